From an optimization exercise on the open Yosys and OpenROAD flow, aimed at small area; shortcuts taken in it are not production practice.
Function was checked by simulation only, so behaviour that the tests miss may differ from the original.
Order is by start time. A run may have started before the one above it ended, and the first run may already hold edits.
The series may have gaps, and a smaller design here may also do less where the tests do not look.
In runs 7 to 18 the design's own scripts or RTL, not TritonCTS, make the clock network.
The clock input has no modelled driver; a real chip could not lean on it and would need a root buffer or a full tree.

[design/flow/design.v]
module fifo #(
	parameter DATA_WIDTH = 8,
	parameter DEPTH = 16
)(
	input wire clk,
	input wire rst,
	input wire wr_en,
	input wire rd_en,
	input wire [DATA_WIDTH-1:0] din,
	output wire [DATA_WIDTH-1:0] dout,
	output reg full,
	output reg empty
);
	localparam PTR_WIDTH = $clog2(DEPTH);
	reg [DATA_WIDTH-1:0] mem [0:DEPTH-1];
	reg [PTR_WIDTH-1:0] wr_ptr, rd_ptr;
	reg [PTR_WIDTH:0] count;
	wire do_wr = wr_en && !full;
	wire do_rd = rd_en && !empty;
	assign dout = mem[rd_ptr];
	always @(posedge clk or posedge rst) begin
	     if (rst) begin
		wr_ptr <= 0;
		rd_ptr <= 0;
		count <= 0;
		full <= 0;
		empty <= 1;
	     end else begin
	         if (wr_en && !full) begin
	            mem[wr_ptr]  <= din;
	            wr_ptr <= wr_ptr + 1;
		 end
		 if (rd_en && !empty) begin
		    rd_ptr <= rd_ptr + 1;
		 end
		 if (do_wr != do_rd)
		    count <= do_wr ? count + 1 : count - 1;
		 full <= (count == DEPTH);
		 empty <= (count == 0);
	     end
	end
endmodule	
module uart_rx (
    input wire clk,
    input wire rst,
    input wire rx,
    output reg [7:0] data_out,
    output reg done
);
    parameter IDLE = 3'd0;
    parameter START = 3'd1;
    parameter DATA = 3'd2;
    parameter STOP = 3'd3;
    parameter DONE_STATE = 3'd4;
    reg [2:0] state;
    reg [3:0] sample_cnt;
    reg [2:0] bit_cnt;
    reg [7:0] shift_reg;
    reg done_d;
    reg done_flag;
    always @(posedge clk or posedge rst) begin
        if (rst) begin
            state <= IDLE;
            sample_cnt <= 0;
            bit_cnt <= 0;
            shift_reg <= 0;
            data_out <= 0;
            done <= 0;
	    done_flag <= 0;
        end else begin
	    done <= done_flag;
	    done_flag <= 0;
            case (state)
                IDLE: begin
                    if (~rx) begin
                        state <= START;
                        sample_cnt <= 0;
                    end
                end
                START: begin
                    sample_cnt <= sample_cnt + 1;
                    if (sample_cnt == 7) begin
                        if (~rx) begin
                            state <= DATA;
                            sample_cnt <= 0;
                            bit_cnt <= 0;
                        end else
                            state <= IDLE;
                    end
                end
                DATA: begin
                    sample_cnt <= sample_cnt + 1;
                    if (sample_cnt == 15) begin
                        shift_reg <= {rx, shift_reg[7:1]};
                        sample_cnt <= 0;
                        if (bit_cnt == 7)
                            state <= STOP;
			else
			    bit_cnt <= bit_cnt + 1;
                    end
                end
                STOP: begin
                    sample_cnt <= sample_cnt + 1;
                    if (sample_cnt == 15) begin
                        if (rx) begin
                            data_out <= shift_reg;
                            done_flag <= 1;
                        end
                        state <= DONE_STATE;
                        sample_cnt <= 0;
                    end
                end
                DONE_STATE: state <= IDLE;
      		default: state <= IDLE;
             endcase
	end
    end
endmodule
module uart_tx(
	input wire clk,  
	input wire rst,  
	input wire tx_start,  
	input wire [7:0] data_in,  
	output reg tx,  
	output reg busy  
); 
	parameter IDLE = 3'b000;
	parameter START = 3'b001;
	parameter DATA = 3'b010;
	parameter STOP = 3'b011;
	parameter DONE = 3'b100;
	reg [2:0] state;
	reg [3:0] bit_cnt;  
	reg [7:0] shift_reg;  
	reg [3:0] baud_cnt;  
	always @(posedge clk or posedge rst) begin
	    if (rst) begin
		state <= IDLE;
		tx <= 1'b1;  
		busy <= 0;
		bit_cnt <= 0;
		shift_reg <= 0;
		baud_cnt <= 0;
	    end else begin
		case (state)
		   IDLE: begin
		      tx <= 1'b1;
		      busy <= 0;
		      if (tx_start) begin
			 shift_reg <= data_in;
			 state <= START;
			 busy <= 1;
			 baud_cnt <= 0;
		      end
		    end
		    START: begin
			tx <= 1'b0;
			if (baud_cnt == 15) begin
			   baud_cnt <= 0;
			   bit_cnt <= 0;
			   state <= DATA;
			end else
			   baud_cnt <= baud_cnt + 1;
		    end
		    DATA: begin
		       tx <= shift_reg[bit_cnt];
		       if (baud_cnt ==15) begin
			  baud_cnt <= 0;
			  if (bit_cnt == 7)
			     state <= STOP;
			  else
			     bit_cnt <= bit_cnt + 1;
		        end else
			     baud_cnt <= baud_cnt + 1;
		    end
		    STOP: begin
		       tx <= 1'b1;
		       if (baud_cnt == 15) begin
			   baud_cnt <= 0;
			   state <= DONE;
		       end else
			   baud_cnt <= baud_cnt + 1;
		    end
		    DONE: begin
		       state <= IDLE;
		    end
		    default: state <= IDLE;
	         endcase
	     end
	end
endmodule	
module uart_fifo_ctrl(
	input wire clk,
	input wire rst,
	input wire rx,
	output wire tx
);
	wire [7:0] rx_data;
	wire rx_done;
	wire tx_busy;
	wire [7:0] tx_data;
	wire fifo_empty, fifo_full;
	reg prev_tx_ready;
	wire tx_ready = !fifo_empty && !tx_busy;
	reg tx_start;
	always @(posedge clk or posedge rst) begin
	     if (rst)
	 	prev_tx_ready <= 0;
	     else
		prev_tx_ready <= tx_ready;
        end
	always @(*) begin
	    tx_start = tx_ready && !prev_tx_ready;
        end
	uart_rx u_rx(
		.clk(clk),
		.rst(rst),
		.rx(rx),
		.data_out(rx_data),
		.done(rx_done)
	);
	fifo u_fifo (
		.clk(clk),
		.rst(rst),
		.wr_en(rx_done),
		.rd_en(tx_start),
		.din(rx_data),
		.dout(tx_data),
		.full(fifo_full),
		.empty(fifo_empty)
	);
	uart_tx u_tx(
		.clk(clk),
		.rst(rst),
		.tx_start(tx_start),
		.data_in(tx_data),
		.tx(tx),
		.busy(tx_busy)	
	);
endmodule
[design/flow/run.sh]
#!/bin/bash
# synth_recipe.tcl (not shown) runs the flow's synth.tcl, then flattens the netlist and writes it again
# the make line also repeats each setting of config.mk as NAME=value (left out here)
make -C /OpenROAD-flow-scripts/flow DESIGN_CONFIG=/design/flow/config.mk WORK_HOME=/design/flow/orfs CLKGATE_MAP_FILE= SYNTH_SCRIPT=/design/flow/synth_recipe.tcl finish
[design/flow/config.mk]
export PLATFORM = sky130hd
export DESIGN_NAME = uart_fifo_ctrl
export DESIGN_NICKNAME = uart_fifo_ctrl
export VERILOG_FILES = /design/flow/design.v
export SDC_FILE = /design/flow/constraint.sdc
export NUM_CORES = 4
export LEC_CHECK = 0
export CAP_MARGIN = 20
export CORE_MARGIN = 2
export CORE_UTILIZATION = 40
export SLEW_MARGIN = 20
[design/flow/constraint.sdc]
create_clock -name core_clock -period 10.0 [get_ports {clk}]
set_input_delay 2.0000 -clock core_clock [delete_from_list [all_inputs] [get_ports {clk}]]
set_output_delay 2.0000 -clock core_clock [all_outputs]
set_load 0.01 [all_outputs]
==> results of run 1 <==
[layout by cell type, fill, tap and decap left out, types with 9 or more instances in the layout]
cell type,Yosys,routed
sky130_fd_sc_hd__edfxtp_1,128,128
sky130_fd_sc_hd__dfrtp_1,63,63
sky130_fd_sc_hd__nand2_1,52,52
sky130_fd_sc_hd__nor2_1,35,35
sky130_fd_sc_hd__a21oi_1,21,21
sky130_fd_sc_hd__mux2_2,19,19
sky130_fd_sc_hd__clkbuf_16,0,19
sky130_fd_sc_hd__a22oi_1,18,18
sky130_fd_sc_hd__o21ai_0,16,16
sky130_fd_sc_hd__o22ai_1,15,15
sky130_fd_sc_hd__ha_1,16,15
sky130_fd_sc_hd__inv_1,14,13
sky130_fd_sc_hd__mux2i_1,11,11
sky130_fd_sc_hd__a221oi_1,11,11
sky130_fd_sc_hd__nand3_1,11,11
sky130_fd_sc_hd__xnor2_1,9,9
[per-stage QoR]
stage,instance area [um^2],hold slack (ns),util (%)
2_1_floorplan,8020,0.331,-
3_3_place_gp,8270,0.334,42.2
3_5_place_dp,8270,0.350,42.2
4_1_cts,8850,0.365,45.2
5_1_grt,8870,0.377,45.3
6_report,8870,0.366,45.3
[routing by layer]
layer	global-route usage, %	wire [um]	up-vias
met3	4.61	1380	26
met4	5.44	341	0
li1	-	-	2182
met2	26.2	7890	194
met5	0	0	-
met1	22.6	7500	2383
[how the worst min path moves through the flow]
stage | start | to | slack, ns | depth (start not counted)
2_1_floorplan | u_rx.done_flag$_DFF_PP0_ | u_rx.done$_DFF_PP0_ | 0.33 | 0
3_3_place_gp | u_rx.done_flag$_DFF_PP0_ | u_rx.done$_DFF_PP0_ | 0.33 | 0
3_5_place_dp | u_rx.done_flag$_DFF_PP0_ | u_rx.done$_DFF_PP0_ | 0.35 | 0
4_1_cts | u_rx.done_flag$_DFF_PP0_ | u_rx.done$_DFF_PP0_ | 0.37 | 0
5_1_grt | u_rx.done_flag$_DFF_PP0_ | u_rx.done$_DFF_PP0_ | 0.38 | 0
6_report | u_rx.done_flag$_DFF_PP0_ | u_rx.done$_DFF_PP0_ | 0.37 | 0
[final cells by class]
class / instances / share of cell area (%)
tap: 265 / 3.74
multi-input combinational: 338 / 26.8
clock inverter: 10 / 0.790
clock buffer: 22 / 5.71
timing repair buffer: 7 / 0.677
sequential: 193 / 61.7
inverter: 14 / 0.592
[critical path: stages]
cell	delay [ns]
sky130_fd_sc_hd__clkdlybuf4s50_1	0.44
sky130_fd_sc_hd__nor2_1	0.32
sky130_fd_sc_hd__nand2_1	0.27
sky130_fd_sc_hd__nor2_1	0.59
[kinds of logic after synthesis]
| family | count (synthesis) | synth area share [%] |
|---|---|---|
| muxes | 34 | 4.93 |
| AOI/OAI and AO/OA | 126 | 11.1 |
| DFF | 193 | 68.2 |
| xor gates and xnor gates | 11 | 1.20 |
| buffers and inverters | 44 | 2.40 |
| adders and majority gates | 17 | 2.75 |
| and+or+nand+nor | 150 | 9.35 |
[synthesized netlist by cell type, types with 11 or more instances]
cell	count	area share, %
sky130_fd_sc_hd__nand3_1	11	0.69
sky130_fd_sc_hd__ha_1	16	2.5
sky130_fd_sc_hd__a22oi_1	18	1.7
sky130_fd_sc_hd__dfrtp_1	63	20
sky130_fd_sc_hd__mux2i_1	11	1.4
sky130_fd_sc_hd__nand2_1	52	2.4
sky130_fd_sc_hd__nor2_1	35	1.6
sky130_fd_sc_hd__o22ai_1	15	1.2
sky130_fd_sc_hd__o21ai_0	16	1.0
sky130_fd_sc_hd__a221oi_1	11	1.2
sky130_fd_sc_hd__a21oi_1	21	1.3
sky130_fd_sc_hd__buf_2	15	0.94
sky130_fd_sc_hd__nor3_1	11	0.69
sky130_fd_sc_hd__edfxtp_1	128	48
sky130_fd_sc_hd__inv_1	14	0.66
sky130_fd_sc_hd__mux2_2	19	2.7
==> results.txt, run 1 <==
- The run finished with no timing, DRC or antenna violations.
- The depth of the most critical reg-to-reg path is 5.
- Of the synthesized area, sequential elements account for between 60 and 70%.
- The final layout contains just under 600 nets.
- The area occupied by multi-input gates is between 2000 and 2500 um^2.
- The count of buffers added on input and output ports is 3.
- Once layout is complete, the cells apart from fillers number around 850.
- Routability-driven placement finished with a final weighted congestion of roughly 0.86.
- The tightest min-delay check is of the register to register type.
- The number of global-route vias before repair is 4,852.
- The CTS tree is yes.
- By startpoint and endpoint, the worst setup path is classified as primary input to register.
- The final-report setup violation count is 0.
- Timing analysis after detailed placement gives a worst setup slack of roughly 5.7 ns.
- The average instance in the mapped netlist occupies 13.9 um^2.
- The Yosys step of the flow raised 5 warnings.
- The number of buffers inserted to repair setup after CTS is 0.
- After layout, the worst path uses 35.7% of the clock period.
- The endpoint class of the critical path is a register.
- The worst setup path is launched from a primary input.
- The horizontal extent of the die is ~150 um.
- The clock transition at the register clock pins on the worst setup and hold paths after CTS is roughly 0.07 ns.
- The count of cells resized by post-cts repair is 0.
- The tool flagged a number of max-cap violations equal to 0.
- The final-layout setup total negative slack is 0 ns.
- The DRC violation count after routing is 0.
- From synthesis to final layout, the design area changed by 10.6%.
- The wire length per cell after detailed routing is roughly 20 um.
- Before antenna repair, the detailed router went through 5 iterations.
- In the synthesized netlist, the number of instances is approximately 580.
- The number of placed instances, taps included, is 817.
- The number of nets with antenna violations after detailed routing is 0.
- The effective utilization at floorplan is 40.9%.
- The count of flip-flops with a built-in enable after synthesis is roughly 130.
- The first-pass GRT wire length is around 27 mm.
- In this run, CTS created clock tree buffers numbering 17.
- The total routed wirelength is around 17 mm.
- In this run the clock root is driven by a sky130_fd_sc_hd__clkbuf_16.
- The startpoint of the worst register-to-register path is u_fifo.full$_DFF_PP0_.
- The critical path starts at rst.
- The hold violation total from the final report is 0.
- The die covers 21,200 um^2.
- Counting flops and latches in the post-synthesis netlist gives around 190.
- The most critical setup path has its endpoint at u_fifo.mem[8][6]$_DFFE_PP_.
- The achievable clock frequency is roughly 280 MHz.
- The setup slack of the most critical reg-to-reg path is 7.37 ns.
- Of all nets on the critical path, the largest fanout is 8.
- The register with the most flip-flops in the layout has about 130 of them.
- For the final database, setup skew stands at 0.00851 ns.
- The core region is 19,600 um^2.
- The post-route minimum period is 3.57 ns.
- No sink is reached through more buffers than the 2 on the longest clock path.
- The cell area that synthesis handed to floorplanning was ~8000 um^2.
- The floorplan row count is 51.
- The initial antenna violation count came to 0.
- In this run the number of H-tree levels came out at 4.
- Among all flip-flop cells after synthesis, the most frequent one is sky130_fd_sc_hd__edfxtp_1.
- The arrival time at the worst endpoint is between 3 and 4 ns.
- In the final layout, flip-flops and latches occupy between 5000 and 6000 um^2.
- The total track usage is 16.7%.
- Counting the fill cells in the layout gives 1,735.
- The largest register by flop count is u_fifo.mem.
- The clock reaches the later pin of the worst-skew pair after around 0.43 ns.
- Setup repair after global routing left no endpoint under its margin.
- The largest net degree at the start of global routing is 38.
- The number of vias per cell is 5.64.
- The final worst setup slack is about 6.4 ns.
- The clock net sink count is 193.
- The worst register-to-register path ends at u_fifo.mem[8][6]$_DFFE_PP_.
- The initial DRC count is 540.
- For the pin with the worst max-slew slack, the measured transition is 1.02 ns.
- The global-route congestion overflow total is 0.
- The number of antenna diodes in the final layout is 0.
- The detailed router placed between 4,000 and 5,000 vias in this run.
- The final-report max-slew violation count is 0.
- For the worst setup path, the data required time is a little over 10 ns.
- The I/O pin total is 4.
- The floorplan step set the die height to approximately 150 um.
- The number of buffers inserted by hold repair at cts is 0.
- The async set or reset register ratio after synthesis is between 30% and 40%.
- Yosys mapped the design onto 60 distinct sky130hd cell types.
- The synthesized netlist net count is 595.
- The fraction of layout cells with a size suffix above 1 is 13.4%.
- The worst slew margin relative to its limit is between 30% and 40%.
- The detailed placer's ending HPWL is about 11 mm.
Power of run 1 is not shown: the default activity estimate is doubtful for this run.
==> run 2: changes to the inputs <==
==> design/flow/design.v (replaced) <==
module uart_fifo_ctrl(
	input wire clk,
	input wire rst,
	input wire rx,
	output wire tx
);
	reg [3:0] lab;
	wire [3:0] lab_n = lab + 4'd1;
	always @(posedge clk)
		lab <= lab_n;
	reg [127:0] ring;
	wire [7:0] ring_out = ring[127:120];
	wire wr_now;
	reg [7:0] rx_sh;
	wire [7:0] ring_in = wr_now ? rx_sh : ring_out;
	always @(posedge clk)
		ring <= {ring[119:0], ring_in};
	reg [3:0] rx_ph;
	reg [3:0] rx_cnt;
	wire rx_idle = (rx_ph == 4'd3) || (rx_ph == 4'd2);
	wire rx_tick = (rx_cnt == 4'd15);
	always @(posedge clk)
		rx_cnt <= (rx_idle && !rx) ? 4'd8 : rx_cnt + 4'd1;
	always @(posedge clk)
		if (rx_ph[3] && rx_tick)
			rx_sh <= {rx, rx_sh[7:1]};
	always @(posedge clk or posedge rst) begin
		if (rst)
			rx_ph <= 4'd3;
		else if (rx_idle)
			rx_ph <= rx ? 4'd3 : 4'd7;
		else if (rx_ph == 4'd1)
			rx_ph <= 4'd2;
		else if (rx_ph == 4'd4)
			rx_ph <= 4'd3;
		else if (rx_tick) begin
			if (rx_ph == 4'd7)
				rx_ph <= rx ? 4'd3 : 4'd8;
			else if (rx_ph == 4'd0)
				rx_ph <= rx ? 4'd1 : 4'd4;
			else
				rx_ph <= rx_ph + 4'd1;
		end
	end
	reg [3:0] wp, rp;
	reg last_wr;	 
	reg full, empty;
	reg pend;	 
	wire do_wr = (rx_ph == 4'd2) && !full;
	wire do_rd;
	wire ptr_eq = (wp == rp);
	wire cnt0 = ptr_eq && !last_wr;
	assign wr_now = pend && (lab_n == wp);
	always @(posedge clk or posedge rst) begin
		if (rst) begin
			wp <= 4'd0;
			rp <= 4'd0;
			last_wr <= 1'b0;
			full <= 1'b0;
			empty <= 1'b1;
			pend <= 1'b0;
		end else begin
			if (do_wr)
				wp <= wp + 4'd1;
			if (do_rd)
				rp <= rp + 4'd1;
			if (do_wr != do_rd)
				last_wr <= do_wr;
			full <= ptr_eq && last_wr;
			empty <= cnt0;
			if (do_wr)
				pend <= 1'b1;
			else if (wr_now)
				pend <= 1'b0;
		end
	end
	reg [3:0] tx_ph;
	reg [3:0] tx_cnt;
	reg [7:0] tx_buf;
	wire tx_idle = (tx_ph == 4'd2);
	assign do_rd = tx_idle && !empty;
	wire tx_free = (tx_ph == 4'd0) || (tx_ph == 4'd1) || tx_idle;
	wire tx_pre = (tx_ph == 4'd6) || (tx_ph == 4'd7);
	always @(posedge clk)
		tx_cnt <= do_rd ? 4'd15 : tx_cnt + 4'd1;
	always @(posedge clk or posedge rst) begin
		if (rst)
			tx_ph <= 4'd2;
		else if (tx_idle) begin
			if (do_rd)
				tx_ph <= 4'd6;
		end else if (tx_cnt == 4'd15 || tx_ph == 4'd1)
			tx_ph <= tx_ph + 4'd1;
	end
	always @(posedge clk)
		if ((tx_free && lab == rp) || (tx_pre && wr_now && cnt0))
			tx_buf <= ring_in;
	assign tx = (tx_ph == 4'd7) ? 1'b0 : (tx_ph[3] ? tx_buf[tx_ph[2:0]] : 1'b1);
endmodule
==> results.txt, run 2 <==
- The initial antenna violation count was 0.
- Summed over all failing endpoints, the final setup total negative slack is 0 ns.
- The part of the cycle the worst path needs is roughly two fifths.
- The height of the chip is 115 um.
- The tool flagged a number of max-cap violations equal to 0.
- The terminus of the critical flop-to-flop path is tx_buf[1]$_DFFE_PP_.
- The worst hold path terminates at ring[40]$_DFF_P_.
- Counting flops per register, the top entry is ring.
- sky130_fd_sc_hd__dfxtp_1 is the most common cell in the netlist.
- The I/O pin total is 4.
- Averaged over all synthesized cells, the footprint is around 15 um^2.
- In this run, post-CTS repair resized a total of 0 instances.
- The worst hold path startpoint is ring[32]$_DFF_P_.
- For the pin with the worst max-slew slack, the measured transition is 0.794 ns.
- TritonCTS created 17 clock buffers.
- Counting instances, the worst hold path has a depth of 0.
- In this run the horizontal extent of the chip is 115 um.
- In this run the remaining antenna-violating nets after routing total 0.
- The number of antenna diodes in the final layout is 0.
- For this run, the slowest stage of the critical path takes 0.55 ns.
- STA puts the critical path data required time at 8.00 ns.
- The core region is 12,000 um^2.
- The initial DRC count is between 100 and 150.
- The floorplan has 40 rows.
- The number of instances in the synthesized netlist is 320.
- The clock root buffer master is sky130_fd_sc_hd__clkbuf_16.
- The most frequent standard cell in the layout excluding fill and tap cells is sky130_fd_sc_hd__dfxtp_1.
- The achievable clock frequency is 241 MHz.
- The clock transition at the register clock pins on the worst setup and hold paths after CTS is around 0.070 ns.
- The hold violation total from the final report was 0.
- The fraction of layout cells with a size suffix above 1 is 15.7%.
- The top-area cell type share of the netlist area is around 57%.
- The detailed placer's ending HPWL is just under 4 mm.
- The number of vias per cell is 4.49.
- The die covers 13,300 um^2.
- Once the floorplan was initialized, standard cells occupied 41.1% of the core.
- The number of buffers inserted to repair setup after CTS is 0.
- The overall via count from detail_route is around 2,200.
- Setup repair after global routing left no endpoint under its margin.
- The number of flip-flops in the largest register is about 130.
- The number of buffers inserted by hold repair at cts is 0.
- The filler cells instantiated in the layout total 1,064.
- The number of nets at the end of the flow is about 350.
- The number of global-route vias before repair was approximately 2,200.
- The count of flip-flops with a built-in enable after synthesis is 16.
- The kind of cell adding the most delay to the critical path is multiplexers.
- The area occupied by multi-input gates is between 1000 and 1500 um^2.
- At the end of routability-driven placement, the weighted congestion stood at a little over 0.7.
- The worst hold slack is between 0.3 and 0.4 ns.
- After detailed routing, the number of remaining DRC violations is 0.
- Counting every net in the synthesized netlist gives roughly 340.
- In the synthesized netlist the async set-or-reset flop fraction comes to a little under an eighth.
- The CTS tree is yes.
- The number of buffers and inverters on the critical path is 1.
- Across the routed clock network, the largest skew measured is between 0.009 and 0.01 ns.
- The pre-CTS setup slack is about 6.3 ns.
- The worst-skew pair later-pin latency is 0.41 ns.
- The number of port buffers is 3.
- STA classifies the critical path endpoint as an output port.
- Ranked by total cell area, the synthesized netlist is headed by sky130_fd_sc_hd__dfxtp_1 (57%), sky130_fd_sc_hd__edfxtp_1 (9.7%), sky130_fd_sc_hd__dfrtp_1 (8.1%), sky130_fd_sc_hd__ha_1 (3.3%), sky130_fd_sc_hd__mux2_4 (2.4%).
- The startpoint identified for the worst register-to-register timing path is lab[0]$_DFF_P_.
- The number of warnings printed during yosys synthesis is 1.
- The final-report setup violation count is 0.
- Dividing the detail-routed wire length by the instance count gives 12.5 um.
- The deepest clock path buffer count is 2.
- In the synthesized netlist the dominant register cell turns out to be sky130_fd_sc_hd__dfxtp_1.
- The type of the worst setup path is register to output port.
- The count of distinct cell types in the synthesized netlist is 47.
- The arrival time at the worst endpoint is roughly 2.2 ns.
- After synthesis the cells add up to a little under 5000 um^2.
- The final worst setup slack is just under 6 ns.
- The register area is ~3800 um^2.
- The critical path goes through mux4_2 -> a21oi_1 -> nor2_1 -> clkdlybuf4s50_1.
- The flow ran to the end and the layout has no timing, DRC or antenna violations.
- The largest net degree at the start of global routing is 21.
- The largest registers in the layout are ring x128, rx_sh x8, tx_buf x8.
- The synthesis-to-finish area growth is 15.5%.
- The synthesized design contains approximately 180 register bits.
- The clock tree synthesis step divided the H-tree into 4 levels.
- The number of cells on the worst reg-to-reg path is 5.
- The worst setup path is launched from a register.
- After synthesis, the most frequently instantiated cells are sky130_fd_sc_hd__dfxtp_1 (140), sky130_fd_sc_hd__dfrtp_1 (16), sky130_fd_sc_hd__edfxtp_1 (16).
- Sequential cells were found to cover 76.7% of the synthesized design area.
- The tree built by TritonCTS fans out to ~180 sinks.
- The first-pass GRT wire length is approximately 11 mm.
- The setup check on the worst reg-to-reg path leaves a slack of 7.58 ns.
- Global routing consumed, over all layers together, about a tenth of the routing resources.
- The worst-path cell with the longest stage delay is sky130_fd_sc_hd__mux4_2.
- The path category of the worst min-delay check is register to register.
- The worst slew margin relative to its limit is between 40% and 50%.
- The global-route congestion overflow total is 0.
- The routed design could run at a clock period as short as ~4.1 ns.
- The top cell types in the final layout, fill and taps aside, are sky130_fd_sc_hd__dfxtp_1 (140), sky130_fd_sc_hd__clkbuf_16 (17), sky130_fd_sc_hd__dfrtp_1 (16), sky130_fd_sc_hd__edfxtp_1 (16).
- The largest fanout of any net on the critical path is 7.
- The first detailed-routing pass ran for 4 iterations.
- The final-report max-slew violation count came to 0.
- Summed over all layers, the routed wires come to a little over 6 mm.
- The cell taking the most area after synthesis is sky130_fd_sc_hd__dfxtp_1.
[run 2: changes by cell type after synthesis, sizes merged, moves of 13 or more]
cell | previous run | this run
nor2 | 37 | 9
a21oi | 21 | 6
dfxtp | 0 | 140
edfxtp | 128 | 16
buf | 19 | 2
o21ai | 16 | 3
o22ai | 15 | 2
nand2 | 53 | 9
a22oi | 18 | 1
dfrtp | 63 | 16
[run 2: metal layers]
metal  vias up  track usage (%)  share of wire, %
met3         7             4.43               2.7
met4         0             5.14               1.4
li1       1124                -                 -
met2        18             15.0                42
met1      1087             14.0                54
met5         -                0                 0
[run 2: cell families after synthesis]
kind of cell             count (synthesis)  share of synthesized area [%]
AND/OR/NAND/NOR                         52                           5.93
AO/OA/AOI/OAI                           25                           3.57
buffers and inverters                   13                           1.29
flip-flops                             176                           76.7
adder cells (fa/ha/maj)                 14                           3.50
XOR/XNOR                                26                           4.76
multiplexers                            14                           4.23
[run 2: per-stage QoR]
stage | cell area [um^2] | instances | utilization [%]
3_5_place_dp | 5120 | 466 | 42.6
4_1_cts | 5710 | 498 | 47.5
3_3_place_gp | 5120 | 466 | 42.6
5_1_grt | 5710 | 498 | 47.5
6_report | 5710 | 498 | 47.5
2_1_floorplan | 4940 | 320 | -
[run 2: worst max-delay path by stage]
stage | cells past startpoint | endpoint | start | slack, ns
floorplan | 3 | tx | tx_ph[0]$_DFFE_PP0P_ | 6.81
global placement | 4 | tx | tx_ph[0]$_DFFE_PP0P_ | 6.28
detailed placement | 4 | tx | tx_ph[0]$_DFFE_PP0P_ | 6.29
CTS | 4 | tx | tx_ph[0]$_DFFE_PP0P_ | 5.83
global route | 4 | tx | tx_ph[0]$_DFFE_PP0P_ | 5.75
finish | 4 | tx | tx_ph[0]$_DFFE_PP0P_ | 5.85
[run 2: cell type report]
cell class,instances,share of cell area (%)
clock inverter,14,2.52
tap,147,3.22
inverter,9,0.592
multi-input combinational,131,19.0
sequential,176,66.4
timing repair buffer,3,0.526
clock buffer,18,7.70
[run 2: worst register-to-register path, cell delays in order, from the launching register on]
cell                      delay (ns)
sky130_fd_sc_hd__dfxtp_1        0.45
sky130_fd_sc_hd__ha_1           0.25
sky130_fd_sc_hd__xor2_2         0.18
sky130_fd_sc_hd__xnor2_1        0.15
sky130_fd_sc_hd__and4_1         0.59
sky130_fd_sc_hd__a32o_1         0.45
Power of run 2 is not shown: the default activity estimate is doubtful for this run.
==> run 3: changes to the inputs <==
--- a/design/flow/config.mk
+++ b/design/flow/config.mk
@@ -7,5 +7,7 @@
 export LEC_CHECK = 0
+export ABC_AREA = 1
 export CAP_MARGIN = 20
 export CORE_MARGIN = 2
-export CORE_UTILIZATION = 40
+export CORE_UTILIZATION = 60
+export CTS_BUF_LIST = sky130_fd_sc_hd__clkbuf_8
 export SLEW_MARGIN = 20
==> results.txt, run 3 <==
- The type of the worst setup path is register to output port.
- The endpoint with the worst hold slack is ring[34]$_DFF_P_.
- The core box area is between 8000 and 9000 um^2.
- The worst setup path is launched from a register.
- The achievable clock frequency is around 250 MHz.
- The CTS tree is yes.
- The final-report setup violation count is 0.
- The first global-routing pass estimated 11.4 mm of wire.
- Dividing the detail-routed via count by the number of cells gives 4.83.
- Synthesis handed over a netlist of 412 instances.
- Across all layers, the routed design uses approximately 2,600 vias.
- The largest clock skew in the final design is ~0.020 ns.
- The worst-path cell with the longest stage delay is sky130_fd_sc_hd__clkdlybuf4s50_1.
- Data on the critical path is required at its endpoint by 8.00 ns.
- In this run the count of I/O pins placed on the die edge is 4.
- The finished layout cell area is approximately 5700 um^2.
- The critical path contains buffers and inverters numbering 3 combined.
- In the final layout, the share of cells above drive strength 1 is roughly 14%.
- The DRC violation count after routing is 0.
- The synthesized design contains roughly 180 register bits.
- The worst hold path was traced through 0 stages.
- Averaged over all synthesized cells, the footprint is 12.5 um^2.
- The library cell with the highest instance count after synthesis is sky130_fd_sc_hd__dfxtp_1.
- The sequential cells in the finished layout cover a total of between 3000 and 4000 um^2.
- The number of nets at the end of the flow is around 450.
- In this run the worst hold path is classified as register to register.
- The count of cells resized by post-cts repair is 0.
- In this run the post-CTS setup repair buffer count came out at 0.
- The post-route minimum period is between 4 and 5 ns.
- The terminus of the critical flop-to-flop path is tx_buf[0]$_DFFE_PP_.
- After global routing the overflow that remains totals 0.
- The detail route stage leaves a number of antenna-violating nets equal to 0.
- After filler insertion, the fill cell instance count of the layout stands at just over 600.
- Setup slack on the worst reg-to-reg path comes out at approximately 8 ns.
- The floorplan row count is 33.
- In the final layout, the registers with the most flip-flops are ring x128, rx_sh x8, tx_buf x8.
- The part of the cycle the worst path needs is around two fifths.
- At the later pin of the worst-skew pair, clock insertion delay measures about 0.45 ns.
- The cell taking the most area after synthesis is sky130_fd_sc_hd__dfxtp_1.
- The clock root buffer master is sky130_fd_sc_hd__clkbuf_8.
- The fraction of the yosys area taken by sequential cells is between 70% and 80%.
- Compared with the post-synthesis result, the final layout area differs by 11.2%.
- The final-layout setup total negative slack is 0 ns.
- The synthesized design contains 16 enable-type register cells.
- The arrival time at the worst endpoint is between 2 and 2.5 ns.
- The run finished with no timing, DRC or antenna violations.
- The kind of cell adding the most delay to the critical path is buffers and inverters.
- For the worst flop-to-flop path, the logic depth is 6.
- The initial utilization of the core area, before any placement, comes to a little over 60%.
- The final antenna diode count is 0.
- Wires add up to 6.95 mm.
- Among all flip-flop cells after synthesis, the most frequent one is sky130_fd_sc_hd__dfxtp_1.
- The number of clock buffers inserted by TritonCTS is 17.
- The clock drives ~180 sinks.
- By area the synthesized netlist is led by sky130_fd_sc_hd__dfxtp_1 (55%), sky130_fd_sc_hd__edfxtp_1 (9.3%), sky130_fd_sc_hd__dfrtp_1 (7.8%), sky130_fd_sc_hd__nand2_1 (5.0%), sky130_fd_sc_hd__ha_1 (3.2%).
- The number of global-route vias before repair came to between 2,000 and 3,000.
- Leaving out fill and tap cells, the most frequent cells in the layout are sky130_fd_sc_hd__dfxtp_1 (140), sky130_fd_sc_hd__nand2_1 (68), sky130_fd_sc_hd__inv_1 (30).
- The floorplan step defined a die boundary enclosing 9320 um^2.
- The number of flip-flops in the largest register is ~130.
- The final-report max-slew violation count is 0.
- At the pin with the least slew margin, the transition time is about 0.83 ns.
- After clock tree synthesis, the clock-pin slew on the worst setup and hold paths is 0.11 ns.
- The number of warnings printed during yosys synthesis is 1.
- The hold violation total from the final report came to 0.
- The die is slightly below 100 um wide.
- By count the netlist is led by sky130_fd_sc_hd__dfxtp_1 (140), sky130_fd_sc_hd__nand2_1 (68), sky130_fd_sc_hd__inv_1 (30).
- Max-cap violations in this run came to 0.
- The initial DRC count is 88.
- In this run the cell area measured after placement is about 5300 um^2.
- Setup repair after global routing left no endpoint under its margin.
- The die is ~97 um tall.
- The worst slew margin relative to its limit is between 40% and 50%.
- The largest single stage delay on the critical path is 0.52 ns.
- The largest register by flop count is ring.
- The area occupied by multi-input gates is roughly 1200 um^2.
- The number of port buffers is 3.
- The cell seen most often among critical-path stages is sky130_fd_sc_hd__nand3_1.
- The worst hold path startpoint is ring[26]$_DFF_P_.
- In the synthesized netlist the async set-or-reset flop fraction comes to approximately 11%.
- The initial antenna violation count is 0.
- In this run the number of H-tree levels came out at 4.
- The mapped netlist covers roughly 5100 um^2.
- The count of distinct cell types in the synthesized netlist is 34.
- Dividing the detail-routed wire length by the instance count gives roughly 13 um.
- The startpoint identified for the worst register-to-register timing path is lab[0]$_DFF_P_.
- The deepest clock path buffer count is 2.
- The top-area cell type share of the netlist area is roughly 55%.
- The number of buffers inserted by hold repair at cts is 0.
- Across every metal layer, demand over resource in global routing totals between 10% and 20%.
- Entering global routing, the biggest net connects 23 pins.
- In this run the worst path has a maximum fanout of 10.
- The most frequent standard cell in the layout excluding fill and tap cells is sky130_fd_sc_hd__dfxtp_1.
- Routability-driven placement finished with a final weighted congestion of around 0.83.
- The first-pass detailed-route iteration total is 4.
- The synthesized netlist net count is between 400 and 500.
- STA classifies the critical path endpoint as an output port.
- Detailed placement finished with a half-perimeter wire length of about 4.5 mm.
- Walking the worst path, the cells encountered are inv_1 -> nand2_1 -> nand3_1 -> nand3_1 -> nand3_1 -> nand2_1 -> inv_1 -> clkdlybuf4s50_1.
-- run 3: area by class of cell --
class                   instances  area share, %
clock inverters                15           3.70
well taps                     105           2.30
inverters                      34           2.28
repair buffers                  3          0.525
clock buffers                  17           4.09
flip-flops and latches        176           66.3
multi-input cells             198           20.8
-- run 3: through the flow --
step                      setup slack, ns  utilization [%]  hold WS (ns)  instances
after floorplan                      6.96                -         0.310        412
after global placement               6.46             63.8         0.310        516
after detailed placement             6.42             63.8         0.312        516
after CTS                            5.91             69.2         0.330        548
after global routing                 5.81             69.2         0.331        548
final                                5.92             69.2         0.324        548
-- run 3: worst max path at each step --
stage / startpoint / end / slack, ns / depth (start not counted)
floorplan: tx_ph[0]$_DFFE_PP0P_ / tx / 6.96 / 8
global placement: tx_ph[0]$_DFFE_PP0P_ / tx / 6.46 / 8
detailed placement: tx_ph[0]$_DFFE_PP0P_ / tx / 6.42 / 8
CTS: tx_ph[0]$_DFFE_PP0P_ / tx / 5.91 / 8
global route: tx_ph[0]$_DFFE_PP0P_ / tx / 5.81 / 8
finish: tx_ph[0]$_DFFE_PP0P_ / tx / 5.92 / 8
-- run 3: metal layers --
metal  track usage (%)  wire, um  share of wire, %
met2              25.5      3040                44
met3              5.12       241               3.5
met1              22.2      3550                51
met5                 0         0                 0
met4              7.39       119               1.7
-- run 3: cells by family after synthesis --
family          Yosys count  share of synthesized area (%)
compound gates           16                           1.75
xor+xnor                 15                           2.56
fa+ha+maj                14                           3.36
buf+inv                  38                           3.16
flops                   176                           73.7
simple gates            153                           15.5
Power of run 3 is not shown: the default activity estimate is doubtful for this run.
==> run 4: changes to the inputs <==
--- a/design/flow/design.v
+++ b/design/flow/design.v
@@ -6,6 +6,8 @@
 );
-	reg [3:0] lab;
-	wire [3:0] lab_n = lab + 4'd1;
+	reg [3:0] pos;
+	reg [3:0] rd_off;
+	wire do_wr, do_rd;
 	always @(posedge clk)
-		lab <= lab_n;
+		if (!do_wr)
+			pos <= pos + 4'd1;
 	reg [127:0] ring;
@@ -44,3 +46,2 @@
 	end
-	reg [3:0] wp, rp;
 	reg last_wr;	 
@@ -48,11 +49,9 @@
 	reg pend;	 
-	wire do_wr = (rx_ph == 4'd2) && !full;
-	wire do_rd;
-	wire ptr_eq = (wp == rp);
+	assign do_wr = (rx_ph == 4'd2) && !full;
+	wire ptr_eq = (rd_off == 4'd0);
 	wire cnt0 = ptr_eq && !last_wr;
-	assign wr_now = pend && (lab_n == wp);
+	assign wr_now = pend && (pos == 4'd15);
 	always @(posedge clk or posedge rst) begin
 		if (rst) begin
-			wp <= 4'd0;
-			rp <= 4'd0;
+			rd_off <= 4'd0;
 			last_wr <= 1'b0;
@@ -62,8 +61,6 @@
 		end else begin
-			if (do_wr)
-				wp <= wp + 4'd1;
-			if (do_rd)
-				rp <= rp + 4'd1;
-			if (do_wr != do_rd)
+			if (do_wr != do_rd) begin
+				rd_off <= do_rd ? rd_off + 4'd1 : rd_off - 4'd1;
 				last_wr <= do_wr;
+			end
 			full <= ptr_eq && last_wr;
@@ -95,3 +92,3 @@
 	always @(posedge clk)
-		if ((tx_free && lab == rp) || (tx_pre && wr_now && cnt0))
+		if ((tx_free && pos == rd_off) || (tx_pre && wr_now && cnt0))
 			tx_buf <= ring_in;
--- a/design/flow/config.mk
+++ b/design/flow/config.mk
@@ -7,7 +7,5 @@
 export LEC_CHECK = 0
-export ABC_AREA = 1
 export CAP_MARGIN = 20
 export CORE_MARGIN = 2
-export CORE_UTILIZATION = 60
-export CTS_BUF_LIST = sky130_fd_sc_hd__clkbuf_8
+export CORE_UTILIZATION = 40
 export SLEW_MARGIN = 20
==> results.txt, run 4 <==
- The flow ran to the end and the layout has no timing, DRC or antenna violations.
- The core box area is about 12,000 um^2.
- Port buffering added 3 buffers.
- Across the run, the number of max-cap violations was 0.
- At the worst endpoint, the required time is around 8 ns.
- The final-report max-slew violation count was 0.
- The actual slew at the worst max-slew pin is between 0.7 and 0.8 ns.
- After the first detailed-routing iteration, the DRC count stood at around 190.
- For this block, the via count after detailed routing is between 2,000 and 2,500.
- The count of cells resized by post-cts repair is 0.
- Global routing used 13.8% of the available met1 tracks.
- The maximum level of the CTS H-tree is 4.
- The synthesized design contains ~170 register bits.
- The cell taking the most area after synthesis is sky130_fd_sc_hd__dfxtp_1.
- The part of the cycle the worst path needs is 42.8%.
- Yosys mapped a number of flops with a built-in enable equal to 20.
- The first-pass GRT wire length is 10.2 mm.
- The largest registers in the layout are ring x128, rx_sh x8, tx_buf x8.
- The largest fanout of any net on the critical path is 9.
- Once the clock tree was built, the setup fixing pass inserted 0 buffers.
- Counting every sink on the clock net gives between 150 and 200.
- 0 antenna diodes ended up in the layout.
- The register with the most flip-flops in the layout has about 130 of them.
- The primary flip-flop cell chosen by synthesis mapping is sky130_fd_sc_hd__dfxtp_1.
- The post-route minimum period is 4.28 ns.
- For the final routed database, the setup TNS stands at 0 ns.
- The die is around 110 um tall.
- Synthesis produced a netlist with a net count of around 330.
- The post-synthesis cell area is a little under 5000 um^2.
- In the routed layout, each cell is associated on average with a via count of 4.48.
- The number of hold buffers added after CTS was 0.
- The synthesized design devotes to its leading area cell type between 50% and 60% of total area.
- The first-pass detailed-route iteration total is 4.
- Ranked by instance count, the synthesized netlist is headed by sky130_fd_sc_hd__dfxtp_1 (136), sky130_fd_sc_hd__edfxtp_1 (20), sky130_fd_sc_hd__ha_1 (13).
- STA classifies the critical path endpoint as an output port.
- Global routing finished with a remaining overflow of 0.
- For the worst setup path, the data arrival time is 2.28 ns.
- In this run the most used layer during global routing was met2.
- Entering global routing, the biggest net connects 17 pins.
- A synthesized cell averages between 15 and 20 um^2.
- The net count of the finished layout is 344.
- The achievable clock frequency is 234 MHz.
- The detailed placer's ending HPWL is approximately 3.7 mm.
- Routability-driven placement finished with a final weighted congestion of ~0.7.
- The met2 layer usage reported by global route is between 10% and 20%.
- The number of global-route vias before repair is between 2,000 and 2,500.
- The async set or reset register ratio after synthesis is 9.30%.
- The nature of the critical path startpoint is a register.
- The I/O pin total is 4.
- Measured along the x axis, the die boundary spans between 100 and 150 um.
- The clock root buffer master is sky130_fd_sc_hd__clkbuf_16.
- In the final routed layout, each cell accounts on average for ~12 um.
- Setup repair after global routing left no endpoint under its margin.
- The critical path is of the register to output port type.
- The largest register by flop count is ring.
- Yosys instantiated no cell more often than sky130_fd_sc_hd__dfxtp_1.
- Sorting the synthesized cells by area gives the leading types as sky130_fd_sc_hd__dfxtp_1 (57%), sky130_fd_sc_hd__edfxtp_1 (13%), sky130_fd_sc_hd__dfrtp_1 (6.3%), sky130_fd_sc_hd__ha_1 (3.4%), sky130_fd_sc_hd__mux2_2 (2.3%).
- The fraction of layout cells with a size suffix above 1 is about 16%.
- The hold violation total from the final report is 0.
- For this run, design rule violations remaining after detail routing come to 0.
- The number of clock buffers inserted by TritonCTS is 17.
- Fill cells in the final layout number about 1,000.
- The die area is approximately 13,000 um^2.
- Once the floorplan was initialized, standard cells occupied 40.5% of the core.
- Global routing consumed, over all layers together, roughly a tenth of the routing resources.
- Summed over all layers, the routed wires come to about 6.1 mm.
- The library cells used most frequently in the layout, excluding fill and tap cells, are sky130_fd_sc_hd__dfxtp_1 (136), sky130_fd_sc_hd__edfxtp_1 (20), sky130_fd_sc_hd__clkbuf_16 (18).
- The count of nets left with antenna violations once routing finished came out at 0.
- For the worst-skew pair, the clock arrives at the later sink with an insertion delay of between 0.4 and 0.5 ns.
- Clock-pin slew was measured on the worst setup and hold paths at 0.06 ns.
- The final-report setup violation count is 0.
- The met3 track utilization from global routing is roughly 4.5%.
- No sink is reached through more buffers than the 2 on the longest clock path.
- Sequential cells were found to cover between 70% and 80% of the synthesized design area.
- The number of instances in the synthesized netlist is around 310.
- The path category of the worst min-delay check is register to register.
- Leaving out fill and tap cells, the most frequent cell in the layout is sky130_fd_sc_hd__dfxtp_1.
- The initial antenna violation count was 1.
- The synthesis-to-finish area growth is 16.1%.
- The worst slew margin relative to its limit is a little over half.
- The count of distinct cell types in the synthesized netlist is 45.
- For this run, the number of Yosys warnings is 1.
- Between clock sinks in the finished design, the worst skew comes to about 0.004 ns.
- The CTS tree is yes.
- The floorplan row count is 40.
[run 4: kinds of logic after synthesis]
| family | synth area share, % |
|---|---|
| compound gates | 3.70 |
| flops | 77.6 |
| buf+inv | 1.51 |
| simple gates | 6.35 |
| xor+xnor | 2.55 |
| mux | 4.48 |
| fa+ha+maj | 3.80 |
[run 4: worst paths after layout]
check                      depth (start not counted)                 start  slack (ns)               endpoint
hold reg to reg                                    0      ring[70]$_DFF_P_        0.32       ring[78]$_DFF_P_
hold / removal                                     0      ring[70]$_DFF_P_        0.32       ring[78]$_DFF_P_
setup / recovery                                   4  tx_ph[0]$_DFFE_PP0P_        5.72                     tx
setup reg to reg                                   8  tx_ph[0]$_DFFE_PP0P_        7.44  rd_off[3]$_DFFE_PP0P_
min in group asynchronous                          2                   rst        2.05   rx_ph[2]$_DFFE_PP0P_
max in group asynchronous                          2                   rst        7.50  rd_off[0]$_DFFE_PP0P_
[run 4: routing by layer]
layer | part of all wire [%] | up-vias | routed length, um
met5 | 0 | - | 0
met3 | 3.8 | 12 | 232
met1 | 51 | 1050 | 3120
met4 | 2.1 | 0 | 130
met2 | 43 | 29 | 2580
li1 | - | 1093 | -
[run 4: through the flow]
step                utilization (%)  hold WS, ns  cell area, um^2  cells  setup WS (ns)
floorplan                         -        0.310             4800    311           6.53
global placement               42.0        0.310             4980    455           6.13
detailed placement             42.0        0.312             4980    455           6.14
CTS                            47.0        0.325             5580    487           5.69
global route                   47.0        0.329             5580    487           5.54
finish                         47.0        0.322             5580    487           5.72
[run 4: cell type report]
class | instances | area (um^2) | share of cell area [%]
clock inverter | 11 | 129 | 2.31
clock buffer | 21 | 472 | 8.45
multi-input combinational | 124 | 1000 | 18.0
tap | 147 | 184 | 3.30
sequential | 172 | 3730 | 66.8
timing repair buffer | 3 | 30.0 | 0.538
inverter | 9 | 33.8 | 0.605
[run 4: critical path: stages, from the launching register on]
cell                              delay (ns)
sky130_fd_sc_hd__dfrtp_1                0.54
sky130_fd_sc_hd__mux4_2                 0.55
sky130_fd_sc_hd__a211oi_1               0.24
sky130_fd_sc_hd__a21oi_1                0.07
sky130_fd_sc_hd__clkdlybuf4s50_1        0.48
Power of run 4 is not shown: the default activity estimate is doubtful for this run.
==> run 5: changes to the inputs <==
--- a/design/flow/config.mk
+++ b/design/flow/config.mk
@@ -9,3 +9,4 @@
 export CORE_MARGIN = 2
-export CORE_UTILIZATION = 40
+export CORE_UTILIZATION = 60
+export CTS_BUF_LIST = sky130_fd_sc_hd__clkbuf_8
 export SLEW_MARGIN = 20
==> results.txt, run 5 <==
- After detailed routing, the number of vias per cell comes to 4.94.
- After technology mapping, the gate count stands at around 310.
- TritonCTS built the clock tree.
- The final-report max-slew violation count is 0.
- The worst setup path is captured at an output port.
- By area the synthesized netlist is led by sky130_fd_sc_hd__dfxtp_1 (57%), sky130_fd_sc_hd__edfxtp_1 (13%), sky130_fd_sc_hd__dfrtp_1 (6.3%), sky130_fd_sc_hd__ha_1 (3.4%), sky130_fd_sc_hd__mux2_2 (2.3%).
- The routing usage on met1 is 22.2%.
- The floorplan row count is 32.
- In this run, synthesis produced a sequential element count of between 150 and 200.
- Adding up every negative setup slack in the final design gives 0 ns.
- The terminus of the critical flop-to-flop path is rd_off[3]$_DFFE_PP0P_.
- After detailed routing, the average wire length per cell comes to roughly 14 um.
- The final weighted congestion in routability-driven placement is 0.845.
- Once detail routing completed, the nets flagged for antenna violations numbered 0.
- The net count of the finished layout is about 340.
- The endpoint with the worst hold slack is ring[8]$_DFF_P_.
- The initial utilization of the core area, before any placement, comes to between 60 and 70%.
- The region available for standard cell placement spans 7730 um^2.
- For this run, asynchronously set or reset flops after synthesis account for under 10%.
- The setup slack of the most critical reg-to-reg path is approximately 7.4 ns.
- The tool flagged a number of max-cap violations equal to 0.
- The number of flip-flops in the largest register is 128.
- The die covers 8740 um^2.
- The largest register by flop count is ring.
- The deepest clock path buffer count is 2.
- Global routing used around 17% of the available tracks.
- The worst setup path is launched from a register.
- Setup repair after global routing left no endpoint under its margin.
- The met2 layer usage reported by global route is 24.0%.
- Clock tree synthesis found a total of around 170 sinks.
- The required time of the worst setup path is 8.00 ns.
- Once detailed placement completed, the half-perimeter wirelength came to about 3.8 mm.
- After clock tree synthesis, the clock-pin slew on the worst setup and hold paths is ~0.090 ns.
- The worst hold path passes through 0 cells.
- The netlist uses 45 different library cells.
- The hold violation total from the final report came to 0.
- The worst-skew pair later-pin latency is approximately 0.42 ns.
- The startpoint of the worst register-to-register path is tx_ph[0]$_DFFE_PP0P_.
- The first detailed-routing pass took 6 iterations.
- The library cell with the highest instance count after synthesis is sky130_fd_sc_hd__dfxtp_1.
- The post-route minimum period is 4.37 ns.
- The busiest metal layer after global routing is met2.
- In the layout the commonest cells are sky130_fd_sc_hd__dfxtp_1 (136), sky130_fd_sc_hd__edfxtp_1 (20), sky130_fd_sc_hd__clkbuf_8 (17).
- Cells with a size suffix above 1 make up between 10% and 20% of the layout.
- Sequential cells were found to cover between 70% and 80% of the synthesized design area.
- The first-pass GRT wire length is roughly 11 mm.
- Along the worst path, the maximum fanout reaches 9.
- For this design, the CTS-stage hold fixing added 0 buffers.
- In this run the most critical hold path is launched from ring[0]$_DFF_P_.
- The clock root buffer master is sky130_fd_sc_hd__clkbuf_8.
- The synthesized netlist net count is 328.
- The number of clock buffers inserted by TritonCTS is 17.
- Counting cells, the worst reg-to-reg path comes to 8.
- The final antenna diode count is 0.
- The met3 track utilization from global routing is between 7 and 8%.
- The cell taking the most area after synthesis is sky130_fd_sc_hd__dfxtp_1.
- The largest registers in the layout are ring x128, rx_sh x8, tx_buf x8.
- The type of the worst setup path is register to output port.
- The part of the cycle the worst path needs is ~44%.
- Prior to clock tree synthesis, the placed netlist has a worst setup slack of about 6.1 ns.
- In the routed design, unresolved DRC markers number 0.
- The flow ran to the end and the layout has no timing, DRC or antenna violations.
- Data on the critical path arrives at its endpoint at ~2.4 ns.
- The number of global-route vias before repair is around 2,200.
- Once the clock tree was built, the setup fixing pass inserted 0 buffers.
- The horizontal extent of the die is roughly 93 um.
- In this run, synthesis inferred 20 flip-flops with an integrated enable.
- The number of filler instances in the final layout is around 520.
- Among all flip-flop cells after synthesis, the most frequent one is sky130_fd_sc_hd__dfxtp_1.
- The top cell type by area accounts for a little under three fifths of the synthesized area.
- The overall via count from detail_route is approximately 2,200.
- The clock tree synthesis step divided the H-tree into 4 levels.
- The post-synthesis cell area is 4800 um^2.
- The I/O pin total is 4.
- The initial antenna violation count is 0.
- The count of cells resized by post-cts repair is 0.
- The die is around 93 um tall.
- The worst hold path belongs to the class register to register.
- In the post-route analysis, the smallest setup slack over all paths is ~5.6 ns.
- The worst slew margin relative to its limit is between 50% and 60%.
- The most frequent standard cell in the layout excluding fill and tap cells is sky130_fd_sc_hd__dfxtp_1.
- The final layout contains routed wiring with a total length of ~6 mm.
- Buffers placed on the I/O ports in this run total 3.
- The number of warnings printed during yosys synthesis is 1.
- The final-report setup violation count is 0.
- Entering global routing, the biggest net connects 19 pins.
- Global routing finished with a remaining overflow of 0.
- For this run, the top clock speed supported by timing is between 200 and 250 MHz.
- The initial DRC count is 65.
- Averaged over all synthesized cells, the footprint is 15.4 um^2.
- Relative to the synthesized area, the layout overhead comes to 11.0%.
- By count the netlist is led by sky130_fd_sc_hd__dfxtp_1 (136), sky130_fd_sc_hd__edfxtp_1 (20), sky130_fd_sc_hd__ha_1 (13).
- For the pin with the worst max-slew slack, the measured transition is between 0.7 and 0.8 ns.
- The largest clock skew in the final design is roughly 0.012 ns.
## run 5: cell count changes in the layout (fill, tap and decap cells not counted), sizes merged
cell	delta
clkinv	+3
bufinv	-1
clkbuf	-4
inv	+2
## run 5: final cells by class
class	instances	area, um^2	area share [%]
repair buffers	3	30.0	0.563
multi-input cells	124	1000	18.8
inverters	9	33.8	0.633
flip-flops and latches	172	3730	69.9
well taps	102	128	2.39
clock buffers	17	234	4.39
clock inverters	15	178	3.33
## run 5: routing by layer
metal,wire length [um],vias up
met2,2760,22
met3,166,6
li1,-,1101
met4,79,0
met5,0,-
met1,3170,1054
## run 5: cells by family after synthesis
family | Yosys count | synth area share (%)
AO/OA/AOI/OAI | 26 | 3.70
XOR/XNOR | 14 | 2.55
adder cells (fa/ha/maj) | 14 | 3.80
buffers and inverters | 15 | 1.51
flip-flops | 172 | 77.6
multiplexers | 18 | 4.48
AND/OR/NAND/NOR | 52 | 6.35
## run 5: critical path: stages, from the launching register on
cell and delay, ns:
sky130_fd_sc_hd__dfrtp_1 0.55, sky130_fd_sc_hd__mux4_2 0.55, sky130_fd_sc_hd__a211oi_1 0.28, sky130_fd_sc_hd__a21oi_1 0.09, sky130_fd_sc_hd__clkdlybuf4s50_1 0.48
## run 5: worst max-delay path by stage
stage	start	end	slack (ns)	cells after the start
2_1_floorplan	tx_ph[0]$_DFFE_PP0P_	tx	6.53	4
3_3_place_gp	tx_ph[0]$_DFFE_PP0P_	tx	6.12	4
3_5_place_dp	tx_ph[0]$_DFFE_PP0P_	tx	6.12	4
4_1_cts	tx_ph[0]$_DFFE_PP0P_	tx	5.59	4
5_1_grt	tx_ph[0]$_DFFE_PP0P_	tx	5.49	4
6_report	tx_ph[0]$_DFFE_PP0P_	tx	5.63	4
## run 5: per-stage QoR
step                utilization, %  instances  instance area [um^2]  hold WS (ns)
global route                  69.0        442                  5340         0.333
global placement              63.7        410                  4920         0.310
finish                        69.0        442                  5340         0.325
detailed placement            63.7        410                  4920         0.312
CTS                           69.0        442                  5340         0.328
floorplan                        -        311                  4800         0.310
Power of run 5 is not shown: the default activity estimate is doubtful for this run.
==> run 6: changes to the inputs <==
==> design/flow/flow/run.sh (new file) <==
#!/bin/bash
# Standard layout, except that clock tree synthesis inserts no dummy loads.
set -euo pipefail
export CTS_ARGS="-sink_clustering_enable -repair_clock_nets -dont_use_dummy_load -buf_list sky130_fd_sc_hd__clkbuf_8"
bash standard.sh > standard_flow.log 2>&1
==> design/flow/standard.sh (new file) <==
#!/bin/bash
# synth_recipe.tcl (not shown) runs the flow's synth.tcl, then flattens the netlist and writes it again
# the make line also repeats each setting of config.mk as NAME=value (left out here)
make -C /OpenROAD-flow-scripts/flow DESIGN_CONFIG=/design/flow/config.mk WORK_HOME=/design/flow/orfs CLKGATE_MAP_FILE= SYNTH_SCRIPT=/design/flow/synth_recipe.tcl "${@:-finish}"
--- a/design/flow/config.mk
+++ b/design/flow/config.mk
@@ -10,3 +10,2 @@
 export CORE_UTILIZATION = 60
-export CTS_BUF_LIST = sky130_fd_sc_hd__clkbuf_8
 export SLEW_MARGIN = 20
removed: design/flow/run.sh
==> results.txt, run 6 <==
- STA classifies the critical path startpoint as a register.
- Of all nets on the critical path, the largest fanout is 9.
- The type of the worst setup path is register to output port.
- Summed over all layers, the routed wires come to between 5 and 6 mm.
- The count of nets left with antenna violations once routing finished came out at 0.
- The total track usage is 16.1%.
- The largest clock skew in the final design is around 0.045 ns.
- The HPWL after detailed placement is 3.82 mm.
- The library cell with the highest instance count after synthesis is sky130_fd_sc_hd__dfxtp_1.
- The largest net degree at the start of global routing is 19.
- The run finished with no timing, DRC or antenna violations.
- Summing all flip-flop and latch instances after layout gives roughly 3700 um^2.
- In the final layout, the multi-input gates occupy 1000 um^2.
- In the post-synthesis netlist, the biggest area contributors are sky130_fd_sc_hd__dfxtp_1 (57%), sky130_fd_sc_hd__edfxtp_1 (13%), sky130_fd_sc_hd__dfrtp_1 (6.3%), sky130_fd_sc_hd__ha_1 (3.4%), sky130_fd_sc_hd__mux2_2 (2.3%).
- The I/O pin total is 4.
- The maximum level of the CTS H-tree is 4.
- By count the netlist is led by sky130_fd_sc_hd__dfxtp_1 (136), sky130_fd_sc_hd__edfxtp_1 (20), sky130_fd_sc_hd__ha_1 (13).
- The wire length per cell after detailed routing is about 14 um.
- The setup slack of the most critical reg-to-reg path is between 7 and 8 ns.
- In the layout the commonest cells are sky130_fd_sc_hd__dfxtp_1 (136), sky130_fd_sc_hd__edfxtp_1 (20), sky130_fd_sc_hd__clkbuf_8 (17).
- The async set or reset register ratio after synthesis is about a tenth.
- In the final layout, the registers with the most flip-flops are ring x128, rx_sh x8, tx_buf x8.
- Of the post-synthesis cell area, the dominant cell type holds a little under three fifths.
- The part of the cycle the worst path needs is a little over two fifths.
- The number of vias per cell is 5.05.
- The flip-flop and latch count after synthesis is 172.
- For the worst-skew pair, the clock arrives at the later sink with an insertion delay of between 0.4 and 0.5 ns.
- The number of antenna diodes in the final layout is 0.
- For this run, the number of Yosys warnings is 1.
- The worst path meets setup with around 5.7 ns of slack.
- The clock transition at the register clock pins on the worst setup and hold paths after CTS is 0.08 ns.
- The clock net sink count is 172.
- The largest total area in the synthesized netlist belongs to sky130_fd_sc_hd__dfxtp_1.
- Once layout is done, the placed cells without fillers occupy about 5200 um^2.
- The actual slew at the worst max-slew pin is 0.694 ns.
- After clock tree synthesis, the repair step resized 0 gates.
- The CTS tree is yes.
- The floorplan step defined a core boundary enclosing 7730 um^2.
- The first detailed-routing pass ran for 4 iterations.
- The final-report max-slew violation count was 0.
- The number of buffers inserted by hold repair at cts is 0.
- Detailed routing inserted a total of 2,155 vias.
- The number of clock buffers added by TritonCTS is 17.
- The effective utilization at floorplan is between 60% and 70%.
- The die area is 8740 um^2.
- The number of flip-flops in the largest register is between 100 and 150.
- The required time of the worst setup path is about 8.0 ns.
- The pre-CTS setup slack is 6.12 ns.
- The count of flip-flops with a built-in enable after synthesis is 20.
- Buffers placed on the I/O ports in this run total 3.
- Ranked by flip-flop count, first place goes to ring.
- Summed over all failing endpoints, the final setup total negative slack is 0 ns.
- The number of global-route vias before repair was about 2,200.
- The netlist uses 45 different library cells.
- The worst hold path belongs to the class register to register.
- The clock passes through at most 2 buffers.
- Setup repair after global routing left no endpoint under its margin.
- For the worst setup path, the data arrival time is approximately 2.3 ns.
- The post-synthesis cell area is around 4800 um^2.
- The horizontal extent of the die is around 93 um.
- The endpoint class of the critical path is an output port.
- The net count of the finished layout is roughly 340.
- The tool flagged a number of max-cap violations equal to 0.
- The most frequent standard cell in the layout excluding fill and tap cells is sky130_fd_sc_hd__dfxtp_1.
- The initial antenna violation count is 0.
- The DRC violation count after routing is 0.
- Fill cells in the final layout number 543.
- For this run, the register share of the synthesized area comes to around 78%.
- In the synthesized netlist the dominant register cell turns out to be sky130_fd_sc_hd__dfxtp_1.
- Static timing analysis puts the maximum clock frequency at 234 MHz.
- Setup violations remaining at the end of the flow were counted as 0.
- The worst slew margin relative to its limit is ~53%.
- The floorplan row count is 32.
- The synthesized netlist net count is about 330.
- The instance area at placement is 4920 um^2.
- The congestion estimate from routability-driven global placement came to ~0.85.
- The height of the chip is approximately 93 um.
- The fraction of layout cells with a size suffix above 1 is approximately an eighth.
- The number of buffers inserted to repair setup after CTS is 0.
- The first-pass GRT wire length is 10.4 mm.
- From synthesis to final layout, the design area changed by 7.34%.
- The per-instance average area after synthesis is about 15 um^2.
- After the first detailed-routing iteration, the DRC count stood at 50.
- The number of instances in the synthesized netlist is 311.
- The hold violation total from the final report is 0.
- Global routing finished with a remaining overflow of 0.
- The clock root buffer master is sky130_fd_sc_hd__clkbuf_8.
- For the finished layout, the period the worst path requires is roughly 4.3 ns.
run 6: cell type report:
| type | instances | area share [%] |
|---|---|---|
| inverter | 9 | 0.655 |
| multi-input combinational | 124 | 19.5 |
| tap | 102 | 2.47 |
| timing repair buffer | 3 | 0.582 |
| clock buffer | 17 | 4.54 |
| sequential | 172 | 72.3 |
run 6: layer usage:
metal	vias up	track usage [%]	routed length (um)	share of wire [%]
met2	22	22.7	2570	43
li1	1082	-	-	-
met4	0	7.84	99	1.7
met5	-	0	0	0
met1	1040	21.9	3170	53
met3	11	6.12	150	2.5
run 6: per-stage QoR:
step	util, %	hold WS, ns	instances
5_1_grt	66.7	0.320	427
4_1_cts	66.7	0.316	427
3_5_place_dp	63.7	0.312	410
3_3_place_gp	63.7	0.310	410
2_1_floorplan	-	0.310	311
6_report	66.7	0.314	427
run 6: kinds of logic after synthesis:
group | share of synthesized area (%)
flip-flops | 77.6
AND/OR/NAND/NOR | 6.35
AO/OA/AOI/OAI | 3.70
multiplexers | 4.48
buffers and inverters | 1.51
XOR/XNOR | 2.55
adder cells (fa/ha/maj) | 3.80
run 6: path summary, 6_finish.rpt:
path	depth (start not counted)	from	to
max in group asynchronous	2	rst	pend$_DFFE_PP0P_
min in group asynchronous	2	rst	rx_ph[2]$_DFFE_PP0P_
max	4	tx_ph[0]$_DFFE_PP0P_	tx
max reg2reg	8	tx_ph[0]$_DFFE_PP0P_	rd_off[3]$_DFFE_PP0P_
min	0	ring[16]$_DFF_P_	ring[24]$_DFF_P_
min reg2reg	0	ring[16]$_DFF_P_	ring[24]$_DFF_P_
run 6: worst max-delay path, stage by stage, from the launching register on:
cell,delay [ns]
sky130_fd_sc_hd__dfrtp_1,0.53
sky130_fd_sc_hd__mux4_2,0.55
sky130_fd_sc_hd__a211oi_1,0.25
sky130_fd_sc_hd__a21oi_1,0.07
sky130_fd_sc_hd__clkdlybuf4s50_1,0.48
Power of run 6 is not shown: the default activity estimate is doubtful for this run.
==> run 7: changes to the inputs <==
==> design/flow/flow/run.sh (replaced) <==
#!/bin/bash
# Standard layout with two changes:
#  - after floorplanning, combinational cells are set to their smallest
#    drive strength (downsize.tcl); placement's repair sizes up where needed;
#  - the clock tree is built by manual_cts.tcl: one root buffer driving 16
#    leaf buffers, each at the centre of an equal-sized group of flip-flops.
set -euo pipefail
F=$PWD/flow
export POST_FLOORPLAN_TCL=$F/downsize.tcl
export PRE_CTS_TCL=$F/manual_cts.tcl
export MCTS_N=16 MCTS_CELL=sky130_fd_sc_hd__clkbuf_4 MCTS_ROOT=sky130_fd_sc_hd__clkbuf_16
bash standard.sh > standard_flow.log 2>&1
==> design/flow/flow/downsize.tcl (new file) <==
# Set every combinational cell to the smallest drive strength of its
# family; the placement's repair_design sizes up again wherever the design
# rules need it. Flip-flops keep the cell that synthesis gave them.
set ds_count 0
set ds_saved 0.0
foreach inst [get_cells *] {
  set lc [get_lib_cells -of_objects $inst]
  set name [get_name $lc]
  if {![regexp {^(sky130_fd_sc_hd__[a-z0-9]+)_([0-9]+)$} $name -> base drive]} continue
  if {[regexp {__(df|edf|sdf|dl|tap|fill|decap|conb)} $name]} continue
  set best $lc
  set best_area [get_property $lc area]
  foreach cand [get_lib_cells ${base}_*] {
    set cn [get_name $cand]
    if {![regexp "^${base}_\[0-9\]+\$" $cn]} continue
    set skip 0
    foreach pat $::env(DONT_USE_CELLS) { if {[string match $pat $cn]} { set skip 1 } }
    if {$skip} continue
    set a [get_property $cand area]
    if {$a < $best_area} { set best $cand; set best_area $a }
  }
  if {$best ne $lc} {
    set ds_saved [expr {$ds_saved + [get_property $lc area] - $best_area}]
    replace_cell $inst $best
    incr ds_count
  }
}
puts "downsize: $ds_count cells, [format %.1f $ds_saved] um2"
==> design/flow/flow/manual_cts.tcl (new file) <==
set mcts_n $::env(MCTS_N)
set block [ord::get_db_block]
set db [ord::get_db]
set clk_net [$block findNet clk]

proc mcts_split {pts n} {
  # pts: list of {x y iterm}; returns a list of n groups
  if {$n <= 1} { return [list $pts] }
  set n1 [expr {$n / 2}]
  set n2 [expr {$n - $n1}]
  set xs [lsort -real [lmap p $pts {lindex $p 0}]]
  set ys [lsort -real [lmap p $pts {lindex $p 1}]]
  set idx [expr {[string is double [lindex $xs end]] ? 0 : 0}]
  if {[lindex $xs end] - [lindex $xs 0] >= [lindex $ys end] - [lindex $ys 0]} { set idx 0 } else { set idx 1 }
  set s [lsort -real -index $idx $pts]
  set k [expr {int(round(double([llength $pts]) * $n1 / $n))}]
  return [concat [mcts_split [lrange $s 0 [expr {$k - 1}]] $n1] [mcts_split [lrange $s $k end] $n2]]
}

proc mcts_buffer {block db cell name in_net out_net x y} {
  set master [$db findMaster $cell]
  set inst [odb::dbInst_create $block $master $name]
  $inst setLocation [expr {int($x)}] [expr {int($y)}]
  $inst setPlacementStatus PLACED
  foreach mt [$master getMTerms] {
    if {[$mt getSigType] == "POWER" || [$mt getSigType] == "GROUND"} continue
    if {[$mt getIoType] == "INPUT"} { [$inst findITerm [$mt getName]] connect $in_net }
    if {[$mt getIoType] == "OUTPUT"} { [$inst findITerm [$mt getName]] connect $out_net }
  }
  return $inst
}

set pts {}
foreach it [$clk_net getITerms] {
  set bb [[$it getInst] getBBox]
  lappend pts [list [expr {([$bb xMin] + [$bb xMax]) / 2.0}] [expr {([$bb yMin] + [$bb yMax]) / 2.0}] $it]
}
puts "manual cts: [llength $pts] sinks, $mcts_n buffers of $::env(MCTS_CELL)"
set groups [mcts_split $pts $mcts_n]
set src_net $clk_net
if {$mcts_n > 4} {
  set src_net [odb::dbNet_create $block "clknet_m_root"]
  $src_net setSigType CLOCK
}
set k 0
set cx 0; set cy 0
foreach g $groups {
  set sx 0; set sy 0
  foreach p $g { set sx [expr {$sx + [lindex $p 0]}]; set sy [expr {$sy + [lindex $p 1]}] }
  set x [expr {$sx / [llength $g]}]; set y [expr {$sy / [llength $g]}]
  set cx [expr {$cx + $x}]; set cy [expr {$cy + $y}]
  set net [odb::dbNet_create $block "clknet_m_$k"]
  $net setSigType CLOCK
  foreach p $g { set it [lindex $p 2]; $it disconnect; $it connect $net }
  mcts_buffer $block $db $::env(MCTS_CELL) "clkbuf_m_$k" $src_net $net $x $y
  puts "  buffer $k at $x $y drives [llength $g] sinks"
  incr k
}
if {$mcts_n > 4} {
  mcts_buffer $block $db $::env(MCTS_ROOT) "clkbuf_m_root" $clk_net $src_net [expr {$cx / $mcts_n}] [expr {$cy / $mcts_n}]
}
rename clock_tree_synthesis orig_clock_tree_synthesis
proc clock_tree_synthesis {args} { puts "clock_tree_synthesis replaced by the manual tree" }
--- a/design/flow/config.mk
+++ b/design/flow/config.mk
@@ -9,3 +9,3 @@
 export CORE_MARGIN = 2
-export CORE_UTILIZATION = 60
+export CORE_UTILIZATION = 70
 export SLEW_MARGIN = 20
==> results.txt, run 7 <==
- The tool flagged a number of max-cap violations equal to 0.
- The most frequent standard cell in the layout excluding fill and tap cells is sky130_fd_sc_hd__dfxtp_1.
- The floorplan row count is 30.
- The final-report max-slew violation count is 0.
- The number of vias per cell is around 5.3.
- Setup repair after global routing left no endpoint under its margin.
- In the synthesized netlist the dominant register cell turns out to be sky130_fd_sc_hd__dfxtp_1.
- The area occupied by multi-input gates is a little under 1000 um^2.
- The number of global-route vias before repair is roughly 2,100.
- The path class of the tightest hold or removal check is register to register.
- The I/O pin total is 4.
- After global routing the overflow that remains totals 0.
- Once layout is done, the placed cells without fillers occupy between 5000 and 6000 um^2.
- The synthesized design contains 172 register bits.
- The count of flip-flops with a built-in enable after synthesis is 20.
- The met2 wire length is ~2.9 mm.
- Data on the critical path is required at its endpoint by 8.00 ns.
- The routed design could run at a clock period as short as 4.24 ns.
- In the layout the commonest cells are sky130_fd_sc_hd__dfxtp_1 (136), sky130_fd_sc_hd__edfxtp_1 (20), sky130_fd_sc_hd__clkbuf_4 (16).
- Tracing the worst setup path back leads to its startpoint at tx_ph[0]$_DFFE_PP0P_.
- Entering global routing, the biggest net connects 17 pins.
- The startpoint of the worst register-to-register path is tx_ph[1]$_DFFE_PP1P_.
- The fraction of layout cells with a size suffix above 1 is about a tenth.
- At the end of routability-driven placement, the weighted congestion stood at approximately 0.84.
- The number of nets at the end of the flow is about 340.
- The endpoint class of the critical path is an output port.
- The count of distinct cell types in the synthesized netlist is between 40 and 50.
- The routed layout has around 2,100 vias.
- The total track usage is 16.9%.
- Wires add up to 6.08 mm.
- For the pin with the worst max-slew slack, the measured transition is ~0.67 ns.
- The first-pass detailed-route iteration total is 4.
- Summed over all failing endpoints, the final setup total negative slack is 0 ns.
- The largest clock skew in the final design is roughly 0.028 ns.
- The initial antenna violation count is 0.
- The largest registers in the layout are ring x128, rx_sh x8, tx_buf x8.
- The synthesized netlist occupies a cell area of about 4800 um^2.
- The number of buffers inserted by hold repair at cts is 0.
- In the post-synthesis netlist, the biggest area contributors are sky130_fd_sc_hd__dfxtp_1 (57%), sky130_fd_sc_hd__edfxtp_1 (13%), sky130_fd_sc_hd__dfrtp_1 (6.3%), sky130_fd_sc_hd__ha_1 (3.4%), sky130_fd_sc_hd__mux2_2 (2.3%).
- STA classifies the critical path startpoint as a register.
- The first-pass GRT wire length is approximately 10 mm.
- Once the floorplan was initialized, standard cells occupied 71.5% of the core.
- The number of warnings printed during yosys synthesis is 1.
- Clock latency on the worst-skew pair, taken at its later pin, is ~0.37 ns.
- After detailed routing, the number of remaining DRC violations is 0.
- Measured in cells, the most critical reg-to-reg path has a length of 7.
- The number of filler instances in the final layout is about 430.
- By count the netlist is led by sky130_fd_sc_hd__dfxtp_1 (136), sky130_fd_sc_hd__edfxtp_1 (20), sky130_fd_sc_hd__ha_1 (13).
- The achievable clock frequency is ~240 MHz.
- Data on the critical path arrives at its endpoint at 2.24 ns.
- Counting every instance in the synthesized netlist gives just over 300.
- The uppermost metal layer occupied by signal nets is met4.
- Dividing the final minimum period by the clock period gives a little over two fifths.
- The setup slack of the most critical reg-to-reg path is between 7 and 8 ns.
- The die covers ~7500 um^2.
- Summed over all nets, the half-perimeter wirelength after detailed placement is between 4 and 5 mm.
- The worst register-to-register path ends at rd_off[3]$_DFFE_PP0P_.
- The number of port buffers is 3.
- The height of the chip is around 87 um.
- The hold violation total from the final report was 0.
- The number of gates resized after CTS was 0.
- Clock-pin slew was measured on the worst setup and hold paths at ~0.10 ns.
- The detailed router finished its first iteration with 92 violations.
- After floorplanning, the core was sized to cover roughly 6700 um^2.
- The largest fanout of any net on the critical path is 9.
- The largest register by flop count is ring.
- The async set or reset register ratio after synthesis is a little under a tenth.
- The end point of the critical path is tx.
- The library cell with the highest instance count after synthesis is sky130_fd_sc_hd__dfxtp_1.
- The per-instance average area after synthesis is approximately 15 um^2.
- Setup violations remaining at the end of the flow were counted as 0.
- Summing the sequential cell areas from Yosys gives 77.6% of the chip area.
- From left edge to right edge, the die measures between 80 and 90 um.
- The cell taking the most area after synthesis is sky130_fd_sc_hd__dfxtp_1.
- In this run the remaining antenna-violating nets after routing total 0.
- The number of flip-flops in the largest register is 128.
- The synthesized netlist net count is between 300 and 400.
- Headroom to the max-slew limit came out at ~55%.
- Summing all placed instances gives a cell area of 4860 um^2.
- The synthesis-to-finish area growth is 4.14%.
- The number of antenna diodes in the final layout is 0.
- The detailed router put a total of 2.91 mm of wire on met1.
- The type of the worst setup path is register to output port.
- The run finished with no timing, DRC or antenna violations.
- Post-CTS timing repair inserted 0 buffers for setup.
- The top-area cell type share of the netlist area is a little under three fifths.
- After detailed routing, the met3 layer carries 178 um of wire.
- After detailed routing, the average wire length per cell comes to between 15 and 20 um.
- Across the whole layout, storage elements account for around 3700 um^2.
run 7: cell counts after synthesis:
No cell type changed its count.
run 7: routing by layer:
layer,vias to the layer above,track usage (%)
li1,1085,-
met1,1018,24.0
met2,32,28.3
met3,11,1.81
met4,0,4.40
met5,-,0
run 7: stage by stage:
stage | util, % | instances | hold WS (ns) | setup WS, ns
2_1_floorplan | - | 311 | 0.310 | 6.53
5_1_grt | 74.5 | 405 | 0.320 | 5.66
3_3_place_gp | 72.3 | 388 | 0.311 | 6.15
4_1_cts | 74.5 | 405 | 0.312 | 6.13
3_5_place_dp | 72.3 | 388 | 0.312 | 6.14
6_report | 74.5 | 405 | 0.320 | 5.76
run 7: how the worst min path moves through the flow:
| stage | from | end | slack, ns | cells past startpoint |
|---|---|---|---|---|
| 3_5_place_dp | ring[116]$_DFF_P_ | ring[124]$_DFF_P_ | 0.31 | 0 |
| 5_1_grt | ring[2]$_DFF_P_ | ring[10]$_DFF_P_ | 0.32 | 0 |
| 3_3_place_gp | ring[117]$_DFF_P_ | ring[125]$_DFF_P_ | 0.31 | 0 |
| 6_report | ring[2]$_DFF_P_ | ring[10]$_DFF_P_ | 0.32 | 0 |
| 2_1_floorplan | ring[92]$_DFF_P_ | ring[100]$_DFF_P_ | 0.31 | 0 |
| 4_1_cts | ring[99]$_DFF_P_ | ring[107]$_DFF_P_ | 0.31 | 0 |
run 7: critical path, cell delays in order, from the launching register on:
cell	delay, ns
sky130_fd_sc_hd__dfrtp_1	0.55
sky130_fd_sc_hd__mux4_2	0.55
sky130_fd_sc_hd__a211oi_1	0.25
sky130_fd_sc_hd__a21oi_1	0.06
sky130_fd_sc_hd__clkdlybuf4s50_1	0.48
run 7: cell type report:
class                   count  area share, %
inverters                   9          0.675
flip-flops and latches    172           74.5
well taps                  80           2.00
plain buffers              17           2.90
repair buffers              3          0.600
multi-input cells         124           19.3
run 7: cell families (layout without fill, tap and decap cells):
logic type               after synthesis  count (layout)  synth area share, %
AO/OA/AOI/OAI                         26              26                 3.70
XOR/XNOR                              14              14                 2.55
adder cells (fa/ha/maj)               14              14                 3.80
buffers and inverters                 15              29                 1.51
flip-flops                           172             172                 77.6
multiplexers                          18              18                 4.48
AND/OR/NAND/NOR                       52              52                 6.35
Power of run 7 is not shown: the default activity estimate is doubtful for this run.
==> run 8: changes to the inputs <==
--- a/design/flow/design.v
+++ b/design/flow/design.v
@@ -21,8 +21,7 @@
 	reg [3:0] rx_cnt;
-	wire rx_idle = (rx_ph == 4'd3) || (rx_ph == 4'd2);
 	wire rx_tick = (rx_cnt == 4'd15);
+	wire rx_idle = rx_ph[3] && !rx_ph[2] && (rx_ph[1] ^ rx_ph[0]) && rx_cnt[0];
+	wire rx_wr = rx_idle && rx_ph[0];
 	always @(posedge clk)
-		rx_cnt <= (rx_idle && !rx) ? 4'd8 : rx_cnt + 4'd1;
-	always @(posedge clk)
-		if (rx_ph[3] && rx_tick)
+		if (!rx_ph[3] && rx_tick)
 			rx_sh <= {rx, rx_sh[7:1]};
@@ -30,17 +29,11 @@
 		if (rst)
-			rx_ph <= 4'd3;
+			{rx_ph, rx_cnt} <= 8'hA1;
 		else if (rx_idle)
-			rx_ph <= rx ? 4'd3 : 4'd7;
-		else if (rx_ph == 4'd1)
-			rx_ph <= 4'd2;
-		else if (rx_ph == 4'd4)
-			rx_ph <= 4'd3;
-		else if (rx_tick) begin
-			if (rx_ph == 4'd7)
-				rx_ph <= rx ? 4'd3 : 4'd8;
-			else if (rx_ph == 4'd0)
-				rx_ph <= rx ? 4'd1 : 4'd4;
-			else
-				rx_ph <= rx_ph + 4'd1;
-		end
+			{rx_ph, rx_cnt} <= rx ? 8'hA1 : 8'hF8;
+		else if (rx_tick && rx_ph == 4'd15 && rx)
+			{rx_ph, rx_cnt} <= 8'hA1;
+		else if (rx_tick && rx_ph == 4'd8 && !rx)
+			{rx_ph, rx_cnt} <= 8'hA0;
+		else
+			{rx_ph, rx_cnt} <= {rx_ph, rx_cnt} + 8'd1;
 	end
@@ -49,3 +42,3 @@
 	reg pend;	 
-	assign do_wr = (rx_ph == 4'd2) && !full;
+	assign do_wr = rx_wr && !full;
 	wire ptr_eq = (rd_off == 4'd0);
==> design/flow/flow/run.sh (replaced) <==
#!/bin/bash
# Standard layout with two changes:
#  - after floorplanning, combinational cells are set to their smallest
#    drive strength (downsize.tcl); placement's repair sizes up where needed;
#  - the clock tree is built by manual_cts.tcl: one root buffer driving 18
#    leaf buffers, each at the centre of an equal-sized group of flip-flops.
set -euo pipefail
F=$PWD/flow
export POST_FLOORPLAN_TCL=$F/downsize.tcl
export PRE_CTS_TCL=$F/manual_cts.tcl
export MCTS_N=18 MCTS_ROOTS=1 MCTS_CELL=sky130_fd_sc_hd__clkbuf_4 MCTS_ROOT=sky130_fd_sc_hd__clkbuf_16
bash standard.sh > standard_flow.log 2>&1
--- a/design/flow/flow/manual_cts.tcl
+++ b/design/flow/flow/manual_cts.tcl
@@ -39,9 +39,14 @@
 set groups [mcts_split $pts $mcts_n]
-set src_net $clk_net
-if {$mcts_n > 4} {
-  set src_net [odb::dbNet_create $block "clknet_m_root"]
-  $src_net setSigType CLOCK
+# Leaf buffers come in bisection order, so consecutive leaves are near each
+# other; with roots, each of the MCTS_ROOTS root buffers drives one run of
+# consecutive leaves.
+set n_roots [expr {$mcts_n > 4 ? (([info exists ::env(MCTS_ROOTS)] && $::env(MCTS_ROOTS) ne "") ? $::env(MCTS_ROOTS) : 1) : 0}]
+set leaf_src {}
+for {set r 0} {$r < $n_roots} {incr r} {
+  set net [odb::dbNet_create $block "clknet_m_root_$r"]
+  $net setSigType CLOCK
+  lappend root_nets $net
 }
 set k 0
-set cx 0; set cy 0
+array unset leaf_xy
 foreach g $groups {
@@ -50,3 +55,2 @@
   set x [expr {$sx / [llength $g]}]; set y [expr {$sy / [llength $g]}]
-  set cx [expr {$cx + $x}]; set cy [expr {$cy + $y}]
   set net [odb::dbNet_create $block "clknet_m_$k"]
@@ -54,3 +58,10 @@
   foreach p $g { set it [lindex $p 2]; $it disconnect; $it connect $net }
-  mcts_buffer $block $db $::env(MCTS_CELL) "clkbuf_m_$k" $src_net $net $x $y
+  if {$n_roots > 0} {
+    set r [expr {$k * $n_roots / $mcts_n}]
+    set src [lindex $root_nets $r]
+    lappend leaf_xy($r) [list $x $y]
+  } else {
+    set src $clk_net
+  }
+  mcts_buffer $block $db $::env(MCTS_CELL) "clkbuf_m_$k" $src $net $x $y
   puts "  buffer $k at $x $y drives [llength $g] sinks"
@@ -58,4 +69,8 @@
 }
-if {$mcts_n > 4} {
-  mcts_buffer $block $db $::env(MCTS_ROOT) "clkbuf_m_root" $clk_net $src_net [expr {$cx / $mcts_n}] [expr {$cy / $mcts_n}]
+for {set r 0} {$r < $n_roots} {incr r} {
+  set sx 0; set sy 0
+  foreach p $leaf_xy($r) { set sx [expr {$sx + [lindex $p 0]}]; set sy [expr {$sy + [lindex $p 1]}] }
+  set n [llength $leaf_xy($r)]
+  mcts_buffer $block $db $::env(MCTS_ROOT) "clkbuf_m_root_$r" $clk_net [lindex $root_nets $r] [expr {$sx / $n}] [expr {$sy / $n}]
+  puts "  root buffer $r drives $n leaf buffers"
 }
==> results.txt, run 8 <==
- The flow ran to the end and the layout has no timing, DRC or antenna violations.
- At the later pin of the worst-skew pair, clock insertion delay measures about 0.36 ns.
- The most critical setup path has its endpoint at tx.
- In the layout the commonest cells are sky130_fd_sc_hd__dfxtp_1 (132), sky130_fd_sc_hd__edfxtp_1 (20), sky130_fd_sc_hd__clkbuf_4 (18).
- Max-cap violations in this run came to 0.
- By area, the combinational part of the netlist is dominated by simple AND/OR/NAND/NOR gates.
- The share of synthesized area in the top cell type comes to about 56%.
- In this run the vertical extent of the chip is roughly 86 um.
- The largest net degree at the start of global routing is 21.
- The part of the cycle the worst path needs is between 40% and 50%.
- The count of nets left with antenna violations once routing finished came out at 0.
- The register with the most flip-flops in the final layout is ring.
- The register area is around 3700 um^2.
- The achievable clock frequency is about 220 MHz.
- Setup slack on the worst reg-to-reg path comes out at about 7.3 ns.
- At the pin with the least slew margin, the transition time is 0.801 ns.
- The synthesized netlist devotes around 3.0% of its cell area to XOR and XNOR gates.
- In the synthesized netlist, the cells that appear most often are sky130_fd_sc_hd__dfxtp_1 (132), sky130_fd_sc_hd__edfxtp_1 (20), sky130_fd_sc_hd__dfrtp_1 (15).
- The floorplan step set the die width to about 86 um.
- The critical path in this run is classified as register to output port.
- The slowest stage of the critical path is the sky130_fd_sc_hd__dfrtp_1 cell.
- The number of antenna diodes in the final layout is 0.
- The initial antenna violation count is 0.
- The cell taking the most area after synthesis is sky130_fd_sc_hd__dfxtp_1.
- In this run the standard cell core region covers between 6000 and 7000 um^2.
- Traced cell by cell, the critical path runs through mux4_2 -> a2111oi_0 -> a31oi_1 -> clkdlybuf4s50_1.
- The post-synthesis cell area is about 4700 um^2.
- The initial utilization of the core area, before any placement, comes to between 70% and 80%.
- Setup repair after global routing left no endpoint under its margin.
- The worst slew margin relative to its limit is roughly 47%.
- The number of global-route vias before repair is 2,143.
- The number of buffers inserted to repair setup after CTS is 0.
- The initial DRC count is 140.
- By instance count, the leading cell after synthesis is sky130_fd_sc_hd__dfxtp_1.
- Setup violations remaining at the end of the flow were counted as 0.
- Global routing finished with a remaining overflow of 0.
- In the global route stage, overall resource usage came out at 16.9%.
- The largest clock skew in the final design is roughly 0.017 ns.
- The number of filler instances in the final layout is 376.
- The number of buffers inserted by hold repair at cts is 0.
- The count of flip-flops with a built-in enable after synthesis is 20.
- The number of port buffers is 3.
- The largest fanout of any net on the critical path is 9.
- The total routed wirelength is roughly 6 mm.
- In the final design database the tool counted roughly 340 nets.
- The first global-routing pass estimated 10.1 mm of wire.
- The number of instances in the synthesized netlist is between 300 and 400.
- The per-instance average area after synthesis is between 15 and 20 um^2.
- For this run, the register share of the synthesized area comes to between 70 and 80%.
- For this run, the number of Yosys warnings is 1.
- The startpoint of the worst register-to-register path is tx_ph[0]$_DFFE_PP0P_.
- The worst setup path is launched from a register.
- For the worst flop-to-flop path, the logic depth is 8.
- Using the TritonRoute via totals, the vias-per-cell ratio works out to approximately 5.2.
- The wire length per cell after detailed routing is 14.7 um.
- Of the total synthesized cell area, the portion taken by AND, OR, NAND and NOR gates is under 10%.
- For the final routed database, the setup TNS stands at 0 ns.
- The multi-input combinational cells in the finished layout cover a total of a little over 900 um^2.
- The die covers around 7400 um^2.
- The first TritonRoute pass finished after 4 iterations.
- The fraction of layout cells with a size suffix above 1 is between 10% and 20%.
- The register with the most flip-flops in the layout has approximately 130 of them.
- The final-report max-slew violation count is 0.
- The largest registers in the layout are ring x128, rx_sh x8, tx_buf x8.
- The I/O pin total is 4.
- The compound-cell area share of the yosys netlist is between 3 and 4%.
- The worst setup path is captured at an output port.
- The count of distinct cell types in the synthesized netlist is 45.
- The proportion of synthesized area in mux cells is about 3.8%.
- Post-CTS repair changed the size of 0 cells.
- In this run the critical register-to-register path is captured at rd_off[3]$_DFFE_PP0P_.
- The arrival time at the worst endpoint is about 2.5 ns.
- The most frequent standard cell in the layout excluding fill and tap cells is sky130_fd_sc_hd__dfxtp_1.
- The hold violation total from the final report is 0.
- In the routed design, unresolved DRC markers number 0.
- The async set or reset register ratio after synthesis is 11.6%.
- Row generation in the floorplan step produced 29 rows.
- The fraction of the mapped netlist area in adder cells is between 3 and 4%.
- The overall via count from detail_route is between 2,000 and 2,500.
- The post-route minimum period is around 4.5 ns.
- The worst hold slack is 0.320 ns.
- Compared with the post-synthesis result, the final layout area differs by 5.10%.
- In the synthesized netlist the dominant register cell turns out to be sky130_fd_sc_hd__dfxtp_1.
- In this run, synthesis produced a sequential element count of 172.
- The worst stage delay on the critical path is between 0.5 and 0.6 ns.
- The detailed placer's ending HPWL is between 3 and 4 mm.
- The final weighted congestion in routability-driven placement is 0.792.
- Ranked by total cell area, the synthesized netlist is headed by sky130_fd_sc_hd__dfxtp_1 (56%), sky130_fd_sc_hd__edfxtp_1 (13%), sky130_fd_sc_hd__dfrtp_1 (7.9%), sky130_fd_sc_hd__ha_1 (2.9%), sky130_fd_sc_hd__dfstp_2 (2.8%).
- When the netlist entered floorplanning its net count stood at between 300 and 400.
- The worst setup path startpoint is tx_ph[0]$_DFFE_PP0P_.
- After clock tree synthesis, the clock-pin slew on the worst setup and hold paths is ~0.10 ns.
- Data on the critical path is required at its endpoint by approximately 8 ns.
- The path category of the worst min-delay check is register to register.
[run 8: worst max-delay path: cells and delay by family, from the launching register on]
kind,cells,cell delay [ns]
flops,1,0.57
compound gates,2,0.56
mux,1,0.54
buf+inv,1,0.50
[run 8: area by class of cell]
| type | instances | area share (%) |
|---|---|---|
| Tap cell | 77 | 1.94 |
| Buffer | 19 | 3.22 |
| Timing Repair Buffer | 3 | 0.603 |
| Multi-Input combinational cell | 118 | 18.2 |
| Sequential cell | 172 | 75.4 |
| Inverter | 9 | 0.679 |
[run 8: worst min path at each step]
| stage | from | to | slack (ns) | depth (start not counted) |
|---|---|---|---|---|
| final | ring[96]$_DFF_P_ | ring[104]$_DFF_P_ | 0.32 | 0 |
| after global routing | ring[96]$_DFF_P_ | ring[104]$_DFF_P_ | 0.32 | 0 |
| after CTS | ring[93]$_DFF_P_ | ring[101]$_DFF_P_ | 0.31 | 0 |
| after detailed placement | ring[104]$_DFF_P_ | ring[112]$_DFF_P_ | 0.31 | 0 |
| after global placement | ring[17]$_DFF_P_ | ring[25]$_DFF_P_ | 0.31 | 0 |
| after floorplan | ring[92]$_DFF_P_ | ring[100]$_DFF_P_ | 0.31 | 0 |
[run 8: cells by family after synthesis]
family / Yosys count
AND/OR/NAND/NOR: 53
multiplexers: 15
AO/OA/AOI/OAI: 22
flip-flops: 172
XOR/XNOR: 16
buffers and inverters: 13
adder cells (fa/ha/maj): 12
[run 8: layer usage]
layer	vias up	share of wire, %	global-route usage (%)
li1	1056	-	-
met1	997	51	25.6
met2	25	44	26.6
met3	7	3.9	2.67
met4	0	1.5	3.41
met5	-	0	0
[run 8: stage by stage]
stage                     utilization (%)  area, um^2  setup slack (ns)  std cells
after floorplan                         -        4730              6.36        303
after global placement               74.6        4820              5.91        379
after detailed placement             74.6        4820              5.91        379
after CTS                            77.0        4980              5.90        398
after global routing                 77.0        4980              5.24        398
final                                77.0        4980              5.47        398
Power of run 8 is not shown: the default activity estimate is doubtful for this run.
==> run 9: changes to the inputs <==
--- a/design/flow/design.v
+++ b/design/flow/design.v
@@ -10,4 +10,3 @@
 	always @(posedge clk)
-		if (!do_wr)
-			pos <= pos + 4'd1;
+		pos <= pos + {3'd0, !do_wr};
 	reg [127:0] ring;
@@ -27,14 +26,20 @@
 			rx_sh <= {rx, rx_sh[7:1]};
-	always @(posedge clk or posedge rst) begin
+	reg [7:0] rx_nxt;
+	always @(*) begin
+		if (rx_idle)
+			rx_nxt = rx ? 8'hA1 : 8'hF8;
+		else if (rx_tick && rx_ph == 4'd15 && rx)
+			rx_nxt = 8'hA1;
+		else if (rx_tick && rx_ph == 4'd8 && !rx)
+			rx_nxt = 8'hA0;
+		else
+			rx_nxt = {rx_ph, rx_cnt} + 8'd1;
+	end
+	always @(posedge clk or posedge rst)
 		if (rst)
-			{rx_ph, rx_cnt} <= 8'hA1;
-		else if (rx_idle)
-			{rx_ph, rx_cnt} <= rx ? 8'hA1 : 8'hF8;
-		else if (rx_tick && rx_ph == 4'd15 && rx)
-			{rx_ph, rx_cnt} <= 8'hA1;
-		else if (rx_tick && rx_ph == 4'd8 && !rx)
-			{rx_ph, rx_cnt} <= 8'hA0;
+			{rx_ph, rx_cnt[0]} <= 5'b10101;
 		else
-			{rx_ph, rx_cnt} <= {rx_ph, rx_cnt} + 8'd1;
-	end
+			{rx_ph, rx_cnt[0]} <= {rx_nxt[7:4], rx_nxt[0]};
+	always @(posedge clk)
+		rx_cnt[3:1] <= rx_nxt[3:1];
 	reg last_wr;	 
@@ -46,2 +51,4 @@
 	assign wr_now = pend && (pos == 4'd15);
+	wire off_up = do_rd && !do_wr;
+	wire off_dn = do_wr && !do_rd;
 	always @(posedge clk or posedge rst) begin
@@ -54,6 +61,5 @@
 		end else begin
-			if (do_wr != do_rd) begin
-				rd_off <= do_rd ? rd_off + 4'd1 : rd_off - 4'd1;
+			rd_off <= rd_off + {{3{off_dn}}, off_dn | off_up};
+			if (do_wr != do_rd)
 				last_wr <= do_wr;
-			end
 			full <= ptr_eq && last_wr;
==> design/flow/flow/run.sh (replaced) <==
#!/bin/bash
# Standard layout (standard.sh) with these changes:
#  - synthesis uses an area-oriented abc script (flow/synth.tcl,
#    flow/abc_area.script) in place of ORFS's abc_speed.script;
#  - after floorplanning, combinational cells are set to their smallest
#    drive strength (downsize.tcl); placement's repair sizes up where needed;
#  - the clock tree is built by manual_cts.tcl: one root buffer driving 18
#    leaf buffers, each at the centre of an equal-sized group of flip-flops.
# Each tool's output is in the ORFS logs under orfs/logs; make's own output
# is in standard_flow.log.
set -euo pipefail
W=$PWD
F=$W/flow
rm -rf "$W/area_scripts"
cp -r "$FLOW_HOME/scripts" "$W/area_scripts"
cp "$F/abc_area.script" "$W/area_scripts/abc_speed.script"
export AREA_SCRIPTS_DIR=$W/area_scripts
export POST_FLOORPLAN_TCL=$F/downsize.tcl
export PRE_CTS_TCL=$F/manual_cts.tcl
export MCTS_N=18 MCTS_ROOTS=1 MCTS_CELL=sky130_fd_sc_hd__clkbuf_4 MCTS_ROOT=sky130_fd_sc_hd__clkbuf_16
bash standard.sh SYNTH_SCRIPT="$F/synth.tcl" finish > standard_flow.log 2>&1
==> design/flow/flow/abc_area.script (new file) <==
strash
&get -n
&fraig -x
&put
dc2
strash
&get -n
&dch -f
&nf
&put
==> design/flow/flow/synth.tcl (new file) <==
# The standard synthesis (synth_recipe.tcl), except that ORFS's scripts
# are read from a copy whose abc_speed.script is the area-oriented
# flow/abc_area.script. Registers are mapped before abc, as in the standard
# synthesis, so they keep their names and cells.
proc synth {args} { yosys synth -nofsm -noshare {*}$args }
set ::env(SCRIPTS_DIR) $::env(AREA_SCRIPTS_DIR)
source $::env(SCRIPTS_DIR)/synth.tcl
# left out here: clear keep_hierarchy, flatten, clean up, hide names made inside functions, write 1_2_yosys.v
==> results.txt, run 9 <==
- Buffers added to address setup during post-CTS repair amount to 0.
- The path category of the worst min-delay check is register to register.
- For this run the aggregate overflow at the end of global routing stands at 0.
- The effective utilization at floorplan is between 70% and 80%.
- Dividing the detail-routed via count by the number of cells gives a little over 5.
- The synthesized design contains 16 enable-type register cells.
- The top cell types in the final layout, fill and taps aside, are sky130_fd_sc_hd__dfxtp_1 (139), sky130_fd_sc_hd__clkbuf_4 (18), sky130_fd_sc_hd__edfxtp_1 (16).
- In this run the remaining antenna-violating nets after routing total 0.
- The detailed placer's ending HPWL is approximately 3.6 mm.
- The number of buffers inserted by hold repair at cts is 0.
- At the pin with the least slew margin, the transition time is 0.839 ns.
- Counting every instance in the synthesized netlist gives 289.
- The share of synthesized area in the top cell type comes to 60.7%.
- Setup repair after global routing left no endpoint under its margin.
- For this run, asynchronously set or reset flops after synthesis account for roughly a tenth.
- The register area is roughly 3700 um^2.
- The area occupied by multi-input gates is roughly 840 um^2.
- The number of gates resized after CTS was 0.
- The mapped netlist covers approximately 4600 um^2.
- The number of global-route vias before repair is around 2,100.
- In this run the horizontal extent of the chip is 84.9 um.
- The synthesized design spends more area on one cell type than any other, namely sky130_fd_sc_hd__dfxtp_1.
- The endpoint class of the critical path is an output port.
- The number of nets at the end of the flow is 330.
- After clock tree synthesis, the clock-pin slew on the worst setup and hold paths is 0.10 ns.
- For this design the top-level I/O count stands at 4.
- The flow ran to the end and the layout has no timing, DRC or antenna violations.
- The die area is about 7000 um^2.
- The required time of the worst setup path is roughly 8.0 ns.
- In this run the worst path has a maximum fanout of 8.
- The arrival time at the worst endpoint is around 2.1 ns.
- The worst slew margin relative to its limit is 43.9%.
- The overall via count from detail_route is between 1,500 and 2,000.
- The total routed wirelength is ~5.7 mm.
- Of the available clock period, the critical path in the final layout requires about two fifths.
- The first-pass GRT wire length is just under 10 mm.
- Based on the critical path, the design can be clocked at up to between 200 and 250 MHz.
- Input and output buffers added on the ports amount to 3.
- After floorplanning, the core was sized to cover about 6300 um^2.
- The post-route netlist has ~8.7% of its cells at a drive strength greater than 1.
- The largest net degree at the start of global routing is 19.
- The final-report max-slew violation count came to 0.
- The hold violation total from the final report is 0.
- The initial antenna violation count was 0.
- The first routing iteration left 62 violations.
- Across all register-to-register paths, the minimum setup slack is just over 7 ns.
- The number of max-cap violations is 0.
- For this run, the number of Yosys warnings is 1.
- The number of different library cells used by synthesis comes to 37.
- The library cell used most frequently in the layout, excluding fill and tap cells, is sky130_fd_sc_hd__dfxtp_1.
- The total track usage is ~17%.
- Routability-driven placement finished with a final weighted congestion of about 0.81.
- The layout has 356 filler cells.
- The final-layout setup total negative slack is 0 ns.
- By instance count, the leading cell after synthesis is sky130_fd_sc_hd__dfxtp_1.
- The number of flip-flops in the largest register is around 130.
- The worst-skew pair later-pin latency is around 0.35 ns.
- The worst setup path is launched from a register.
- The first-pass detailed-route iteration total is 4.
- The floorplan has 29 rows.
- The primary flip-flop cell chosen by synthesis mapping is sky130_fd_sc_hd__dfxtp_1.
- From synthesis to final layout, the design area changed by 6.39%.
- The DRC violation count after routing is 0.
- Synthesis inferred 172 register bits.
- Sorting the synthesized cells by how often they occur yields sky130_fd_sc_hd__dfxtp_1 (139), sky130_fd_sc_hd__edfxtp_1 (16), sky130_fd_sc_hd__ha_1 (14).
- By area the synthesized netlist is led by sky130_fd_sc_hd__dfxtp_1 (61%), sky130_fd_sc_hd__edfxtp_1 (10%), sky130_fd_sc_hd__dfrtp_1 (6.6%), sky130_fd_sc_hd__ha_1 (3.8%), sky130_fd_sc_hd__dfstp_2 (2.9%).
- The final antenna diode count is 0.
- After detailed routing, the average wire length per cell comes to about 15 um.
- Setup violations remaining at the end of the flow were counted as 0.
- The type of the worst setup path is register to output port.
- Sequential cells were found to cover 80.7% of the synthesized design area.
- The height of the chip is 84.9 um.
- For the finished layout, the period the worst path requires is between 4 and 5 ns.
- The largest register by flop count is ring.
- The synthesized netlist net count is 306.
- In the final layout, the registers with the most flip-flops are ring x128, rx_sh x8, tx_buf x8.
- The per-instance average area after synthesis is approximately 16 um^2.
- The largest clock skew in the final design is 0.0140 ns.
==> run 9: worst max-delay path, cell delays in order, from the launching register on <==
cell	delay, ns
sky130_fd_sc_hd__dfrtp_1	0.52
sky130_fd_sc_hd__mux4_2	0.53
sky130_fd_sc_hd__mux2i_1	0.15
sky130_fd_sc_hd__a22oi_1	0.08
sky130_fd_sc_hd__clkdlybuf4s50_1	0.48
==> run 9: layout make-up <==
class / count / area share [%]
Tap cell: 77 / 1.98
Inverter: 13 / 1.00
Multi-Input combinational cell: 104 / 17.3
Buffer: 19 / 3.29
Sequential cell: 172 / 75.8
Timing Repair Buffer: 3 / 0.616
==> run 9: metrics by stage <==
stage	instance area (um^2)	util (%)	setup WS, ns	hold WS, ns	instances
final	4870	76.7	5.88	0.323	388
after global routing	4870	76.7	5.72	0.327	388
after CTS	4870	76.7	6.27	0.312	388
after detailed placement	4710	74.1	6.27	0.312	369
after global placement	4710	74.1	6.26	0.310	369
after floorplan	4580	-	6.78	0.310	289
==> run 9: kinds of logic after synthesis <==
| group | synth area share, % |
|---|---|
| AOI/OAI and AO/OA | 3.22 |
| and+or+nand+nor | 4.59 |
| adders and majority gates | 3.82 |
| buffers and inverters | 1.07 |
| DFF | 80.7 |
| xor gates and xnor gates | 3.25 |
| muxes | 3.39 |
==> run 9: metal layers <==
layer	track usage [%]	vias up	share of wire (%)
li1	-	1021	-
met1	24.2	946	50
met2	26.7	18	45
met3	2.33	9	3.2
met4	3.75	0	1.8
met5	0	-	0
==> run 9: final timing paths <==
kind,cells past startpoint,start,endpoint
max in group asynchronous,2,rst,rx_cnt[0]$_DFF_PP1_
worst min register to register,0,ring[80]$_DFF_P_,ring[88]$_DFF_P_
worst max-delay path,4,tx_ph[0]$_DFFE_PP0P_,tx
worst max register to register,9,tx_ph[1]$_DFFE_PP1P_,rd_off[3]$_DFF_PP0_
worst min-delay path,0,ring[80]$_DFF_P_,ring[88]$_DFF_P_
min in group asynchronous,2,rst,tx_ph[0]$_DFFE_PP0P_
Power of run 9 is not shown: the default activity estimate is doubtful for this run.
==> run 10: changes to the inputs <==
--- a/design/flow/design.v
+++ b/design/flow/design.v
@@ -75,17 +75,14 @@
 	reg [7:0] tx_buf;
-	wire tx_idle = (tx_ph == 4'd2);
+	wire tx_idle = (tx_ph == 4'd1) && tx_cnt[0];
 	assign do_rd = tx_idle && !empty;
-	wire tx_free = (tx_ph == 4'd0) || (tx_ph == 4'd1) || tx_idle;
-	wire tx_pre = (tx_ph == 4'd6) || (tx_ph == 4'd7);
+	wire tx_free = (tx_ph[3:1] == 3'd0);
+	wire tx_pre = (tx_ph[3:1] == 3'd3);
+	wire [7:0] tx_nxt = tx_idle ? (do_rd ? 8'h6F : 8'h11) : {tx_ph, tx_cnt} + 8'd1;
+	always @(posedge clk or posedge rst)
+		if (rst)
+			{tx_ph, tx_cnt[0]} <= 5'b00011;
+		else
+			{tx_ph, tx_cnt[0]} <= {tx_nxt[7:4], tx_nxt[0]};
 	always @(posedge clk)
-		tx_cnt <= do_rd ? 4'd15 : tx_cnt + 4'd1;
-	always @(posedge clk or posedge rst) begin
-		if (rst)
-			tx_ph <= 4'd2;
-		else if (tx_idle) begin
-			if (do_rd)
-				tx_ph <= 4'd6;
-		end else if (tx_cnt == 4'd15 || tx_ph == 4'd1)
-			tx_ph <= tx_ph + 4'd1;
-	end
+		tx_cnt[3:1] <= tx_nxt[3:1];
 	always @(posedge clk)
==> results.txt, run 10 <==
- The synthesized netlist occupies a cell area of 4540 um^2.
- Ranked by flip-flop count, first place goes to ring.
- The primary flip-flop cell chosen by synthesis mapping is sky130_fd_sc_hd__dfxtp_1.
- The most frequent standard cell in the layout excluding fill and tap cells is sky130_fd_sc_hd__dfxtp_1.
- Dividing the detail-routed wire length by the instance count gives roughly 15 um.
- During placement, the flow inserted port buffers numbering 3.
- The path category of the worst min-delay check is register to register.
- The arrival time at the worst endpoint is 2.26 ns.
- The region available for standard cell placement spans 6310 um^2.
- The initial DRC count is 54.
- Once layout is done, the placed cells without fillers occupy 4820 um^2.
- The clock transition at the register clock pins on the worst setup and hold paths after CTS is approximately 0.10 ns.
- The height of the chip is 84.5 um.
- Yosys instantiated no cell more often than sky130_fd_sc_hd__dfxtp_1.
- The worst-path cell with the longest stage delay is sky130_fd_sc_hd__dfstp_2.
- Yosys mapped a number of flops with a built-in enable equal to 16.
- The achievable clock frequency is about 230 MHz.
- The number of nets at the end of the flow is between 300 and 400.
- Of the synthesized area, sequential elements account for about four fifths.
- sky130_fd_sc_hd__dfxtp_1 takes more of the synthesized area than any other cell.
- The die is about 84 um wide.
- The actual slew at the worst max-slew pin is ~0.85 ns.
- The terminus of the critical flop-to-flop path is rd_off[3]$_DFF_PP0_.
- The initialized floorplan defines 29 standard-cell rows.
- The initial antenna violation count was 0.
- The flow ran to the end and the layout has no timing, DRC or antenna violations.
- The depth of the most critical reg-to-reg path is 12.
- The number of warnings printed during yosys synthesis is 1.
- Including well taps, the total number of placed cells is between 300 and 400.
- In the layout the commonest cells are sky130_fd_sc_hd__dfxtp_1 (138), sky130_fd_sc_hd__clkbuf_4 (18), sky130_fd_sc_hd__edfxtp_1 (16).
- The multi-input combinational cells in the finished layout cover a total of approximately 800 um^2.
- The per-instance average area after synthesis is 16.0 um^2.
- The count of cells resized by post-cts repair is 0.
- Ranked by total cell area, the synthesized netlist is headed by sky130_fd_sc_hd__dfxtp_1 (61%), sky130_fd_sc_hd__edfxtp_1 (11%), sky130_fd_sc_hd__dfrtp_1 (6.6%), sky130_fd_sc_hd__dfstp_2 (3.5%), sky130_fd_sc_hd__ha_1 (2.8%).
- For this run, the number of standard cells in the final layout without fillers is 383.
- The number of nets with antenna violations after detailed routing is 0.
- Counting flops with an async set or reset pin after synthesis yields a share of a little over a tenth.
- The startpoint of the worst register-to-register path is rx_ph[1]$_DFF_PP1_.
- Summed over all layers, the routed wires come to about 5.7 mm.
- The worst-skew pair later-pin latency is ~0.36 ns.
- The count of buffer and inverter cells on the critical path is 1.
- Traced cell by cell, the critical path runs through mux4_2 -> mux2i_1 -> a22oi_1 -> clkdlybuf4s50_1.
- The startpoint identified for the worst hold timing path is ring[119]$_DFF_P_.
- The number of instances in the synthesized netlist is ~280.
- For this run, design rule violations remaining after detail routing come to 0.
- The number of antenna diodes in the final layout is 0.
- After routing, the total negative slack on setup checks comes to 0 ns.
- The detailed router placed just under 2,000 vias in this run.
- The nature of the critical path startpoint is a register.
- The worst hold path passes through 0 cells.
- At the worst endpoint, the required time is approximately 8 ns.
- For hold timing, the worst endpoint is ring[127]$_DFF_P_.
- The part of the cycle the worst path needs is 42.6%.
- The number of flip-flops in the largest register is between 100 and 150.
- The register area is between 3000 and 4000 um^2.
- Summing all placed instances gives a cell area of between 4000 and 5000 um^2.
- The worst slew margin relative to its limit is between 40% and 50%.
- Entering global routing, the biggest net connects 19 pins.
- Counting distinct cell types in the post-synthesis netlist gives 36.
- Once the floorplan was initialized, standard cells occupied ~70% of the core.
- The number of max-cap violations is 0.
- The largest fanout of any net on the critical path is 9.
- In this run the count of I/O pins placed on the die edge is 4.
- The first-pass detailed-route iteration total is 4.
- Global routing consumed, over all layers together, roughly 17% of the routing resources.
- The top-area cell type share of the netlist area is 60.9%.
- The fraction of layout cells with a size suffix above 1 is between 8 and 9%.
- The setup slack of the most critical reg-to-reg path is about 7.0 ns.
- At the end of routability-driven placement, the weighted congestion stood at 0.804.
- The final-report max-slew violation count is 0.
- The endpoint class of the critical path is an output port.
- The hold violation total from the final report was 0.
- Across the routed clock network, the largest skew measured is between 0.015 and 0.02 ns.
- Hold repair after CTS inserted 0 buffers.
- The area growth from synthesis to layout is 6.32%.
- The post-route minimum period is roughly 4.3 ns.
- The cell family contributing the most delay on the critical path is multiplexers.
- The worst setup path is of the register to output port kind.
- The synthesized netlist net count is approximately 300.
- The first-pass GRT wire length is about 9.9 mm.
- By count the netlist is led by sky130_fd_sc_hd__dfxtp_1 (138), sky130_fd_sc_hd__edfxtp_1 (16), sky130_fd_sc_hd__dfrtp_1 (12), sky130_fd_sc_hd__xnor2_1 (12), sky130_fd_sc_hd__nand2_1 (11).
- The worst stage delay on the critical path is between 0.6 and 0.7 ns.
- The detailed placer's ending HPWL is between 3 and 4 mm.
- The synthesized design contains 172 register bits.
- The number of buffers inserted to repair setup after CTS is 0.
- Using the TritonRoute via totals, the vias-per-cell ratio works out to slightly above 5.
- For this run the aggregate overflow at the end of global routing stands at 0.
- The floorplan step defined a die boundary enclosing between 7000 and 8000 um^2.
- Setup repair after global routing left no endpoint under its margin.
- The final-report setup violation count is 0.
- The largest registers in the layout are ring x128, rx_sh x8, tx_buf x8.
- After filler insertion, the fill cell instance count of the layout stands at about 380.
- The number of global-route vias before repair is approximately 2,100.
## run 10: logic make-up (layout without fill, tap and decap cells)
| logic type | count (synthesis) | after routing | share of synthesized area, % |
|---|---|---|---|
| buffers and inverters | 9 | 31 | 0.745 |
| flip-flops | 172 | 172 | 81.6 |
| adder cells (fa/ha/maj) | 11 | 11 | 3.20 |
| AO/OA/AOI/OAI | 20 | 20 | 2.70 |
| AND/OR/NAND/NOR | 43 | 43 | 5.08 |
| multiplexers | 11 | 11 | 3.20 |
| XOR/XNOR | 18 | 18 | 3.48 |
## run 10: cell type report
type,instances,area share [%]
multi-input combinational,103,16.6
sequential,172,76.8
inverter,9,0.701
buffer,19,3.32
tap,77,2.00
timing repair buffer,3,0.623
## run 10: metal layers
| metal | global-route usage, % | up-vias | share of wire [%] |
|---|---|---|---|
| li1 | - | 998 | - |
| met1 | 25.3 | 939 | 48 |
| met2 | 27.3 | 36 | 47 |
| met3 | 2.56 | 4 | 4.7 |
| met4 | 3.90 | 0 | 0.88 |
| met5 | 0 | - | 0 |
## run 10: worst max-delay path by stage
stage	startpoint	end	slack [ns]	depth (start not counted)
after global routing	tx_ph[0]$_DFF_PP1_	tx	5.63	4
after floorplan	tx_ph[0]$_DFF_PP1_	tx	6.66	3
final	tx_ph[0]$_DFF_PP1_	tx	5.74	4
after detailed placement	tx_ph[0]$_DFF_PP1_	tx	6.13	4
after global placement	tx_ph[0]$_DFF_PP1_	tx	6.16	4
after CTS	tx_ph[0]$_DFF_PP1_	tx	6.14	4
## run 10: through the flow
step                      hold WS [ns]  utilization, %  setup slack [ns]
after floorplan                  0.310               -              6.66
after global routing             0.324            76.4              5.63
after detailed placement         0.312            73.8              6.13
after CTS                        0.312            76.4              6.14
final                            0.316            76.4              5.74
after global placement           0.310            73.8              6.16
Power of run 10 is not shown: the default activity estimate is doubtful for this run.
==> run 11: changes to the inputs <==
--- a/design/flow/flow/run.sh
+++ b/design/flow/flow/run.sh
@@ -6,2 +6,3 @@
 #    drive strength (downsize.tcl); placement's repair sizes up where needed;
+#  - ports are buffered with buf_1 cells;
 #  - the clock tree is built by manual_cts.tcl: one root buffer driving 18
@@ -19,3 +20,4 @@
 export PRE_CTS_TCL=$F/manual_cts.tcl
-export MCTS_N=18 MCTS_ROOTS=1 MCTS_CELL=sky130_fd_sc_hd__clkbuf_4 MCTS_ROOT=sky130_fd_sc_hd__clkbuf_16
+export BUFFER_PORTS_ARGS="-buffer_cell sky130_fd_sc_hd__buf_1"
+export MCTS_N=18 MCTS_ROOTS=1 MCTS_CELL=sky130_fd_sc_hd__clkbuf_4 MCTS_ROOT=sky130_fd_sc_hd__clkbuf_8
 bash standard.sh SYNTH_SCRIPT="$F/synth.tcl" finish > standard_flow.log 2>&1
==> results.txt, run 11 <==
- The run finished with no timing, DRC or antenna violations.
- Summing the sequential cell areas from Yosys gives approximately 80% of the chip area.
- Measured along the x axis, the die boundary spans 84.5 um.
- The most common cell in the synthesized netlist is sky130_fd_sc_hd__dfxtp_1.
- In the routed layout, each cell is associated on average with a via count of roughly 5.2.
- The largest fanout of any net on the critical path is 9.
- The min-delay analysis places its worst path in the category register to register.
- In this run, the number of DRC markers left after iteration 0 of detailed routing was 82.
- The critical path starts at tx_ph[0]$_DFF_PP1_.
- In the final layout, the registers with the most flip-flops are ring x128, rx_sh x8, tx_buf x8.
- Setup repair after global routing left no endpoint under its margin.
- The final antenna diode count is 0.
- The final worst setup slack is roughly 6.0 ns.
- The number of flip-flops in the largest register is 128.
- Cells with a size suffix above 1 make up ~9% of the layout.
- In the layout the commonest cells are sky130_fd_sc_hd__dfxtp_1 (138), sky130_fd_sc_hd__clkbuf_4 (18), sky130_fd_sc_hd__edfxtp_1 (16).
- The die covers about 7000 um^2.
- The primary flip-flop cell chosen by synthesis mapping is sky130_fd_sc_hd__dfxtp_1.
- The number of nets at the end of the flow is about 320.
- The number of nets with antenna violations after detailed routing is 0.
- The per-instance average area after synthesis is between 15 and 20 um^2.
- The synthesis-to-finish area growth is 5.66%.
- By startpoint and endpoint, the worst setup path is classified as register to output port.
- The post-route minimum period is around 4 ns.
- The finished cells cover about 4800 um^2.
- Leaving out fill and tap cells, the most frequent cell in the layout is sky130_fd_sc_hd__dfxtp_1.
- Summing all placed instances gives a cell area of between 4000 and 5000 um^2.
- The async set or reset register ratio after synthesis is around a tenth.
- STA classifies the critical path endpoint as an output port.
- In the routed design, unresolved DRC markers number 0.
- The floorplan row count is 29.
- The achievable clock frequency is between 200 and 300 MHz.
- The required time of the worst setup path is 8.00 ns.
- The post-synthesis cell area is 4540 um^2.
- Ranked by flip-flop count, first place goes to ring.
- Synthesis produced 284 cells.
- Clock latency on the worst-skew pair, taken at its later pin, is between 0.4 and 0.5 ns.
- The total routed wirelength is about 5.4 mm.
- The congestion estimate from routability-driven global placement came to about 0.82.
- The clock transition at the register clock pins on the worst setup and hold paths after CTS is about 0.09 ns.
- The worst stage delay on the critical path is 0.64 ns.
- The arrival time at the worst endpoint is ~2 ns.
- For the final database, setup skew stands at between 0.015 and 0.02 ns.
- The worst-path cell with the longest stage delay is sky130_fd_sc_hd__dfstp_2.
- Walking the worst path, the cells encountered are mux4_2 -> mux2i_1 -> a22oi_1 -> buf_1.
- In the final layout, flip-flops and latches occupy 3700 um^2.
- In this run the most critical hold path is launched from ring[98]$_DFF_P_.
- For this run, the share of the core covered by cells in the final layout is 75.9%.
- Entering global routing, the biggest net connects 19 pins.
- The final-report max-slew violation count is 0.
- The pre-CTS setup slack is ~6.5 ns.
- The hold violation total from the final report is 0.
- The nature of the critical path startpoint is a register.
- The height of the chip is 84.5 um.
- The number of filler instances in the final layout is 392.
- For this design the top-level I/O count stands at 4.
- Global routing consumed, over all layers together, 15.9% of the routing resources.
- The cell taking the most area after synthesis is sky130_fd_sc_hd__dfxtp_1.
- The number of buffers inserted to repair setup after CTS is 0.
- Ranked by total cell area, the synthesized netlist is headed by sky130_fd_sc_hd__dfxtp_1 (61%), sky130_fd_sc_hd__edfxtp_1 (11%), sky130_fd_sc_hd__dfrtp_1 (6.6%), sky130_fd_sc_hd__dfstp_2 (3.5%), sky130_fd_sc_hd__ha_1 (2.8%).
- In this run, post-CTS repair resized a total of 0 instances.
- The worst slew margin relative to its limit is 29.9%.
- The overall via count from detail_route is between 1,500 and 2,000.
- The first global-routing pass estimated about 9.4 mm of wire.
- Counting flops with a built-in enable in the synthesized netlist gives 16.
- The top-area cell type share of the netlist area is about 60%.
- The effective utilization at floorplan is 71.8%.
- The number of hold buffers added after CTS was 0.
- The core box area is roughly 6300 um^2.
- The count of distinct cell types in the synthesized netlist is 36.
- For this run, the number of Yosys warnings is 1.
- At the pin with the least slew margin, the transition time is 1.04 ns.
- The flip-flop and latch count after synthesis is between 150 and 200.
- The part of the cycle the worst path needs is 39.6%.
- Setup violations remaining at the end of the flow were counted as 0.
- The commonest cells after synthesis are sky130_fd_sc_hd__dfxtp_1 (138), sky130_fd_sc_hd__edfxtp_1 (16), sky130_fd_sc_hd__dfrtp_1 (12), sky130_fd_sc_hd__xnor2_1 (12), sky130_fd_sc_hd__nand2_1 (11).
- The number of global-route vias before repair was 2,016.
- Dividing the detail-routed wire length by the instance count gives 14.2 um.
- The first-pass detailed-route iteration total is 4.
- The global-route congestion overflow total is 0.
- Buffers placed on the I/O ports in this run total 3.
- The multi-input combinational cells in the finished layout cover a total of about 800 um^2.
- The initial antenna violation count is 0.
- The detailed placer's ending HPWL is between 3 and 4 mm.
- Max-cap violations in this run came to 0.
- The worst register-to-register path begins at rx_ph[1]$_DFF_PP1_.
- Synthesis produced a netlist with a net count of approximately 300.
- The final-layout setup total negative slack is 0 ns.
==> run 11: per-stage QoR <==
step                      hold WS (ns)  cells
after global placement           0.310    364
after global routing             0.324    383
after floorplan                  0.310    284
final                            0.316    383
after detailed placement         0.312    364
after CTS                        0.312    383
==> run 11: final cells by class <==
cell class | instances | area share (%)
sequential | 172 | 77.2
multi-input combinational | 103 | 16.7
buffer | 19 | 3.11
tap | 77 | 2.01
inverter | 9 | 0.705
timing repair buffer | 3 | 0.235
==> run 11: worst max-delay path, delay by kind of cell, from the launching register on <==
kind | cells | cell delay (ns)
flops | 1 | 0.64
buf+inv | 1 | 0.14
mux | 2 | 0.67
compound gates | 1 | 0.09
==> run 11: path summary, 6_finish.rpt <==
| kind | end | slack (ns) | cells past startpoint |
|---|---|---|---|
| setup / recovery | tx | 6.04 | 4 |
| hold / removal | ring[106]$_DFF_P_ | 0.32 | 0 |
| setup reg to reg | rd_off[3]$_DFF_PP0_ | 7.06 | 12 |
| hold reg to reg | ring[106]$_DFF_P_ | 0.32 | 0 |
| max in group asynchronous | rx_cnt[0]$_DFF_PP1_ | 8.07 | 2 |
| min in group asynchronous | full$_DFF_PP0_ | 1.56 | 2 |
==> run 11: kinds of logic after synthesis <==
group	count (synthesis)	synth area share (%)
AND/OR/NAND/NOR	43	5.08
adder cells (fa/ha/maj)	11	3.20
multiplexers	11	3.20
XOR/XNOR	18	3.48
flip-flops	172	81.6
buffers and inverters	9	0.745
AO/OA/AOI/OAI	20	2.70
==> run 11: layer usage <==
layer | share of wire, % | global-route usage [%]
met5 | 0 | 0
met4 | 1.9 | 3.75
met3 | 3.9 | 2.56
met2 | 44 | 24.3
met1 | 50 | 24.4
Power of run 11 is not shown: the default activity estimate is doubtful for this run.
==> run 12: changes to the inputs <==
--- a/design/flow/design.v
+++ b/design/flow/design.v
@@ -45,3 +45,5 @@
 	reg last_wr;	 
-	reg full, empty;
+	reg empty;
+	wire [3:0] tx_ph_w;
+	wire full = (rd_off == 4'd0 && last_wr) || (tx_ph_w == 4'd6 && rd_off == 4'd1);
 	reg pend;	 
@@ -57,3 +59,2 @@
 			last_wr <= 1'b0;
-			full <= 1'b0;
 			empty <= 1'b1;
@@ -64,3 +65,2 @@
 				last_wr <= do_wr;
-			full <= ptr_eq && last_wr;
 			empty <= cnt0;
@@ -75,2 +75,3 @@
 	reg [7:0] tx_buf;
+	assign tx_ph_w = tx_ph;
 	wire tx_idle = (tx_ph == 4'd1) && tx_cnt[0];
==> design/flow/flow/abc_area.script (replaced) <==
strash
&get -n
&fraig -x
&put
dc2
strash
&get -n
&dch -f
&nf -R 1000 -p
&put
==> results.txt, run 12 <==
- The library cell with the highest instance count after synthesis is sky130_fd_sc_hd__dfxtp_1.
- After the last flow step, the layout net total stands at 326.
- Yosys mapped a number of flops with a built-in enable equal to 16.
- The synthesis-to-finish area growth is 5.69%.
- The number of max-cap violations is 0.
- The terminus of the critical flop-to-flop path is rd_off[2]$_DFF_PP0_.
- The total routed wirelength is 5.41 mm.
- The utilization after layout is between 70% and 80%.
- The actual slew at the worst max-slew pin is 1.02 ns.
- The first-pass detailed-route iteration total is 4.
- The worst hold path startpoint is ring[74]$_DFF_P_.
- The largest register by flop count is ring.
- The I/O pin total is 4.
- The finished layout cell area is between 4000 and 5000 um^2.
- The cell taking the most area after synthesis is sky130_fd_sc_hd__dfxtp_1.
- The nature of the critical path startpoint is a register.
- The smallest clock period supported by the final layout is computed as approximately 3.9 ns.
- The number of port buffers is 3.
- STA classifies the critical path endpoint as an output port.
- The final-layout setup total negative slack is 0 ns.
- By count the netlist is led by sky130_fd_sc_hd__dfxtp_1 (138), sky130_fd_sc_hd__nand2_1 (19), sky130_fd_sc_hd__edfxtp_1 (16).
- The total area inside the core boundary comes to around 6300 um^2.
- In this run the vertical extent of the chip is between 80 and 90 um.
- The number of nets handed over by synthesis was between 300 and 400.
- The count of distinct cell types in the synthesized netlist is 35.
- Counting flops and latches in the post-synthesis netlist gives 171.
- The final weighted congestion in routability-driven placement is approximately 0.79.
- The number of warnings printed during yosys synthesis is 1.
- The number of nets with antenna violations after detailed routing is 0.
- The required time of the worst setup path is 8.00 ns.
- The per-instance average area after synthesis is roughly 16 um^2.
- The number of global-route vias before repair was approximately 2,000.
- Across the routed clock network, the largest skew measured is 0.0122 ns.
- The worst setup path is of the register to output port kind.
- The detailed placer's ending HPWL is between 3 and 4 mm.
- Global routing consumed, over all layers together, about 16% of the routing resources.
- The number of buffers inserted to repair setup after CTS is 0.
- The number of buffers inserted by hold repair at cts is 0.
- For the worst setup path, the data arrival time is a little under 2 ns.
- The library cell used most frequently in the layout, excluding fill and tap cells, is sky130_fd_sc_hd__dfxtp_1.
- The path class of the tightest hold or removal check is register to register.
- The top-area cell type share of the netlist area is 61.3%.
- By area the synthesized netlist is led by sky130_fd_sc_hd__dfxtp_1 (61%), sky130_fd_sc_hd__edfxtp_1 (11%), sky130_fd_sc_hd__dfrtp_1 (6.1%), sky130_fd_sc_hd__dfstp_2 (3.5%), sky130_fd_sc_hd__ha_1 (2.8%).
- The initial antenna violation count is 0.
- The number of filler instances in the final layout is approximately 380.
- The floorplan row count is 29.
- The instance count along the most critical hold path is 0.
- The worst register-to-register path has a depth of 11.
- The first-pass GRT wire length is slightly above 9 mm.
- The final-report max-slew violation count is 0.
- The die is ~84 um wide.
- The clock transition at the register clock pins on the worst setup and hold paths after CTS is roughly 0.10 ns.
- The total overflow left after global routing is 0.
- The register with the most flip-flops in the layout has 128 of them.
- The most used flip-flop cell after synthesis is sky130_fd_sc_hd__dfxtp_1.
- The flow ran to the end and the layout has no timing, DRC or antenna violations.
- The final antenna diode count is 0.
- The effective utilization at floorplan is 71.8%.
- Setup repair after global routing left no endpoint under its margin.
- The worst-skew pair later-pin latency is 0.41 ns.
- The wire length per cell after detailed routing is 14.0 um.
- After detailed routing, the number of vias per cell comes to 5.14.
- After the first detailed-routing iteration, the DRC count stood at 68.
- The part of the cycle the worst path needs is between 30 and 40%.
- Once placement finished, the instance area stood at roughly 4600 um^2.
- The floorplan step defined a die boundary enclosing just over 7000 um^2.
- The pre-CTS setup slack is 6.50 ns.
- The area occupied by multi-input gates is 795 um^2.
- The overall via count from detail_route is 1,988.
- The worst pin sits at a relative slew slack of 31.5%.
- The achievable clock frequency is ~250 MHz.
- In the layout the commonest cells are sky130_fd_sc_hd__dfxtp_1 (138), sky130_fd_sc_hd__nand2_1 (19), sky130_fd_sc_hd__clkbuf_4 (18).
- In the routed design, unresolved DRC markers number 0.
- Of all flip-flops after synthesis, the portion carrying an async set or reset was 9.94%.
- The hold violation total from the final report is 0.
- The startpoint identified for the worst register-to-register timing path is rx_ph[1]$_DFF_PP1_.
- The number of instances in the synthesized netlist is about 290.
- The cell area that synthesis handed to floorplanning was between 4000 and 5000 um^2.
- Setup violations remaining at the end of the flow were counted as 0.
- Of the synthesized area, sequential elements account for between 80% and 90%.
- The count of cells resized by post-cts repair is 0.
- The fraction of layout cells with a size suffix above 1 is between 8 and 9%.
- The worst hold path terminates at ring[82]$_DFF_P_.
- The largest registers in the layout are ring x128, rx_sh x8, tx_buf x8.
- The setup slack of the most critical reg-to-reg path is approximately 7.2 ns.
- Setup slack on the critical path of the routed design comes to 6.06 ns.
- The largest fanout of any net on the critical path is 8.
- The register area is roughly 3700 um^2.
- Entering global routing, the biggest net connects 19 pins.
run 12: cell count changes in the layout (fill, tap and decap cells not counted), sizes merged, moves of 2 or more:
| cell | previous run | this run |
|---|---|---|
| nand2 | 11 | 19 |
| nand3 | 6 | 11 |
| a21oi | 1 | 4 |
| nand2b | 3 | 0 |
| nor2b | 1 | 4 |
| o21ai | 9 | 6 |
| or3 | 2 | 0 |
| xnor2 | 12 | 10 |
| xor2 | 6 | 4 |
run 12: cell type report:
type	count	area share (%)
sequential	171	77.2
multi-input combinational	108	16.7
buffer	19	3.13
tap	77	2.02
inverter	9	0.710
timing repair buffer	3	0.237
run 12: critical path, stage by stage (launching register included):
cell	delay [ns]
sky130_fd_sc_hd__dfstp_2	0.64
sky130_fd_sc_hd__mux4_2	0.52
sky130_fd_sc_hd__mux2i_1	0.14
sky130_fd_sc_hd__a22oi_1	0.08
sky130_fd_sc_hd__buf_1	0.14
run 12: logic make-up after synthesis:
kind of cell | synth area share (%)
AOI/OAI and AO/OA | 3.03
xor gates and xnor gates | 2.72
adders and majority gates | 3.22
buffers and inverters | 0.750
DFF | 81.6
muxes | 3.22
and+or+nand+nor | 5.44
run 12: metrics by stage:
| stage | hold slack [ns] | std cells |
|---|---|---|
| 2_1_floorplan | 0.310 | 288 |
| 3_3_place_gp | 0.311 | 368 |
| 3_5_place_dp | 0.312 | 368 |
| 4_1_cts | 0.312 | 387 |
| 5_1_grt | 0.323 | 387 |
| 6_report | 0.325 | 387 |
run 12: how the worst max path moves through the flow:
stage	startpoint	end	slack (ns)	cells after the start
floorplan	tx_ph[0]$_DFF_PP1_	tx	6.67	3
global placement	tx_ph[0]$_DFF_PP1_	tx	6.51	4
detailed placement	tx_ph[0]$_DFF_PP1_	tx	6.50	4
CTS	tx_ph[0]$_DFF_PP1_	tx	6.50	4
global route	tx_ph[0]$_DFF_PP1_	tx	5.95	4
finish	tx_ph[0]$_DFF_PP1_	tx	6.06	4
run 12: metal layers:
| metal | vias to the layer above | track usage [%] | wire, um |
|---|---|---|---|
| met5 | - | 0 | 0 |
| met4 | 0 | 4.69 | 96 |
| met3 | 8 | 2.36 | 176 |
| met2 | 27 | 24.2 | 2420 |
| met1 | 942 | 23.6 | 2720 |
| li1 | 1011 | - | - |
Power of run 12 is not shown: the default activity estimate is doubtful for this run.
==> run 13: changes to the inputs <==
--- a/design/flow/flow/run.sh
+++ b/design/flow/flow/run.sh
@@ -7,3 +7,3 @@
 #  - ports are buffered with buf_1 cells;
-#  - the clock tree is built by manual_cts.tcl: one root buffer driving 18
+#  - the clock tree is built by manual_cts.tcl: one root buffer driving 17
 #    leaf buffers, each at the centre of an equal-sized group of flip-flops.
@@ -21,3 +21,3 @@
 export BUFFER_PORTS_ARGS="-buffer_cell sky130_fd_sc_hd__buf_1"
-export MCTS_N=18 MCTS_ROOTS=1 MCTS_CELL=sky130_fd_sc_hd__clkbuf_4 MCTS_ROOT=sky130_fd_sc_hd__clkbuf_8
+export MCTS_N=17 MCTS_ROOTS=1 MCTS_CELL=sky130_fd_sc_hd__clkbuf_4 MCTS_ROOT=sky130_fd_sc_hd__clkbuf_8
 bash standard.sh SYNTH_SCRIPT="$F/synth.tcl" finish > standard_flow.log 2>&1
--- a/design/flow/config.mk
+++ b/design/flow/config.mk
@@ -9,3 +9,3 @@
 export CORE_MARGIN = 2
-export CORE_UTILIZATION = 70
+export CORE_UTILIZATION = 80
 export SLEW_MARGIN = 20
==> results.txt, run 13 <==
- Setup repair after global routing left no endpoint under its margin.
- The largest fanout of any net on the critical path is 8.
- In the final layout, the share of cells above drive strength 1 is under 10%.
- In this run the post-CTS setup repair buffer count came out at 0.
- Once placement finished, the instance area stood at around 4600 um^2.
- In this run the count of I/O pins placed on the die edge is 4.
- After the first detailed-routing iteration, the DRC count stood at about 190.
- The post-synthesis cell area is roughly 4500 um^2.
- The first-pass GRT wire length is roughly 13 mm.
- The number of max-cap violations is 0.
- The top-area cell type share of the netlist area is about three fifths.
- The total routed wirelength is between 7 and 8 mm.
- Global routing finished with a remaining overflow of 0.
- Entering global routing, the biggest net connects 18 pins.
- The number of warnings printed during yosys synthesis is 1.
- The run finished with no timing, DRC or antenna violations.
- The multi-input combinational cells in the finished layout cover a total of 795 um^2.
- After synthesis the netlist holds a flip-flop and latch count of between 150 and 200.
- The number of global-route vias before repair is between 2,000 and 2,500.
- The min-delay analysis places its worst path in the category register to register.
- ring holds more flip-flops than any other register.
- The initial antenna violation count is 0.
- The post-route minimum period is approximately 4 ns.
- In the synthesized netlist the dominant register cell turns out to be sky130_fd_sc_hd__dfxtp_1.
- At the later pin of the worst-skew pair, clock insertion delay measures ~0.42 ns.
- The end point of the critical path is tx.
- The number of antenna diodes in the final layout is 0.
- The first-pass detailed-route iteration total is 4.
- The clock transition at the register clock pins on the worst setup and hold paths after CTS is about 0.12 ns.
- STA classifies the critical path endpoint as an output port.
- Compared with the post-synthesis result, the final layout area differs by 5.39%.
- The hold violation total from the final report is 0.
- The actual slew at the worst max-slew pin is 1.05 ns.
- The worst slew margin relative to its limit is between 20% and 30%.
- Once the clock tree was built, the resizer swapped 0 gates to a different size.
- The floorplan row count is 27.
- In this run the tool buffered the top-level ports with 3 buffer cells.
- The setup slack of the most critical reg-to-reg path is around 7.0 ns.
- The commonest cells after synthesis are sky130_fd_sc_hd__dfxtp_1 (138), sky130_fd_sc_hd__nand2_1 (19), sky130_fd_sc_hd__edfxtp_1 (16).
- The number of buffers inserted by hold repair at cts is 0.
- STA puts the critical path data required time at ~8 ns.
- In the post-synthesis netlist, the biggest area contributors are sky130_fd_sc_hd__dfxtp_1 (61%), sky130_fd_sc_hd__edfxtp_1 (11%), sky130_fd_sc_hd__dfrtp_1 (6.1%), sky130_fd_sc_hd__dfstp_2 (3.5%), sky130_fd_sc_hd__ha_1 (2.8%).
- The nature of the critical path startpoint is a register.
- After the last flow step, the layout net total stands at 325.
- The final-layout setup total negative slack is 0 ns.
- The library cells used most frequently in the layout, excluding fill and tap cells, are sky130_fd_sc_hd__dfxtp_1 (138), sky130_fd_sc_hd__nand2_1 (19), sky130_fd_sc_hd__clkbuf_4 (17).
- Of all flip-flops after synthesis, the portion carrying an async set or reset was about 9.9%.
- After legalization and detailed placement, the total HPWL measured about 5.2 mm.
- The floorplan step defined a die boundary enclosing ~6200 um^2.
- Setup violations remaining at the end of the flow were counted as 0.
- Sequential elements use around four fifths of the synthesized area.
- The part of the cycle the worst path needs is around two fifths.
- Leaving out fill and tap cells, the most frequent cell in the layout is sky130_fd_sc_hd__dfxtp_1.
- The routed layout has 2,229 vias.
- The core box area is between 5000 and 6000 um^2.
- The number of instances in the synthesized netlist is around 290.
- After detailed routing, the average wire length per cell comes to around 21 um.
- The number of flip-flops in the largest register is 128.
- The count of distinct cell types in the synthesized netlist is 35.
- The largest clock skew in the final design is around 0.017 ns.
- The critical path in this run is classified as register to output port.
- The worst setup path startpoint is tx_ph[0]$_DFF_PP1_.
- The horizontal extent of the die is ~79 um.
- The height of the chip is about 79 um.
- The depth of the most critical reg-to-reg path is 8.
- For this run, the top clock speed supported by timing is roughly 240 MHz.
- Of all cell types, the one taking the most synthesized area is sky130_fd_sc_hd__dfxtp_1.
- The final-report max-slew violation count is 0.
- The worst register-to-register path begins at tx_ph[1]$_DFF_PP0_.
- Synthesis produced a netlist with a net count of 302.
- Data arrives at the worst endpoint at ~2.1 ns.
- Once the floorplan was initialized, standard cells occupied 82.3% of the core.
- For this run, the total global-route usage over all layers was measured as between 20% and 30%.
- The terminus of the critical flop-to-flop path is rd_off[2]$_DFF_PP0_.
- The largest registers in the layout are ring x128, rx_sh x8, tx_buf x8.
- Summing all non-filler instances in the final layout gives an area of 4750 um^2.
- By instance count, the leading cell after synthesis is sky130_fd_sc_hd__dfxtp_1.
- The per-instance average area after synthesis is 15.6 um^2.
- The number of filler instances in the final layout is about 210.
- The register area is around 3700 um^2.
- Yosys mapped a number of flops with a built-in enable equal to 16.
- In the routed design, unresolved DRC markers number 0.
- The number of vias per cell is 5.85.
- The congestion estimate from routability-driven global placement came to roughly 0.8.
- The number of nets with antenna violations after detailed routing is 0.
==> run 13: cell counts after synthesis <==
No cell type changed its count.
==> run 13: worst min path at each step <==
| stage | startpoint | end | cells past startpoint |
|---|---|---|---|
| after floorplan | ring[92]$_DFF_P_ | ring[100]$_DFF_P_ | 0 |
| after global placement | ring[119]$_DFF_P_ | ring[127]$_DFF_P_ | 0 |
| after detailed placement | ring[112]$_DFF_P_ | ring[120]$_DFF_P_ | 0 |
| after CTS | ring[4]$_DFF_P_ | ring[12]$_DFF_P_ | 0 |
| after global routing | ring[10]$_DFF_P_ | ring[18]$_DFF_P_ | 0 |
| final | ring[83]$_DFF_P_ | ring[91]$_DFF_P_ | 0 |
==> run 13: area by class of cell <==
cell class / instances / share of cell area, %
flip-flops and latches: 171 / 77.4
multi-input cells: 108 / 16.7
plain buffers: 18 / 2.98
well taps: 72 / 1.90
inverters: 9 / 0.712
repair buffers: 3 / 0.237
==> run 13: kinds of logic after synthesis <==
| logic type | after synthesis | share of synthesized area (%) |
|---|---|---|
| flops | 171 | 81.6 |
| simple gates | 51 | 5.44 |
| compound gates | 21 | 3.03 |
| xor+xnor | 14 | 2.72 |
| mux | 11 | 3.22 |
| fa+ha+maj | 11 | 3.22 |
| buf+inv | 9 | 0.750 |
==> run 13: stage by stage <==
stage / hold WS (ns) / instances / util [%] / setup slack, ns
after CTS: 0.312 / 381 / 86.7 / 6.39
after global routing: 0.336 / 381 / 86.7 / 5.85
after global placement: 0.311 / 363 / 84.2 / 6.51
after floorplan: 0.310 / 288 / - / 6.67
final: 0.329 / 381 / 86.7 / 5.91
after detailed placement: 0.312 / 363 / 84.2 / 6.39
==> run 13: worst max-delay path, cell delays in order, from the launching register on <==
cell                      delay (ns)
sky130_fd_sc_hd__dfstp_2        0.66
sky130_fd_sc_hd__mux4_2         0.57
sky130_fd_sc_hd__mux2i_1        0.18
sky130_fd_sc_hd__a22oi_1        0.12
sky130_fd_sc_hd__buf_1          0.15
==> run 13: metal layers <==
metal  global-route usage [%]  wire [um]
met1                     35.5       3140
met2                     47.8       4060
met3                     2.61        436
met4                     11.6        359
met5                        0          0
Power of run 13 is not shown: the default activity estimate is doubtful for this run.
==> run 14: changes to the inputs <==
--- a/design/flow/flow/run.sh
+++ b/design/flow/flow/run.sh
@@ -7,3 +7,3 @@
 #  - ports are buffered with buf_1 cells;
-#  - the clock tree is built by manual_cts.tcl: one root buffer driving 17
+#  - the clock tree is built by manual_cts.tcl: one root buffer driving 16
 #    leaf buffers, each at the centre of an equal-sized group of flip-flops.
@@ -21,3 +21,3 @@
 export BUFFER_PORTS_ARGS="-buffer_cell sky130_fd_sc_hd__buf_1"
-export MCTS_N=17 MCTS_ROOTS=1 MCTS_CELL=sky130_fd_sc_hd__clkbuf_4 MCTS_ROOT=sky130_fd_sc_hd__clkbuf_8
+export MCTS_N=16 MCTS_ROOTS=1 MCTS_CELL=sky130_fd_sc_hd__clkbuf_4 MCTS_ROOT=sky130_fd_sc_hd__clkbuf_8
 bash standard.sh SYNTH_SCRIPT="$F/synth.tcl" finish > standard_flow.log 2>&1
--- a/design/flow/config.mk
+++ b/design/flow/config.mk
@@ -9,3 +9,3 @@
 export CORE_MARGIN = 2
-export CORE_UTILIZATION = 80
+export CORE_UTILIZATION = 70
 export SLEW_MARGIN = 20
==> results.txt, run 14 <==
- The number of buffers inserted to repair setup after CTS is 0.
- The number of nets with antenna violations after detailed routing is 0.
- The largest clock skew in the final design is roughly 0.013 ns.
- The initial antenna violation count is 0.
- The required time of the worst setup path is ~8.0 ns.
- The final-report max-slew violation count was 0.
- The number of max-cap violations is 0.
- The synthesized design contains 16 enable-type register cells.
- The register area is between 3000 and 4000 um^2.
- By count the netlist is led by sky130_fd_sc_hd__dfxtp_1 (138), sky130_fd_sc_hd__nand2_1 (19), sky130_fd_sc_hd__edfxtp_1 (16).
- Measured along the x axis, the die boundary spans 84.2 um.
- The largest registers in the layout are ring x128, rx_sh x8, tx_buf x8.
- After technology mapping, the gate count stands at between 200 and 300.
- In this run the worst path has a maximum fanout of 8.
- The endpoint class of the critical path is an output port.
- The height of the chip is approximately 84 um.
- The global-route congestion overflow total is 0.
- Subtracting the final worst setup slack from the clock period gives between 3 and 4 ns.
- The effective utilization at floorplan is 71.8%.
- The area growth from synthesis to layout is 5.36%.
- For this run, the register share of the synthesized area comes to 81.6%.
- The overall via count from detail_route is between 1,500 and 2,000.
- The synthesized design spends more area on one cell type than any other, namely sky130_fd_sc_hd__dfxtp_1.
- The synthesized netlist devotes 2.72% of its cell area to XOR and XNOR gates.
- The worst-skew pair later-pin latency is just over 0.4 ns.
- Synthesis inferred ~170 register bits.
- The fraction of layout cells with a size suffix above 1 is under 10%.
- The number of warnings printed during yosys synthesis is 1.
- For the pin with the worst max-slew slack, the measured transition is ~1.0 ns.
- The synthesized netlist devotes 3.03% of its cell area to compound gates.
- Setup repair after global routing left no endpoint under its margin.
- After filler insertion, the fill cell instance count of the layout stands at between 300 and 400.
- Clock-pin slew was measured on the worst setup and hold paths at 0.11 ns.
- The final weighted congestion in routability-driven placement is approximately 0.79.
- The number of flip-flops in the largest register is 128.
- The nature of the critical path startpoint is a register.
- The library cell used most frequently in the layout, excluding fill and tap cells, is sky130_fd_sc_hd__dfxtp_1.
- Global routing used 15.7% of the available tracks across all layers.
- Summing all non-filler instances in the final layout gives an area of about 4700 um^2.
- The core box area is 6280 um^2.
- The largest register by flop count is ring.
- The type of the worst setup path is register to output port.
- The first-pass detailed-route iteration total is 5.
- Measured against the total synthesized area, the mux share comes to between 3 and 4%.
- Summed over its instances, the top area cell type makes up 61.3% of the synthesized netlist area.
- In this run the tightest slew margin relative to its limit is around a third.
- Setup violations remaining at the end of the flow were counted as 0.
- The die area is slightly above 7000 um^2.
- The number of vias per cell is 5.10.
- The top cell types in the final layout, fill and taps aside, are sky130_fd_sc_hd__dfxtp_1 (138), sky130_fd_sc_hd__nand2_1 (19), sky130_fd_sc_hd__clkbuf_4 (16), sky130_fd_sc_hd__edfxtp_1 (16).
- The path category of the worst min-delay check is register to register.
- After synthesis, the netlist uses 35 different library cells.
- The synthesized netlist net count is 302.
- The arrival time at the worst endpoint is 1.93 ns.
- The library cell with the highest instance count after synthesis is sky130_fd_sc_hd__dfxtp_1.
- The first global-routing pass estimated 9.16 mm of wire.
- The primary flip-flop cell chosen by synthesis mapping is sky130_fd_sc_hd__dfxtp_1.
- The post-synthesis cell area is 4500 um^2.
- The detailed router finished its first iteration with 74 violations.
- The number of global-route vias before repair came to 2,015.
- The instance area at placement is between 4000 and 5000 um^2.
- The run finished with no timing, DRC or antenna violations.
- The hold violation total from the final report came to 0.
- The DRC violation count after routing is 0.
- The combinational family with the most area after synthesis is simple AND/OR/NAND/NOR gates.
- In the final timing run, aggregate negative setup slack is 0 ns.
- The floorplan row count is 29.
- The synthesized netlist devotes approximately 3.2% of its cell area to adder and majority cells.
- The detailed placer's ending HPWL is between 3 and 4 mm.
- In the final routed layout, each cell accounts on average for about 14 um.
- The number of buffers inserted by hold repair at cts is 0.
- Entering global routing, the biggest net connects 18 pins.
- Dividing the final minimum period by the clock period gives 39.3%.
- In the synthesized netlist the async set-or-reset flop fraction comes to under 10%.
- Buffers placed on the I/O ports in this run total 3.
- The I/O pin total is 4.
- The number of antenna diodes in the final layout is 0.
- The per-instance average area after synthesis is between 15 and 20 um^2.
- The area occupied by multi-input gates is about 800 um^2.
- The total routed wirelength is approximately 5.4 mm.
- The achievable clock frequency is roughly 250 MHz.
- The number of nets at the end of the flow is 324.
- By area the synthesized netlist is led by sky130_fd_sc_hd__dfxtp_1 (61%), sky130_fd_sc_hd__edfxtp_1 (11%), sky130_fd_sc_hd__dfrtp_1 (6.1%), sky130_fd_sc_hd__dfstp_2 (3.5%), sky130_fd_sc_hd__ha_1 (2.8%).
- The count of cells resized by post-cts repair is 0.
- The simple logic cell fraction of the synthesized area is ~5.4%.
run 14: cell type report:
type,count,area share [%]
multi-input cells,108,16.7
inverters,9,0.712
plain buffers,17,2.82
well taps,77,2.03
flip-flops and latches,171,77.5
repair buffers,3,0.237
run 14: worst max-delay path, stage by stage, from the launching register on:
cell and delay, ns:
sky130_fd_sc_hd__dfstp_2 0.65, sky130_fd_sc_hd__mux4_2 0.52, sky130_fd_sc_hd__mux2i_1 0.14, sky130_fd_sc_hd__a22oi_1 0.08, sky130_fd_sc_hd__buf_1 0.14
run 14: kinds of logic (layout without fill, tap and decap cells):
group	count (synthesis)	after routing
buffers and inverters	9	29
AOI/OAI and AO/OA	21	21
muxes	11	11
DFF	171	171
xor gates and xnor gates	14	14
adders and majority gates	11	11
and+or+nand+nor	51	51
run 14: final timing paths:
| path | startpoint | cells past startpoint | end | slack, ns |
|---|---|---|---|---|
| setup / recovery | tx_ph[0]$_DFF_PP1_ | 4 | tx | 6.07 |
| hold / removal | ring[108]$_DFF_P_ | 0 | ring[116]$_DFF_P_ | 0.33 |
| setup reg to reg | rx_ph[1]$_DFF_PP1_ | 11 | rd_off[2]$_DFF_PP0_ | 7.23 |
| hold reg to reg | ring[108]$_DFF_P_ | 0 | ring[116]$_DFF_P_ | 0.33 |
| max in group asynchronous | rst | 2 | rx_ph[1]$_DFF_PP1_ | 8.10 |
| min in group asynchronous | rst | 2 | rx_ph[0]$_DFF_PP0_ | 1.55 |
run 14: per-stage QoR:
step                      util [%]  hold slack (ns)  cells  setup slack, ns
after floorplan                  -            0.310    288             6.67
after global placement        73.5            0.311    368             6.51
after detailed placement      73.5            0.312    368             6.50
after CTS                     75.6            0.312    385             6.50
after global routing          75.6            0.331    385             5.96
final                         75.6            0.329    385             6.07
run 14: per-layer routing:
layer  up-vias  track usage (%)  part of all wire [%]
li1       1008                -                     -
met1       916             23.9                    50
met2        30             24.3                    45
met3         8             2.26                   3.0
met4         0             4.11                   1.9
met5         -                0                     0
Power of run 14 is not shown: the default activity estimate is doubtful for this run.
==> run 15: changes to the inputs <==
--- a/design/flow/design.v
+++ b/design/flow/design.v
@@ -21,4 +21,4 @@
 	wire rx_tick = (rx_cnt == 4'd15);
-	wire rx_idle = rx_ph[3] && !rx_ph[2] && (rx_ph[1] ^ rx_ph[0]) && rx_cnt[0];
-	wire rx_wr = rx_idle && rx_ph[0];
+	wire rx_idle = rx_ph[3] && !rx_ph[1] && rx_ph[0] && rx_cnt[0];
+	wire rx_wr = rx_idle && !rx_cnt[1];
 	always @(posedge clk)
@@ -29,7 +29,7 @@
 		if (rx_idle)
-			rx_nxt = rx ? 8'hA1 : 8'hF8;
+			rx_nxt = rx ? 8'h93 : 8'hF8;
 		else if (rx_tick && rx_ph == 4'd15 && rx)
-			rx_nxt = 8'hA1;
+			rx_nxt = 8'h93;
 		else if (rx_tick && rx_ph == 4'd8 && !rx)
-			rx_nxt = 8'hA0;
+			rx_nxt = 8'h92;
 		else
@@ -39,7 +39,7 @@
 		if (rst)
-			{rx_ph, rx_cnt[0]} <= 5'b10101;
+			{rx_ph, rx_cnt[1:0]} <= 6'b100111;
 		else
-			{rx_ph, rx_cnt[0]} <= {rx_nxt[7:4], rx_nxt[0]};
+			{rx_ph, rx_cnt[1:0]} <= {rx_nxt[7:4], rx_nxt[1:0]};
 	always @(posedge clk)
-		rx_cnt[3:1] <= rx_nxt[3:1];
+		rx_cnt[3:2] <= rx_nxt[3:2];
 	reg last_wr;	 
==> results.txt, run 15 <==
- The post-route minimum period is between 4 and 5 ns.
- The wire length per cell after detailed routing is roughly 14 um.
- The library cell with the highest instance count after synthesis is sky130_fd_sc_hd__dfxtp_1.
- For this run, the number of Yosys warnings is 1.
- The number of nets at the end of the flow is 321.
- The hold violation total from the final report is 0.
- The later pin in the worst-skew pair is clocked with a latency of between 0.4 and 0.5 ns.
- The type of the worst setup path is register to output port.
- The number of global-route vias before repair is approximately 2,000.
- In the post-synthesis netlist, the biggest area contributors are sky130_fd_sc_hd__dfxtp_1 (61%), sky130_fd_sc_hd__edfxtp_1 (11%), sky130_fd_sc_hd__dfrtp_1 (6.1%), sky130_fd_sc_hd__dfstp_2 (4.1%), sky130_fd_sc_hd__ha_1 (2.2%).
- The count of nets left with antenna violations once routing finished came out at 0.
- The flow ran to the end and the layout has no timing, DRC or antenna violations.
- The number of instances in the synthesized netlist is approximately 290.
- The commonest cells after synthesis are sky130_fd_sc_hd__dfxtp_1 (137), sky130_fd_sc_hd__nand2_1 (18), sky130_fd_sc_hd__edfxtp_1 (16).
- The worst path uses 40.4% of the clock period.
- Yosys mapped the design onto 37 distinct sky130hd cell types.
- More flip-flops sit in one register than any other, and that register is ring.
- Setup repair after global routing left no endpoint under its margin.
- Leaving out fill and tap cells, the most frequent cell in the layout is sky130_fd_sc_hd__dfxtp_1.
- Leaving out fill and tap cells, the most frequent cells in the layout are sky130_fd_sc_hd__dfxtp_1 (137), sky130_fd_sc_hd__nand2_1 (18), sky130_fd_sc_hd__clkbuf_4 (16), sky130_fd_sc_hd__edfxtp_1 (16), sky130_fd_sc_hd__dfrtp_1 (11).
- The floorplan step defined a die boundary enclosing about 7100 um^2.
- The clock transition at the register clock pins on the worst setup and hold paths after CTS is 0.11 ns.
- The initial antenna violation count is 0.
- The die is 84.1 um wide.
- The wire-length estimate of the detail-placed layout is about 3.4 mm.
- Buffers placed on the I/O ports in this run total 3.
- The initial DRC count is 54.
- The total track usage is about 16%.
- Global routing finished with a remaining overflow of 0.
- STA puts the critical path data required time at ~8 ns.
- The total area inside the core boundary comes to 6280 um^2.
- A synthesized cell averages between 15 and 20 um^2.
- Across all layers, the routed design uses just over 2,000 vias.
- The async set or reset register ratio after synthesis is about a tenth.
- In the post-route analysis, the smallest setup slack over all paths is about 6 ns.
- Of the cells placed in the final design, the portion with a size suffix greater than 1 is 8.79%.
- In the synthesized netlist the dominant register cell turns out to be sky130_fd_sc_hd__dfxtp_1.
- The final-report max-slew violation count is 0.
- Setup violations remaining at the end of the flow were counted as 0.
- The share of synthesized area in the top cell type comes to between 60% and 70%.
- The I/O pin total is 4.
- Wires add up to between 5 and 6 mm.
- The utilization after layout is between 70% and 80%.
- Setup total negative slack on the finished layout was measured at 0 ns.
- The cell taking the most area after synthesis is sky130_fd_sc_hd__dfxtp_1.
- The number of antenna diodes in the final layout is 0.
- The number of flip-flops in the largest register is ~130.
- The first-pass detailed-route iteration total is 5.
- The fraction of the yosys area taken by sequential cells is 82.0%.
- The largest clock skew in the final design is approximately 0.019 ns.
- After clock tree synthesis, the repair step resized 0 gates.
- Measured along the y axis, the die boundary spans 84.1 um.
- Across the run, the number of max-cap violations was 0.
- The effective utilization at floorplan is 71.5%.
- The largest registers in the layout are ring x128, rx_sh x8, tx_buf x8.
- The floorplan row count is 29.
- At the end of routability-driven placement, the weighted congestion stood at 0.708.
- For the worst setup path, the data arrival time is between 2 and 2.5 ns.
- Using the TritonRoute via totals, the vias-per-cell ratio works out to 5.24.
- For the pin with the worst max-slew slack, the measured transition is about 0.79 ns.
- After detailed routing, the number of remaining DRC violations is 0.
- The largest fanout of any net on the critical path is 9.
- The worst setup path is launched from a register.
- Measured against its own limit, the worst slew margin works out to 47.4%.
- The pre-CTS setup slack is ~6.4 ns.
- Entering global routing, the biggest net connects 19 pins.
- The synthesis-to-finish area growth is 5.49%.
- Buffers inserted to repair hold after CTS numbered 0.
- The path class of the tightest hold or removal check is register to register.
- STA classifies the critical path endpoint as an output port.
- Yosys mapped a number of flops with a built-in enable equal to 16.
- Summing every instance area after synthesis gives about 4500 um^2.
- After synthesis the netlist holds a flip-flop and latch count of between 150 and 200.
- The achievable clock frequency is approximately 250 MHz.
- The first global-routing pass estimated 9.27 mm of wire.
- The number of buffers inserted to repair setup after CTS is 0.
- The synthesized netlist net count is around 300.
-- run 15: final timing paths --
kind	slack (ns)	startpoint	endpoint	cells after the start
worst max-delay path	5.96	tx_ph[0]$_DFF_PP1_	tx	5
worst min-delay path	0.32	ring[108]$_DFF_P_	ring[116]$_DFF_P_	0
worst max register to register	7.16	tx_ph[1]$_DFF_PP0_	rd_off[1]$_DFF_PP0_	9
worst min register to register	0.32	ring[108]$_DFF_P_	ring[116]$_DFF_P_	0
max in group asynchronous	8.05	rst	rx_cnt[1]$_DFF_PP1_	2
min in group asynchronous	1.58	rst	tx_ph[3]$_DFF_PP0_	2
-- run 15: kinds of logic (layout without fill, tap and decap cells) --
group / count (synthesis) / count (layout) / synth area share, %
compound gates: 23 / 23 / 3.26
xor+xnor: 13 / 13 / 2.54
fa+ha+maj: 9 / 9 / 2.67
buf+inv: 8 / 28 / 0.669
flops: 171 / 171 / 82.0
mux: 10 / 10 / 3.01
simple gates: 53 / 53 / 5.85
-- run 15: per-stage QoR --
step	hold WS [ns]	area, um^2	cells
after floorplan	0.310	4490	287
after global placement	0.311	4600	367
after detailed placement	0.312	4600	367
after CTS	0.312	4730	384
after global routing	0.335	4740	384
final	0.324	4740	384
-- run 15: worst max-delay path, cell delays in order, from the launching register on --
cell and delay (ns):
sky130_fd_sc_hd__dfstp_2 0.65, sky130_fd_sc_hd__mux4_2 0.51, sky130_fd_sc_hd__nand2b_1 0.15, sky130_fd_sc_hd__o21ai_0 0.08, sky130_fd_sc_hd__a22oi_1 0.09, sky130_fd_sc_hd__buf_1 0.14
-- run 15: layer usage --
metal	track usage [%]	vias to the layer above	wire length [um]
li1	-	1008	-
met3	2.27	13	152
met1	23.4	962	2680
met4	4.25	0	141
met5	0	-	0
met2	24.8	28	2340
-- run 15: final cells by class --
class / instances / area [um^2]
Inverter: 8 / 30.0
Timing Repair Buffer: 3 / 11.3
Multi-Input combinational cell: 108 / 783
Fill cell: 386 / 1540
Buffer: 17 / 134
Tap cell: 77 / 96.3
Sequential cell: 171 / 3680
Power of run 15 is not shown: the default activity estimate is doubtful for this run.
==> run 16: changes to the inputs <==
--- a/design/flow/flow/run.sh
+++ b/design/flow/flow/run.sh
@@ -21,3 +21,3 @@
 export BUFFER_PORTS_ARGS="-buffer_cell sky130_fd_sc_hd__buf_1"
-export MCTS_N=16 MCTS_ROOTS=1 MCTS_CELL=sky130_fd_sc_hd__clkbuf_4 MCTS_ROOT=sky130_fd_sc_hd__clkbuf_8
+export MCTS_N=16 MCTS_ROOTS=1 MCTS_CELL=sky130_fd_sc_hd__clkbuf_4 MCTS_ROOT=sky130_fd_sc_hd__clkbuf_4
 bash standard.sh SYNTH_SCRIPT="$F/synth.tcl" finish > standard_flow.log 2>&1
==> results.txt, run 16 <==
- The critical path goes through mux4_2 -> nand2b_1 -> o21ai_0 -> a22oi_1 -> buf_1.
- The part of the cycle the worst path needs is 41.3%.
- The initial utilization of the core area, before any placement, comes to just over 70%.
- Global routing used 15.8% of the available tracks across all layers.
- The hold violation total from the final report is 0.
- The type of the worst setup path is register to output port.
- Ranked by total cell area, the synthesized netlist is headed by sky130_fd_sc_hd__dfxtp_1 (61%), sky130_fd_sc_hd__edfxtp_1 (11%), sky130_fd_sc_hd__dfrtp_1 (6.1%), sky130_fd_sc_hd__dfstp_2 (4.1%), sky130_fd_sc_hd__ha_1 (2.2%).
- Before antenna repair, the detailed router went through 4 iterations.
- The slowest stage of the critical path belongs to the cell sky130_fd_sc_hd__dfstp_2.
- In this design, the stage delay of the slowest critical-path cell is 0.66 ns.
- The worst path needs 4.13 ns of the cycle, external delays included.
- The required time of the worst setup path is 8.00 ns.
- The wire length per cell after detailed routing is 13.8 um.
- For this run, the leading register cell type out of synthesis is sky130_fd_sc_hd__dfxtp_1.
- The run finished with no timing, DRC or antenna violations.
- The per-instance average area after synthesis is around 16 um^2.
- The most frequent standard cell in the layout excluding fill and tap cells is sky130_fd_sc_hd__dfxtp_1.
- Of all nets on the critical path, the largest fanout is 9.
- The final-report max-slew violation count came to 0.
- For this run, the post-layout net count is approximately 320.
- The register with the most flip-flops in the layout has 128 of them.
- The number of buffers inserted by hold repair at cts is 0.
- The detailed placer's ending HPWL is 3.40 mm.
- Across the routed clock network, the largest skew measured is between 0.015 and 0.02 ns.
- The number of global-route vias before repair came to ~2,000.
- The fraction of the yosys area taken by sequential cells is 82.0%.
- The worst setup path is captured at an output port.
- The height of the chip is 84.1 um.
- In the post-synthesis netlist, the cell with the most instances is sky130_fd_sc_hd__dfxtp_1.
- The number of buffers inserted to repair setup after CTS is 0.
- Synthesis produced ~290 cells.
- After clock tree synthesis, the repair step resized 0 gates.
- The first global-routing pass estimated about 9.3 mm of wire.
- The floorplan row count is 29.
- The synthesized design spends more area on one cell type than any other, namely sky130_fd_sc_hd__dfxtp_1.
- The final-report setup violation count is 0.
- Clock-pin slew was measured on the worst setup and hold paths at 0.11 ns.
- Adding up every negative setup slack in the final design gives 0 ns.
- The largest net degree at the start of global routing is 19.
- The number of max-cap violations is 0.
- The path class of the tightest hold or removal check is register to register.
- The worst slew margin relative to its limit is a little under half.
- The initial DRC count is 59.
- The final route contains roughly 2,000 vias.
- The worst-skew pair later-pin latency is just over 0.5 ns.
- For this run, asynchronously set or reset flops after synthesis account for approximately a tenth.
- In this run the critical register-to-register path is launched from tx_ph[1]$_DFF_PP0_.
- The global-route congestion overflow total is 0.
- The floorplan step defined a die boundary enclosing 7070 um^2.
- The synthesis-to-finish area growth is 5.35%.
- Setup repair after global routing left no endpoint under its margin.
- At the end of routability-driven placement, the weighted congestion stood at a little over 0.7.
- Sorting the synthesized cells by how often they occur yields sky130_fd_sc_hd__dfxtp_1 (137), sky130_fd_sc_hd__nand2_1 (18), sky130_fd_sc_hd__edfxtp_1 (16).
- The fraction of layout cells with a size suffix above 1 is about 8.8%.
- The synthesized design contains around 170 register bits.
- The count of flip-flops with a built-in enable after synthesis is 16.
- At the worst endpoint, the arrival time is 2.13 ns.
- In the routed design, unresolved DRC markers number 0.
- Using the TritonRoute via totals, the vias-per-cell ratio works out to a little over 5.
- ring holds more flip-flops than any other register.
- Port buffering added 3 buffers.
- The die is 84.1 um wide.
- The nature of the critical path startpoint is a register.
- The initial antenna violation count is 0.
- After floorplanning, the core was sized to cover 6280 um^2.
- The number of antenna diodes in the final layout is 0.
- The cell area that synthesis handed to floorplanning was around 4500 um^2.
- In the layout the commonest cells are sky130_fd_sc_hd__dfxtp_1 (137), sky130_fd_sc_hd__nand2_1 (18), sky130_fd_sc_hd__clkbuf_4 (17).
- The worst setup path startpoint is tx_ph[0]$_DFF_PP1_.
- After synthesis, the netlist uses 37 different library cells.
- The actual slew at the worst max-slew pin is 0.785 ns.
- The synthesized netlist net count is about 300.
- The worst hold path startpoint is ring[108]$_DFF_P_.
- 4 I/O pins were placed.
- The achievable clock frequency is roughly 240 MHz.
- For this block, the routed nets add up to between 5 and 6 mm of wire.
- The number of filler instances in the final layout is about 390.
- The number of warnings printed during yosys synthesis is 1.
- The number of nets with antenna violations after detailed routing is 0.
- The top cell type by area accounts for about 61% of the synthesized area.
- In the final layout, the registers with the most flip-flops are ring x128, rx_sh x8, tx_buf x8.
[run 16: worst paths after layout]
| kind | end | slack (ns) | cells after the start |
|---|---|---|---|
| max | tx | 5.87 | 5 |
| min | ring[116]$_DFF_P_ | 0.32 | 0 |
| max reg2reg | rd_off[1]$_DFF_PP0_ | 7.16 | 9 |
| min reg2reg | ring[116]$_DFF_P_ | 0.32 | 0 |
| max in group asynchronous | rx_cnt[1]$_DFF_PP1_ | 8.14 | 2 |
| min in group asynchronous | tx_ph[3]$_DFF_PP0_ | 1.49 | 2 |
[run 16: area by class of cell]
class / instances / area, um^2 / area share [%]
buffer: 17 / 128 / 2.70
timing repair buffer: 3 / 11.3 / 0.238
inverter: 8 / 30.0 / 0.635
tap: 77 / 96.3 / 2.04
multi-input combinational: 108 / 783 / 16.6
sequential: 171 / 3680 / 77.8
[run 16: per-layer routing]
metal  vias up  routed length, um  track usage (%)  share of wire (%)
li1       1010                  -                -                  -
met1       953               2690             23.4                 51
met2        17               2380             24.8                 45
met3         6                161             2.77                3.0
met4         0                 80             3.52                1.5
met5         -                  0                0                  0
[run 16: logic make-up (layout without fill, tap and decap cells)]
logic type                 count (synthesis)  in the layout  synth area share, %
xor gates and xnor gates                  13             13                 2.54
DFF                                      171            171                 82.0
and+or+nand+nor                           53             53                 5.85
AOI/OAI and AO/OA                         23             23                 3.26
buffers and inverters                      8             28                0.669
adders and majority gates                  9              9                 2.67
muxes                                     10             10                 3.01
[run 16: stage by stage]
| step | hold WS (ns) | setup WS, ns | cell area [um^2] | util [%] | cells |
|---|---|---|---|---|---|
| floorplan | 0.310 | 6.59 | 4490 | - | 287 |
| global placement | 0.311 | 6.43 | 4600 | 73.3 | 367 |
| detailed placement | 0.312 | 6.42 | 4600 | 73.3 | 367 |
| CTS | 0.312 | 6.41 | 4730 | 75.3 | 384 |
| global route | 0.335 | 5.70 | 4730 | 75.4 | 384 |
| finish | 0.324 | 5.87 | 4730 | 75.4 | 384 |
[run 16: critical path, delay by kind of cell (launching register included)]
family	cells	cell delay, ns
flops	1	0.66
compound gates	2	0.17
buf+inv	1	0.14
simple gates	1	0.15
mux	1	0.51
Power of run 16 is not shown: the default activity estimate is doubtful for this run.
==> run 17: changes to the inputs <==
--- a/design/flow/design.v
+++ b/design/flow/design.v
@@ -9,4 +9,7 @@
 	wire do_wr, do_rd;
-	always @(posedge clk)
-		pos <= pos + {3'd0, !do_wr};
+	always @(posedge clk or posedge rst)
+		if (rst)
+			pos <= 4'd0;
+		else
+			pos <= pos + {3'd0, !do_wr};
 	reg [127:0] ring;
==> results.txt, run 17 <==
- Counting the fill cells in the layout gives approximately 370.
- Clock-pin slew was measured on the worst setup and hold paths at between 0.1 and 0.15 ns.
- The critical path goes through mux4_2 -> nand2b_1 -> o21ai_0 -> a22oi_1 -> buf_1.
- The first-pass GRT wire length is roughly 10 mm.
- The final layout contains ~320 nets.
- The global-route congestion overflow total is 0.
- Along the worst path, the maximum fanout reaches 9.
- The endpoint class of the critical path is an output port.
- The required time of the worst setup path is approximately 8 ns.
- The instance count along the most critical hold path is 0.
- The largest net degree at the start of global routing is 23.
- The instance area at placement is 4620 um^2.
- The first-pass detailed-route iteration total is 4.
- The part of the cycle the worst path needs is between 40 and 50%.
- The async set or reset register ratio after synthesis is 12.9%.
- The finished layout cell area is 4750 um^2.
- The initial antenna violation count was 0.
- For this run, the number of Yosys warnings is 1.
- The hold violation total from the final report was 0.
- Broken down by cell family, the worst path's largest delay share belongs to flip-flops.
- The number of global-route vias before repair is between 2,000 and 2,500.
- The primary flip-flop cell chosen by synthesis mapping is sky130_fd_sc_hd__dfxtp_1.
- The total track usage is about 18%.
- The final-report setup violation count is 0.
- The largest register by flop count is ring.
- The worst setup path is launched from a register.
- Sorting the synthesized cells by area gives the leading types as sky130_fd_sc_hd__dfxtp_1 (59%), sky130_fd_sc_hd__edfxtp_1 (11%), sky130_fd_sc_hd__dfrtp_1 (8.3%), sky130_fd_sc_hd__dfstp_2 (4.1%), sky130_fd_sc_hd__ha_1 (2.2%).
- The number of instances in the synthesized netlist is 287.
- The worst slew margin relative to its limit is between 40% and 50%.
- For this run, the top clock speed supported by timing is roughly 240 MHz.
- Setup repair after global routing left no endpoint under its margin.
- The non-filler instance count after layout is approximately 380.
- For the pin with the worst max-slew slack, the measured transition is 0.842 ns.
- In the final layout, the registers with the most flip-flops are ring x128, rx_sh x8, tx_buf x8.
- The fraction of the yosys area taken by sequential cells is 82.1%.
- The type of the worst setup path is register to output port.
- Counting both buffers and inverters, the worst setup path holds a total of 1.
- Row generation in the floorplan step produced 29 rows.
- The synthesis-to-finish area growth is 5.33%.
- Max-cap violations in this run came to 0.
- The count of nets left with antenna violations once routing finished came out at 0.
- The setup check on the worst reg-to-reg path leaves a slack of between 7 and 8 ns.
- The final-report max-slew violation count is 0.
- The die covers around 7000 um^2.
- The core box area is 6280 um^2.
- In this run the vertical extent of the chip is ~84 um.
- Buffers inserted to repair hold after CTS numbered 0.
- The number of port buffers is 3.
- The largest clock skew in the final design is around 0.013 ns.
- After clock tree synthesis, the setup repair step added 0 buffers.
- The detailed placer's ending HPWL is 3.70 mm.
- The terminus of the critical flop-to-flop path is rd_off[1]$_DFF_PP0_.
- The DRC violation count after routing is 0.
- Summed over all layers, the routed wires come to just under 6 mm.
- The effective utilization at floorplan is about 70%.
- The depth of the most critical reg-to-reg path is 9.
- The congestion estimate from routability-driven global placement came to roughly 0.73.
- The number of flip-flops in the largest register is 128.
- Counting every net in the synthesized netlist gives ~300.
- After the first detailed-routing iteration, the DRC count stood at roughly 100.
- The total instance count after detailed placement is approximately 370.
- Counting flops with a built-in enable in the synthesized netlist gives 16.
- Clock latency on the worst-skew pair, taken at its later pin, is between 0.5 and 0.6 ns.
- OpenSTA, run right after detailed placement, puts the worst setup slack at ~6.4 ns.
- The count of distinct cell types in the synthesized netlist is 37.
- The number of vias per cell is about 5.3.
- The final antenna diode count is 0.
- The post-synthesis cell area is about 4500 um^2.
- During I/O placement, the number of pins put on the boundary was 4.
- Synthesis inferred between 150 and 200 register bits.
- The worst hold path startpoint is ring[96]$_DFF_P_.
- The path category of the worst min-delay check is register to register.
- The worst hold path terminates at ring[104]$_DFF_P_.
- The most frequent standard cell in the layout excluding fill and tap cells is sky130_fd_sc_hd__dfxtp_1.
- The library cell with the highest instance count after synthesis is sky130_fd_sc_hd__dfxtp_1.
- In the synthesized netlist, the cells that appear most often are sky130_fd_sc_hd__dfxtp_1 (133), sky130_fd_sc_hd__nand2_1 (18), sky130_fd_sc_hd__edfxtp_1 (16).
- Cells with a size suffix above 1 make up between 8 and 9% of the layout.
- The flow ran to the end and the layout has no timing, DRC or antenna violations.
- The top cell types in the final layout, fill and taps aside, are sky130_fd_sc_hd__dfxtp_1 (133), sky130_fd_sc_hd__nand2_1 (18), sky130_fd_sc_hd__clkbuf_4 (17).
- The per-instance average area after synthesis is ~16 um^2.
- The overall via count from detail_route is 2,028.
- In this run the horizontal extent of the chip is about 84 um.
- The count of cells resized by post-cts repair is 0.
- Of all cell types, the one taking the most synthesized area is sky130_fd_sc_hd__dfxtp_1.
- The final worst setup slack is between 5 and 6 ns.
- The final-layout setup total negative slack is 0 ns.
- The post-route minimum period is roughly 4.1 ns.
- The top-area cell type share of the netlist area is between 50% and 60%.
- In this design, the stage delay of the slowest critical-path cell is around 0.65 ns.
- The startpoint of the worst register-to-register path is tx_ph[1]$_DFF_PP0_.
- STA puts the critical path data arrival time at approximately 2.1 ns.
- The wire length per cell after detailed routing is between 15 and 20 um.
- On the critical path, the stage with the largest delay is an instance of sky130_fd_sc_hd__dfstp_2.
-- run 17: layout make-up --
cell class	instances	area [um^2]	area share (%)
Sequential cell	171	3700	77.9
Multi-Input combinational cell	108	783	16.5
Buffer	17	128	2.69
Tap cell	77	96.3	2.03
Inverter	8	30.0	0.632
Timing Repair Buffer	3	11.3	0.237
-- run 17: per-stage QoR --
step / util (%) / hold WS (ns)
finish: 75.7 / 0.320
global route: 75.7 / 0.327
CTS: 75.6 / 0.312
detailed placement: 73.6 / 0.312
global placement: 73.6 / 0.310
floorplan: - / 0.310
-- run 17: worst register-to-register path, delay by kind of cell, from the launching register on --
family / cells / cell delay (ns)
and+or+nand+nor: 3 / 1.08
adders and majority gates: 3 / 1.03
DFF: 1 / 0.47
buffers and inverters: 3 / 0.19
-- run 17: routing by layer --
metal  global-route usage [%]  part of all wire, %  vias to the layer above
met5                        0                    0                        -
met4                     4.11                  1.4                        0
met3                     2.26                  3.3                        8
met2                     28.6                   48                       22
met1                     25.7                   48                      989
li1                         -                    -                     1009
-- run 17: cells by family (layout without fill, tap and decap cells) --
| family | count (synthesis) | in the layout | synth area share (%) |
|---|---|---|---|
| flip-flops | 171 | 171 | 82.1 |
| AND/OR/NAND/NOR | 53 | 53 | 5.83 |
| AO/OA/AOI/OAI | 23 | 23 | 3.25 |
| XOR/XNOR | 13 | 13 | 2.52 |
| multiplexers | 10 | 10 | 3.00 |
| adder cells (fa/ha/maj) | 9 | 9 | 2.66 |
| buffers and inverters | 8 | 28 | 0.666 |
-- run 17: worst max-delay path by stage --
stage                             startpoint  end  slack [ns]  cells after the start
final                     tx_ph[0]$_DFF_PP1_   tx        5.87                      5
after global routing      tx_ph[0]$_DFF_PP1_   tx        5.70                      5
after CTS                 tx_ph[0]$_DFF_PP1_   tx        6.41                      5
after detailed placement  tx_ph[0]$_DFF_PP1_   tx        6.41                      5
after global placement    tx_ph[0]$_DFF_PP1_   tx        6.43                      5
after floorplan           tx_ph[0]$_DFF_PP1_   tx        6.59                      4
Power of run 17 is not shown: the default activity estimate is doubtful for this run.
==> run 18: changes to the inputs <==
--- a/design/flow/flow/run.sh
+++ b/design/flow/flow/run.sh
@@ -7,3 +7,3 @@
 #  - ports are buffered with buf_1 cells;
-#  - the clock tree is built by manual_cts.tcl: one root buffer driving 16
+#  - the clock tree is built by manual_cts.tcl: one root buffer driving 15
 #    leaf buffers, each at the centre of an equal-sized group of flip-flops.
@@ -21,3 +21,3 @@
 export BUFFER_PORTS_ARGS="-buffer_cell sky130_fd_sc_hd__buf_1"
-export MCTS_N=16 MCTS_ROOTS=1 MCTS_CELL=sky130_fd_sc_hd__clkbuf_4 MCTS_ROOT=sky130_fd_sc_hd__clkbuf_4
+export MCTS_N=15 MCTS_ROOTS=1 MCTS_CELL=sky130_fd_sc_hd__clkbuf_4 MCTS_ROOT=sky130_fd_sc_hd__clkbuf_4
 bash standard.sh SYNTH_SCRIPT="$F/synth.tcl" finish > standard_flow.log 2>&1
==> results.txt, run 18 <==
- The run finished with no timing, DRC or antenna violations.
- Setup repair after global routing left no endpoint under its margin.
- The number of nets at the end of the flow is 320.
- At the worst endpoint, the arrival time is ~2.1 ns.
- The post-route minimum period is 4.12 ns.
- The largest clock skew in the final design is 0.0131 ns.
- The initial DRC count is about 70.
- The actual slew at the worst max-slew pin is about 0.84 ns.
- Entering global routing, the biggest net connects 23 pins.
- Buffers added to address setup during post-CTS repair amount to 0.
- The number of warnings printed during yosys synthesis is 1.
- The die covers approximately 7000 um^2.
- The wire length per cell after detailed routing is between 10 and 15 um.
- The final antenna diode count is 0.
- After detailed routing, the number of remaining DRC violations is 0.
- The largest register by flop count is ring.
- The largest registers in the layout are ring x128, rx_sh x8, tx_buf x8.
- The later pin in the worst-skew pair is clocked with a latency of 0.50 ns.
- Sorting the synthesized cells by area gives the leading types as sky130_fd_sc_hd__dfxtp_1 (59%), sky130_fd_sc_hd__edfxtp_1 (11%), sky130_fd_sc_hd__dfrtp_1 (8.3%), sky130_fd_sc_hd__dfstp_2 (4.1%), sky130_fd_sc_hd__ha_1 (2.2%).
- The setup path with the least slack is of type register to output port.
- For this run the aggregate overflow at the end of global routing stands at 0.
- After synthesis, the netlist uses 37 different library cells.
- The routed layout has roughly 2,000 vias.
- The die is between 80 and 90 um tall.
- The first-pass GRT wire length is about 10 mm.
- Yosys mapped a number of flops with a built-in enable equal to 16.
- The finished layout holds approximately 380 standard cells, fillers aside.
- The cell taking the most area after synthesis is sky130_fd_sc_hd__dfxtp_1.
- The worst slew margin relative to its limit is between 40 and 50%.
- The slowest stage of the critical path is the sky130_fd_sc_hd__dfstp_2 cell.
- The primary flip-flop cell chosen by synthesis mapping is sky130_fd_sc_hd__dfxtp_1.
- The path category of the worst min-delay check is register to register.
- The final weighted congestion in routability-driven placement is ~0.73.
- The initial antenna violation count came to 0.
- Of all nets on the critical path, the largest fanout is 9.
- The detailed placer's ending HPWL is roughly 3.7 mm.
- The number of max-cap violations is 0.
- The total routed wirelength is between 5 and 6 mm.
- The final-report max-slew violation count came to 0.
- Compared with the post-synthesis result, the final layout area differs by 5.16%.
- The hold violation total from the final report was 0.
- Adding up every negative setup slack in the final design gives 0 ns.
- The worst setup path is captured at an output port.
- The count of cells resized by post-cts repair is 0.
- The required time of the worst setup path is roughly 8.0 ns.
- During placement, the flow inserted port buffers numbering 3.
- In the routed layout, each cell is associated on average with a via count of 5.26.
- Pin placement for this block handled 4 I/O pins.
- In this design, the stage delay of the slowest critical-path cell is between 0.6 and 0.7 ns.
- The number of global-route vias before repair is about 2,100.
- Measured on the finished design, the core utilization comes to between 70% and 80%.
- The clock transition at the register clock pins on the worst setup and hold paths after CTS is between 0.1 and 0.15 ns.
- Counting flops and latches in the post-synthesis netlist gives 171.
- The post-synthesis cell area is 4510 um^2.
- The part of the cycle the worst path needs is between 40% and 50%.
- Summing all multi-input logic gate instances after layout gives around 800 um^2.
- The first-pass detailed-route iteration total is 4.
- The register area is ~3700 um^2.
- The fraction of the yosys area taken by sequential cells is between 80% and 90%.
- The effective utilization at floorplan is between 70% and 80%.
- Dividing the synthesized area by the synthesized cell count gives 15.7 um^2.
- The number of filler instances in the final layout is about 370.
- The nature of the critical path startpoint is a register.
- When the netlist entered floorplanning its net count stood at approximately 300.
- The number of nets with antenna violations after detailed routing is 0.
- The top-area cell type share of the netlist area is between 50 and 60%.
- The number of instances in the synthesized netlist is ~290.
- The most frequent standard cell in the layout excluding fill and tap cells is sky130_fd_sc_hd__dfxtp_1.
- Buffers inserted to repair hold after CTS numbered 0.
- The worst hold slack is roughly 0.33 ns.
- The horizontal extent of the die is around 84 um.
- For this run, asynchronously set or reset flops after synthesis account for between 10% and 20%.
- The floorplan row count is 29.
- By instance count, the leading cell after synthesis is sky130_fd_sc_hd__dfxtp_1.
- The core box area is about 6300 um^2.
- The register with the most flip-flops in the layout has between 100 and 150 of them.
- The signal on the critical path passes through mux4_2 -> nand2b_1 -> o21ai_0 -> a22oi_1 -> buf_1.
- Timing would allow up to around 240 MHz.
- The total instance count after detailed placement is about 370.
- Of the cells placed in the final design, the portion with a size suffix greater than 1 is about 8.5%.
- In the layout the commonest cells are sky130_fd_sc_hd__dfxtp_1 (133), sky130_fd_sc_hd__nand2_1 (18), sky130_fd_sc_hd__clkbuf_4 (16), sky130_fd_sc_hd__edfxtp_1 (16), sky130_fd_sc_hd__dfrtp_1 (15).
- Global routing used 17.2% of the available tracks across all layers.
- Setup violations remaining at the end of the flow were counted as 0.
- Counting instances in the post-synthesis netlist gives the leading cell types as sky130_fd_sc_hd__dfxtp_1 (133), sky130_fd_sc_hd__nand2_1 (18), sky130_fd_sc_hd__edfxtp_1 (16).
[run 18: worst max-delay path: cells and delay by family, from the launching register on]
family | cells | cell delay [ns]
compound gates | 2 | 0.18
buf+inv | 1 | 0.14
flops | 1 | 0.65
mux | 1 | 0.51
simple gates | 1 | 0.14
[run 18: cell families after synthesis]
logic type,Yosys count,share of synthesized area (%)
xor+xnor,13,2.52
flops,171,82.1
simple gates,53,5.83
fa+ha+maj,9,2.66
compound gates,23,3.25
buf+inv,8,0.666
mux,10,3.00
[run 18: path summary, 6_finish.rpt]
kind	start	to	slack, ns	cells past startpoint
setup / recovery	tx_ph[0]$_DFF_PP1_	tx	5.88	5
hold / removal	ring[85]$_DFF_P_	ring[93]$_DFF_P_	0.33	0
setup reg to reg	tx_ph[1]$_DFF_PP0_	rd_off[1]$_DFF_PP0_	7.16	9
hold reg to reg	ring[85]$_DFF_P_	ring[93]$_DFF_P_	0.33	0
max in group asynchronous	rst	tx_ph[2]$_DFF_PP0_	8.08	2
min in group asynchronous	rst	rx_ph[2]$_DFF_PP0_	1.52	2
[run 18: area by class of cell]
class,count,share of cell area (%)
sequential,171,78.1
multi-input combinational,108,16.5
buffer,16,2.53
tap,77,2.03
inverter,8,0.633
timing repair buffer,3,0.237
[run 18: metal layers]
metal / vias up / global-route usage, % / share of wire [%]
li1: 1004 / - / -
met1: 978 / 25.1 / 48
met2: 22 / 28.5 / 47
met3: 9 / 1.97 / 3.0
met4: 0 / 3.81 / 2.2
met5: - / 0 / 0
[run 18: stage by stage]
stage	setup slack (ns)	area (um^2)
finish	5.88	4740
floorplan	6.59	4510
global route	5.72	4740
detailed placement	6.41	4620
global placement	6.43	4620
CTS	6.41	4740
Power of run 18 is not shown: the default activity estimate is doubtful for this run.

==> re-timing with driven ports <==
Ports are ideal in the flow. The routed layouts listed here were re-timed in OpenROAD. Step 1: set_driving_cell puts a clkbuf_16 on clk and a buf_2 on each other input, an assumption about the parent block. Step 2 times the ports against the registers' clock, not the clock port: input delays grow and output delays shrink by t, the midpoint of the rising clock arrivals with the driver on. Slacks: no drivers / after step 1 / after step 2; pairs: no drivers / after step 1.
run	shift t [ns]	slack for setup (ns)	worst data-port slew with drivers (ns)	cell pins on the clock port's net
run 1	0.471	6.431 / 6.453 / 5.983	0.03	1
run 2	0.440	5.855 / 5.821 / 6.261	0.03	1
run 3	0.472	5.920 / 5.889 / 6.360	0.03	1
run 4	0.446	5.722 / 5.683 / 6.129	0.03	1
run 5	0.449	5.625 / 5.595 / 6.044	0.03	1
run 6	0.436	5.728 / 5.697 / 6.133	0.03	1
run 7	0.387	5.765 / 5.733 / 6.120	0.03	1
run 8	0.389	5.470 / 5.433 / 5.822	0.03	1
run 9	0.381	5.879 / 5.846 / 6.227	0.03	1
run 10	0.380	5.744 / 5.711 / 6.091	0.03	1
run 11	0.440	6.042 / 6.013 / 6.453	0.03	1
run 12	0.430	6.064 / 6.036 / 6.466	0.03	1
run 13	0.438	5.906 / 5.879 / 6.317	0.05	1
run 14	0.424	6.067 / 6.038 / 6.462	0.03	1
run 15	0.436	5.961 / 5.931 / 6.367	0.03	1
run 16	0.524	5.871 / 5.843 / 6.367	0.03	1
run 17	0.540	5.868 / 5.838 / 6.378	0.03	1
run 18	0.523	5.882 / 5.853 / 6.376	0.03	1
After both steps setup and hold are still met in every run listed. For run 1, which loses most, drivers alone change the setup slack by +0.022 ns; drivers and shift together by -0.448 ns.
